Background: an optimization exercise with open tools, aiming at small area and a short achievable clock period. Do not read the settings as production practice. RTL that was checked went through simulation tests only; none was proved equivalent to the original. Runs are listed by start time; runs that overlapped did not see each other's results, and the first one shown may already differ from the original design. The series may have gaps, and a smaller design here may also do less where the tests do not look. Function not checked in run 2: the RTL went through the layout flow alone. Power figures rest on the tool's default switching activity, not on a simulated workload.

==> design.v <==
module ALU(A, B, ALUFun, Sign, Z);
    input [31:0] A, B;
    input [5:0] ALUFun;
    input Sign;
    output reg [31:0] Z;
    wire [31:0] add_out, logic_out, shift_out;
    wire cmp_out;
    wire z, lt;
    ADD add(A, B, ALUFun[0], Sign, z, lt, add_out);
    CMP cmp(A[31], z, lt, ALUFun[3:1], cmp_out);
    LOGIC lgc(A, B, ALUFun[3:2], logic_out);
    SHIFT shift(A[4:0], B, ALUFun[1:0], shift_out);
    always@*
        case (ALUFun[5:4])
            2'b00: Z <= add_out;
            2'b01: Z <= logic_out;
            2'b10: Z <= shift_out;
            default: Z <= {31'b0, cmp_out};
        endcase
endmodule
module ADD(A, B, Fun, Sign, Z, LT, out);
    input [31:0] A, B;
    input Fun;  
    input Sign;
    output Z;
    output LT;
    output [31:0] out;
    assign out = Fun? A - B : A + B;
    assign Z = ~(|out);
    assign LT = (~Sign & (A[31] ^ B[31]))? B[31] : out[31];
endmodule
module CMP(A_31, Z, LT, Fun, out);
    input A_31;
    input Z;
    input LT;
    input [2:0] Fun;  
    output out;
    assign out =
        (Fun[2:0] == 3'b001)? Z :  
        (Fun[2:0] == 3'b000)? ~Z :  
        (Fun[2:0] == 3'b010)? LT:
        (Fun[2:0] == 3'b110)? A_31 | Z :
        (Fun[2:0] == 3'b101)? A_31 :
        ~ (A_31 | Z);
endmodule
module LOGIC(A, B, Fun, out);
    input [31:0] A, B;
    input [1:0] Fun;  
    output [31:0] out;
    assign out =
        (Fun[1:0] == 2'b10)? A & B :
        (Fun[1:0] == 2'b11)? A | B :
        (Fun[1:0] == 2'b01)? A ^ B :
        ~(A | B);
endmodule
module SHIFT(Shamt, B, Fun, out);
    input [4:0] Shamt;  
    input [31:0] B;
    input [1:0] Fun;  
    output [31:0] out;
    wire [31:0] sll_1, sll_2, sll_4, sll_8, sll_16;
    wire [31:0] srl_1, srl_2, srl_4, srl_8, srl_16;
    wire [31:0] sra_1, sra_2, sra_4, sra_8, sra_16;
    assign sll_1 = Shamt[0]? {B[30:0], 1'b0} : B;
    assign sll_2 = Shamt[1]? {sll_1[29:0], 2'b0} : sll_1;
    assign sll_4 = Shamt[2]? {sll_2[27:0], 4'b0} : sll_2;
    assign sll_8 = Shamt[3]? {sll_4[23:0], 8'b0} : sll_4;
    assign sll_16 = Shamt[4]? {sll_8[15:0], 16'b0} : sll_8;
    assign srl_1 = Shamt[0]? {1'b0, B[31:1]} : B;
    assign srl_2 = Shamt[1]? {2'b0, srl_1[31:2]} : srl_1;
    assign srl_4 = Shamt[2]? {4'b0, srl_2[31:4]} : srl_2;
    assign srl_8 = Shamt[3]? {8'b0, srl_4[31:8]} : srl_4;
    assign srl_16 = Shamt[4]? {16'b0, srl_8[31:16]} : srl_8;
    assign sra_1 = Shamt[0]? {{1{B[31]}}, B[31:1]} : B;
    assign sra_2 = Shamt[1]? {{2{B[31]}}, sra_1[31:2]} : sra_1;
    assign sra_4 = Shamt[2]? {{4{B[31]}}, sra_2[31:4]} : sra_2;
    assign sra_8 = Shamt[3]? {{8{B[31]}}, sra_4[31:8]} : sra_4;
    assign sra_16 = Shamt[4]? {{16{B[31]}}, sra_8[31:16]} : sra_8;
    assign out =
        (Fun[1:0] == 2'b00)? sll_16 :
        (Fun[1:0] == 2'b01)? srl_16 :
        sra_16;
endmodule
module Control(OpCode, Funct, IRQ,
    PCSrc, Sign, RegWrite, RegDst, 
    MemRead, MemWrite, MemtoReg, 
    ALUSrc1, ALUSrc2, ExtOp, LuOp, B, J, ALUFun);
    input [5:0] OpCode;
    input [5:0] Funct;
    input IRQ;  
    output [2:0] PCSrc;
    output Sign;
    output RegWrite;
    output [1:0] RegDst;
    output MemRead;
    output MemWrite;
    output [1:0] MemtoReg;
    output ALUSrc1;
    output ALUSrc2;
    output ExtOp;
    output LuOp;
    output reg [5:0] ALUFun;
    output B;
    output J;
    wire exception;
    assign exception = 
        (OpCode == 6'h00 ||
         OpCode == 6'h01 ||
         OpCode == 6'h02 ||
         OpCode == 6'h03 ||
         OpCode == 6'h04 ||
         OpCode == 6'h05 ||
         OpCode == 6'h06 ||
         OpCode == 6'h07 ||
         OpCode == 6'h08 ||
         OpCode == 6'h09 ||
         OpCode == 6'h0a ||
         OpCode == 6'h0b ||
         OpCode == 6'h0c ||
         OpCode == 6'h0f ||
         OpCode == 6'h23 ||
         OpCode == 6'h2b) ? 1'b0 : 1'b1;
    assign PCSrc[2:0] =
        IRQ? 3'b100 :
        exception? 3'b101 :
        (OpCode == 6'h02 ||  
         OpCode == 6'h03)? 3'b010:  
        (OpCode == 6'h00 && (Funct == 6'h08 ||  
                             Funct == 6'h09))? 3'b011:  
        3'b000;
    assign B = 
        (OpCode == 6'h04 ||  
         OpCode == 6'h05 ||  
         OpCode == 6'h06 ||  
         OpCode == 6'h07 ||  
         OpCode == 6'h01);
    assign J = 
        (OpCode == 6'h02 ||  
         OpCode == 6'h03 ||  
        (OpCode == 6'h00 && (Funct == 6'h08 ||  
                             Funct == 6'h09)));  
    assign Sign = 
    	((OpCode == 6'h00 && Funct == 6'h2b) ||  
    	 OpCode == 6'h0b)? 1'b0:  
    	1'b1;
    assign RegWrite =
        (IRQ || exception)? 1'b1:
        (OpCode == 6'h2b ||  
         OpCode == 6'h04 ||  
         OpCode == 6'h05 ||  
         OpCode == 6'h06 ||  
         OpCode == 6'h07 ||  
         OpCode == 6'h01 ||  
         OpCode == 6'h02 ||  
        (OpCode == 6'h00 && Funct == 6'h08))? 1'b0:  
        1'b1;
    assign RegDst[1:0] =
        (IRQ || exception)? 2'b11:
        (OpCode == 6'h03)? 2'b10:  
        (OpCode == 6'h00)? 2'b01:  
        2'b00;
    assign MemRead =
        (OpCode == 6'h23)? 1'b1:  
        1'b0;
    assign MemWrite =
        (OpCode == 6'h2b)? 1'b1:  
        1'b0;
    assign MemtoReg =
        IRQ? 2'b11 :
        (exception ||
        OpCode == 6'h03 ||  
        (OpCode == 6'h00 && Funct == 6'h09))? 2'b10:  
        (OpCode == 6'h23)? 2'b01:  
        2'b00;
    assign ALUSrc1 = 
        (OpCode == 6'h00 && (Funct == 6'h00 ||  
                             Funct == 6'h02 ||  
                             Funct == 6'h03))? 1'b1:  
        1'b0;
    assign ALUSrc2 =
        (OpCode == 6'h00 ||  
         OpCode == 6'h04 ||  
         OpCode == 6'h05 ||  
         OpCode == 6'h06 ||  
         OpCode == 6'h07 ||  
         OpCode == 6'h01)? 1'b0:  
        1'b1;
    assign ExtOp =
        (OpCode == 6'h0c)? 1'b0:  
        1'b1;
    assign LuOp =
        (OpCode == 6'h0f)? 1'b1:  
        1'b0;
    reg [5:0] ALUFunTmp;
    always@(*)
        case(Funct)
            6'h22: ALUFunTmp[5:0] <= 6'b000001;  
            6'h23: ALUFunTmp[5:0] <= 6'b000001;  
            6'h24: ALUFunTmp[5:0] <= 6'b011000;  
            6'h25: ALUFunTmp[5:0] <= 6'b011110;  
            6'h26: ALUFunTmp[5:0] <= 6'b010110;  
            6'h27: ALUFunTmp[5:0] <= 6'b010001;  
            6'h00: ALUFunTmp[5:0] <= 6'b100000;  
            6'h02: ALUFunTmp[5:0] <= 6'b100001;  
            6'h03: ALUFunTmp[5:0] <= 6'b100011;  
            6'h2a: ALUFunTmp[5:0] <= 6'b110101;  
            6'h2b: ALUFunTmp[5:0] <= 6'b110101;  
            default: ALUFunTmp[5:0] <= 6'b000000;
        endcase
    always@(*)
        case(OpCode)
            6'h00: ALUFun[5:0] <= ALUFunTmp;  
            6'h0c: ALUFun[5:0] <= 6'b011000;  
            6'h0a: ALUFun[5:0] <= 6'b110101;  
            6'h0b: ALUFun[5:0] <= 6'b110101;  
            6'h04: ALUFun[5:0] <= 6'b110011;  
            6'h05: ALUFun[5:0] <= 6'b110001;  
            6'h06: ALUFun[5:0] <= 6'b111101;  
            6'h07: ALUFun[5:0] <= 6'b111111;  
            6'h01: ALUFun[5:0] <= 6'b111011;  
            default: ALUFun[5:0] <= 6'b000000;
        endcase
endmodule
module hazard_detection_unit(ID_EX_MemRead,
							ID_EX_RegisterRt,
							IF_ID_RegisterRs,
							IF_ID_RegisterRt,
							stall);
input ID_EX_MemRead;
input [4:0] ID_EX_RegisterRt,IF_ID_RegisterRs,IF_ID_RegisterRt;
output stall;
assign stall = ( ID_EX_MemRead & ( (ID_EX_RegisterRt == IF_ID_RegisterRs) | (ID_EX_RegisterRt == IF_ID_RegisterRt) ) )? 1'b0 : 1'b1;
endmodule
module flush_detection_units(EX_B,
							EX_ALUOut,
							ID_J,
							IF_Flush,
							ID_Flush);
	input EX_B;
	input EX_ALUOut;
	input ID_J;
	output IF_Flush;
	output ID_Flush;
	assign IF_Flush = (ID_J | (EX_B & EX_ALUOut));
	assign ID_Flush = EX_B & EX_ALUOut;
endmodule
module bypassing_unit(ID_EX_RegisterRs,
					  ID_EX_RegisterRt,
					  EX_MEM_RegisterRd,
					  EX_MEM_RegWrite,
					  MEM_WB_RegisterRd,
					  MEM_WB_RegWrite,
					  ForwardA,
					  ForwardB);
input [4:0] ID_EX_RegisterRs,ID_EX_RegisterRt,EX_MEM_RegisterRd,MEM_WB_RegisterRd;
input EX_MEM_RegWrite,MEM_WB_RegWrite;
output [1:0] ForwardA,ForwardB;
assign ForwardA =    
					( EX_MEM_RegWrite & (EX_MEM_RegisterRd != 5'b0) & (EX_MEM_RegisterRd == ID_EX_RegisterRs) )? 2'b10:
					( MEM_WB_RegWrite & (MEM_WB_RegisterRd != 5'b0) 
						& (MEM_WB_RegisterRd == ID_EX_RegisterRs) )? 2'b01:
					2'b00;
assign ForwardB =	 
					( EX_MEM_RegWrite & (EX_MEM_RegisterRd != 5'b0) & (EX_MEM_RegisterRd == ID_EX_RegisterRt) )? 2'b10:
					( MEM_WB_RegWrite & (MEM_WB_RegisterRd != 5'b0) 
						& (MEM_WB_RegisterRd == ID_EX_RegisterRt) )? 2'b01: 
					2'b00;
endmodule
module RegFile (reset,clk,addr1,data1,addr2,data2,wr,addr3,data3);
input reset,clk;
input wr;
input [4:0] addr1,addr2,addr3;
output [31:0] data1,data2;
input [31:0] data3;
reg [31:0] RF_DATA[31:1];
integer i;
wire byp1 = wr && (addr3 != 5'b0) && (addr3 == addr1);
wire byp2 = wr && (addr3 != 5'b0) && (addr3 == addr2);
assign data1=(addr1==5'b0)?32'b0:byp1?data3:RF_DATA[addr1];	 
assign data2=(addr2==5'b0)?32'b0:byp2?data3:RF_DATA[addr2];
always@(negedge reset or posedge clk) begin
	if(~reset) begin
		for(i=1;i<32;i=i+1) RF_DATA[i]<=32'b0;
	end
	else begin
		if(wr && addr3) RF_DATA[addr3] <= data3;
	end
end
endmodule
module IF_ID_Register(sysclk,reset,IF_Flush,
					IF_ID_Write,IF_PC_plus_4,IF_Instruction,
					ID_Instruction,ID_PC_plus_4);
	input sysclk,reset;
	input IF_Flush;
	input IF_ID_Write;		 
	input [31:0] IF_Instruction;
	input [31:0] IF_PC_plus_4;
	output reg [31:0] ID_Instruction;
	output reg [31:0] ID_PC_plus_4;
	always @(posedge sysclk or negedge reset) begin
		if (~reset) begin
			ID_Instruction <= 32'b0;
		end
		else begin
			if(IF_Flush)	
				ID_Instruction <= 32'b0;
			else begin
				if(IF_ID_Write)		
					ID_Instruction <= IF_Instruction;
			end
			ID_PC_plus_4 <= IF_PC_plus_4;
		end
	end
endmodule
module ID_EX_Register(sysclk,
					reset,
					wholeSignal,
					IF_ID_RegisterRs,
					IF_ID_RegisterRt,
					IF_ID_RegisterRd,
					input_DataBusA,
					ID_ConBA,
					ID_PC_plus_4,
					ID_DataBusB,
					ID_ALUSrc2,
					ID_LUOut,
					ID_IRQ,
					ID_branchIRQ,
					EX_ctrlSignal,
					WB_ctrlSignal,
					MEM_ctrlSignal,
					Rs,Rt,Rd,
					output_DataBusA,
					EX_ConBA,
					EX_PC_plus_4,
					EX_DataBusB,
					EX_ALUSrc2,
					EX_LUOut,
					EX_IRQ,
					EX_branchIRQ);
	input sysclk,reset;		
	input [15:0] wholeSignal;	 
	input [4:0] IF_ID_RegisterRs,IF_ID_RegisterRt,IF_ID_RegisterRd;
	input [31:0] input_DataBusA; 
	input [31:0] ID_ConBA,ID_PC_plus_4,ID_DataBusB;
	input ID_ALUSrc2;
	input [31:0] ID_LUOut;
	input ID_IRQ;
	input [1:0] ID_branchIRQ;
	output reg [31:0] EX_ConBA,EX_PC_plus_4;
	output reg [10:0] EX_ctrlSignal;
	output reg [1:0] MEM_ctrlSignal;
	output reg [2:0] WB_ctrlSignal;
	output reg [4:0] Rs,Rt,Rd;
	output reg [31:0] output_DataBusA,EX_DataBusB;
	output reg EX_ALUSrc2;
	output reg [31:0] EX_LUOut;
	output reg EX_IRQ;
	output reg [1:0] EX_branchIRQ;
	always @(posedge sysclk or negedge reset) begin
		if (~reset) begin
			EX_ctrlSignal <= 11'b0;
			MEM_ctrlSignal <= 2'b0;
			WB_ctrlSignal <= 3'b0;
			Rs <= 5'b0;
			Rt <= 5'b0; 
			Rd <= 5'b0;
			output_DataBusA <= 32'b0;
			EX_ConBA <= 32'b0;
			EX_DataBusB <= 32'b0;
			EX_ALUSrc2 <= 0;
			EX_LUOut <= 32'b0;
			EX_IRQ <= 1'b0;
			EX_branchIRQ <= 2'b0;
		end
		else begin
			EX_ctrlSignal <= wholeSignal[10:0];
			MEM_ctrlSignal <= wholeSignal[12:11];
			WB_ctrlSignal <= wholeSignal[15:13];
			Rs <= IF_ID_RegisterRs;
			Rt <= IF_ID_RegisterRt;
			Rd <= IF_ID_RegisterRd;
			output_DataBusA <= input_DataBusA;
			EX_ConBA <= ID_ConBA;
			EX_PC_plus_4 <= ID_PC_plus_4;
			EX_DataBusB <= ID_DataBusB;
			EX_ALUSrc2 <= ID_ALUSrc2;
			EX_LUOut <= ID_LUOut;
			EX_IRQ <= ID_IRQ;
			EX_branchIRQ <= ID_branchIRQ;
		end
	end
endmodule
module EX_MEM_Register(sysclk,
						reset,
						ID_EX_WB_ctrlSignal,
						ID_EX_MEM_ctrlSignal,
						EX_DataBusB,
						EX_ALUOut,
						EX_AddrC,
						EX_PC_plus_4,
						EX_IRQ,
						EX_branchIRQ,
						EX_B,
						MEM_ALUOut,
						WB_ctrlSignal,
						MEM_ctrlSignal,
						EX_MEM_RegisterRd,
						MEM_DataBusB,
						MEM_PC_plus_4,
						MEM_IRQ,
						MEM_branchIRQ,
						MEM_B);
	input sysclk,reset;		
	input [1:0] ID_EX_MEM_ctrlSignal;
	input [2:0] ID_EX_WB_ctrlSignal;
	input [31:0] EX_DataBusB,EX_ALUOut,EX_PC_plus_4;
	input [4:0] EX_AddrC;
	input EX_IRQ;
	input [1:0] EX_branchIRQ;
	input EX_B;
	output reg [31:0] MEM_ALUOut,MEM_DataBusB;
	output reg [31:0] MEM_PC_plus_4;
	output reg [1:0] MEM_ctrlSignal;
	output reg [2:0] WB_ctrlSignal;
	output reg [4:0] EX_MEM_RegisterRd;
	output reg MEM_IRQ;
	output reg [1:0] MEM_branchIRQ;
	output reg MEM_B;
	always @(posedge sysclk or negedge reset) begin
		if (~reset) begin
			EX_MEM_RegisterRd <= 5'b0;
			MEM_ALUOut <= 32'b0;
			MEM_DataBusB <= 32'b0;
			MEM_ctrlSignal <= 2'b0;
			WB_ctrlSignal <= 3'b0;
			MEM_IRQ <= 1'b0;
			MEM_branchIRQ <= 2'b0;
			MEM_B <= 1'b0;
		end
		else begin
			EX_MEM_RegisterRd <= EX_AddrC;
			MEM_ALUOut <= EX_ALUOut;
			MEM_DataBusB <= EX_DataBusB;
			MEM_ctrlSignal <= ID_EX_MEM_ctrlSignal;
			WB_ctrlSignal <= ID_EX_WB_ctrlSignal;
			MEM_PC_plus_4 <= EX_PC_plus_4;
			MEM_IRQ <= EX_IRQ;
			MEM_branchIRQ <= EX_branchIRQ;
			MEM_B <= EX_B;
		end
	end
endmodule
module MEM_WB_Register(sysclk,
						reset,
						MEM_RegWrite,
						MEM_DataBusC,
						EX_MEM_RegisterRd,
						MEM_IRQ,
						WB_RegWrite,
						WB_DataBusC,
						MEM_WB_RegisterRd,
						WB_IRQ);
	input sysclk,reset;	
	input MEM_RegWrite;
	input [31:0] MEM_DataBusC;
	input [4:0] EX_MEM_RegisterRd;
	input MEM_IRQ;
	output reg WB_RegWrite;
	output reg [31:0] WB_DataBusC;
	output reg [4:0] MEM_WB_RegisterRd;
	output reg WB_IRQ;
	always @(posedge sysclk or negedge reset) begin
		if (~reset) begin
			WB_RegWrite <= 1'b0;
			MEM_WB_RegisterRd <= 5'b0;
			WB_DataBusC <= 32'b0;
			WB_IRQ <= 0;
		end
		else begin
			WB_RegWrite <= MEM_RegWrite;
			MEM_WB_RegisterRd <= EX_MEM_RegisterRd;
			WB_DataBusC <= MEM_DataBusC;
			WB_IRQ <= MEM_IRQ;
		end
	end
endmodule
module PipelineCpu (reset, clk, PerData, IRQ, MEM_MemRead, MEM_MemWrite, MEM_ALUOut, MEM_DataBusB, PC_31,
                    PC, IF_Instruction);
    input reset;
    input clk;
    input IRQ;
    output [31:0] MEM_ALUOut;
    parameter ILLOP = 32'h80000004;  
    parameter XADR = 32'h80000008;  
    wire ID_Flush,IF_Flush;
    wire stall;
    output reg [31:0] PC;
    reg [31:0] PC_next;
    always @(posedge clk or negedge reset) begin
        if (~reset)
            PC <= 32'h80000000;
        else if(stall)
            PC <= PC_next;
    end
    output PC_31;
    assign PC_31 = PC[31];
    wire [31:0] PC_plus_4;
    assign PC_plus_4 = {PC[31], PC[30:0] + 31'd4};
    input [31:0] IF_Instruction;
    wire [31:0] ID_Instruction;
    wire [31:0] ID_PC_plus_4;
    IF_ID_Register RegisterI(.sysclk(clk),
                            .reset(reset),
                            .IF_Flush(IF_Flush | IRQ),
                            .IF_ID_Write(stall),
                            .IF_PC_plus_4(PC_plus_4),
                            .IF_Instruction(IF_Instruction),
                            .ID_Instruction(ID_Instruction),
                            .ID_PC_plus_4(ID_PC_plus_4));
    wire [31:0] DataBusA;
    wire [31:0] DataBusB;
    wire [31:0] WB_DataBusC;
    wire [4:0] Rd;
    wire [4:0] Rt;
    wire [4:0] Rs;
    wire [4:0] Shamt;
    wire [15:0] Imm16;
    wire [25:0] ID_JT;
    wire [5:0] OpCode;
    wire [5:0] Funct;
    assign Rd = ID_Instruction[15:11];
    assign Rt = ID_Instruction[20:16];
    assign Rs = ID_Instruction[25:21];
    assign Imm16 = ID_Instruction[15:0];
    assign ID_JT = ID_Instruction[25:0];
    assign Shamt = ID_Instruction[10:6];
    assign OpCode = ID_Instruction[31:26];
    assign Funct = ID_Instruction[5:0];
    wire [2:0] Initial_PCSrc;
    wire [1:0] RegDst;
    wire RegWrite;
    wire ALUSrc1;
    wire ALUSrc2;
    wire [5:0] ALUFun;
    wire Sign;
    wire MemWrite;
    wire MemRead;
    wire [1:0] MemtoReg;
    wire ExtOp;
    wire LUOp;
    wire B;
    wire J;
    Control ctrl(
        .OpCode(OpCode),
        .Funct(Funct),
        .IRQ(IRQ),
        .PCSrc(Initial_PCSrc),
        .ALUSrc1(ALUSrc1),
        .ALUSrc2(ALUSrc2),
        .RegDst(RegDst),
        .RegWrite(RegWrite),
        .ALUFun(ALUFun),
        .Sign(Sign),
        .MemWrite(MemWrite),
        .MemRead(MemRead),
        .MemtoReg(MemtoReg),
        .ExtOp(ExtOp),
        .LuOp(LUOp),
        .B(B),
        .J(J));
    wire [2:0] WB_ctrlSignal;
    wire [1:0] MEM_ctrlSignal;
    wire [10:0] EX_ctrlSignal;
    wire [15:0] whole_ctrlSignal;
    assign EX_ctrlSignal = {B,J,Sign,ALUFun,RegDst};
    assign MEM_ctrlSignal = {MemRead,MemWrite};
    assign WB_ctrlSignal = {MemtoReg,RegWrite};
    assign whole_ctrlSignal = {WB_ctrlSignal,MEM_ctrlSignal,EX_ctrlSignal};
    wire [15:0] sent_to_Register_ctrlSignal;
    wire [4:0] ID_EX_RegisterRt;
    wire ID_EX_MemRead;
    hazard_detection_unit hazard_unit(.ID_EX_MemRead(ID_EX_MemRead),
                                    .ID_EX_RegisterRt(ID_EX_RegisterRt),
                                    .IF_ID_RegisterRs(Rs),
                                    .IF_ID_RegisterRt(Rt),
                                    .stall(stall));
    assign sent_to_Register_ctrlSignal = (~stall | ID_Flush | IRQ)?  16'b0 : whole_ctrlSignal;
    wire [4:0] MEM_WB_RegisterRd;
    wire MEM_WB_RegWrite;
    wire WB_IRQ;
    RegFile rgf(
        .reset(reset),
        .clk(clk),
        .addr1(Rs),
        .data1(DataBusA),
        .addr2(Rt),
        .data2(DataBusB),
        .wr(MEM_WB_RegWrite | WB_IRQ),
        .addr3(MEM_WB_RegisterRd),
        .data3(WB_DataBusC));
    wire [31:0] Ext_out;  
    assign Ext_out = {ExtOp? {16{Imm16[15]}} : 16'h0000, Imm16};
    wire [31:0] LUOut;  
    assign LUOut = (LUOp)? {Imm16, 16'h0000} : Ext_out;
    wire [31:0] ID_ConBA;
    assign ID_ConBA = {ID_PC_plus_4[31], ID_PC_plus_4[30:0] + {Ext_out[28:0], 2'b00}};
    wire [31:0] ID_processed_DataBusA; 
    assign ID_processed_DataBusA = (ALUSrc1)? {27'b0, Shamt} : DataBusA;
    wire [31:0] Branch;  
    wire [2:0] PCSrc;
    wire EX_B;
    wire EX_J;
    wire MEM_B;
    assign PCSrc = (EX_B & ~IRQ)?3'b001 : Initial_PCSrc;
    always@*
        case (PCSrc[2:0])
            3'b100: PC_next <= ILLOP;                   
            3'b001: PC_next <= Branch;
            3'b000: PC_next <= PC_plus_4;
            3'b010: PC_next <= {PC_plus_4[31:28], ID_JT, 2'b00};
            3'b011: PC_next <= DataBusA;
            default: PC_next <= XADR;
        endcase
    wire [31:0] ALUOut;
    wire [1:0] ID_branchIRQ;
    assign ID_branchIRQ = (EX_B & ALUOut[0]) ? 2'b01 :
    						(EX_J | (MEM_B & MEM_ALUOut[0]) )? 2'b10 : 2'b00;
    wire [10:0] EX_EX_ctrlSignal;
    wire [1:0] EX_MEM_ctrlSignal;
    wire [2:0] EX_WB_ctrlSignal;
    wire [31:0] EX_processed_DataBusA; 
    wire [4:0] ID_EX_RegisterRs,ID_EX_RegisterRd;
    wire [31:0] EX_ConBA,EX_PC_plus_4;
    wire [31:0] EX_DataBusA,EX_DataBusB;
    wire EX_ALUSrc2;
    wire [31:0] EX_LUOut;
    wire EX_IRQ;
    wire [1:0] EX_branchIRQ;
    ID_EX_Register RegisterII(.sysclk(clk),
                              .reset(reset),
                              .wholeSignal(sent_to_Register_ctrlSignal),
                              .IF_ID_RegisterRs(Rs),
                              .IF_ID_RegisterRt(Rt),
                              .IF_ID_RegisterRd(Rd),
                              .input_DataBusA(ID_processed_DataBusA),
                              .ID_ConBA(ID_ConBA),
                              .ID_PC_plus_4(ID_PC_plus_4),
                              .ID_DataBusB(DataBusB),
                              .ID_ALUSrc2(ALUSrc2),      
                              .ID_LUOut(LUOut),
                              .ID_IRQ(IRQ),
                              .ID_branchIRQ(ID_branchIRQ),
                              .EX_ctrlSignal(EX_EX_ctrlSignal),
                              .WB_ctrlSignal(EX_WB_ctrlSignal),
                              .MEM_ctrlSignal(EX_MEM_ctrlSignal),
                              .Rs(ID_EX_RegisterRs),
                              .Rt(ID_EX_RegisterRt),
                              .Rd(ID_EX_RegisterRd),
                              .output_DataBusA(EX_processed_DataBusA),
                              .EX_ConBA(EX_ConBA),
                              .EX_PC_plus_4(EX_PC_plus_4),
                              .EX_DataBusB(EX_DataBusB),
                              .EX_ALUSrc2(EX_ALUSrc2),
                              .EX_LUOut(EX_LUOut),
                              .EX_IRQ(EX_IRQ),
                              .EX_branchIRQ(EX_branchIRQ));
    assign EX_J = EX_EX_ctrlSignal[9];
    assign EX_B = EX_EX_ctrlSignal[10];
    wire [1:0] EX_RegDst;
    assign EX_RegDst = EX_EX_ctrlSignal[1:0];
    wire [5:0] EX_ALUFun;
    assign EX_ALUFun = EX_EX_ctrlSignal[7:2];
    wire EX_Sign;
    assign EX_Sign = EX_EX_ctrlSignal[8];
    assign ID_EX_MemRead = EX_MEM_ctrlSignal[1];
    wire [1:0] ForwardA,ForwardB;
    wire [4:0] EX_MEM_RegisterRd;
    wire EX_MEM_RegWrite;
    bypassing_unit Bypassing(.ID_EX_RegisterRs(ID_EX_RegisterRs),
                             .ID_EX_RegisterRt(ID_EX_RegisterRt),
                             .EX_MEM_RegisterRd(EX_MEM_RegisterRd),
                             .EX_MEM_RegWrite(EX_MEM_RegWrite),
                             .MEM_WB_RegisterRd(MEM_WB_RegisterRd),
                             .MEM_WB_RegWrite(MEM_WB_RegWrite),
                             .ForwardA(ForwardA),
                             .ForwardB(ForwardB));
    flush_detection_units flush_unit(.EX_B(EX_B),
                                     .EX_ALUOut(ALUOut[0]),
                                     .ID_J(J),
                                     .IF_Flush(IF_Flush),
                                     .ID_Flush(ID_Flush));
    reg [31:0] input_A;
    wire [31:0] input_B;
    always@*
        case (ForwardA[1:0])
            2'b00: input_A <= EX_processed_DataBusA;
            2'b01: input_A <= WB_DataBusC;
            2'b10: input_A <= MEM_ALUOut;
            default: input_A <= 5'b0;
        endcase
    wire [31:0] forwarding_DataBusB;
    assign forwarding_DataBusB = 
        (ForwardB == 2'b00)? EX_DataBusB:
        (ForwardB == 2'b01)? WB_DataBusC:
        (ForwardB == 2'b10)? MEM_ALUOut:
        5'b0;
    assign input_B = (EX_ALUSrc2)? EX_LUOut : forwarding_DataBusB;
    assign Branch = ALUOut[0]? EX_ConBA : PC_plus_4;
    ALU alu(
    	.A(input_A),
    	.B(input_B),
    	.ALUFun(EX_ALUFun),
    	.Sign(EX_Sign),
    	.Z(ALUOut));
    parameter Xp = 5'd26;  
    parameter Ra = 5'd31;  
    reg [4:0] EX_AddrC;
    always@*
        case (EX_RegDst[1:0])
            2'b00: EX_AddrC <= EX_IRQ? Xp : ID_EX_RegisterRt; 
            2'b01: EX_AddrC <= ID_EX_RegisterRd;
            2'b10: EX_AddrC <= Ra;
            default: EX_AddrC <= Xp;
        endcase
    wire [2:0] MEM_WB_ctrlSignal;
    wire [1:0] MEM_MEM_ctrlSignal;
    output [31:0] MEM_DataBusB;
    wire [31:0] MEM_PC_plus_4;
    wire MEM_IRQ;
    wire [1:0] MEM_branchIRQ;
    EX_MEM_Register RegisterIII(.sysclk(clk),
                                .reset(reset),
                                .ID_EX_WB_ctrlSignal(EX_WB_ctrlSignal),
                                .ID_EX_MEM_ctrlSignal(EX_MEM_ctrlSignal),
                                .EX_ALUOut(ALUOut),
                                .EX_AddrC(EX_AddrC),
                                .EX_DataBusB(forwarding_DataBusB),
                                .EX_PC_plus_4(EX_PC_plus_4),
                                .EX_IRQ(EX_IRQ),
                                .EX_branchIRQ(EX_branchIRQ),
                                .EX_B(EX_B),
                                .MEM_ALUOut(MEM_ALUOut),
                                .WB_ctrlSignal(MEM_WB_ctrlSignal),
                                .MEM_ctrlSignal(MEM_MEM_ctrlSignal),
                                .EX_MEM_RegisterRd(EX_MEM_RegisterRd),       
                                .MEM_DataBusB(MEM_DataBusB),
                                .MEM_PC_plus_4(MEM_PC_plus_4),
                                .MEM_IRQ(MEM_IRQ),
                                .MEM_branchIRQ(MEM_branchIRQ),
                                .MEM_B(MEM_B));
    output MEM_MemWrite;
    assign MEM_MemWrite = MEM_MEM_ctrlSignal[0];
    output MEM_MemRead;
    assign MEM_MemRead = MEM_MEM_ctrlSignal[1];
    assign EX_MEM_RegWrite = MEM_WB_ctrlSignal[0];
    wire [31:0] DataOut;
    input [31:0] PerData;
    assign DataOut = PerData;
    reg [31:0] interruption_target;
    always@*
        case (MEM_branchIRQ[1:0])
            2'b00: interruption_target <= MEM_PC_plus_4 - 32'd4;
            2'b01: interruption_target <= MEM_PC_plus_4 - 32'd8;
            default: interruption_target <= EX_PC_plus_4 - 32'd4;
        endcase
    reg [31:0] DataBusC;
    wire [1:0] MEM_MemtoReg = MEM_WB_ctrlSignal[2:1];
    wire MEM_RegWrite = MEM_WB_ctrlSignal[0];
    always@*
        case (MEM_MemtoReg[1:0])
            2'b00: DataBusC <= MEM_IRQ? interruption_target : MEM_ALUOut;
            2'b01: DataBusC <= DataOut;
            2'b10: DataBusC <= MEM_PC_plus_4;
            default: DataBusC <= interruption_target;
        endcase
    MEM_WB_Register  RegisterIV(.sysclk(clk),
                                .reset(reset),
                                .MEM_RegWrite(MEM_RegWrite),
                                .MEM_DataBusC(DataBusC),
                                .EX_MEM_RegisterRd(EX_MEM_RegisterRd),
                                .MEM_IRQ(MEM_IRQ),
                                .WB_RegWrite(MEM_WB_RegWrite),
                                .WB_DataBusC(WB_DataBusC),
                                .MEM_WB_RegisterRd(MEM_WB_RegisterRd),
                                .WB_IRQ(WB_IRQ));
endmodule
module mips_pipe (
    input         clk,
    input         rst_n,
    input         irq,
    output [31:0] imem_addr,
    input  [31:0] imem_data,
    output        dmem_re,
    output        dmem_we,
    output [31:0] dmem_addr,
    output [31:0] dmem_wdata,
    input  [31:0] dmem_rdata
);
    wire pc_31;
    PipelineCpu cpu (
        .reset(rst_n),
        .clk(clk),
        .PerData(dmem_rdata),
        .IRQ(irq & ~pc_31),
        .MEM_MemRead(dmem_re),
        .MEM_MemWrite(dmem_we),
        .MEM_ALUOut(dmem_addr),
        .MEM_DataBusB(dmem_wdata),
        .PC_31(pc_31),
        .PC(imem_addr),
        .IF_Instruction(imem_data));
endmodule
==> run.sh <==
#!/bin/bash
# synth_recipe.tcl (not shown) runs the flow's synth.tcl, then flattens the netlist and writes it again
# the make line also repeats each setting of config.mk as NAME=value (left out here)
make -C /OpenROAD-flow-scripts/flow DESIGN_CONFIG=/design/flow/config.mk WORK_HOME=/design/flow/orfs CLKGATE_MAP_FILE= SYNTH_SCRIPT=/design/flow/synth_recipe.tcl finish
==> config.mk <==
export PLATFORM = sky130hd
export DESIGN_NAME = mips_pipe
export DESIGN_NICKNAME = mips_pipe
export VERILOG_FILES = /design/flow/design.v
export SDC_FILE = /design/flow/constraint.sdc
export NUM_CORES = 8
export LEC_CHECK = 0
export CAP_MARGIN = 20
export CORE_MARGIN = 2
export CORE_UTILIZATION = 40
export SLEW_MARGIN = 20
==> constraint.sdc <==
create_clock -name core_clock -period 10.5 [get_ports {clk}]
set_input_delay 2.1000 -clock core_clock [delete_from_list [all_inputs] [get_ports {clk}]]
set_output_delay 2.1000 -clock core_clock [all_outputs]
set_load 0.01 [all_outputs]
==> out/metrics.yaml, run 1 <==
drt_iter0_drc: 13150
first_global_vias: 70060
fp.dieW_um: 452.2
hold_class: "reg -> reg"
critPathSlowestCell: "dfrtp_1"
synth_area_leaders: "dfrtp_1 42%, mux2_2 14%, a22oi_1 5.5%, edfxtp_1 3.6%, mux2i_1 3.6%"
antenna_found_initial: 43
synth_compound_area_share_pct: 18.30
cts_hold_buf: 0
dp_hpwl_mm: 247.1
h-tree-depth: 4
area_delta_synth_final_pct: 13.73
setup_viol: 0
clk_pin_slew_ns: 0.06
muxShareOfSynthArea_pct: 18.24
drt_wl_total_mm: 399.0
rsz0062_at_grt: "no"
cpPeakStageDelay_ns: 0.71
worst_pin_slew_ns: 1.342
synth_top_area_cell: "dfrtp_1"
slew_viol_final: 0
clock_sinks: 1432
synth-simple-area-share_pct: 9.925
grt-ovfl-total: 0
period_minus_slack_ns: 10.02
endpoint_kind: "register"
die_height_um: 452.2
final_util_pct: 45.77
syn_nets: 7822
clockBufferDepth: 3
syn_inst: 7626
critPathArrivalTime_ns: 10.74
ys_seq_area_share_pct: 45.19
synth_seq_cells: 1432
finalSetupTns_ns: 0
syn_area_per_cell_um2: 10.54
synthAdderAreaFrac_pct: 2.027
syn-cell-area_um2: 80350
crit_top_cell: "and3_1"
final_cells: 10330
vdd_drop_max_mv: 0.1952
vias: 73500
powerDensity_nw_per_um2: 351.5
drive_gt1_share_pct: 23.24
grt_max_degree: 163
die-area_um2: 204500
num_rows: 164
gp_congestion: 1.021
viasPerCell: 7.113
numCtsBuffers: 159
worstSkewPairLatency_ns: 0.89
globalRouteTotalUtil_pct: 37.90
yosysMostFrequentCell: "dfrtp_1"
firstDrtPassIters: 10
start_util_pct: 40.25
drc: 0
synthDistinctLibCells: 99
synth-edff-count: 96
async_flop_share_pct: 93.30
grt_pass1_wl_mm: 551.1
final_nets: 7724
pin_count: 165
period_share_pct: 95.40
whs_ns: 0.3516
core_area_um2: 199700
synth_xor_area_share_pct: 2.143
max-cap-violations: 0
critPathRequiredTime_ns: 11.22
status: "no timing/DRC/antenna violations"
synth_top_area_share_pct: 41.57
synthTopCellsByCount: "1,335 x dfrtp_1, 1,004 x mux2_2, 587 x a22oi_1, 585 x clkbuf_1, 464 x nor2_1"
finalHoldViolations: 0
place_inst: 10020
worst_clock_skew_ns: 0.08114
max_freq_ghz: 0.09983
synth_top_family_by_area: "compound AO/OA/AOI/OAI gates"
ys_warn_count: 9
final_antenna_net_count: 0
critPathKind: "reg -> reg"
fin_total_pwr_mw: 32.12
start_kind: "register"
ys.flop_type: "dfrtp_1"
slew_headroom_pct: 9.832
wl_per_cell_um: 38.62
p_leak_nw: 38.36
cts_tree: "done"
crit_path_max_fanout: 18
port_buffers: 164
clock-root-buffer: "clkbuf_16"
==> cells by family (layout without fill, tap and decap cells) <==
logic type	after synthesis	count (layout)
compound gates	2071	2071
xor+xnor	194	194
fa+ha+maj	129	129
buf+inv	853	887
flops	1432	1432
mux	1312	1312
other cells	0	18
simple gates	1635	1635
==> sequential cells by signal, summed over array words and instances (netlist names), 11 cells and up <==
register and cells:
cpu.RegisterII.output_DataBusA 32, cpu.PC 32, cpu.RegisterI.ID_PC_plus_4 32, cpu.RegisterII.EX_LUOut 32
cpu.RegisterII.EX_ctrlSignal 11, cpu.RegisterII.EX_ConBA 32, cpu.RegisterII.EX_PC_plus_4 32, cpu.RegisterIII.MEM_PC_plus_4 32
cpu.RegisterII.EX_DataBusB 32, cpu.RegisterIV.WB_DataBusC 32, cpu.RegisterIII.MEM_DataBusB 32, cpu.RegisterIII.MEM_ALUOut 32
cpu.RegisterI.ID_Instruction 32, cpu.rgf.RF_DATA 992
==> per-layer routing <==
metal | global-route usage, % | vias to the layer above | wire, um
li1 | - | 28690 | -
met1 | 47.18 | 36700 | 145200
met2 | 53.39 | 6119 | 161700
met3 | 14.69 | 1947 | 55660
met4 | 27.06 | 46 | 36000
met5 | 0.5364 | - | 474
==> report_power, final <==
group | internal (mW) | total, mW | switching, mW | leakage [nW]
combinational | 5.54 | 15.9 | 10.4 | 17.5
sequential | 7.75 | 10.1 | 2.38 | 18.1
clock | 3.49 | 6.07 | 2.59 | 2.76
total | 16.8 | 32.1 | 15.3 | 38.4
==> stage by stage <==
step | cell area, um2 | setup slack (ns)
2_1_floorplan | 80350 | 2.455
3_3_place_gp | 85610 | 0.3851
3_5_place_dp | 85620 | 0.4335
4_1_cts | 91260 | 0.3693
5_1_grt | 91350 | 0.04748
6_report | 91390 | 0.4831
==> what timing repair did <==
action | 4_1_cts | 5_1_grt
buffers inserted | 0 | 0
gates resized for setup | 0 | 2
setup endpoints to repair | 0 | 31
==> final timing paths <==
| check | from | endpoint | slack, ns | depth (start not counted) |
|---|---|---|---|---|
| worst max register to register | cpu.RegisterIV.MEM_WB_RegisterRd[3] | cpu.PC[15] | 0.48 | 30 |
| max in group asynchronous | rst_n | cpu.RegisterI.ID_Instruction[21] | 7.02 | 3 |
| worst max-delay path | cpu.RegisterIV.MEM_WB_RegisterRd[3] | cpu.PC[15] | 0.48 | 30 |
| worst min register to register | cpu.RegisterII.EX_branchIRQ[1] | cpu.RegisterIII.MEM_branchIRQ[1] | 0.35 | 0 |
| worst min-delay path | cpu.RegisterII.EX_branchIRQ[1] | cpu.RegisterIII.MEM_branchIRQ[1] | 0.35 | 0 |
| min in group asynchronous | rst_n | cpu.RegisterIII.MEM_ALUOut[29] | 1.19 | 1 |
==> cells in the final DEF (no fill, tap or decap), types with 192 or more instances in the layout <==
cell / n
dfrtp_1: 1325
mux2_2: 1004
a22oi_1: 587
nor2_1: 382
a21oi_1: 369
nand2_1: 333
buf_4: 286
mux2i_1: 284
o21ai_0: 258
a221oi_1: 201
nand3_1: 192
==> critical path, delay by kind of cell, from the launching register on <==
family	cells	cell delay, ns
AOI/OAI and AO/OA	11	3.62
xor gates and xnor gates	2	0.41
adders and majority gates	2	0.72
buffers and inverters	1	0.27
DFF	1	0.71
muxes	2	0.65
and+or+nand+nor	12	3.47
==> area by class of cell <==
type	instances	area, um2
inverters	135	506.7
multi-input cells	5341	41570
clock inverters	77	1066
fillers	18480	108300
diodes	18	45.04
clock buffers	216	4576
repair buffers	459	3971
flip-flops and latches	1432	36330
well taps	2656	3323
==> run 2, diff against run 1 <==
==> design.v (replaced) <==
module RegFile (
    input         clk,
    input         rst_n,
    input         we,
    input  [4:0]  wa,
    input  [31:0] wd,
    input  [4:0]  ra1,
    output [31:0] rd1,
    input  [4:0]  ra2,
    output [31:0] rd2
);
    wire [31:0] q [1:31];
    wire [31:1] valid;
    wire [31:1] sel1, sel2;
    genvar g;
    generate
        for (g = 1; g < 32; g = g + 1) begin : r
            reg [31:0] d;
            reg v;
            wire wr = we && (wa == g);
            always @(posedge clk)
                if (wr) d <= wd;
            always @(posedge clk or negedge rst_n)
                if (~rst_n) v <= 1'b0;
                else if (wr) v <= 1'b1;
            assign valid[g] = v;
            assign q[g] = d;
            assign sel1[g] = valid[g] && (ra1 == g);
            assign sel2[g] = valid[g] && (ra2 == g);
        end
    endgenerate
    reg [31:0] r1, r2;
    integer i;
    always @* begin
        r1 = 32'b0;
        r2 = 32'b0;
        for (i = 1; i < 32; i = i + 1) begin
            r1 = r1 | ({32{sel1[i]}} & q[i]);
            r2 = r2 | ({32{sel2[i]}} & q[i]);
        end
    end
    assign rd1 = r1;
    assign rd2 = r2;
endmodule
module mips_pipe (
    input         clk,
    input         rst_n,
    input         irq,
    output [31:0] imem_addr,
    input  [31:0] imem_data,
    output        dmem_re,
    output        dmem_we,
    output [31:0] dmem_addr,
    output [31:0] dmem_wdata,
    input  [31:0] dmem_rdata
);
    reg  [31:0] PC;
    reg  [31:0] ID_I;         
    reg  [31:0] ID_PC4;       
    reg         EX_B, EX_J, EX_re, EX_we, EX_wr, EX_link, EX_IRQ;
    reg  [2:0]  EX_bt;        
    reg  [3:0]  EX_op;        
    reg         EX_fwdA, EX_fwdB, EX_fwdS;
    reg  [1:0]  EX_bIRQ;
    reg  [4:0]  EX_Rt, EX_dst;
    reg  [31:0] EX_A, EX_Bv, EX_P;
    reg         MEM_re, MEM_we, MEM_wr, MEM_link, MEM_IRQ, MEM_tk;
    reg  [4:0]  MEM_dst;
    reg  [31:0] MEM_ALUOut, MEM_X;
    wire [31:0] PC4 = {PC[31], PC[30:0] + 31'd4};
    wire IRQ = irq & ~PC[31];
    wire [5:0] op = ID_I[31:26];
    wire [5:0] fn = ID_I[5:0];
    wire [4:0] Rs = ID_I[25:21];
    wire [4:0] Rt = ID_I[20:16];
    wire [4:0] Rd = ID_I[15:11];
    wire [15:0] imm = ID_I[15:0];
    wire opR   = op == 6'h00;
    wire opJ   = op == 6'h02;
    wire opJAL = op == 6'h03;
    wire opLW  = op == 6'h23;
    wire opSW  = op == 6'h2b;
    wire opB   = op == 6'h01 || op == 6'h04 || op == 6'h05 || op == 6'h06 || op == 6'h07;
    wire opANDI = op == 6'h0c;
    wire opLUI  = op == 6'h0f;
    wire opSLTI = op == 6'h0a || op == 6'h0b;
    wire opI    = op == 6'h08 || op == 6'h09 || opSLTI || opANDI || opLUI;
    wire exc = ~(opR | opJ | opJAL | opLW | opSW | opB | opI);
    wire fJR   = opR && fn == 6'h08;
    wire fJALR = opR && fn == 6'h09;
    wire isJ   = opJ | opJAL | fJR | fJALR;
    wire fSH   = opR && (fn == 6'h00 || fn == 6'h02 || fn == 6'h03);    
    wire srcImm = ~(opR | opB);                                           
    wire regWrite = exc | ~(opSW | opB | opJ | fJR);
    wire link = exc | opJAL | fJALR;
    wire [4:0] dst = exc ? 5'd26 : opJAL ? 5'd31 : opR ? Rd : Rt;
    localparam OP_ADD = 4'd0, OP_SUB = 4'd1, OP_AND = 4'd2, OP_OR = 4'd3,
               OP_XOR = 4'd4, OP_NOR = 4'd5, OP_SLL = 4'd6, OP_SRL = 4'd7,
               OP_SRA = 4'd8, OP_SLT = 4'd9, OP_SLTU = 4'd10;
    reg [3:0] aluop;
    always @* begin
        aluop = OP_ADD;
        if (opR)
            case (fn)
                6'h22, 6'h23: aluop = OP_SUB;
                6'h24: aluop = OP_AND;
                6'h25: aluop = OP_OR;
                6'h26: aluop = OP_XOR;
                6'h27: aluop = OP_NOR;
                6'h00: aluop = OP_SLL;
                6'h02: aluop = OP_SRL;
                6'h03: aluop = OP_SRA;
                6'h2a: aluop = OP_SLT;
                6'h2b: aluop = OP_SLTU;
                default: aluop = OP_ADD;
            endcase
        else if (opANDI) aluop = OP_AND;
        else if (op == 6'h0a) aluop = OP_SLT;
        else if (op == 6'h0b) aluop = OP_SLTU;
    end
    wire [2:0] bt = (op == 6'h04) ? 3'd0 : (op == 6'h05) ? 3'd1 :
                    (op == 6'h06) ? 3'd2 : (op == 6'h07) ? 3'd3 : 3'd4;
    wire [31:0] rf1, rf2;
    wire [31:0] DataBusC;
    wire        rf_we = MEM_wr | MEM_IRQ;
    RegFile rgf (
        .clk(clk), .rst_n(rst_n),
        .we(rf_we), .wa(MEM_dst), .wd(DataBusC),
        .ra1(Rs), .rd1(rf1),
        .ra2(Rt), .rd2(rf2));
    wire bypA = MEM_wr && MEM_dst == Rs;
    wire bypB = MEM_wr && MEM_dst == Rt;
    wire [31:0] valA = bypA ? DataBusC : fSH ? {27'b0, ID_I[10:6]} : rf1;
    wire [31:0] valB = bypB ? DataBusC : rf2;
    wire [31:0] ext = {opANDI ? 16'h0000 : {16{imm[15]}}, imm};
    wire [31:0] luout = opLUI ? {imm, 16'h0000} : ext;
    wire [31:0] conba = {ID_PC4[31], ID_PC4[30:0] + {ext[28:0], 2'b00}};
    wire hazard = EX_re && (EX_Rt == Rs || EX_Rt == Rt);
    wire cond;
    wire taken = EX_B & cond;
    wire kill = hazard | taken | IRQ;
    reg [31:0] PC_base;
    always @* begin
        if (IRQ)       PC_base = 32'h80000004;
        else if (EX_B) PC_base = PC4;
        else if (exc)  PC_base = 32'h80000008;
        else if (opJ | opJAL) PC_base = {PC4[31:28], ID_I[25:0], 2'b00};
        else if (fJR | fJALR) PC_base = rf1;
        else           PC_base = PC4;
    end
    wire [31:0] PC_next = (taken & ~IRQ) ? EX_P : PC_base;
    always @(posedge clk or negedge rst_n) begin
        if (~rst_n)
            PC <= 32'h80000000;
        else if (~hazard)
            PC <= PC_next;
    end
    always @(posedge clk or negedge rst_n) begin
        if (~rst_n)
            ID_I <= 32'b0;
        else if (isJ | taken | IRQ)
            ID_I <= 32'b0;
        else if (~hazard)
            ID_I <= imem_data;
    end
    always @(posedge clk)
        ID_PC4 <= PC4;
    always @(posedge clk or negedge rst_n) begin
        if (~rst_n) begin
            EX_B <= 1'b0; EX_J <= 1'b0; EX_re <= 1'b0; EX_we <= 1'b0;
            EX_wr <= 1'b0; EX_link <= 1'b0; EX_IRQ <= 1'b0;
        end else begin
            EX_B    <= ~kill & opB;
            EX_J    <= ~kill & isJ;
            EX_re   <= ~kill & opLW;
            EX_we   <= ~kill & opSW;
            EX_wr   <= ~kill & regWrite & (dst != 5'd0);
            EX_link <= ~kill & link;
            EX_IRQ  <= IRQ;
        end
    end
    wire MEM_tk_n;
    always @(posedge clk) begin
        EX_op   <= aluop;
        EX_bt   <= bt;
        EX_bIRQ <= taken ? 2'b01 : (EX_J | MEM_tk) ? 2'b10 : 2'b00;
        EX_Rt   <= Rt;
        EX_dst  <= IRQ ? 5'd26 : dst;
        EX_fwdA <= EX_wr && EX_dst == Rs;
        EX_fwdB <= EX_wr && EX_dst == Rt && ~srcImm;
        EX_fwdS <= EX_wr && EX_dst == Rt;
        EX_A    <= valA;
        EX_Bv   <= srcImm ? luout : valB;
        EX_P    <= IRQ ? ID_PC4 : opSW ? valB : opB ? conba : ID_PC4;
    end
    wire [31:0] A  = EX_fwdA ? MEM_ALUOut : EX_A;
    wire [31:0] Bo = EX_fwdB ? MEM_ALUOut : EX_Bv;
    wire sub = EX_op == OP_SUB || EX_op == OP_SLT || EX_op == OP_SLTU;
    wire [32:0] sum = {A, 1'b1} + {Bo ^ {32{sub}}, sub};
    wire [31:0] s = sum[32:1];
    wire lt = (EX_op == OP_SLTU && (A[31] ^ Bo[31])) ? Bo[31] : s[31];
    wire isSLL = EX_op == OP_SLL;
    wire [31:0] shin;
    wire [31:0] shout;
    genvar k;
    generate
        for (k = 0; k < 32; k = k + 1) begin : rv
            assign shin[k] = isSLL ? Bo[31 - k] : Bo[k];
        end
    endgenerate
    wire fill = (EX_op == OP_SRA) & Bo[31];
    wire [63:0] shx = {{32{fill}}, shin} >> A[4:0];
    generate
        for (k = 0; k < 32; k = k + 1) begin : rv2
            assign shout[k] = isSLL ? shx[31 - k] : shx[k];
        end
    endgenerate
    reg [31:0] res;
    always @* begin
        case (EX_op)
            OP_AND:  res = A & Bo;
            OP_OR:   res = A | Bo;
            OP_XOR:  res = A ^ Bo;
            OP_NOR:  res = ~(A | Bo);
            OP_SLL, OP_SRL, OP_SRA: res = shout;
            OP_SLT, OP_SLTU: res = {31'b0, lt};
            default: res = s;
        endcase
    end
    wire eq = A == Bo;
    assign cond = (EX_bt == 3'd0) ? eq :
                  (EX_bt == 3'd1) ? ~eq :
                  (EX_bt == 3'd2) ? (A[31] | eq) :
                  (EX_bt == 3'd3) ? ~(A[31] | eq) :
                  A[31];
    wire [31:0] irq_tgt = (EX_bIRQ == 2'b00) ? EX_P - 32'd4 :
                          (EX_bIRQ == 2'b01) ? EX_P - 32'd8 :
                          ID_PC4 - 32'd4;
    wire [31:0] stdata = EX_fwdS ? MEM_ALUOut : EX_P;
    always @(posedge clk or negedge rst_n) begin
        if (~rst_n) begin
            MEM_re <= 1'b0; MEM_we <= 1'b0; MEM_wr <= 1'b0;
            MEM_IRQ <= 1'b0; MEM_tk <= 1'b0;
        end else begin
            MEM_re  <= EX_re;
            MEM_we  <= EX_we;
            MEM_wr  <= EX_wr;
            MEM_IRQ <= EX_IRQ;
            MEM_tk  <= taken;
        end
    end
    always @(posedge clk) begin
        MEM_link   <= EX_link;
        MEM_dst    <= EX_dst;
        MEM_ALUOut <= res;
        MEM_X      <= EX_we ? stdata : EX_IRQ ? irq_tgt : EX_P;
    end
    assign DataBusC = (MEM_link | MEM_IRQ) ? MEM_X :
                      MEM_re ? dmem_rdata : MEM_ALUOut;
    assign imem_addr  = PC;
    assign dmem_re    = MEM_re;
    assign dmem_we    = MEM_we;
    assign dmem_addr  = MEM_ALUOut;
    assign dmem_wdata = MEM_X;
endmodule
==> out/metrics.yaml, run 2 <==
status: "no timing/DRC/antenna violations"
h-tree-depth: 4  # unchanged
critPathTopFamily: "buffers and inverters"
start_util_pct: 40.28  # about the same
critPathSlowestCell: "clkinv_1"
slew_viol_final: 0  # unchanged
rsz0062_at_grt: "no"
firstDrtPassIters: 14  # +4
async_flop_share_pct: 8.112  # -85 points
yosysMostFrequentCell: "edfxtp_1"
largest_reg_flops: 992  # unchanged
period_minus_slack_ns: 5.257  # -4.759 ns
globalRouteTotalUtil_pct: 39.86  # +2.0 points
syn_inst: 5786  # -24%
setup_viol: 0  # unchanged
p_leak_nw: 27.47  # -28%
synth_top_area_cell: "edfxtp_1"
crit_buf_inv: 3  # +2
synthDistinctLibCells: 95  # -4.0%
whs_endpoint: "MEM_dst[1]"
endpoint_kind: "register"
slew_headroom_pct: 10.47  # +0.63 points
final_antenna_net_count: 0  # unchanged
grt_pass1_wl_mm: 462.8  # -16%
path_depth: 14  # -53%
fill_cells: 14790  # -20%
antenna_found_initial: 28  # -35%
regMostFlops: "rgf.r.d"
cts_tree: "done"
mostFrequentLayoutCells: "992 x edfxtp_1, 714 x a22oi_1, 424 x nand2_1"
syn_area_per_cell_um2: 11.33  # +7.5%
layout_commonest_cell: "edfxtp_1"
vdd_drop_max_mv: 0.2004  # +2.7%
fin_total_pwr_mw: 21.23  # -34%
syn_nets: 5982  # -24%
wl_per_cell_um: 42.28  # +9.5%
seqCellArea_um2: 36880  # +1.5%
grt-ovfl-total: 0  # unchanged
grt_max_degree: 77  # -53%
synthTopCellsByCount: "992 x edfxtp_1, 714 x a22oi_1, 426 x nand2_1, 350 x clkbuf_1, 294 x nor2_1"
drt_wl_total_mm: 345.9  # -13%
worst_pin_slew_ns: 1.337  # -0.005424 ns
reg2reg_to: "MEM_ALUOut[0]"
critPathRequiredTime_ns: 11.22  # about the same
clock-root-buffer: "clkbuf_16"
gp_congestion: 0.9994  # -2.1%
synth_seq_cells: 1319  # -7.9%
num_rows: 148  # -9.8%
ys_warn_count: 2  # -7
final_area_um2: 75300  # -18%
ys_seq_area_share_pct: 56.24  # +11 points
synth-edff-count: 992  # +930%
critPathArrivalTime_ns: 5.98  # -4.76 ns
place_ws_ns: 5.434  # +5.000 ns
die_height_um: 408.9  # -9.6%
hold_class: "reg -> reg"
drt_iter0_drc: 13360  # +1.6%
pin_count: 165  # unchanged
finalSetupTns_ns: 0  # unchanged
start_kind: "register"
drc: 0  # unchanged
synth_top_area_share_pct: 45.43  # +3.9 points
reg2regPathDepth: 14  # -53%
core_area_um2: 162800  # -18%
r2r_setup_slack_ns: 5.24  # +4.76 ns
syn-cell-area_um2: 65560  # -18%
r2r-start: "EX_fwdA"
worstSkewPairLatency_ns: 0.83  # -0.06 ns
max_freq_ghz: 0.1902  # +91%
clockBufferDepth: 3  # unchanged
clock_sinks: 1319  # -7.9%
crit_chain: "buf_4, mux2i_4, buf_4, clkinv_1, ha_1, a21oi_1, nor2_1, a2111oi_0, nand3_1, o211a_1, nor2_1, o311ai_0, mux2_2, o221ai_1"
fp.dieW_um: 408.9  # -9.6%
period_share_pct: 50.07  # -45 points
hold_depth: 0  # unchanged
numCtsBuffers: 144  # -9.4%
cts-resized-gates: 0  # unchanged
min-delay-start: "EX_dst[1]"
cpPeakStageDelay_ns: 0.66  # -0.05 ns
clk_pin_slew_ns: 0.07  # about the same
viasPerCell: 7.315  # +2.8%
worst_clock_skew_ns: 0.04925  # -0.03189 ns
synth_area_leaders: "edfxtp_1 45%, a22oi_1 8.2%, dfxtp_1 6.7%, dfrtp_1 4.0%, mux2i_1 3.3%"
powerDensity_nw_per_um2: 281.9  # -20%
postCtsSetupRepairBufs: 0  # unchanged
port_buffers: 164  # unchanged
drive_gt1_share_pct: 11.74  # -12 points
area_delta_synth_final_pct: 14.85
vias: 59850  # -19%
crit_path_max_fanout: 33  # +15
max-cap-violations: 0  # unchanged
final_nets: 6061  # -22%
critPathKind: "reg -> reg"
multi_input_area_um2: 27230  # -34%
worst_slack_ns: 5.243  # +4.759 ns
dp_hpwl_mm: 209.2  # -15%
placedInstanceArea_um2: 70400  # -18%
finalHoldViolations: 0  # unchanged
cts_hold_buf: 0  # unchanged
die-area_um2: 167200  # -18%
ys.flop_type: "edfxtp_1"
first_global_vias: 55570  # -21%
## run 2: cells by family after synthesis
family	Yosys count	synth area share, %
mux	263	4.212
xor+xnor	171	2.284
compound gates	1761	19.18
simple gates	1599	12.37
fa+ha+maj	129	2.473
flops	1319	56.24
buf+inv	544	3.248
## run 2: worst max path at each step
stage	slack (ns)	start	endpoint
final	5.24	EX_fwdA	MEM_ALUOut[0]
after detailed placement	5.43	EX_fwdA	MEM_ALUOut[0]
after CTS	5.41	EX_fwdA	MEM_ALUOut[0]
after floorplan	6.25	EX_fwdA	PC[10]
after global routing	4.93	EX_fwdA	MEM_ALUOut[0]
after global placement	5.42	EX_fwdA	MEM_ALUOut[0]
## run 2: routing by layer
| layer | GRT usage (%) | wire length, um | up-vias |
|---|---|---|---|
| met5 | 0 | 470 | - |
| met1 | 47.61 | 116300 | 28940 |
| met2 | 56.88 | 140700 | 6135 |
| li1 | - | - | 22950 |
| met3 | 17.66 | 56040 | 1806 |
| met4 | 28.56 | 32320 | 30 |
## run 2: per-stage QoR
step | util, % | instances | hold slack, ns
2_1_floorplan | - | 5786 | 0.3242
3_3_place_gp | 43.23 | 7891 | 0.3942
3_5_place_dp | 43.25 | 7893 | 0.3911
4_1_cts | 46.18 | 8156 | 0.4021
5_1_grt | 46.24 | 8164 | 0.4054
6_report | 46.26 | 8182 | 0.4071
## run 2: where the power goes
part / switching (mW) / internal [mW]
Clock: 2.27 / 3.01
Combinational: 5.61 / 2.22
Sequential: 0.879 / 7.25
## run 2: area by class of cell
class,instances,share of cell area [%]
diodes,25,0.08308
inverters,102,0.5084
flip-flops and latches,1319,48.97
clock inverters,74,1.058
multi-input cells,3923,36.16
repair buffers,375,4.323
clock buffers,189,5.282
well taps,2175,3.614
==> run 3, diff against run 2 <==
==> design.v (replaced) <==
module RegFile (
    input         clk,
    input         rst_n,
    input         we,
    input  [4:0]  wa,
    input  [31:0] wd,
    input  [4:0]  ra1,
    output [31:0] rd1,
    input  [4:0]  ra2,
    output [31:0] rd2
);
    wire [31:0] q [1:31];
    wire [31:1] valid;
    wire [31:1] sel1, sel2;
    genvar g;
    generate
        for (g = 1; g < 32; g = g + 1) begin : r
            reg [31:0] d;
            reg v;
            wire wr = we && (wa == g);
            always @(posedge clk)
                if (wr) d <= wd;
            always @(posedge clk or negedge rst_n)
                if (~rst_n) v <= 1'b0;
                else if (wr) v <= 1'b1;
            assign valid[g] = v;
            assign q[g] = d;
            assign sel1[g] = valid[g] && (ra1 == g);
            assign sel2[g] = valid[g] && (ra2 == g);
        end
    endgenerate
    reg [31:0] r1, r2;
    integer i;
    always @* begin
        r1 = 32'b0;
        r2 = 32'b0;
        for (i = 1; i < 32; i = i + 1) begin
            r1 = r1 | ({32{sel1[i]}} & q[i]);
            r2 = r2 | ({32{sel2[i]}} & q[i]);
        end
    end
    assign rd1 = r1;
    assign rd2 = r2;
endmodule
module mips_pipe (
    input         clk,
    input         rst_n,
    input         irq,
    output [31:0] imem_addr,
    input  [31:0] imem_data,
    output        dmem_re,
    output        dmem_we,
    output [31:0] dmem_addr,
    output [31:0] dmem_wdata,
    input  [31:0] dmem_rdata
);
    reg  [31:0] PC;
    reg  [31:0] ID_I;         
    reg  [31:0] ID_PC4;       
    reg         EX_B, EX_J, EX_re, EX_we, EX_wr, EX_link, EX_IRQ;
    reg         EX_beq, EX_bne, EX_blez, EX_bgtz, EX_bltz;
    reg         EX_ssum, EX_sand, EX_sor, EX_sxor, EX_snor, EX_ssh, EX_sslt;
    reg         EX_sub, EX_sltu, EX_sll, EX_sra;
    reg  [1:0]  EX_bIRQ;
    reg  [4:0]  EX_Rt, EX_dst;
    reg  [31:0] EX_A, EX_Bv, EX_P;
    reg         MEM_re, MEM_we, MEM_wr, MEM_link, MEM_IRQ, MEM_tk;
    reg  [4:0]  MEM_dst;
    reg  [31:0] MEM_ALUOut, MEM_X;
    wire [31:0] PC4 = {PC[31], PC[30:0] + 31'd4};
    wire IRQ = irq & ~PC[31];
    wire [5:0] op = ID_I[31:26];
    wire [5:0] fn = ID_I[5:0];
    wire [4:0] Rs = ID_I[25:21];
    wire [4:0] Rt = ID_I[20:16];
    wire [4:0] Rd = ID_I[15:11];
    wire [15:0] imm = ID_I[15:0];
    wire opR    = op == 6'h00;
    wire opJ    = op == 6'h02;
    wire opJAL  = op == 6'h03;
    wire opLW   = op == 6'h23;
    wire opSW   = op == 6'h2b;
    wire opBEQ  = op == 6'h04;
    wire opBNE  = op == 6'h05;
    wire opBLEZ = op == 6'h06;
    wire opBGTZ = op == 6'h07;
    wire opBLTZ = op == 6'h01;
    wire opB    = opBEQ | opBNE | opBLEZ | opBGTZ | opBLTZ;
    wire opANDI = op == 6'h0c;
    wire opLUI  = op == 6'h0f;
    wire opSLTI = op == 6'h0a;
    wire opSLTIU = op == 6'h0b;
    wire opI    = op == 6'h08 || op == 6'h09 || opSLTI || opSLTIU || opANDI || opLUI;
    wire exc = ~(opR | opJ | opJAL | opLW | opSW | opB | opI);
    wire fJR   = opR && fn == 6'h08;
    wire fJALR = opR && fn == 6'h09;
    wire isJ   = opJ | opJAL | fJR | fJALR;
    wire fSH   = opR && (fn == 6'h00 || fn == 6'h02 || fn == 6'h03);    
    wire srcImm = ~(opR | opB);                                           
    wire regWrite = exc | ~(opSW | opB | opJ | fJR);
    wire link = exc | opJAL | fJALR;
    wire [4:0] dst = exc ? 5'd26 : opJAL ? 5'd31 : opR ? Rd : Rt;
    wire rSUB  = opR && (fn == 6'h22 || fn == 6'h23);
    wire rAND  = opR && fn == 6'h24;
    wire rOR   = opR && fn == 6'h25;
    wire rXOR  = opR && fn == 6'h26;
    wire rNOR  = opR && fn == 6'h27;
    wire rSLL  = opR && fn == 6'h00;
    wire rSRA  = opR && fn == 6'h03;
    wire rSLT  = opR && fn == 6'h2a;
    wire rSLTU = opR && fn == 6'h2b;
    wire aAND  = rAND | opANDI;
    wire aSLT  = rSLT | rSLTU | opSLTI | opSLTIU;
    wire aSLTU = rSLTU | opSLTIU;
    wire aSUM  = ~(aAND | rOR | rXOR | rNOR | fSH | aSLT);
    wire [31:0] rf1, rf2;
    wire [31:0] DataBusC;
    wire        rf_we = MEM_wr | MEM_IRQ;
    RegFile rgf (
        .clk(clk), .rst_n(rst_n),
        .we(rf_we), .wa(MEM_dst), .wd(DataBusC),
        .ra1(Rs), .rd1(rf1),
        .ra2(Rt), .rd2(rf2));
    wire bypA = MEM_wr && MEM_dst == Rs;
    wire bypB = MEM_wr && MEM_dst == Rt;
    wire [31:0] valA = bypA ? DataBusC : fSH ? {27'b0, ID_I[10:6]} : rf1;
    wire [31:0] valB = bypB ? DataBusC : rf2;
    wire [31:0] res;
    wire fwdA = EX_wr && EX_dst == Rs;
    wire fwdB = EX_wr && EX_dst == Rt;
    wire [31:0] opA  = fwdA ? res : valA;
    wire [31:0] rtv  = fwdB ? res : valB;
    wire [31:0] ext = {opANDI ? 16'h0000 : {16{imm[15]}}, imm};
    wire [31:0] luout = opLUI ? {imm, 16'h0000} : ext;
    wire [31:0] conba = {ID_PC4[31], ID_PC4[30:0] + {ext[28:0], 2'b00}};
    wire hazard = EX_re && (EX_Rt == Rs || EX_Rt == Rt);
    wire taken;
    wire kill = hazard | taken | IRQ;
    reg [31:0] PC_base;
    always @* begin
        if (IRQ)       PC_base = 32'h80000004;
        else if (EX_B) PC_base = PC4;
        else if (exc)  PC_base = 32'h80000008;
        else if (opJ | opJAL) PC_base = {PC4[31:28], ID_I[25:0], 2'b00};
        else if (fJR | fJALR) PC_base = rf1;
        else           PC_base = PC4;
    end
    wire [31:0] PC_next = (taken & ~IRQ) ? EX_P : PC_base;
    always @(posedge clk or negedge rst_n) begin
        if (~rst_n)
            PC <= 32'h80000000;
        else if (~hazard)
            PC <= PC_next;
    end
    always @(posedge clk or negedge rst_n) begin
        if (~rst_n)
            ID_I <= 32'b0;
        else if (isJ | taken | IRQ)
            ID_I <= 32'b0;
        else if (~hazard)
            ID_I <= imem_data;
    end
    always @(posedge clk)
        ID_PC4 <= PC4;
    always @(posedge clk or negedge rst_n) begin
        if (~rst_n) begin
            EX_B <= 1'b0; EX_J <= 1'b0; EX_re <= 1'b0; EX_we <= 1'b0;
            EX_wr <= 1'b0; EX_IRQ <= 1'b0;
            EX_beq <= 1'b0; EX_bne <= 1'b0; EX_blez <= 1'b0;
            EX_bgtz <= 1'b0; EX_bltz <= 1'b0;
        end else begin
            EX_B    <= ~kill & opB;
            EX_J    <= ~kill & isJ;
            EX_re   <= ~kill & opLW;
            EX_we   <= ~kill & opSW;
            EX_wr   <= ~kill & regWrite & (dst != 5'd0);
            EX_IRQ  <= IRQ;
            EX_beq  <= ~kill & opBEQ;
            EX_bne  <= ~kill & opBNE;
            EX_blez <= ~kill & opBLEZ;
            EX_bgtz <= ~kill & opBGTZ;
            EX_bltz <= ~kill & opBLTZ;
        end
    end
    always @(posedge clk) begin
        EX_link <= link;
        EX_ssum <= aSUM;
        EX_sand <= aAND;
        EX_sor  <= rOR;
        EX_sxor <= rXOR;
        EX_snor <= rNOR;
        EX_ssh  <= fSH;
        EX_sslt <= aSLT;
        EX_sub  <= rSUB | aSLT;
        EX_sltu <= aSLTU;
        EX_sll  <= rSLL;
        EX_sra  <= rSRA;
        EX_bIRQ <= taken ? 2'b01 : (EX_J | MEM_tk) ? 2'b10 : 2'b00;
        EX_Rt   <= Rt;
        EX_dst  <= IRQ ? 5'd26 : dst;
        EX_A    <= opA;
        EX_Bv   <= srcImm ? luout : rtv;
        EX_P    <= IRQ ? ID_PC4 : opSW ? rtv : opB ? conba : ID_PC4;
    end
    wire [31:0] A = EX_A;
    wire [31:0] B = EX_Bv;
    wire [32:0] sum = {A, 1'b1} + {B ^ {32{EX_sub}}, EX_sub};
    wire [31:0] s = sum[32:1];
    wire lt = (EX_sltu && (A[31] ^ B[31])) ? B[31] : s[31];
    wire [31:0] shin;
    wire [31:0] shout;
    genvar k;
    generate
        for (k = 0; k < 32; k = k + 1) begin : rv
            assign shin[k] = EX_sll ? B[31 - k] : B[k];
        end
    endgenerate
    wire fill = EX_sra & B[31];
    wire [63:0] shx = {{32{fill}}, shin} >> A[4:0];
    generate
        for (k = 0; k < 32; k = k + 1) begin : rv2
            assign shout[k] = EX_sll ? shx[31 - k] : shx[k];
        end
    endgenerate
    assign res = ({32{EX_ssum}} & s)
               | ({32{EX_sand}} & (A & B))
               | ({32{EX_sor}}  & (A | B))
               | ({32{EX_sxor}} & (A ^ B))
               | ({32{EX_snor}} & ~(A | B))
               | ({32{EX_ssh}}  & shout)
               | {31'b0, EX_sslt & lt};
    wire eq = A == B;
    assign taken = (EX_beq & eq) | (EX_bne & ~eq) | (EX_blez & (A[31] | eq)) |
                   (EX_bgtz & ~(A[31] | eq)) | (EX_bltz & A[31]);
    wire [31:0] tsrc = EX_bIRQ[1] ? ID_PC4 : EX_P;
    wire [31:0] irq_tgt = tsrc - ((EX_bIRQ == 2'b01) ? 32'd8 : 32'd4);
    always @(posedge clk or negedge rst_n) begin
        if (~rst_n) begin
            MEM_re <= 1'b0; MEM_we <= 1'b0; MEM_wr <= 1'b0;
            MEM_IRQ <= 1'b0; MEM_tk <= 1'b0;
        end else begin
            MEM_re  <= EX_re;
            MEM_we  <= EX_we;
            MEM_wr  <= EX_wr;
            MEM_IRQ <= EX_IRQ;
            MEM_tk  <= taken;
        end
    end
    always @(posedge clk) begin
        MEM_link   <= EX_link;
        MEM_dst    <= EX_dst;
        MEM_ALUOut <= res;
        MEM_X      <= EX_IRQ ? irq_tgt : EX_P;
    end
    assign DataBusC = (MEM_link | MEM_IRQ) ? MEM_X :
                      MEM_re ? dmem_rdata : MEM_ALUOut;
    assign imem_addr  = PC;
    assign dmem_re    = MEM_re;
    assign dmem_we    = MEM_we;
    assign dmem_addr  = MEM_ALUOut;
    assign dmem_wdata = MEM_X;
endmodule
--- a/config.mk
+++ b/config.mk
@@ -8,4 +8,5 @@
 export CAP_MARGIN = 20
 export CORE_MARGIN = 2
 export CORE_UTILIZATION = 40
+export SETUP_SLACK_MARGIN = 5
 export SLEW_MARGIN = 20
==> out/metrics.yaml, run 3 <==
hold_class: "reg -> reg"
first_global_vias: 52760  # -5.1%
critPathTopFamily: "simple AND/OR/NAND/NOR gates"
period_minus_slack_ns: 5.113  # -0.1441 ns
ys.flop_type: "edfxtp_1"
slew_headroom_pct: 12.31  # +1.8 points
final_antenna_net_count: 0  # unchanged
start_kind: "register"
ys_seq_area_share_pct: 57.57  # +1.3 points
die-area_um2: 164000  # -1.9%
slew_viol_final: 0  # unchanged
max-cap-violations: 0  # unchanged
reg2reg_to: "PC[11]"
final_nets: 5647  # -6.8%
min-delay-start: "EX_link"
syn-cell-area_um2: 64290  # -1.9%
synth_seq_cells: 1325  # +0.45%
h-tree-depth: 4  # unchanged
worst_pin_slew_ns: 1.312  # -0.02451 ns
critPathKind: "reg -> reg"
synth-edff-count: 992  # unchanged
placedInstanceArea_um2: 68710  # -2.4%
worst_clock_skew_ns: 0.05284  # +0.003584 ns
hold_depth: 0  # unchanged
reg2regPathDepth: 13  # -1
endpoint_kind: "register"
dp_hpwl_mm: 196.1  # -6.3%
r2r_setup_slack_ns: 5.39  # +0.14 ns
status: "no timing/DRC/antenna violations"
p_leak_nw: 26.27  # -4.4%
syn_area_per_cell_um2: 11.93  # +5.3%
layout_commonest_cell: "edfxtp_1"
clk_pin_slew_ns: 0.06  # about the same
cts_tree: "done"
cpPeakStageDelay_ns: 0.70  # +0.04 ns
crit_buf_inv: 2  # -1
clock-root-buffer: "clkbuf_16"
globalRouteTotalUtil_pct: 38.18  # -1.7 points
vias: 57560  # -3.8%
max_freq_ghz: 0.1956  # +2.8%
critPathSlowestCell: "dfxtp_1"
powerDensity_nw_per_um2: 284.1  # +0.75%
viasPerCell: 7.515  # +2.7%
place_ws_ns: 5.220  # -0.2133 ns
fp.dieW_um: 404.9  # -0.97%
drt_wl_total_mm: 322.9  # -6.7%
crit_path_max_fanout: 15  # -55%
final_area_um2: 73590  # -2.3%
drc: 0  # unchanged
syn_inst: 5388  # -6.9%
die_height_um: 404.9  # -0.97%
antenna_found_initial: 27  # -3.6%
clock_sinks: 1325  # +0.45%
whs_endpoint: "MEM_link"
pin_count: 165  # unchanged
numCtsBuffers: 141  # -2.1%
synth_top_area_share_pct: 46.33  # +0.90 points
core_area_um2: 160000  # -1.7%
largest_reg_flops: 992  # unchanged
async_flop_share_pct: 8.377  # +0.27 points
regMostFlops: "rgf.r.d"
drt_iter0_drc: 13330  # -0.22%
area_delta_synth_final_pct: 14.47
critPathArrivalTime_ns: 5.81  # -0.17 ns
critPathRequiredTime_ns: 11.20  # -0.02 ns
vdd_drop_max_mv: 0.1756  # -12%
ys_warn_count: 2  # unchanged
synth_top_area_cell: "edfxtp_1"
synthDistinctLibCells: 91  # -4.2%
setup_viol: 0  # unchanged
path_depth: 13  # -1
drive_gt1_share_pct: 12.87  # +1.1 points
port_buffers: 164  # unchanged
num_rows: 147  # -0.68%
grt-ovfl-total: 0  # unchanged
clockBufferDepth: 3  # unchanged
worstSkewPairLatency_ns: 0.83  # about the same
start_util_pct: 40.18  # -0.10 points
grt_max_degree: 74  # -3.9%
grt_pass1_wl_mm: 434.4  # -6.1%
synthTopCellsByCount: "992 x edfxtp_1, 516 x a22oi_1, 320 x clkbuf_1, 278 x nand2_1, 274 x a21oi_1"
synth_area_leaders: "edfxtp_1 46%, dfxtp_1 6.9%, a22oi_1 6.0%, dfrtp_1 4.3%, a221oi_1 3.7%"
rsz0062_at_grt: "no"
r2r-start: "EX_Bv[14]"
period_share_pct: 48.70  # -1.4 points
syn_nets: 5583  # -6.7%
worst_slack_ns: 5.387  # +0.1441 ns
mostFrequentLayoutCells: "992 x edfxtp_1, 516 x a22oi_1, 277 x nand2_1"
gp_congestion: 0.9994  # unchanged
crit_top_cell: "a21oi_1"
wl_per_cell_um: 42.15  # -0.29%
firstDrtPassIters: 13  # -1
yosysMostFrequentCell: "edfxtp_1"
finalSetupTns_ns: 0  # unchanged
finalHoldViolations: 0  # unchanged
postCtsSetupRepairBufs: 0  # unchanged
crit_chain: "inv_1, ha_1, nor4_1, nand4_1, or4_1, a22o_1, or2_1, nor2_1, buf_4, and2_1, a21oi_1, a21oi_1, a2bb2oi_1"
cts_hold_buf: 0  # unchanged
[run 3: worst register-to-register path, cell delays in order (launching register included)]
cell       delay [ns]
dfxtp_1          0.70
inv_1            0.20
ha_1             0.33
nor4_1           0.54
nand4_1          0.40
or4_1            0.51
a22o_1           0.37
or2_1            0.33
nor2_1           0.14
buf_4            0.26
and2_1           0.65
a21oi_1          0.23
a21oi_1          0.19
a2bb2oi_1        0.18
[run 3: stage by stage]
| step | power (mW) | instances | utilization (%) | hold slack (ns) |
|---|---|---|---|---|
| after floorplan | 11.52 | 5388 | - | 0.3096 |
| after global placement | 15.20 | 7392 | 42.94 | 0.3130 |
| after detailed placement | 15.24 | 7392 | 42.94 | 0.3227 |
| after CTS | 20.39 | 7646 | 45.92 | 0.3273 |
| after global routing | 21.27 | 7650 | 45.98 | 0.3358 |
| final | 20.90 | 7659 | 45.99 | 0.3279 |
[run 3: worst max path at each step]
| stage | slack (ns) | startpoint | endpoint |
|---|---|---|---|
| after floorplan | 5.57 | EX_bIRQ[1] | MEM_X[31] |
| after global placement | 5.09 | EX_A[2] | PC[11] |
| after detailed placement | 5.22 | EX_A[2] | PC[11] |
| after CTS | 5.20 | EX_A[2] | PC[17] |
| after global routing | 5.29 | EX_A[2] | PC[7] |
| final | 5.39 | EX_Bv[14] | PC[11] |
[run 3: power breakdown]
| group | switching, mW | internal (mW) |
|---|---|---|
| combinational | 5.49 | 2.18 |
| clock | 2.25 | 3.00 |
| sequential | 0.826 | 7.16 |
[run 3: kinds of logic (layout without fill, tap and decap cells)]
group / after synthesis / count (layout) / share of synthesized area, %
AO/OA/AOI/OAI: 1794 / 1794 / 20.93
flip-flops: 1325 / 1325 / 57.57
AND/OR/NAND/NOR: 1214 / 1214 / 9.357
buffers and inverters: 585 / 760 / 3.626
multiplexers: 177 / 177 / 3.758
XOR/XNOR: 165 / 165 / 2.248
adder cells (fa/ha/maj): 128 / 128 / 2.514
other: 0 / 10 / 0
[run 3: routing by layer]
| layer | up-vias | part of all wire [%] | global-route usage [%] |
|---|---|---|---|
| li1 | 21680 | - | - |
| met1 | 27710 | 34 | 46.47 |
| met2 | 6373 | 40 | 53.55 |
| met3 | 1770 | 17 | 17.64 |
| met4 | 34 | 8.8 | 25.85 |
| met5 | - | 0.16 | 1.427 |
[run 3: final cells by class]
class,count,area [um2]
fillers,14310,86420
flip-flops and latches,1325,37020
multi-input cells,3478,25480
clock buffers,184,3880
repair buffers,359,3139
well taps,2086,2610
clock inverters,70,885.9
inverters,147,551.8
diodes,10,25.02
[run 3: what timing repair did]
action | CTS | global route
endpoints found under the hold margin | 0 | 0
setup endpoints to repair | 0 | 7
gates resized for setup | 0 | 1
==> run 4, diff against run 3 <==
--- a/design.v
+++ b/design.v
@@ -61,7 +61,6 @@
     reg         EX_beq, EX_bne, EX_blez, EX_bgtz, EX_bltz;
     reg         EX_ssum, EX_sand, EX_sor, EX_sxor, EX_snor, EX_ssh, EX_sslt;
     reg         EX_sub, EX_sltu, EX_sll, EX_sra;
-    reg  [1:0]  EX_bIRQ;
     reg  [4:0]  EX_Rt, EX_dst;
     reg  [31:0] EX_A, EX_Bv, EX_P;
     reg         MEM_re, MEM_we, MEM_wr, MEM_link, MEM_IRQ, MEM_tk;
@@ -132,7 +131,8 @@
     wire [31:0] rtv  = fwdB ? res : valB;
     wire [31:0] ext = {opANDI ? 16'h0000 : {16{imm[15]}}, imm};
     wire [31:0] luout = opLUI ? {imm, 16'h0000} : ext;
-    wire [31:0] conba = {ID_PC4[31], ID_PC4[30:0] + {ext[28:0], 2'b00}};
+    wire [31:0] sext = {{16{imm[15]}}, imm};
+    wire [31:0] conba = {ID_PC4[31], ID_PC4[30:0] + {sext[28:0], 2'b00}};
     wire hazard = EX_re && (EX_Rt == Rs || EX_Rt == Rt);
     wire taken;
     wire kill = hazard | taken | IRQ;
@@ -182,25 +182,25 @@
             EX_bltz <= ~kill & opBLTZ;
         end
     end
+    wire irq_next = ~taken & (EX_J | MEM_tk);
     always @(posedge clk) begin
-        EX_link <= link;
-        EX_ssum <= aSUM;
-        EX_sand <= aAND;
-        EX_sor  <= rOR;
-        EX_sxor <= rXOR;
-        EX_snor <= rNOR;
-        EX_ssh  <= fSH;
-        EX_sslt <= aSLT;
-        EX_sub  <= rSUB | aSLT;
+        EX_link <= link & ~IRQ;
+        EX_ssum <= aSUM | IRQ;
+        EX_sand <= aAND & ~IRQ;
+        EX_sor  <= rOR & ~IRQ;
+        EX_sxor <= rXOR & ~IRQ;
+        EX_snor <= rNOR & ~IRQ;
+        EX_ssh  <= fSH & ~IRQ;
+        EX_sslt <= aSLT & ~IRQ;
+        EX_sub  <= (rSUB | aSLT) & ~IRQ;
         EX_sltu <= aSLTU;
         EX_sll  <= rSLL;
         EX_sra  <= rSRA;
-        EX_bIRQ <= taken ? 2'b01 : (EX_J | MEM_tk) ? 2'b10 : 2'b00;
         EX_Rt   <= Rt;
         EX_dst  <= IRQ ? 5'd26 : dst;
-        EX_A    <= opA;
-        EX_Bv   <= srcImm ? luout : rtv;
-        EX_P    <= IRQ ? ID_PC4 : opSW ? rtv : opB ? conba : ID_PC4;
+        EX_A    <= IRQ ? (irq_next ? PC4 : ID_PC4) : opA;
+        EX_Bv   <= IRQ ? {29'h1fffffff, ~taken, 2'b00} : srcImm ? luout : rtv;
+        EX_P    <= opSW ? rtv : opB ? conba : ID_PC4;
     end
     wire [31:0] A = EX_A;
     wire [31:0] B = EX_Bv;
@@ -232,8 +232,6 @@
     wire eq = A == B;
     assign taken = (EX_beq & eq) | (EX_bne & ~eq) | (EX_blez & (A[31] | eq)) |
                    (EX_bgtz & ~(A[31] | eq)) | (EX_bltz & A[31]);
-    wire [31:0] tsrc = EX_bIRQ[1] ? ID_PC4 : EX_P;
-    wire [31:0] irq_tgt = tsrc - ((EX_bIRQ == 2'b01) ? 32'd8 : 32'd4);
     always @(posedge clk or negedge rst_n) begin
         if (~rst_n) begin
             MEM_re <= 1'b0; MEM_we <= 1'b0; MEM_wr <= 1'b0;
@@ -250,10 +248,9 @@
         MEM_link   <= EX_link;
         MEM_dst    <= EX_dst;
         MEM_ALUOut <= res;
-        MEM_X      <= EX_IRQ ? irq_tgt : EX_P;
-    end
-    assign DataBusC = (MEM_link | MEM_IRQ) ? MEM_X :
-                      MEM_re ? dmem_rdata : MEM_ALUOut;
+        MEM_X      <= EX_P;
+    end
+    assign DataBusC = MEM_link ? MEM_X : MEM_re ? dmem_rdata : MEM_ALUOut;
     assign imem_addr  = PC;
     assign dmem_re    = MEM_re;
     assign dmem_we    = MEM_we;
==> flow/run.sh (new file) <==
#!/bin/bash
set -euo pipefail
MARGIN=${MARGIN:-6.8}
PORTBUF=${PORTBUF:-sky130_fd_sc_hd__buf_2}
bash standard.sh synth > log_synth.txt 2>&1
for step in floorplan place cts route finish; do
  bash standard.sh "SETUP_SLACK_MARGIN=$MARGIN" \
    "BUFFER_PORTS_ARGS=-buffer_cell $PORTBUF" $step > log_$step.txt 2>&1
done
test -f out/final.def
==> standard.sh (new file) <==
#!/bin/bash
# synth_recipe.tcl (not shown) runs the flow's synth.tcl, then flattens the netlist and writes it again
# the make line also repeats each setting of config.mk as NAME=value (left out here)
make -C /OpenROAD-flow-scripts/flow DESIGN_CONFIG=/design/flow/config.mk WORK_HOME=/design/flow/orfs CLKGATE_MAP_FILE= SYNTH_SCRIPT=/design/flow/synth_recipe.tcl "${@:-finish}"
--- a/config.mk
+++ b/config.mk
@@ -8,5 +8,6 @@
 export CAP_MARGIN = 20
 export CORE_MARGIN = 2
 export CORE_UTILIZATION = 40
-export SETUP_SLACK_MARGIN = 5
+export CTS_CLUSTER_DIAMETER = 100
+export CTS_CLUSTER_SIZE = 22
 export SLEW_MARGIN = 20
removed: run.sh
==> out/metrics.yaml, run 4 <==
status: "no timing/DRC/antenna violations"
powerDensity_nw_per_um2: 284.5  # +0.15%
regMostFlops: "rgf.r.d"
slew_headroom_pct: 19.08  # +6.8 points
syn_nets: 5571  # -0.21%
vias: 57940  # +0.66%
fin_total_pwr_mw: 20.49  # -2.0%
core_area_um2: 158700  # -0.79%
max_freq_ghz: 0.2530  # +29%
async_flop_share_pct: 8.390  # +0.013 points
area_delta_synth_final_pct: 12.38
clock-root-buffer: "clkbuf_16"
gp_congestion: 1.048  # +4.8%
drt_iter0_drc: 13770  # +3.4%
finalSetupTns_ns: 0  # unchanged
rsz0062_at_grt: "yes"
die-area_um2: 163500  # -0.30%
critPathRequiredTime_ns: 11.12  # -0.08 ns
drc: 0  # unchanged
worst_clock_skew_ns: 0.06716  # +0.01432 ns
syn_area_per_cell_um2: 11.92  # -0.14%
reg2regPathDepth: 10  # -3
first_global_vias: 53110  # +0.66%
final_nets: 5661  # +0.25%
hold_depth: 0  # unchanged
setup_viol: 0  # unchanged
vdd_drop_max_mv: 0.2401  # +37%
h-tree-depth: 3  # -1
drive_gt1_share_pct: 18.31  # +5.4 points
synthDistinctLibCells: 92  # +1.1%
grt_pass1_wl_mm: 442.1  # +1.8%
yosysMostFrequentCell: "edfxtp_1"
antenna_found_initial: 32  # +19%
clock_sinks: 1323  # -0.15%
hold_class: "reg -> reg"
slew_viol_final: 0  # unchanged
synth_area_leaders: "edfxtp_1 46%, a22oi_1 8.7%, dfxtp_1 6.9%, dfrtp_1 4.3%, ha_1 2.4%"
viasPerCell: 7.629  # +1.5%
clkPwrFrac_pct: 15.4  # -9.7 points
mostFrequentLayoutCells: "992 x edfxtp_1, 742 x a22oi_1, 326 x nand2_1"
die_height_um: 404.3  # -0.15%
period_share_pct: 37.64  # -11 points
synthTopCellsByCount: "992 x edfxtp_1, 742 x a22oi_1, 332 x nand2_1, 302 x clkbuf_1, 232 x nor2_1"
grt_max_degree: 85  # +15%
synth-edff-count: 992  # unchanged
finalHoldViolations: 0  # unchanged
layout_commonest_cell: "edfxtp_1"
wl_per_cell_um: 43.74  # +3.8%
grt-ovfl-total: 0  # unchanged
clk_pin_slew_ns: 0.11  # +0.05 ns
power_frac_seq_pct: 40.5  # +2.3 points
synth_top_area_share_pct: 46.48  # +0.14 points
fp.dieW_um: 404.3  # -0.15%
max-cap-violations: 0  # unchanged
critPathArrivalTime_ns: 4.57  # -1.24 ns
ys_warn_count: 2  # unchanged
largest_reg_flops: 992  # unchanged
ys_seq_area_share_pct: 57.68  # +0.11 points
port_buffers: 164  # unchanged
cell_internal_pwr_mw: 11.30  # -8.4%
p_sw_mw: 9.190  # +7.3%
swShare_pct: 44.85  # +3.9 points
syn-cell-area_um2: 64100  # -0.31%
final_antenna_net_count: 0  # unchanged
numCtsBuffers: 73  # -48%
worstSkewPairLatency_ns: 0.77  # -0.06 ns
start_util_pct: 40.38  # +0.20 points
dp_hpwl_mm: 199.4  # +1.6%
critPathKind: "reg -> reg"
num_rows: 146  # -0.68%
p_comb_share_pct: 44.1  # +7.4 points
p_leak_nw: 26.46  # +0.70%
crit_path_max_fanout: 21  # +6
syn_inst: 5379  # -0.17%
start_kind: "register"
clockBufferDepth: 3  # unchanged
pin_count: 165  # unchanged
worst_pin_slew_ns: 1.211  # -0.1013 ns
synth_top_area_cell: "edfxtp_1"
endpoint_kind: "register"
period_minus_slack_ns: 3.952  # -1.161 ns
drt_wl_total_mm: 332.2  # +2.9%
ys.flop_type: "edfxtp_1"
firstDrtPassIters: 15  # +2
globalRouteTotalUtil_pct: 39.16  # +0.97 points
synth_seq_cells: 1323  # -0.15%
cts_tree: "done"
==> run 4: cell count changes in the layout (fill, tap and decap cells not counted), moves of 40 or more <==
cell	before	now
nor2_1	235	195
clkdlybuf4s50_1	163	0
a22oi_1	516	742
buf_2	0	163
nand2_1	277	326
clkbuf_16	141	78
and3_1	27	129
a22o_1	252	73
a221oi_1	270	97
a21oi_1	242	138
and3_2	63	20
==> run 4: final timing paths <==
| kind | slack [ns] | from | endpoint |
|---|---|---|---|
| min in group asynchronous | 1.39 | rst_n | MEM_re |
| max | 6.55 | ID_I[17] | EX_Bv[12] |
| min reg2reg | 0.33 | EX_link | MEM_link |
| max in group asynchronous | 7.68 | rst_n | ID_I[0] |
| max reg2reg | 6.55 | ID_I[17] | EX_Bv[12] |
| min | 0.33 | EX_link | MEM_link |
==> run 4: layout make-up <==
cell class	instances	area, um2
diodes	29	72.57
clock buffers	89	1908
clock inverters	11	185.2
fillers	14340	86710
inverters	139	543.0
multi-input cells	3504	26500
flip-flops and latches	1323	37060
well taps	2072	2592
repair buffers	428	3162
==> run 4: power by group through the flow <==
stage	Combinational [mW]	Sequential (mW)	Clock [mW]
after global placement	7.89	8.33	0
after CTS	8.23	8.22	3.13
final	9.04	8.31	3.15
after floorplan	4.34	7.82	0
after detailed placement	7.94	8.32	0
after global routing	9.17	8.32	3.30
==> run 4: timing repair <==
action,CTS,global route
resized for setup,208,136
pin swaps,8,22
cloned,1,4
hold buffers,0,0
setup buffers,20,31
endpoints found under the setup margin,180,141
==> run 4: critical path: stages (launching register included) <==
cell     delay, ns
dfrtp_2       0.56
nor3_1        0.58
and3_4        0.53
buf_4         0.59
a22oi_1       0.16
nand4_1       0.16
nor2_1        0.06
a31oi_2       0.60
nor2_1        0.12
o21a_1        0.14
nor2_1        0.25
==> run 4: cells by family after synthesis <==
family	share of synthesized area, %
AOI/OAI and AO/OA	19.45
and+or+nand+nor	10.72
DFF	57.68
buffers and inverters	3.406
muxes	4.498
xor gates and xnor gates	1.790
adders and majority gates	2.452
==> run 4: routing by layer <==
| layer | routed length [um] | vias to the layer above | share of wire [%] | track usage, % |
|---|---|---|---|---|
| li1 | - | 21590 | - | - |
| met1 | 109400 | 27790 | 33 | 46.89 |
| met2 | 130300 | 6533 | 39 | 54.08 |
| met3 | 57270 | 2019 | 17 | 18.30 |
| met4 | 35060 | 14 | 11 | 30.25 |
| met5 | 176 | - | 0.053 | 0.1487 |
==> run 4: per-stage QoR <==
stage	hold WS (ns)	cells	setup WS, ns	instance area (um2)	utilization (%)
2_1_floorplan	0.3096	5379	6.659	64130	-
3_3_place_gp	0.3108	7409	5.200	68030	42.86
3_5_place_dp	0.3118	7410	5.420	68060	42.88
4_1_cts	0.3295	7531	6.803	71050	44.76
5_1_grt	0.3404	7567	6.564	71960	45.33
6_report	0.3303	7595	6.548	72030	45.37
==> run 5, diff against run 4 <==
--- a/design.v
+++ b/design.v
@@ -4,9 +4,9 @@
     input         we,
     input  [4:0]  wa,
     input  [31:0] wd,
-    input  [4:0]  ra1,
+    input  [11:0] ra1,
     output [31:0] rd1,
-    input  [4:0]  ra2,
+    input  [11:0] ra2,
     output [31:0] rd2
 );
     wire [31:0] q [1:31];
@@ -25,8 +25,8 @@
                 else if (wr) v <= 1'b1;
             assign valid[g] = v;
             assign q[g] = d;
-            assign sel1[g] = valid[g] && (ra1 == g);
-            assign sel2[g] = valid[g] && (ra2 == g);
+            assign sel1[g] = valid[g] && ra1[8 + g / 8] && ra1[g % 8];
+            assign sel2[g] = valid[g] && ra2[8 + g / 8] && ra2[g % 8];
         end
     endgenerate
     reg [31:0] r1, r2;
@@ -57,6 +57,7 @@
     reg  [31:0] PC;
     reg  [31:0] ID_I;         
     reg  [31:0] ID_PC4;       
+    reg  [11:0] ID_rs, ID_rt;  
     reg         EX_B, EX_J, EX_re, EX_we, EX_wr, EX_link, EX_IRQ;
     reg         EX_beq, EX_bne, EX_blez, EX_bgtz, EX_bltz;
     reg         EX_ssum, EX_sand, EX_sor, EX_sxor, EX_snor, EX_ssh, EX_sslt;
@@ -118,8 +119,8 @@
     RegFile rgf (
         .clk(clk), .rst_n(rst_n),
         .we(rf_we), .wa(MEM_dst), .wd(DataBusC),
-        .ra1(Rs), .rd1(rf1),
-        .ra2(Rt), .rd2(rf2));
+        .ra1(ID_rs), .rd1(rf1),
+        .ra2(ID_rt), .rd2(rf2));
     wire bypA = MEM_wr && MEM_dst == Rs;
     wire bypB = MEM_wr && MEM_dst == Rt;
     wire [31:0] valA = bypA ? DataBusC : fSH ? {27'b0, ID_I[10:6]} : rf1;
@@ -162,6 +163,14 @@
     end
     always @(posedge clk)
         ID_PC4 <= PC4;
+    always @(posedge clk)
+        if (isJ | taken | IRQ) begin
+            ID_rs <= 12'b0;
+            ID_rt <= 12'b0;
+        end else if (~hazard) begin
+            ID_rs <= {4'b0001 << imem_data[25:24], 8'b00000001 << imem_data[23:21]};
+            ID_rt <= {4'b0001 << imem_data[20:19], 8'b00000001 << imem_data[18:16]};
+        end
     always @(posedge clk or negedge rst_n) begin
         if (~rst_n) begin
             EX_B <= 1'b0; EX_J <= 1'b0; EX_re <= 1'b0; EX_we <= 1'b0;
--- a/flow/run.sh
+++ b/flow/run.sh
@@ -1,6 +1,6 @@
 #!/bin/bash
 set -euo pipefail
-MARGIN=${MARGIN:-6.8}
+MARGIN=${MARGIN:-6.9}
 PORTBUF=${PORTBUF:-sky130_fd_sc_hd__buf_2}
 bash standard.sh synth > log_synth.txt 2>&1
 for step in floorplan place cts route finish; do
==> out/metrics.yaml, run 5 <==
slew_viol_final: 0  # unchanged
drc: 0  # unchanged
synthTopCellsByCount: "992 x edfxtp_1, 559 x a22oi_1, 402 x clkbuf_1, 323 x nand2_1, 253 x a221oi_1"
grt_max_degree: 88  # +3.5%
status: "no timing/DRC/antenna violations"
cts_hold_buf: 0  # unchanged
critPathArrivalTime_ns: 4.36  # -0.21 ns
power_frac_seq_pct: 42.6  # +2.1 points
critPathKind: "reg -> reg"
hold_class: "reg -> reg"
final_nets: 5530  # -2.3%
drt_wl_total_mm: 331.2  # -0.30%
synth_compound_area_share_pct: 20.45  # +1.0 points
ys.flop_type: "edfxtp_1"
max-cap-violations: 0  # unchanged
finalSetupTns_ns: 0  # unchanged
synth_top_family_by_area: "compound AO/OA/AOI/OAI gates"
period_minus_slack_ns: 3.735  # -0.2176 ns
synth-edff-count: 992  # unchanged
clk_pin_slew_ns: 0.09  # -0.02 ns
grt_pass1_wl_mm: 439.5  # -0.58%
p_sw_mw: 8.409  # -8.5%
cell_internal_pwr_mw: 11.16  # -1.3%
clockBufferDepth: 3  # unchanged
regMostFlops: "rgf.r.d"
synth_xor_area_share_pct: 1.820  # +0.030 points
h-tree-depth: 3  # unchanged
slew_headroom_pct: 20.82  # +1.7 points
die_height_um: 404.0  # about the same
p_comb_share_pct: 40.7  # -3.4 points
critPathRequiredTime_ns: 11.12  # about the same
synthDistinctLibCells: 83  # -9.8%
synthAdderAreaFrac_pct: 2.455  # +0.0033 points
async_flop_share_pct: 8.241  # -0.15 points
final_antenna_net_count: 0  # unchanged
synth_seq_cells: 1347  # +1.8%
vias: 56780  # -2.0%
synth_top_area_share_pct: 46.54  # +0.063 points
num_rows: 146  # unchanged
globalRouteTotalUtil_pct: 39.09  # -0.066 points
endpoint_kind: "register"
crit_path_max_fanout: 20  # -4.8%
max_freq_ghz: 0.2678  # +5.8%
layout_commonest_cell: "edfxtp_1"
syn_inst: 5313  # -1.2%
ys_warn_count: 2  # unchanged
gp_congestion: 1.021  # -2.5%
setup_viol: 0  # unchanged
largest_reg_flops: 992  # unchanged
place_inst: 7274  # -1.8%
first_global_vias: 52030  # -2.0%
yosysMostFrequentCell: "edfxtp_1"
synth_top_area_cell: "edfxtp_1"
port_buffers: 164  # unchanged
syn-cell-area_um2: 64010  # -0.13%
fp.dieW_um: 404.0  # about the same
syn_nets: 5505  # -1.2%
numCtsBuffers: 74  # +1.4%
syn_area_per_cell_um2: 12.05  # +1.1%
finalHoldViolations: 0  # unchanged
ys_seq_area_share_pct: 58.51  # +0.83 points
viasPerCell: 7.600  # -0.37%
dp_hpwl_mm: 193.3  # -3.0%
clkPwrFrac_pct: 16.7  # +1.3 points
powerDensity_nw_per_um2: 273.2  # -4.0%
clock-root-buffer: "clkbuf_16"
fill_cells: 14330  # -0.13%
die-area_um2: 163200  # -0.13%
rsz0062_at_grt: "yes"
period_share_pct: 35.57  # -2.1 points
swShare_pct: 42.97  # -1.9 points
start_util_pct: 40.37  # about the same
clock_sinks: 1347  # +1.8%
mostFrequentLayoutCells: "992 x edfxtp_1, 558 x a22oi_1, 320 x nand2_1"
drt_iter0_drc: 13030  # -5.4%
area_delta_synth_final_pct: 11.91
worstSkewPairLatency_ns: 0.75  # -0.02 ns
drive_gt1_share_pct: 17.88  # -0.43 points
worst_clock_skew_ns: 0.03862  # -0.02854 ns
start_kind: "register"
core_area_um2: 158600  # -0.12%
synth-simple-area-share_pct: 9.007  # -1.7 points
muxShareOfSynthArea_pct: 4.201  # -0.30 points
final_cells: 7471  # -1.6%
pin_count: 165  # unchanged
grt-ovfl-total: 0  # unchanged
cts_tree: "done"
p_leak_nw: 25.58  # -3.3%
worst_pin_slew_ns: 1.188  # -0.02318 ns
antenna_found_initial: 23  # -28%
vdd_drop_max_mv: 0.2376  # -1.0%
wl_per_cell_um: 44.33  # +1.4%
synth_area_leaders: "edfxtp_1 47%, dfxtp_1 7.6%, a22oi_1 6.6%, dfrtp_1 4.3%, a221oi_1 3.5%"
firstDrtPassIters: 10  # -5
## run 5: per-stage QoR
step	instance area (um2)	util, %	power (mW)	hold WS (ns)	setup WS, ns
floorplan	64130	-	11.71	0.3096	6.902
global placement	67570	42.61	15.23	0.3349	5.611
detailed placement	67580	42.62	15.24	0.3428	5.445
CTS	70590	44.52	18.69	0.3670	6.737
global route	71570	45.14	19.91	0.3821	6.789
finish	71630	45.18	19.57	0.3652	6.765
## run 5: worst paths after layout
| path | from | endpoint | slack [ns] | depth (start not counted) |
|---|---|---|---|---|
| max in group asynchronous | rst_n | ID_I[2] | 7.66 | 2 |
| max reg2reg | ID_rt[11] | EX_Bv[31] | 6.77 | 12 |
| min | EX_P[6] | MEM_X[6] | 0.37 | 0 |
| min in group asynchronous | rst_n | ID_I[15] | 1.40 | 1 |
| min reg2reg | EX_P[6] | MEM_X[6] | 0.37 | 0 |
| max | ID_rt[11] | EX_Bv[31] | 6.77 | 12 |
## run 5: cells by family (layout without fill, tap and decap cells)
| group | Yosys count | after routing |
|---|---|---|
| AOI/OAI and AO/OA | 1743 | 1743 |
| xor gates and xnor gates | 133 | 133 |
| adders and majority gates | 125 | 125 |
| buffers and inverters | 592 | 652 |
| DFF | 1347 | 1347 |
| muxes | 203 | 203 |
| other | 0 | 25 |
| and+or+nand+nor | 1170 | 1171 |
## run 5: cell type report
type                       count  area [um2]  area share [%]
timing repair buffer         405        2998           4.185
tap                         2072        2592           3.619
sequential                  1347       37570           52.45
clock buffer                  96        1956           2.730
clock inverter                16       250.2          0.3493
inverter                     135       531.8          0.7423
multi-input combinational   3375       25670           35.84
antenna                       25       62.56         0.08733
## run 5: routing by layer
layer / share of wire [%] / vias to the layer above / track usage [%]
met3: 17 / 1740 / 17.42
li1: - / 21290 / -
met4: 10 / 8 / 29.16
met1: 33 / 27460 / 47.02
met5: 0.027 / - / 0.4758
met2: 40 / 6282 / 54.88
## run 5: repair_timing
action,4_1_cts,5_1_grt
pin swaps,10,25
resized for setup,142,161
setup endpoints to repair,235,173
hold endpoints to repair,0,0
cloned,4,5
buffers inserted,23,28
## run 5: critical path, cell delays in order, from the launching register on
cell	delay (ns)
dfxtp_1	0.64
and3_2	0.70
buf_4	0.66
a22o_1	0.25
a221oi_1	0.05
nand4_1	0.16
nor3_1	0.05
buf_4	0.18
nand2_1	0.07
o21ai_0	0.13
nor2_1	0.28
a21oi_2	0.07
o211ai_1	0.32
## run 5: power by group through the flow
stage          Combinational (mW)  Clock, mW  Sequential [mW]
3_3_place_gp                 6.88          0             8.35
5_1_grt                      8.15       3.41             8.36
4_1_cts                      7.20       3.24             8.25
2_1_floorplan                3.89          0             7.82
3_5_place_dp                 6.88          0             8.35
6_report                     7.97       3.26             8.34
==> run 6, diff against run 5 <==
--- a/flow/run.sh
+++ b/flow/run.sh
@@ -1,6 +1,6 @@
 #!/bin/bash
 set -euo pipefail
-MARGIN=${MARGIN:-6.9}
+MARGIN=${MARGIN:-7.1}
 PORTBUF=${PORTBUF:-sky130_fd_sc_hd__buf_2}
 bash standard.sh synth > log_synth.txt 2>&1
 for step in floorplan place cts route finish; do
--- a/config.mk
+++ b/config.mk
@@ -11,3 +11,4 @@
 export CTS_CLUSTER_DIAMETER = 100
 export CTS_CLUSTER_SIZE = 22
 export SLEW_MARGIN = 20
+export TNS_END_PERCENT = 5
==> out/metrics.yaml, run 6 <==
crit_path_max_fanout: 26  # +30%
slew_headroom_pct: 17.52  # -3.3 points
die_height_um: 404.0  # unchanged
antenna_found_initial: 21  # -8.7%
critPathArrivalTime_ns: 4.45  # +0.09 ns
syn_inst: 5313  # unchanged
largest_reg_flops: 992  # unchanged
powerDensity_nw_per_um2: 272.6  # -0.21%
vdd_drop_max_mv: 0.2101  # -12%
drc: 0  # unchanged
wl_per_cell_um: 43.54  # -1.8%
viasPerCell: 7.647  # +0.62%
drive_gt1_share_pct: 19.17  # +1.3 points
syn_area_per_cell_um2: 12.05  # unchanged
synth_top_area_share_pct: 46.54  # unchanged
cts_tree: "done"
layout_commonest_cell: "edfxtp_1"
final_area_um2: 72060  # +0.59%
area_delta_synth_final_pct: 12.57
clockBufferDepth: 3  # unchanged
drt_wl_total_mm: 325.8  # -1.6%
muxShareOfSynthArea_pct: 4.201  # unchanged
status: "no timing/DRC/antenna violations"
clock-root-buffer: "clkbuf_16"
firstDrtPassIters: 9  # -1
grt-ovfl-total: 0  # unchanged
setup_viol: 0  # unchanged
ys.flop_type: "edfxtp_1"
die-area_um2: 163200  # unchanged
whs_ns: 0.3295  # -0.03576 ns
ys_seq_area_share_pct: 58.51  # unchanged
r2r_setup_slack_ns: 6.64  # -0.12 ns
synthTopCellsByCount: "992 x edfxtp_1, 559 x a22oi_1, 402 x clkbuf_1, 323 x nand2_1, 253 x a221oi_1"
final_antenna_net_count: 0  # unchanged
cell_internal_pwr_mw: 11.22  # +0.60%
rsz0062_at_grt: "yes"
core_area_um2: 158600  # unchanged
worst_pin_slew_ns: 1.234  # +0.04650 ns
reg2regPathDepth: 11  # -1
first_global_vias: 52110  # +0.15%
p_sw_mw: 8.416  # about the same
clock_sinks: 1347  # unchanged
synth_compound_area_share_pct: 20.45  # unchanged
min-delay-start: "EX_link"
power_frac_seq_pct: 42.2  # -0.4 points
fin_total_pwr_mw: 19.64  # +0.38%
finalSetupTns_ns: 0  # unchanged
fp.dieW_um: 404.0  # unchanged
gp_congestion: 1.086  # +6.4%
period_share_pct: 36.75  # +1.2 points
h-tree-depth: 3  # unchanged
startpoint: "ID_rt[9]"
port_buffers: 164  # unchanged
r2r-start: "ID_rt[9]"
final_nets: 5561  # +0.56%
fill_cells: 14230  # -0.70%
synth-edff-count: 992  # unchanged
hold_depth: 0  # unchanged
worst_clock_skew_ns: 0.04062  # +0.001992 ns
synth_top_family_by_area: "compound AO/OA/AOI/OAI gates"
critPathKind: "reg -> reg"
critPathRequiredTime_ns: 11.09  # -0.03 ns
place_ws_ns: 5.474  # +0.02901 ns
clk_pin_slew_ns: 0.09  # about the same
placedInstanceArea_um2: 67580  # about the same
grt_pass1_wl_mm: 431.5  # -1.8%
syn-cell-area_um2: 64010  # unchanged
reg2reg_to: "EX_Bv[1]"
grt_max_degree: 88  # unchanged
clkPwrFrac_pct: 15.9  # -0.8 points
regMostFlops: "rgf.r.d"
start_kind: "register"
whs_endpoint: "MEM_link"
max-cap-violations: 0  # unchanged
async_flop_share_pct: 8.241  # unchanged
max_freq_ghz: 0.2592  # -3.2%
synth-simple-area-share_pct: 9.007  # unchanged
endpoint_kind: "register"
finalHoldViolations: 0  # unchanged
p_comb_share_pct: 41.9  # +1.2 points
synth_xor_area_share_pct: 1.820  # unchanged
final_util_pct: 45.44  # +0.27 points
vias: 57230  # +0.79%
globalRouteTotalUtil_pct: 38.19  # -0.90 points
hold_class: "reg -> reg"
period_minus_slack_ns: 3.858  # +0.1237 ns
synth_area_leaders: "edfxtp_1 47%, dfxtp_1 7.6%, a22oi_1 6.6%, dfrtp_1 4.3%, a221oi_1 3.5%"
final_cells: 7483  # +0.16%
place_inst: 7276  # +0.027%
syn_nets: 5505  # unchanged
slew_viol_final: 0  # unchanged
drt_iter0_drc: 12700  # -2.6%
dp_hpwl_mm: 192.0  # -0.69%
swShare_pct: 42.85  # -0.12 points
ys_warn_count: 2  # unchanged
worstSkewPairLatency_ns: 0.75  # about the same
synthDistinctLibCells: 83  # unchanged
worst_slack_ns: 6.642  # -0.1237 ns
synth_seq_cells: 1347  # unchanged
numCtsBuffers: 72  # -2.7%
synth_top_area_cell: "edfxtp_1"
p_leak_nw: 25.65  # +0.28%
pin_count: 165  # unchanged
synthAdderAreaFrac_pct: 2.455  # unchanged
num_rows: 146  # unchanged
yosysMostFrequentCell: "edfxtp_1"
mostFrequentLayoutCells: "992 x edfxtp_1, 558 x a22oi_1, 320 x nand2_1"
start_util_pct: 40.37  # unchanged
-- run 6: changes by cell type in the layout (fill, tap and decap cells not counted), moves of 5 or more --
cell       previous run  this run
buf_6                 8        19
a221oi_1            252       247
nor2_2                2         8
dfxtp_4              17        32
ha_4                  6        11
clkbuf_1             21        16
o21ai_1              21        15
dfxtp_1             199       188
o21ai_0              88        94
clkbuf_16            79        74
buf_4               212       229
ha_1                115       107
diode_2              25        17
-- run 6: worst max path at each step --
stage | end | slack [ns] | cells after the start
global placement | EX_A[0] | 5.56 | 10
finish | EX_Bv[1] | 6.64 | 11
global route | EX_Bv[26] | 6.91 | 15
CTS | EX_Bv[31] | 6.90 | 13
detailed placement | EX_A[0] | 5.47 | 10
floorplan | EX_P[3] | 6.91 | 6
-- run 6: per-layer routing --
layer  GRT usage (%)  routed length [um]
met3           17.44               57470
met5         0.08921                 286
met1           45.75              105200
met4           28.70               32510
met2           53.45              130400
-- run 6: timing repair --
item,in CTS,in global routing
hold buffers,0,0
cloned,8,4
endpoints found under the setup margin,270,242
gates resized for setup,149,225
pin swaps,10,52
setup buffers,17,62
-- run 6: power by group through the flow --
stage	sequential [mW]	clock (mW)	combinational, mW
global placement	8.30	0	6.88
floorplan	7.81	0	3.90
CTS	8.19	3.10	7.26
finish	8.29	3.13	8.22
detailed placement	8.30	0	6.89
global route	8.31	3.27	8.35
-- run 6: cells by family after synthesis --
| kind of cell | count (synthesis) |
|---|---|
| AO/OA/AOI/OAI | 1743 |
| XOR/XNOR | 133 |
| adder cells (fa/ha/maj) | 125 |
| buffers and inverters | 592 |
| flip-flops | 1347 |
| multiplexers | 203 |
| AND/OR/NAND/NOR | 1170 |
-- run 6: worst max-delay path, cell delays in order, from the launching register on --
cell	delay [ns]
dfxtp_1	0.45
and3_2	0.44
buf_4	0.45
a22o_1	0.36
a221oi_1	0.28
nand4_1	0.14
nor3_1	0.69
nand2_1	0.13
o211ai_1	0.16
o21ai_0	0.30
nand2_1	0.15
o41ai_1	0.08
-- run 6: layout make-up --
type                       instances  area (um2)  area share (%)
inverter                         135       539.3          0.7484
tap                             2072        2592           3.598
timing repair buffer             436        3337           4.631
clock buffer                      88        1862           2.584
timing repair inverter             1       5.005        0.006946
sequential                      1347       37620           52.22
multi-input combinational       3376       25870           35.90
clock inverter                    11       185.2          0.2570
antenna                           17       42.54         0.05904
==> run 7, diff against run 6 <==
--- a/flow/run.sh
+++ b/flow/run.sh
@@ -1,6 +1,6 @@
 #!/bin/bash
 set -euo pipefail
-MARGIN=${MARGIN:-7.1}
+MARGIN=${MARGIN:-7.05}
 PORTBUF=${PORTBUF:-sky130_fd_sc_hd__buf_2}
 bash standard.sh synth > log_synth.txt 2>&1
 for step in floorplan place cts route finish; do
--- a/config.mk
+++ b/config.mk
@@ -11,4 +11,3 @@
 export CTS_CLUSTER_DIAMETER = 100
 export CTS_CLUSTER_SIZE = 22
 export SLEW_MARGIN = 20
-export TNS_END_PERCENT = 5
==> out/metrics.yaml, run 7 <==
slew_headroom_pct: 22.44  # +4.9 points
synth_top_area_share_pct: 46.54  # unchanged
endpoint_kind: "register"
cpPeakStageDelay_ns: 0.64  # -0.05 ns
wl_met1_mm: 109.6  # +4.2%
area_delta_synth_final_pct: 15.69
ys.flop_type: "edfxtp_1"
synthDistinctLibCells: 83  # unchanged
clkPwrFrac_pct: 15.8  # about the same
synth_top_area_cell: "edfxtp_1"
regMostFlops: "rgf.r.d"
clock-root-buffer: "clkbuf_16"
syn-cell-area_um2: 64010  # unchanged
dp_hpwl_mm: 198.2  # +3.2%
num_rows: 146  # unchanged
grt-ovfl-total: 0  # unchanged
final_nets: 5656  # +1.7%
grt_max_degree: 88  # unchanged
globalRouteTotalUtil_pct: 39.48  # +1.3 points
viasPerCell: 7.560  # -1.1%
ys_warn_count: 2  # unchanged
layout_commonest_cell: "edfxtp_1"
ys_seq_area_share_pct: 58.51  # unchanged
fp.dieW_um: 404.0  # unchanged
critPathRequiredTime_ns: 11.09  # about the same
fill_cells: 14230  # +0.056%
antenna_found_initial: 21  # unchanged
largest_reg_flops: 992  # unchanged
mostFrequentLayoutCells: "992 x edfxtp_1, 556 x a22oi_1, 316 x nand2_1"
drc: 0  # unchanged
status: "no timing/DRC/antenna violations"
critPathArrivalTime_ns: 4.24  # -0.21 ns
clk_pin_slew_ns: 0.10  # about the same
place_inst: 7276  # unchanged
top_layer_used: "met5"
yosysMostFrequentCell: "edfxtp_1"
seqCellArea_um2: 37610  # about the same
start_util_pct: 40.37  # unchanged
clock_sinks: 1347  # unchanged
final_antenna_net_count: 0  # unchanged
async_flop_share_pct: 8.241  # unchanged
power_frac_seq_pct: 39.9  # -2.3 points
die_height_um: 404.0  # unchanged
worst_slack_ns: 6.856  # +0.2149 ns
syn_nets: 5505  # unchanged
p_comb_share_pct: 44.3  # +2.4 points
die-area_um2: 163200  # unchanged
drt_iter0_drc: 12780  # +0.63%
place_ws_ns: 5.210  # -0.2639 ns
syn_inst: 5313  # unchanged
synth_area_leaders: "edfxtp_1 47%, dfxtp_1 7.6%, a22oi_1 6.6%, dfrtp_1 4.3%, a221oi_1 3.5%"
crit_path_max_fanout: 19  # -27%
p_leak_nw: 26.40  # +2.9%
drt_wl_total_mm: 336.2  # +3.2%
critPathKind: "reg -> reg"
firstDrtPassIters: 12  # +3
start_kind: "register"
clockBufferDepth: 3  # unchanged
rsz0062_at_grt: "yes"
grt_pass1_wl_mm: 444.3  # +3.0%
period_minus_slack_ns: 3.644  # -0.2149 ns
port_buffers: 164  # unchanged
swShare_pct: 42.72  # -0.13 points
max_freq_ghz: 0.2745  # +5.9%
p_sw_mw: 8.804  # +4.6%
critPathSlowestCell: "buf_4"
worst_clock_skew_ns: 0.06386  # +0.02324 ns
setup_viol: 0  # unchanged
finalHoldViolations: 0  # unchanged
dr_wl_met3_mm: 56.61  # -1.5%
vias: 57340  # +0.20%
wl_met2_mm: 134.9  # +3.5%
gp_congestion: 1.016  # -6.5%
period_share_pct: 34.70  # -2.0 points
vdd_drop_max_mv: 0.2847  # +35%
finalSetupTns_ns: 0  # unchanged
max-cap-violations: 0  # unchanged
drive_gt1_share_pct: 22.57  # +3.4 points
hold_class: "reg -> reg"
powerDensity_nw_per_um2: 278.3  # +2.1%
synth_seq_cells: 1347  # unchanged
worstSkewPairLatency_ns: 0.76  # about the same
cts_tree: "done"
cell_internal_pwr_mw: 11.81  # +5.2%
numCtsBuffers: 73  # +1.4%
final_cells: 7585  # +1.4%
multi_input_area_um2: 26660  # +3.1%
synth-edff-count: 992  # unchanged
crit_chain: "and3_4, buf_4, a22o_1, a221oi_1, nand4_1, nor3_1, a21oi_1, a21oi_2, o21ai_1, a21boi_4"
h-tree-depth: 3  # unchanged
worst_pin_slew_ns: 1.163  # -0.07083 ns
core_area_um2: 158600  # unchanged
syn_area_per_cell_um2: 12.05  # unchanged
slew_viol_final: 0  # unchanged
synthTopCellsByCount: "992 x edfxtp_1, 559 x a22oi_1, 402 x clkbuf_1, 323 x nand2_1, 253 x a221oi_1"
pin_count: 165  # unchanged
first_global_vias: 52870  # +1.5%
wl_per_cell_um: 44.33  # +1.8%
## run 7: cells by family (layout without fill, tap and decap cells)
group / Yosys count / in the layout / share of synthesized area (%)
buffers and inverters: 592 / 776 / 3.558
other: 0 / 14 / 0
adders and majority gates: 125 / 125 / 2.455
DFF: 1347 / 1347 / 58.51
muxes: 203 / 203 / 4.201
xor gates and xnor gates: 133 / 133 / 1.820
and+or+nand+nor: 1170 / 1172 / 9.007
AOI/OAI and AO/OA: 1743 / 1743 / 20.45
## run 7: worst max-delay path, delay by kind of cell, from the launching register on
family	cells	cell delay [ns]
compound gates	6	1.42
simple gates	3	0.89
buf+inv	1	0.64
flops	1	0.55
## run 7: cell type report
cell class              count  area share (%)
clock buffers              94           2.631
clock inverters            16          0.3548
inverters                 135          0.7434
well taps                2072           3.501
repair buffers            530           5.914
flip-flops and latches   1347           50.79
repair inverters            1         0.01521
diodes                     14         0.04731
multi-input cells        3376           36.00
## run 7: per-stage QoR
| stage | area, um2 | utilization, % | hold WS [ns] | total power [mW] |
|---|---|---|---|---|
| floorplan | 64150 | - | 0.3096 | 11.72 |
| global placement | 67570 | 42.61 | 0.3210 | 15.21 |
| detailed placement | 67570 | 42.62 | 0.3321 | 15.22 |
| CTS | 72000 | 45.41 | 0.3464 | 19.25 |
| global route | 74020 | 46.68 | 0.3515 | 20.93 |
| finish | 74050 | 46.70 | 0.3469 | 20.61 |
## run 7: worst paths after layout
path / from / to / slack [ns] / depth (start not counted)
max: ID_rt[8] / EX_Bv[2] / 6.86 / 10
min: EX_link / MEM_link / 0.35 / 0
max reg2reg: ID_rt[8] / EX_Bv[2] / 6.86 / 10
min reg2reg: EX_link / MEM_link / 0.35 / 0
max in group asynchronous: rst_n / PC[26] / 7.69 / 2
min in group asynchronous: rst_n / ID_I[29] / 1.37 / 1
## run 7: power groups by stage
stage                     Sequential, mW  Combinational (mW)  Clock [mW]
after floorplan                     7.81                3.90           0
after global placement              8.20                7.01           0
after detailed placement            8.22                7.00           0
after CTS                           8.11                7.90        3.24
after global routing                8.24                9.28        3.41
final                               8.22                9.14        3.25
## run 7: per-layer routing
metal	vias to the layer above	track usage, %
met5	-	1.219
met1	27780	46.97
met3	1791	17.97
met4	20	29.60
li1	21520	-
met2	6226	55.61
## run 7: repair_timing
| action | in CTS | in global routing |
|---|---|---|
| endpoints found under the setup margin | 266 | 208 |
| gates resized for setup | 338 | 273 |
| hold buffers | 0 | 0 |
| buffers inserted | 84 | 85 |
| gates cloned | 7 | 9 |
| pin swaps | 32 | 97 |
==> run 8, diff against run 7 <==
--- a/flow/run.sh
+++ b/flow/run.sh
@@ -1,6 +1,6 @@
 #!/bin/bash
 set -euo pipefail
-MARGIN=${MARGIN:-7.05}
+MARGIN=${MARGIN:-7.25}
 PORTBUF=${PORTBUF:-sky130_fd_sc_hd__buf_2}
 bash standard.sh synth > log_synth.txt 2>&1
 for step in floorplan place cts route finish; do
==> out/metrics.yaml, run 8 <==
cpPeakStageDelay_ns: 0.49  # -0.15 ns
ys_warn_count: 2  # unchanged
crit_chain: "buf_6, buf_6, clkinv_8, ha_4, nor4_4, nand4_1, buf_6, or4_4, a22oi_2, buf_4, buf_6, o21ai_4, buf_12, mux2i_1, a222oi_1"
setup_viol: 0  # unchanged
pin_count: 165  # unchanged
fin_total_pwr_mw: 22.42  # +8.8%
cts_hold_buf: 0  # unchanged
syn_area_per_cell_um2: 12.05  # unchanged
worst_slack_ns: 6.873  # +0.01647 ns
start_util_pct: 40.37  # unchanged
start_kind: "register"
synthDistinctLibCells: 83  # unchanged
period_minus_slack_ns: 3.627  # -0.01647 ns
synth_area_leaders: "edfxtp_1 47%, dfxtp_1 7.6%, a22oi_1 6.6%, dfrtp_1 4.3%, a221oi_1 3.5%"
die-area_um2: 163200  # unchanged
slew_viol_final: 0  # unchanged
rsz0062_at_grt: "yes"
clockBufferDepth: 3  # unchanged
port_buffers: 164  # unchanged
finalSetupTns_ns: 0  # unchanged
dp_hpwl_mm: 193.0  # -2.6%
drc: 0  # unchanged
worst_pin_slew_ns: 1.171  # +0.007138 ns
area_delta_synth_final_pct: 21.37
synth_top_area_share_pct: 46.54  # unchanged
clock-root-buffer: "clkbuf_16"
async_flop_share_pct: 8.241  # unchanged
critPathArrivalTime_ns: 4.23  # about the same
synth_seq_cells: 1347  # unchanged
placedInstanceArea_um2: 67640  # about the same
clock_sinks: 1347  # unchanged
globalRouteTotalUtil_pct: 40.11  # +0.63 points
fp.dieW_um: 404.0  # unchanged
crit_top_cell: "buf_6"
finalHoldViolations: 0  # unchanged
gp_congestion: 1.051  # +3.5%
worstSkewPairLatency_ns: 0.76  # about the same
status: "no timing/DRC/antenna violations"
place_inst: 7256  # -0.27%
endpoint_kind: "register"
critPathRequiredTime_ns: 11.11  # +0.02 ns
critPathKind: "reg -> reg"
place_ws_ns: 5.501  # +0.2914 ns
grt-ovfl-total: 0  # unchanged
syn_nets: 5505  # unchanged
cts_tree: "done"
max-cap-violations: 0  # unchanged
drive_gt1_share_pct: 28.56  # +6.0 points
ys_seq_area_share_pct: 58.51  # unchanged
synth-edff-count: 992  # unchanged
die_height_um: 404.0  # unchanged
vdd_drop_max_mv: 0.3749  # +32%
firstDrtPassIters: 13  # +1
viasPerCell: 7.723  # +2.2%
yosysMostFrequentCell: "edfxtp_1"
numCtsBuffers: 73  # unchanged
syn_inst: 5313  # unchanged
worst_clock_skew_ns: 0.05948  # -0.004376 ns
period_share_pct: 34.54  # -0.16 points
mostFrequentLayoutCells: "992 x edfxtp_1, 557 x a22oi_1, 349 x buf_4"
syn-cell-area_um2: 64010  # unchanged
vias: 59750  # +4.2%
final_nets: 5798  # +2.5%
fill_cells: 13750  # -3.4%
final_antenna_net_count: 0  # unchanged
layout_commonest_cell: "edfxtp_1"
critPathSlowestCell: "or4_4"
num_rows: 146  # unchanged
crit_path_max_fanout: 7  # -12
clk_pin_slew_ns: 0.11  # about the same
drt_iter0_drc: 13470  # +5.4%
synth_top_area_cell: "edfxtp_1"
regMostFlops: "rgf.r.d"
grt_max_degree: 88  # unchanged
p_leak_nw: 27.57  # +4.4%
final_cells: 7737  # +2.0%
core_area_um2: 158600  # unchanged
final_util_pct: 49.00  # +2.3 points
final_area_um2: 77690  # +4.9%
hold_class: "reg -> reg"
synthTopCellsByCount: "992 x edfxtp_1, 559 x a22oi_1, 402 x clkbuf_1, 323 x nand2_1, 253 x a221oi_1"
wl_per_cell_um: 45.22  # +2.0%
powerDensity_nw_per_um2: 288.6  # +3.7%
grt_pass1_wl_mm: 451.4  # +1.6%
max_freq_ghz: 0.2757  # +0.45%
slew_headroom_pct: 21.67  # -0.77 points
antenna_found_initial: 29  # +38%
h-tree-depth: 3  # unchanged
largest_reg_flops: 992  # unchanged
ys.flop_type: "edfxtp_1"
first_global_vias: 53310  # +0.83%
drt_wl_total_mm: 349.9  # +4.1%
whs_ns: 0.3599  # +0.01298 ns
-- run 8: power breakdown --
part	internal (mW)	switching, mW
logic	3.97	6.77
registers	7.34	1.09
clock network	1.36	1.89
total	12.7	9.75
-- run 8: worst max-delay path: cells and delay by family, from the launching register on --
| family | cells | cell delay (ns) |
|---|---|---|
| AO/OA/AOI/OAI | 3 | 0.73 |
| flip-flops | 1 | 0.45 |
| multiplexers | 1 | 0.12 |
| adder cells (fa/ha/maj) | 1 | 0.24 |
| AND/OR/NAND/NOR | 3 | 0.97 |
| buffers and inverters | 7 | 0.95 |
-- run 8: layer usage --
metal	share of wire (%)	global-route usage (%)	up-vias
met5	0.099	0.4163	-
met4	10	30.54	33
met3	18	19.78	2071
met2	39	55.21	6839
met1	32	47.72	28920
li1	-	-	21890
-- run 8: cell type report --
type / instances / area, um2 / share of cell area, %
well taps: 2072 / 2592 / 3.337
repair buffers: 653 / 6291 / 8.098
inverters: 135 / 555.5 / 0.7151
flip-flops and latches: 1347 / 37780 / 48.63
multi-input cells: 3396 / 28260 / 36.37
clock inverters: 12 / 224.0 / 0.2883
diodes: 24 / 60.06 / 0.07730
clock buffers: 98 / 1931 / 2.485
-- run 8: timing repair --
item                       4_1_cts  5_1_grt
pin swaps                       90      177
resized for setup              650      451
cloned                          21       26
setup endpoints to repair      325      305
buffers inserted               168      129
-- run 8: cells by family (layout without fill, tap and decap cells) --
logic type               count (synthesis)  in the layout  share of synthesized area [%]
multiplexers                           203            203                          4.201
AND/OR/NAND/NOR                       1170           1176                          9.007
flip-flops                            1347           1347                          58.51
other                                    0             24                              0
AO/OA/AOI/OAI                         1743           1759                          20.45
XOR/XNOR                               133            133                          1.820
adder cells (fa/ha/maj)                125            125                          2.455
buffers and inverters                  592            898                          3.558
-- run 8: path summary, 6_finish.rpt --
check                                 to  cells after the start     from  slack (ns)
worst max register to register   EX_A[0]                     15  EX_A[0]        6.87
worst min-delay path            MEM_link                      0  EX_link        0.36
worst max-delay path             EX_A[0]                     15  EX_A[0]        6.87
min in group asynchronous       ID_I[15]                      1    rst_n        1.30
worst min register to register  MEM_link                      0  EX_link        0.36
max in group asynchronous         PC[25]                      2    rst_n        8.00
==> run 9, diff against run 8 <==
--- a/design.v
+++ b/design.v
@@ -123,13 +123,9 @@
         .ra2(ID_rt), .rd2(rf2));
     wire bypA = MEM_wr && MEM_dst == Rs;
     wire bypB = MEM_wr && MEM_dst == Rt;
-    wire [31:0] valA = bypA ? DataBusC : fSH ? {27'b0, ID_I[10:6]} : rf1;
-    wire [31:0] valB = bypB ? DataBusC : rf2;
     wire [31:0] res;
     wire fwdA = EX_wr && EX_dst == Rs;
     wire fwdB = EX_wr && EX_dst == Rt;
-    wire [31:0] opA  = fwdA ? res : valA;
-    wire [31:0] rtv  = fwdB ? res : valB;
     wire [31:0] ext = {opANDI ? 16'h0000 : {16{imm[15]}}, imm};
     wire [31:0] luout = opLUI ? {imm, 16'h0000} : ext;
     wire [31:0] sext = {{16{imm[15]}}, imm};
@@ -137,16 +133,19 @@
     wire hazard = EX_re && (EX_Rt == Rs || EX_Rt == Rt);
     wire taken;
     wire kill = hazard | taken | IRQ;
-    reg [31:0] PC_base;
-    always @* begin
-        if (IRQ)       PC_base = 32'h80000004;
-        else if (EX_B) PC_base = PC4;
-        else if (exc)  PC_base = 32'h80000008;
-        else if (opJ | opJAL) PC_base = {PC4[31:28], ID_I[25:0], 2'b00};
-        else if (fJR | fJALR) PC_base = rf1;
-        else           PC_base = PC4;
-    end
-    wire [31:0] PC_next = (taken & ~IRQ) ? EX_P : PC_base;
+    wire pc_irq = IRQ;
+    wire pc_tk  = ~IRQ & taken;
+    wire pc_id  = ~IRQ & ~taken & ~EX_B;
+    wire pc_exc = pc_id & exc;
+    wire pc_j   = pc_id & ~exc & (opJ | opJAL);
+    wire pc_jr  = pc_id & ~exc & (fJR | fJALR);
+    wire pc_4   = ~IRQ & ~taken & (EX_B | ~(exc | opJ | opJAL | fJR | fJALR));
+    wire [31:0] PC_next = ({32{pc_irq}} & 32'h80000004)
+                        | ({32{pc_tk}}  & EX_P)
+                        | ({32{pc_4}}   & PC4)
+                        | ({32{pc_exc}} & 32'h80000008)
+                        | ({32{pc_j}}   & {PC4[31:28], ID_I[25:0], 2'b00})
+                        | ({32{pc_jr}}  & rf1);
     always @(posedge clk or negedge rst_n) begin
         if (~rst_n)
             PC <= 32'h80000000;
@@ -192,6 +191,38 @@
         end
     end
     wire irq_next = ~taken & (EX_J | MEM_tk);
+    wire a_res = ~IRQ & fwdA;
+    wire a_pc4 = IRQ & irq_next;
+    wire a_id4 = IRQ & ~irq_next;
+    wire a_byp = ~IRQ & ~fwdA & bypA;
+    wire a_sh  = ~IRQ & ~fwdA & ~bypA & fSH;
+    wire a_rf  = ~IRQ & ~fwdA & ~bypA & ~fSH;
+    wire [31:0] EX_A_n = ({32{a_res}} & res)
+                       | ({32{a_pc4}} & PC4)
+                       | ({32{a_id4}} & ID_PC4)
+                       | ({32{a_byp}} & DataBusC)
+                       | ({32{a_sh}}  & {27'b0, ID_I[10:6]})
+                       | ({32{a_rf}}  & rf1);
+    wire b_irq = IRQ;
+    wire b_imm = ~IRQ & srcImm;
+    wire b_res = ~IRQ & ~srcImm & fwdB;
+    wire b_byp = ~IRQ & ~srcImm & ~fwdB & bypB;
+    wire b_rf  = ~IRQ & ~srcImm & ~fwdB & ~bypB;
+    wire [31:0] EX_Bv_n = ({32{b_irq}} & {29'h1fffffff, ~taken, 2'b00})
+                        | ({32{b_imm}} & luout)
+                        | ({32{b_res}} & res)
+                        | ({32{b_byp}} & DataBusC)
+                        | ({32{b_rf}}  & rf2);
+    wire p_res = opSW & fwdB;
+    wire p_byp = opSW & ~fwdB & bypB;
+    wire p_rf  = opSW & ~fwdB & ~bypB;
+    wire p_ba  = ~opSW & opB;
+    wire p_pc4 = ~opSW & ~opB;
+    wire [31:0] EX_P_n = ({32{p_res}} & res)
+                       | ({32{p_byp}} & DataBusC)
+                       | ({32{p_rf}}  & rf2)
+                       | ({32{p_ba}}  & conba)
+                       | ({32{p_pc4}} & ID_PC4);
     always @(posedge clk) begin
         EX_link <= link & ~IRQ;
         EX_ssum <= aSUM | IRQ;
@@ -207,9 +238,9 @@
         EX_sra  <= rSRA;
         EX_Rt   <= Rt;
         EX_dst  <= IRQ ? 5'd26 : dst;
-        EX_A    <= IRQ ? (irq_next ? PC4 : ID_PC4) : opA;
-        EX_Bv   <= IRQ ? {29'h1fffffff, ~taken, 2'b00} : srcImm ? luout : rtv;
-        EX_P    <= opSW ? rtv : opB ? conba : ID_PC4;
+        EX_A    <= EX_A_n;
+        EX_Bv   <= EX_Bv_n;
+        EX_P    <= EX_P_n;
     end
     wire [31:0] A = EX_A;
     wire [31:0] B = EX_Bv;
--- a/flow/run.sh
+++ b/flow/run.sh
@@ -1,6 +1,6 @@
 #!/bin/bash
 set -euo pipefail
-MARGIN=${MARGIN:-7.25}
+MARGIN=${MARGIN:-6.9}
 PORTBUF=${PORTBUF:-sky130_fd_sc_hd__buf_2}
 bash standard.sh synth > log_synth.txt 2>&1
 for step in floorplan place cts route finish; do
==> out/metrics.yaml, run 9 <==
synth_top_area_share_pct: 46.99  # +0.45 points
critPathKind: "reg -> reg"
fin_total_pwr_mw: 18.07  # -19%
async_flop_share_pct: 8.241  # unchanged
final_util_pct: 44.98  # -4.0 points
start_util_pct: 40.17  # -0.20 points
whs_ns: 0.3356  # -0.02430 ns
area_delta_synth_final_pct: 11.98
final_cells: 7362  # -4.8%
period_share_pct: 36.71  # +2.2 points
final_nets: 5437  # -6.2%
critPathRequiredTime_ns: 11.04  # -0.07 ns
yosysMostFrequentCell: "edfxtp_1"
synth_top_area_cell: "edfxtp_1"
period_minus_slack_ns: 3.854  # +0.2270 ns
wl_per_cell_um: 44.32  # -2.0%
viasPerCell: 7.662  # -0.79%
synthDistinctLibCells: 83  # unchanged
whs_endpoint: "MEM_link"
r2r_setup_slack_ns: 6.65  # -0.23 ns
synth_seq_cells: 1347  # unchanged
regMostFlops: "rgf.r.d"
cts_tree: "done"
min-delay-start: "EX_link"
drc: 0  # unchanged
cts_hold_buf: 0  # unchanged
slew_viol_final: 0  # unchanged
hold_class: "reg -> reg"
powerDensity_nw_per_um2: 254.6  # -12%
finalSetupTns_ns: 0  # unchanged
grt-ovfl-total: 0  # unchanged
max-cap-violations: 0  # unchanged
drt_iter0_drc: 13200  # -2.0%
critPathTopFamily: "simple AND/OR/NAND/NOR gates"
reg2regPathDepth: 9  # -6
clk_pin_slew_ns: 0.10  # about the same
slew_headroom_pct: 11.03  # -11 points
dp_hpwl_mm: 183.2  # -5.1%
cpPeakStageDelay_ns: 0.66  # +0.17 ns
critPathArrivalTime_ns: 4.39  # +0.16 ns
vdd_drop_max_mv: 0.1420  # -62%
numCtsBuffers: 72  # -1.4%
worst_clock_skew_ns: 0.05710  # -0.002382 ns
critPathSlowestCell: "buf_4"
crit_path_max_fanout: 25  # +18
status: "no timing/DRC/antenna violations"
globalRouteTotalUtil_pct: 38.41  # -1.7 points
finalHoldViolations: 0  # unchanged
firstDrtPassIters: 13  # unchanged
hold_depth: 0  # unchanged
fp.dieW_um: 402.1  # -0.48%
ys_seq_area_share_pct: 59.08  # +0.57 points
endpoint_kind: "register"
clock_sinks: 1347  # unchanged
place_inst: 7165  # -1.3%
rsz0062_at_grt: "yes"
drive_gt1_share_pct: 17.98  # -11 points
syn_nets: 5392  # -2.1%
grt_pass1_wl_mm: 431.2  # -4.5%
clock-root-buffer: "clkbuf_16"
r2r-start: "ID_rs[10]"
reg2reg_to: "EX_A[4]"
first_global_vias: 51150  # -4.1%
setup_viol: 0  # unchanged
worstSkewPairLatency_ns: 0.74  # -0.02 ns
layout_commonest_cell: "edfxtp_1"
grt_max_degree: 99  # +13%
mostFrequentLayoutCells: "992 x edfxtp_1, 672 x a22oi_1, 312 x nand2_1"
drt_wl_total_mm: 326.3  # -6.7%
die-area_um2: 161700  # -0.95%
core_area_um2: 157800  # -0.46%
port_buffers: 164  # unchanged
gp_congestion: 1.022  # -2.7%
syn_area_per_cell_um2: 12.19  # +1.2%
synthTopCellsByCount: "992 x edfxtp_1, 672 x a22oi_1, 376 x clkbuf_1, 316 x nand2_1, 244 x dfxtp_1"
h-tree-depth: 3  # unchanged
die_height_um: 402.1  # -0.48%
clockBufferDepth: 3  # unchanged
synth-edff-count: 992  # unchanged
vias: 56410  # -5.6%
worst_pin_slew_ns: 1.318  # +0.1473 ns
syn_inst: 5200  # -2.1%
synth_area_leaders: "edfxtp_1 47%, a22oi_1 8.0%, dfxtp_1 7.7%, dfrtp_1 4.3%, a221oi_1 2.6%"
crit_buf_inv: 1  # -6
crit_chain: "and3_2, buf_4, a22oi_1, nand4_1, or3_1, mux2i_1, nor2_1, a21oi_1, o221ai_2"
p_leak_nw: 25.14  # -8.8%
pin_count: 165  # unchanged
syn-cell-area_um2: 63390  # -0.96%
max_freq_ghz: 0.2595  # -5.9%
num_rows: 146  # unchanged
start_kind: "register"
largest_reg_flops: 992  # unchanged
antenna_found_initial: 24  # -17%
ys.flop_type: "edfxtp_1"
final_antenna_net_count: 0  # unchanged
ys_warn_count: 2  # unchanged
-- run 9: per-stage QoR --
stage                     setup slack [ns]  cell area, um2
after global routing                 6.741           70940
after floorplan                      6.901           63400
after detailed placement             5.804           66910
final                                6.646           70990
after CTS                            6.717           69550
after global placement               5.819           66900
-- run 9: cell families (layout without fill, tap and decap cells) --
logic type	Yosys count	after routing	share of synthesized area [%]
other	0	18	0
buffers and inverters	552	623	3.336
XOR/XNOR	140	140	1.934
adder cells (fa/ha/maj)	125	125	2.479
AO/OA/AOI/OAI	1683	1683	20.06
AND/OR/NAND/NOR	1176	1177	9.371
multiplexers	177	177	3.738
flip-flops	1347	1347	59.08
-- run 9: final cells by class --
class	instances	area [um2]
diodes	18	45.04
clock buffers	89	1897
clock inverters	12	168.9
fillers	14360	86840
inverters	114	467.9
multi-input cells	3302	25170
flip-flops and latches	1347	37540
well taps	2072	2592
repair buffers	407	3095
repair inverters	1	7.507
-- run 9: worst max-delay path by stage --
stage / start / endpoint / slack, ns / depth (start not counted)
2_1_floorplan: dmem_rdata[24] / EX_P[24] / 6.90 / 5
3_3_place_gp: EX_sub / EX_A[0] / 5.82 / 12
3_5_place_dp: EX_sub / EX_A[0] / 5.80 / 12
4_1_cts: ID_rs[10] / EX_A[0] / 6.72 / 10
5_1_grt: ID_rs[10] / EX_A[4] / 6.74 / 9
6_report: ID_rs[10] / EX_A[4] / 6.65 / 9
-- run 9: what timing repair did --
action / CTS / global route
setup endpoints to repair: 221 / 191
gates resized for setup: 93 / 206
cloned: 3 / 13
buffers inserted: 18 / 43
pin swaps: 11 / 43
-- run 9: worst reg2reg max path: stages, from the launching register on --
cell      delay (ns)
dfxtp_1         0.62
and3_2          0.60
buf_4           0.67
a22oi_1         0.21
nand4_1         0.14
or3_1           0.40
mux2i_1         0.15
nor2_1          0.15
a21oi_1         0.08
o221ai_2        0.64
-- run 9: power breakdown --
part	switching (mW)	leakage [nW]	internal, mW
clock network	1.86	1.00	1.31
registers	0.806	12.5	7.03
logic	4.91	11.6	2.16
-- run 9: per-layer routing --
metal	track usage [%]	share of wire, %	up-vias
li1	-	-	21010
met2	54.33	40	6214
met4	26.47	9.4	27
met3	18.15	18	1774
met5	0	0.084	-
met1	46.07	33	27390
==> run 10, diff against run 9 <==
--- a/flow/run.sh
+++ b/flow/run.sh
@@ -1,6 +1,6 @@
 #!/bin/bash
 set -euo pipefail
-MARGIN=${MARGIN:-6.9}
+MARGIN=${MARGIN:-7.05}
 PORTBUF=${PORTBUF:-sky130_fd_sc_hd__buf_2}
 bash standard.sh synth > log_synth.txt 2>&1
 for step in floorplan place cts route finish; do
==> out/metrics.yaml, run 10 <==
status: "no timing/DRC/antenna violations"
endpoint_kind: "register"
drt_wl_total_mm: 327.7  # +0.42%
p_leak_nw: 25.93  # +3.1%
vdd_drop_max_mv: 0.2026  # +43%
cpPeakStageDelay_ns: 0.74  # +0.08 ns
finalSetupTns_ns: 0  # unchanged
synthDistinctLibCells: 83  # unchanged
clock-root-buffer: "clkbuf_16"
ys_seq_area_share_pct: 59.08  # unchanged
cts_tree: "done"
first_global_vias: 52150  # +2.0%
syn_area_per_cell_um2: 12.19  # unchanged
cts_hold_buf: 0  # unchanged
grt-ovfl-total: 0  # unchanged
slew_viol_final: 0  # unchanged
powerDensity_nw_per_um2: 258.6  # +1.6%
clock_sinks: 1347  # unchanged
syn_inst: 5200  # unchanged
finalHoldViolations: 0  # unchanged
grt_pass1_wl_mm: 436.3  # +1.2%
critPathSlowestCell: "or4_1"
worst_clock_skew_ns: 0.02843  # -0.02867 ns
pin_count: 165  # unchanged
max-cap-violations: 0  # unchanged
reg2regPathDepth: 8  # -1
grt_max_degree: 63  # -36%
fill_cells: 14140  # -1.6%
synthTopCellsByCount: "992 x edfxtp_1, 672 x a22oi_1, 376 x clkbuf_1, 316 x nand2_1, 244 x dfxtp_1"
wl_per_cell_um: 43.83  # -1.1%
crit_path_end: "EX_A[6]"
setup_viol: 0  # unchanged
clockBufferDepth: 3  # unchanged
worst_pin_slew_ns: 1.205  # -0.1124 ns
drt_iter0_drc: 13250  # +0.43%
crit_chain: "and3_2, buf_4, a22o_1, a221oi_1, nand3_1, or4_1, a222oi_1, o211ai_1"
synth_top_area_share_pct: 46.99  # unchanged
drive_gt1_share_pct: 21.32  # +3.3 points
crit_path_max_fanout: 33  # +32%
critPathArrivalTime_ns: 4.22  # -0.17 ns
final_cells: 7476  # +1.5%
ys_warn_count: 2  # unchanged
layout_commonest_cell: "edfxtp_1"
area_delta_synth_final_pct: 15.35
yosysMostFrequentCell: "edfxtp_1"
port_buffers: 164  # unchanged
final_util_pct: 46.33  # +1.4 points
firstDrtPassIters: 13  # unchanged
synth_seq_cells: 1347  # unchanged
die_height_um: 402.1  # unchanged
synth_top_area_cell: "edfxtp_1"
clk_pin_slew_ns: 0.10  # about the same
mostFrequentLayoutCells: "992 x edfxtp_1, 672 x a22oi_1, 313 x nand2_1"
max_freq_ghz: 0.2628  # +1.3%
period_minus_slack_ns: 3.805  # -0.04930 ns
ys.flop_type: "edfxtp_1"
r2r_setup_slack_ns: 6.70  # +0.05 ns
h-tree-depth: 3  # unchanged
multi_input_area_um2: 25820  # +2.6%
core_area_um2: 157800  # unchanged
globalRouteTotalUtil_pct: 38.85  # +0.45 points
antenna_found_initial: 31  # +29%
worstSkewPairLatency_ns: 0.75  # about the same
synth_area_leaders: "edfxtp_1 47%, a22oi_1 8.0%, dfxtp_1 7.7%, dfrtp_1 4.3%, a221oi_1 2.6%"
place_inst: 7173  # +0.11%
path_depth: 8  # -1
r2r-start: "rgf.r[4].v"
syn-cell-area_um2: 63390  # unchanged
startpoint: "rgf.r[4].v"
critPathRequiredTime_ns: 10.91  # -0.13 ns
seqCellArea_um2: 37640  # +0.26%
final_antenna_net_count: 0  # unchanged
critPathKind: "reg -> reg"
start_kind: "register"
dp_hpwl_mm: 182.5  # -0.38%
hold_class: "reg -> reg"
num_rows: 146  # unchanged
async_flop_share_pct: 8.241  # unchanged
drc: 0  # unchanged
critPathTopFamily: "compound AO/OA/AOI/OAI gates"
whs_ns: 0.3504  # +0.01473 ns
hold_depth: 0  # unchanged
numCtsBuffers: 72  # unchanged
regMostFlops: "rgf.r.d"
syn_nets: 5392  # unchanged
fin_total_pwr_mw: 18.91  # +4.6%
start_util_pct: 40.17  # unchanged
viasPerCell: 7.642  # -0.26%
reg2reg_to: "EX_A[6]"
gp_congestion: 1.025  # +0.31%
vias: 57130  # +1.3%
fp.dieW_um: 402.1  # unchanged
final_nets: 5548  # +2.0%
largest_reg_flops: 992  # unchanged
synth-edff-count: 992  # unchanged
die-area_um2: 161700  # unchanged
rsz0062_at_grt: "yes"
crit_buf_inv: 1  # unchanged
slew_headroom_pct: 18.62  # +7.6 points
period_share_pct: 36.24  # -0.47 points
-- run 10: cell counts after synthesis --
Identical to the previous run, type by type.
-- run 10: worst register-to-register path, cell delays in order, from the launching register on --
cell      delay (ns)
dfrtp_1         0.41
and3_2          0.22
buf_4           0.41
a22o_1          0.32
a221oi_1        0.29
nand3_1         0.15
or4_1           0.74
a222oi_1        0.37
o211ai_1        0.57
-- run 10: repair_timing --
item,CTS,global route
resized for setup,350,208
gates cloned,14,6
setup buffers,97,64
hold endpoints to repair,0,0
endpoints found under the setup margin,256,188
pin swaps,53,74
-- run 10: report_power, final --
part | total, mW | leakage [nW] | internal (mW) | switching (mW)
clock network | 3.17 | 1.00 | 1.34 | 1.83
logic | 8.01 | 12.4 | 2.66 | 5.35
registers | 7.74 | 12.5 | 7.06 | 0.680
-- run 10: routing by layer --
metal	up-vias	routed length (um)	global-route usage (%)
met4	30	31360	27.97
met1	27640	108000	47.03
met5	-	429	0.5947
met2	6367	129900	53.77
met3	1855	58040	18.50
li1	21230	-	-
-- run 10: how the worst min path moves through the flow --
stage / start / to / slack, ns
after floorplan: EX_link / MEM_link / 0.31
after global placement: EX_link / MEM_link / 0.31
after detailed placement: EX_link / MEM_link / 0.32
after CTS: EX_link / MEM_link / 0.35
after global routing: EX_link / MEM_link / 0.35
final: EX_link / MEM_link / 0.35
-- run 10: cell type report --
| type | instances | share of cell area, % |
|---|---|---|
| repair buffers | 518 | 6.071 |
| repair inverters | 2 | 0.02396 |
| flip-flops and latches | 1347 | 51.48 |
| clock inverters | 9 | 0.2070 |
| well taps | 2072 | 3.545 |
| inverters | 114 | 0.6622 |
| diodes | 23 | 0.07871 |
| clock buffers | 90 | 2.628 |
| multi-input cells | 3301 | 35.31 |
-- run 10: kinds of logic after synthesis --
family	Yosys count	share of synthesized area (%)
compound gates	1683	20.06
flops	1347	59.08
simple gates	1176	9.371
buf+inv	552	3.336
mux	177	3.738
xor+xnor	140	1.934
fa+ha+maj	125	2.479
-- run 10: through the flow --
step	setup WS [ns]	cell area (um2)
floorplan	7.039	63530
global placement	5.470	66950
detailed placement	5.614	66970
CTS	6.898	71580
global route	6.804	73070
finish	6.695	73120
==> run 11, diff against run 10 <==
==> design.v: back to that of run 5 <==
--- a/flow/run.sh
+++ b/flow/run.sh
@@ -1,6 +1,6 @@
 #!/bin/bash
 set -euo pipefail
-MARGIN=${MARGIN:-7.05}
+MARGIN=${MARGIN:-6.75}
 PORTBUF=${PORTBUF:-sky130_fd_sc_hd__buf_2}
 bash standard.sh synth > log_synth.txt 2>&1
 for step in floorplan place cts route finish; do
==> out/metrics.yaml, run 11 <==
status: "no timing/DRC/antenna violations"
globalRouteTotalUtil_pct: 38.16  # -0.69 points
start_kind: "register"
antenna_found_initial: 35  # +13%
place_ws_ns: 5.645  # +0.03066 ns
finalSetupTns_ns: 0  # unchanged
synthTopCellsByCount: "992 x edfxtp_1, 559 x a22oi_1, 402 x clkbuf_1, 323 x nand2_1, 253 x a221oi_1"
die_height_um: 404.0  # +0.48%
place_inst: 7282  # +1.5%
clock-root-buffer: "clkbuf_16"
clkPwrFrac_pct: 16.7  # about the same
cts_tree: "done"
clock_sinks: 1347  # unchanged
firstDrtPassIters: 13  # unchanged
syn-cell-area_um2: 64010  # +0.97%
worst_pin_slew_ns: 1.202  # -0.003380 ns
num_rows: 146  # unchanged
synth_top_area_share_pct: 46.54  # -0.45 points
yosysMostFrequentCell: "edfxtp_1"
syn_area_per_cell_um2: 12.05  # -1.2%
grt-ovfl-total: 0  # unchanged
cts_hold_buf: 0  # unchanged
fin_total_pwr_mw: 19.15  # +1.3%
core_area_um2: 158600  # +0.46%
power_frac_seq_pct: 43.0  # +2.1 points
worst_clock_skew_ns: 0.02790  # -0.0005344 ns
final_nets: 5514  # -0.61%
fp.dieW_um: 404.0  # +0.48%
setup_viol: 0  # unchanged
gp_congestion: 1.078  # +5.1%
max-cap-violations: 0  # unchanged
whs_ns: 0.3599  # +0.009555 ns
grt_pass1_wl_mm: 431.3  # -1.1%
vdd_drop_max_mv: 0.1788  # -12%
slew_viol_final: 0  # unchanged
synthDistinctLibCells: 83  # unchanged
ys_seq_area_share_pct: 58.51  # -0.57 points
synth_top_area_cell: "edfxtp_1"
async_flop_share_pct: 8.241  # unchanged
regMostFlops: "rgf.r.d"
synth-edff-count: 992  # unchanged
period_minus_slack_ns: 3.930  # +0.1248 ns
critPathRequiredTime_ns: 11.12  # +0.21 ns
swShare_pct: 42.71  # +1.2 points
clockBufferDepth: 3  # unchanged
final_antenna_net_count: 0  # unchanged
p_leak_nw: 25.39  # -2.1%
critPathKind: "reg -> reg"
ys.flop_type: "edfxtp_1"
final_area_um2: 70760  # -3.2%
numCtsBuffers: 72  # unchanged
pin_count: 165  # unchanged
slew_headroom_pct: 19.86  # +1.2 points
grt_max_degree: 88  # +40%
h-tree-depth: 3  # unchanged
ys_warn_count: 2  # unchanged
endpoint_kind: "register"
syn_nets: 5505  # +2.1%
period_share_pct: 37.42  # +1.2 points
vias: 56380  # -1.3%
synth_seq_cells: 1347  # unchanged
drt_wl_total_mm: 323.5  # -1.3%
drive_gt1_share_pct: 15.98  # -5.3 points
mostFrequentLayoutCells: "992 x edfxtp_1, 558 x a22oi_1, 320 x nand2_1"
p_comb_share_pct: 40.2  # -2.1 points
drc: 0  # unchanged
clk_pin_slew_ns: 0.09  # about the same
critPathArrivalTime_ns: 4.55  # +0.33 ns
p_sw_mw: 8.180  # +4.2%
largest_reg_flops: 992  # unchanged
viasPerCell: 7.571  # -0.92%
drt_iter0_drc: 13730  # +3.6%
fill_cells: 14500  # +2.6%
final_util_pct: 44.62  # -1.7 points
start_util_pct: 40.37  # +0.20 points
synth_area_leaders: "edfxtp_1 47%, dfxtp_1 7.6%, a22oi_1 6.6%, dfrtp_1 4.3%, a221oi_1 3.5%"
die-area_um2: 163200  # +0.96%
rsz0062_at_grt: "yes"
finalHoldViolations: 0  # unchanged
port_buffers: 164  # unchanged
wl_per_cell_um: 43.45  # -0.87%
syn_inst: 5313  # +2.2%
max_freq_ghz: 0.2545  # -3.2%
cell_internal_pwr_mw: 10.97  # -0.75%
final_cells: 7446  # -0.40%
layout_commonest_cell: "edfxtp_1"
first_global_vias: 51500  # -1.3%
area_delta_synth_final_pct: 10.54
hold_class: "reg -> reg"
worst_slack_ns: 6.570  # -0.1248 ns
placedInstanceArea_um2: 67600  # +0.94%
powerDensity_nw_per_um2: 270.7  # +4.7%
dp_hpwl_mm: 189.5  # +3.8%
crit_path_max_fanout: 7  # -79%
worstSkewPairLatency_ns: 0.75  # about the same
[run 11: changes by cell type after synthesis, moves of 30 or more]
cell and delta:
nand4_1 +30, nor2_1 +37, a21oi_1 +33, a221oi_1 +65, a222oi_1 -45, a22o_1 +59
a221o_1 -32, nor3_1 +40, a22oi_1 -113, nand3_1 -66
[run 11: cells by family (layout without fill, tap and decap cells)]
kind of cell    Yosys count  count (layout)  synth area share (%)
other cells               0              18                     0
buf+inv                 592             635                 3.558
compound gates         1743            1743                 20.45
xor+xnor                133             133                 1.820
mux                     203             203                 4.201
simple gates           1170            1170                 9.007
fa+ha+maj               125             125                 2.455
flops                  1347            1347                 58.51
[run 11: power by group through the flow]
| stage | sequential (mW) | clock, mW | combinational, mW |
|---|---|---|---|
| global route | 8.27 | 3.35 | 7.86 |
| finish | 8.24 | 3.20 | 7.71 |
| detailed placement | 8.29 | 0 | 6.89 |
| CTS | 8.16 | 3.18 | 7.10 |
| floorplan | 7.83 | 0 | 3.85 |
| global placement | 8.28 | 0 | 6.86 |
[run 11: layout make-up]
| cell class | count | area (um2) | share of cell area (%) |
|---|---|---|---|
| Inverter | 135 | 525.5 | 0.7427 |
| Timing Repair Buffer | 391 | 2763 | 3.904 |
| Sequential cell | 1347 | 37500 | 53.00 |
| Clock inverter | 11 | 167.7 | 0.2370 |
| Antenna cell | 18 | 45.04 | 0.06366 |
| Clock buffer | 97 | 1938 | 2.739 |
| Multi-Input combinational cell | 3374 | 25220 | 35.65 |
| Timing Repair inverter | 1 | 5.005 | 0.007073 |
| Tap cell | 2072 | 2592 | 3.664 |
[run 11: timing repair]
action | CTS | global route
hold endpoints to repair | 0 | 0
setup buffers | 15 | 15
cloned | 3 | 4
gates resized for setup | 69 | 73
endpoints found under the setup margin | 213 | 85
pin swaps | 6 | 9
[run 11: worst max-delay path, cell delays in order, from the launching register on]
cell and delay (ns):
dfxtp_1 0.72, mux4_2 0.42, mux2_2 0.16, mux2i_1 0.08, o22ai_1 0.58, nor2_1 0.12, o31ai_1 0.56, a21oi_1 0.19
buf_4 0.26, o21ai_0 0.29, nand2_1 0.10, nand3_1 0.32
[run 11: final timing paths]
path	slack, ns	depth (start not counted)	from	end
max in group asynchronous	7.77	2	rst_n	MEM_re
worst min register to register	0.36	0	EX_P[14]	MEM_X[14]
worst min-delay path	0.36	0	EX_P[14]	MEM_X[14]
min in group asynchronous	1.42	1	rst_n	ID_I[28]
worst max register to register	6.57	11	EX_Bv[9]	EX_Bv[4]
worst max-delay path	6.57	11	EX_Bv[9]	EX_Bv[4]
[run 11: per-layer routing]
layer	routed length, um	GRT usage, %	vias up
met2	130500	53.88	6135
met1	106900	46.68	27260
met5	422	0	-
li1	-	-	21250
met3	54900	16.34	1705
met4	30830	27.06	28
==> run 12, diff against run 11 <==
==> design.v: back to that of run 9 <==
==> out/metrics.yaml, run 12 <==
synth_top_area_share_pct: 46.99  # +0.45 points
clockBufferDepth: 3  # unchanged
clk_pin_slew_ns: 0.10  # about the same
clock_sinks: 1347  # unchanged
critPathArrivalTime_ns: 4.54  # about the same
numCtsBuffers: 72  # unchanged
start_util_pct: 40.17  # -0.20 points
yosysMostFrequentCell: "edfxtp_1"
layout_commonest_cell: "edfxtp_1"
firstDrtPassIters: 13  # unchanged
drc: 0  # unchanged
final_area_um2: 69760  # -1.4%
max_freq_ghz: 0.2490  # -2.2%
critPathRequiredTime_ns: 11.02  # -0.10 ns
dp_hpwl_mm: 182.0  # -4.0%
ys_seq_area_share_pct: 59.08  # +0.57 points
start_kind: "primary input"
slew_headroom_pct: 14.67  # -5.2 points
final_antenna_net_count: 0  # unchanged
port_buffers: 164  # unchanged
gr-max-usage-layer: "met2"
worstSkewPairLatency_ns: 0.73  # -0.02 ns
max-cap-violations: 0  # unchanged
grt_max_degree: 65  # -26%
drt_iter0_drc: 13780  # +0.31%
synthTopCellsByCount: "992 x edfxtp_1, 672 x a22oi_1, 376 x clkbuf_1, 316 x nand2_1, 244 x dfxtp_1"
vdd_drop_max_mv: 0.1942  # +8.7%
final_nets: 5376  # -2.5%
cts_tree: "done"
fill_cells: 14380  # -0.81%
critPathKind: "in -> reg"
grt_pass1_wl_mm: 431.5  # about the same
ys.flop_type: "edfxtp_1"
period_minus_slack_ns: 4.017  # +0.08700 ns
synth_top_area_cell: "edfxtp_1"
fin_total_pwr_mw: 17.69  # -7.7%
setup_viol: 0  # unchanged
grt-ovfl-total: 0  # unchanged
syn_nets: 5392  # -2.1%
viasPerCell: 7.681  # +1.5%
globalRouteTotalUtil_pct: 38.39  # +0.23 points
wl_per_cell_um: 44.41  # +2.2%
die_height_um: 402.1  # -0.48%
mostFrequentLayoutCells: "992 x edfxtp_1, 672 x a22oi_1, 314 x nand2_1"
cts_hold_buf: 0  # unchanged
num_rows: 146  # unchanged
regMostFlops: "rgf.r.d"
rsz0062_at_grt: "yes"
largest_reg_flops: 992  # unchanged
area_delta_synth_final_pct: 10.05
clock-root-buffer: "clkbuf_16"
core_area_um2: 157800  # -0.46%
synth-edff-count: 992  # unchanged
p_leak_nw: 24.73  # -2.6%
globalRouteMet1Util_pct: 46.61  # -0.078 points
vias: 56040  # -0.59%
gp_congestion: 1.016  # -5.7%
synth_seq_cells: 1347  # unchanged
die-area_um2: 161700  # -0.95%
whs_ns: 0.3354  # -0.02446 ns
period_share_pct: 38.25  # +0.83 points
worst_clock_skew_ns: 0.03885  # +0.01096 ns
antenna_found_initial: 28  # -20%
gr-usage-met2_pct: 53.57  # -0.31 points
pin_count: 165  # unchanged
synthDistinctLibCells: 83  # unchanged
status: "no timing/DRC/antenna violations"
synth_area_leaders: "edfxtp_1 47%, a22oi_1 8.0%, dfxtp_1 7.7%, dfrtp_1 4.3%, a221oi_1 2.6%"
syn_inst: 5200  # -2.1%
powerDensity_nw_per_um2: 253.5  # -6.3%
placedInstanceArea_um2: 66890  # -1.0%
grt_use_met3_pct: 18.12  # +1.8 points
endpoint_kind: "register"
first_global_vias: 51540  # +0.091%
slew_viol_final: 0  # unchanged
hold_class: "reg -> reg"
finalHoldViolations: 0  # unchanged
syn-cell-area_um2: 63390  # -0.96%
async_flop_share_pct: 8.241  # unchanged
fp.dieW_um: 402.1  # -0.48%
h-tree-depth: 3  # unchanged
crit_path_max_fanout: 35  # +28
drive_gt1_share_pct: 15.18  # -0.81 points
ys_warn_count: 2  # unchanged
finalSetupTns_ns: 0  # unchanged
syn_area_per_cell_um2: 12.19  # +1.2%
drt_wl_total_mm: 324.0  # +0.15%
worst_pin_slew_ns: 1.277  # +0.07495 ns
## run 12: worst max-delay path, stage by stage
cell and delay, ns:
buf_2 0.10, nand2b_1 0.07, buf_4 0.41, clkinvlp_2 1.01
a221oi_1 0.55, nand3_1 0.27
## run 12: through the flow
step	instances	setup WS (ns)	util, %
2_1_floorplan	5200	6.771	-
3_3_place_gp	7159	5.722	42.38
3_5_place_dp	7160	5.648	42.38
4_1_cts	7268	6.680	43.85
5_1_grt	7286	6.678	44.19
6_report	7296	6.483	44.20
## run 12: kinds of logic (layout without fill, tap and decap cells)
kind of cell | Yosys count | in the layout | share of synthesized area, %
DFF | 1347 | 1347 | 59.08
and+or+nand+nor | 1176 | 1176 | 9.371
other | 0 | 12 | 0
xor gates and xnor gates | 140 | 140 | 1.934
adders and majority gates | 125 | 125 | 2.479
AOI/OAI and AO/OA | 1683 | 1683 | 20.06
buffers and inverters | 552 | 564 | 3.336
muxes | 177 | 177 | 3.738
## run 12: what timing repair did
action,CTS,global route
endpoints found under the setup margin,197,161
resized for setup,61,75
buffers inserted,6,8
pin swaps,6,7
cloned,0,7
## run 12: path summary, 6_finish.rpt
kind                            startpoint           to  slack (ns)  cells past startpoint
worst max register to register   ID_rs[11]      EX_A[0]        6.68                     10
worst min-delay path               EX_link     MEM_link        0.34                      0
worst max-delay path                   irq     EX_Bv[3]        6.48                      6
min in group asynchronous            rst_n     ID_I[27]        1.40                      1
max in group asynchronous            rst_n  rgf.r[14].v        7.76                      2
worst min register to register     EX_link     MEM_link        0.34                      0
## run 12: layer usage
| layer | wire [um] | share of wire [%] |
|---|---|---|
| met4 | 29700 | 9.2 |
| met2 | 129900 | 40 |
| met5 | 483 | 0.15 |
| met1 | 106800 | 33 |
| met3 | 57190 | 18 |
## run 12: cell type report
type	count	area, um2	area share [%]
timing repair inverter	1	5.005	0.007174
antenna	12	30.03	0.04304
timing repair buffer	347	2442	3.501
clock buffer	91	1894	2.715
tap	2072	2592	3.716
sequential	1347	37510	53.77
inverter	114	467.9	0.6708
clock inverter	11	157.7	0.2260
multi-input combinational	3301	24660	35.35
## run 12: power breakdown
part / internal, mW / switching [mW]
sequential: 7.03 / 0.886
combinational: 1.93 / 4.68
clock: 1.32 / 1.83
total: 10.3 / 7.40
==> run 13, diff against run 12 <==
--- a/flow/run.sh
+++ b/flow/run.sh
@@ -1,6 +1,6 @@
 #!/bin/bash
 set -euo pipefail
-MARGIN=${MARGIN:-6.75}
+MARGIN=${MARGIN:-6.9}
 PORTBUF=${PORTBUF:-sky130_fd_sc_hd__buf_2}
 bash standard.sh synth > log_synth.txt 2>&1
 for step in floorplan place cts route finish; do
--- a/config.mk
+++ b/config.mk
@@ -7,7 +7,7 @@
 export LEC_CHECK = 0
 export CAP_MARGIN = 20
 export CORE_MARGIN = 2
-export CORE_UTILIZATION = 40
+export CORE_UTILIZATION = 50
 export CTS_CLUSTER_DIAMETER = 100
 export CTS_CLUSTER_SIZE = 22
 export SLEW_MARGIN = 20
==> out/metrics.yaml, run 13 <==
status: "no timing/DRC/antenna violations"
area_delta_synth_final_pct: 12.25
final_nets: 5494  # +2.2%
first_global_vias: 51610  # +0.12%
gp_congestion: 1.008  # -0.77%
period_minus_slack_ns: 3.776  # -0.2409 ns
ys_warn_count: 2  # unchanged
die_height_um: 360.1  # -10%
synthTopCellsByCount: "992 x edfxtp_1, 672 x a22oi_1, 376 x clkbuf_1, 316 x nand2_1, 244 x dfxtp_1"
yosysMostFrequentCell: "edfxtp_1"
grt-ovfl-total: 0  # unchanged
wl_per_cell_um: 46.40  # +4.5%
endpoint_kind: "register"
antenna_found_initial: 24  # -14%
hold_depth: 0  # unchanged
syn_inst: 5200  # unchanged
clock-root-buffer: "clkbuf_16"
cell_internal_pwr_mw: 10.73  # +4.4%
reg2regPathDepth: 12  # +2
syn_area_per_cell_um2: 12.19  # unchanged
syn-cell-area_um2: 63390  # unchanged
syn_nets: 5392  # unchanged
clockBufferDepth: 3  # unchanged
powerDensity_nw_per_um2: 257.7  # +1.7%
clock_sinks: 1347  # unchanged
numCtsBuffers: 73  # +1.4%
rsz0062_at_grt: "yes"
crit_path_max_fanout: 9  # -74%
drt_wl_total_mm: 324.9  # +0.26%
slew_viol_final: 0  # unchanged
synth_top_area_cell: "edfxtp_1"
firstDrtPassIters: 11  # -2
worst_clock_skew_ns: 0.03436  # -0.004489 ns
power_frac_seq_pct: 43.0  # -1.8 points
worstSkewPairLatency_ns: 0.72  # about the same
dp_hpwl_mm: 187.2  # +2.9%
clk_pin_slew_ns: 0.10  # about the same
async_flop_share_pct: 8.241  # unchanged
mostFrequentLayoutCells: "992 x edfxtp_1, 672 x a22oi_1, 313 x nand2_1"
start_util_pct: 50.42  # +10 points
slew_headroom_pct: 15.24  # +0.57 points
p_leak_nw: 25.48  # +3.0%
start_kind: "register"
grt_pass1_wl_mm: 432.1  # +0.16%
final_antenna_net_count: 0  # unchanged
swShare_pct: 41.48  # -0.37 points
worst_pin_slew_ns: 1.271  # -0.005514 ns
synthDistinctLibCells: 83  # unchanged
h-tree-depth: 3  # unchanged
largest_reg_flops: 992  # unchanged
synth_seq_cells: 1347  # unchanged
p_sw_mw: 7.606  # +2.8%
drive_gt1_share_pct: 18.90  # +3.7 points
globalRouteTotalUtil_pct: 48.36  # +10 points
hold_class: "reg -> reg"
pin_count: 165  # unchanged
fill_cells: 10380  # -28%
period_share_pct: 35.96  # -2.3 points
critPathRequiredTime_ns: 11.07  # +0.05 ns
vdd_drop_max_mv: 0.1728  # -11%
drc: 0  # unchanged
layout_commonest_cell: "edfxtp_1"
synth-edff-count: 992  # unchanged
max_freq_ghz: 0.2649  # +6.4%
regMostFlops: "rgf.r.d"
grt_max_degree: 99  # +52%
synth_top_area_share_pct: 46.99  # unchanged
port_buffers: 164  # unchanged
cts_tree: "done"
ys_seq_area_share_pct: 59.08  # unchanged
viasPerCell: 8.079  # +5.2%
vias: 56570  # +0.95%
ys.flop_type: "edfxtp_1"
p_comb_share_pct: 39.7  # +2.3 points
fp.dieW_um: 360.1  # -10%
final_util_pct: 56.60  # +12 points
drt_iter0_drc: 12220  # -11%
clkPwrFrac_pct: 17.3  # -0.5 points
num_rows: 130  # -11%
finalHoldViolations: 0  # unchanged
synth_area_leaders: "edfxtp_1 47%, a22oi_1 8.0%, dfxtp_1 7.7%, dfrtp_1 4.3%, a221oi_1 2.6%"
die-area_um2: 129700  # -20%
setup_viol: 0  # unchanged
critPathArrivalTime_ns: 4.35  # -0.19 ns
max-cap-violations: 0  # unchanged
critPathKind: "reg -> reg"
finalSetupTns_ns: 0  # unchanged
core_area_um2: 125700  # -20%
## run 13: final cells by class
class / instances / area [um2] / share of cell area, %
clock buffers: 94 / 1926 / 2.706
well taps: 1650 / 2064 / 2.901
diodes: 19 / 47.55 / 0.06681
flip-flops and latches: 1347 / 37670 / 52.93
repair buffers: 462 / 3651 / 5.131
clock inverters: 12 / 173.9 / 0.2444
inverters: 114 / 495.5 / 0.6963
repair inverters: 3 / 30.03 / 0.04220
multi-input cells: 3301 / 25110 / 35.28
## run 13: power groups by stage
stage          Combinational (mW)  Clock, mW  Sequential, mW
2_1_floorplan                3.31          0            7.54
4_1_cts                      6.30       3.15            7.84
5_1_grt                      7.39       3.33            7.91
6_report                     7.27       3.18            7.89
3_3_place_gp                 6.00          0            7.93
3_5_place_dp                 6.00          0            7.93
## run 13: layer usage
layer  share of wire [%]  track usage [%]
met1                  33            57.49
met5                0.13            1.332
met2                  41            68.60
met4                  10            36.96
met3                  16            21.27
## run 13: cells by family (layout without fill, tap and decap cells)
kind of cell    after synthesis  count (layout)  synth area share, %
buf+inv                     552             685                3.336
other cells                   0              19                    0
fa+ha+maj                   125             125                2.479
flops                      1347            1347                59.08
compound gates             1683            1683                20.06
xor+xnor                    140             140                1.934
simple gates               1176            1176                9.371
mux                         177             177                3.738
## run 13: final timing paths
path,start,endpoint,slack [ns]
setup / recovery,EX_sub,EX_A[7],6.72
hold / removal,EX_link,MEM_link,0.33
setup reg to reg,EX_sub,EX_A[7],6.72
hold reg to reg,EX_link,MEM_link,0.33
max in group asynchronous,rst_n,PC[24],7.74
min in group asynchronous,rst_n,rgf.r[17].v,1.45
## run 13: timing repair
item,4_1_cts,5_1_grt
setup buffers,19,84
endpoints found under the hold margin,0,0
gates cloned,10,10
setup endpoints to repair,210,169
hold buffers,0,0
pin swaps,17,44
gates resized for setup,156,188
## run 13: worst max-delay path, cell delays in order, from the launching register on
cell       delay (ns)
dfxtp_4          0.44
clkbuf_16        0.20
xor2_1           0.17
ha_1             0.30
a21oi_1          0.17
o211ai_1         0.19
and2_1           0.22
a21o_1           0.19
a21oi_1          0.17
xor2_1           0.31
o221a_2          0.59
o211ai_1         0.34
clkbuf_4         0.33
## run 13: per-stage QoR
step                      instance area [um2]  std cells  total power, mW  hold slack, ns  setup slack [ns]
after floorplan                         63400       5200            10.85          0.3096             6.901
after global placement                  66430       6752            13.93          0.3138             5.757
after detailed placement                66440       6752            13.93          0.3182             5.772
after CTS                               69520       6887            17.29          0.3337             6.759
after global routing                    71120       6985            18.63          0.3411             6.745
final                                   71160       7002            18.34          0.3342             6.724
==> run 14, diff against run 13 <==
--- a/config.mk
+++ b/config.mk
@@ -7,7 +7,7 @@
 export LEC_CHECK = 0
 export CAP_MARGIN = 20
 export CORE_MARGIN = 2
-export CORE_UTILIZATION = 50
+export CORE_UTILIZATION = 60
 export CTS_CLUSTER_DIAMETER = 100
 export CTS_CLUSTER_SIZE = 22
 export SLEW_MARGIN = 20
==> out/metrics.yaml, run 14 <==
start_util_pct: 60.39  # +10 points
fp.dieW_um: 329.0  # -8.6%
viasPerCell: 8.590  # +6.3%
wl_per_cell_um: 46.12  # -0.59%
synthTopCellsByCount: "992 x edfxtp_1, 672 x a22oi_1, 376 x clkbuf_1, 316 x nand2_1, 244 x dfxtp_1"
multi_input_area_um2: 25040  # -0.27%
gr-max-usage-layer: "met2"
worst_slack_ns: 6.659  # -0.06495 ns
min-delay-start: "EX_link"
drt_wl_total_mm: 309.1  # -4.8%
hold_depth: 0  # unchanged
grt_max_degree: 76  # -23%
drive_gt1_share_pct: 17.21  # -1.7 points
largest_reg_flops: 992  # unchanged
synth_area_leaders: "edfxtp_1 47%, a22oi_1 8.0%, dfxtp_1 7.7%, dfrtp_1 4.3%, a221oi_1 2.6%"
drt_iter0_drc: 14210  # +16%
finalSetupTns_ns: 0  # unchanged
slew_headroom_pct: 10.21  # -5.0 points
syn-cell-area_um2: 63390  # unchanged
synth_top_area_cell: "edfxtp_1"
port_buffers: 164  # unchanged
mostFrequentLayoutCells: "992 x edfxtp_1, 672 x a22oi_1, 313 x nand2_1"
grt-ovfl-total: 0  # unchanged
place_ws_ns: 5.477  # -0.2951 ns
r2r-start: "EX_sub"
gp_congestion: 1.071  # +6.2%
syn_inst: 5200  # unchanged
first_global_vias: 52160  # +1.1%
numCtsBuffers: 73  # unchanged
ys.flop_type: "edfxtp_1"
hold_class: "reg -> reg"
area_delta_synth_final_pct: 10.53
cts_tree: "done"
synth-edff-count: 992  # unchanged
regMostFlops: "rgf.r.d"
period_minus_slack_ns: 3.841  # +0.06495 ns
period_share_pct: 36.58  # +0.62 points
die-area_um2: 108300  # -16%
ys_warn_count: 2  # unchanged
whs_endpoint: "MEM_link"
status: "no timing/DRC/antenna violations"
globalRouteTotalUtil_pct: 55.31  # +7.0 points
critPathKind: "reg -> reg"
clk_pin_slew_ns: 0.11  # about the same
reg2regPathDepth: 13  # +1
grt_use_met3_pct: 29.51  # +8.2 points
max_freq_ghz: 0.2604  # -1.7%
clock-root-buffer: "clkbuf_16"
clockBufferDepth: 3  # unchanged
reg2reg_to: "EX_A[10]"
r2r_setup_slack_ns: 6.66  # -0.06 ns
dp_hpwl_mm: 175.0  # -6.5%
core_area_um2: 105000  # -17%
critPathRequiredTime_ns: 11.02  # -0.05 ns
firstDrtPassIters: 12  # +1
grt_pass1_wl_mm: 411.2  # -4.9%
num_rows: 119  # -8.5%
endpoint_kind: "register"
critPathArrivalTime_ns: 4.36  # about the same
h-tree-depth: 3  # unchanged
vdd_drop_max_mv: 0.3491  # +100%
syn_nets: 5392  # unchanged
crit_path_max_fanout: 18  # +9
cts_hold_buf: 0  # unchanged
max-cap-violations: 0  # unchanged
setup_viol: 0  # unchanged
pin_count: 165  # unchanged
finalHoldViolations: 0  # unchanged
synthDistinctLibCells: 83  # unchanged
worst_pin_slew_ns: 1.335  # +0.06308 ns
gr-usage-met2_pct: 74.64  # +6.0 points
worstSkewPairLatency_ns: 0.75  # +0.03 ns
powerDensity_nw_per_um2: 257.2  # -0.19%
slew_viol_final: 0  # unchanged
globalRouteMet1Util_pct: 64.57  # +7.1 points
start_kind: "register"
layout_commonest_cell: "edfxtp_1"
rsz0062_at_grt: "yes"
drc: 0  # unchanged
ys_seq_area_share_pct: 59.08  # unchanged
p_leak_nw: 25.21  # -1.1%
final_antenna_net_count: 0  # unchanged
whs_ns: 0.3596  # +0.02540 ns
synth_top_area_share_pct: 46.99  # unchanged
syn_area_per_cell_um2: 12.19  # unchanged
synth_seq_cells: 1347  # unchanged
seqCellArea_um2: 37540  # -0.33%
vias: 57570  # +1.8%
worst_clock_skew_ns: 0.03955  # +0.005183 ns
yosysMostFrequentCell: "edfxtp_1"
clock_sinks: 1347  # unchanged
final_nets: 5432  # -1.1%
fill_cells: 7859  # -24%
antenna_found_initial: 32  # +33%
async_flop_share_pct: 8.241  # unchanged
die_height_um: 329.0  # -8.6%
[run 14: cell types whose count changed in the layout (fill, tap and decap cells not counted), sizes merged, moves of 2 or more]
cell | before | now
buf | 449 | 389
diode | 19 | 36
clkbuf | 103 | 106
bufbuf | 4 | 6
clkinvlp | 5 | 3
inv | 118 | 116
[run 14: cell type report]
type	count	area share, %
Multi-Input combinational cell	3303	35.73
Sequential cell	1347	53.58
Tap cell	1391	2.484
Antenna cell	36	0.1286
Clock buffer	101	2.877
Clock inverter	9	0.2107
Timing Repair Buffer	400	4.307
Inverter	114	0.6732
Timing Repair inverter	1	0.007143
[run 14: how the worst max path moves through the flow]
stage	startpoint	end	slack [ns]	cells past startpoint
2_1_floorplan	dmem_rdata[24]	EX_P[24]	6.90	5
3_3_place_gp	EX_A[3]	PC[15]	5.52	11
3_5_place_dp	EX_A[3]	PC[16]	5.48	11
4_1_cts	EX_Bv[28]	EX_A[10]	6.90	11
5_1_grt	EX_sub	EX_A[10]	6.74	13
6_report	EX_sub	EX_A[10]	6.66	13
[run 14: what timing repair did]
action	in CTS	in global routing
resized for setup	115	127
pin swaps	11	22
gates cloned	7	8
setup endpoints to repair	221	155
buffers inserted	18	37
[run 14: per-stage QoR]
stage | instance area [um2] | util (%) | cells | power (mW)
after floorplan | 63400 | - | 5200 | 10.85
after global placement | 66040 | 62.91 | 6485 | 13.72
after detailed placement | 66060 | 62.93 | 6486 | 13.75
after CTS | 69050 | 65.78 | 6621 | 17.13
after global routing | 69980 | 66.67 | 6668 | 18.22
final | 70070 | 66.75 | 6702 | 18.02
[run 14: cells by family (layout without fill, tap and decap cells)]
group                      after synthesis  after routing  share of synthesized area (%)
other                                    0             36                              0
muxes                                  177            177                          3.738
xor gates and xnor gates               140            140                          1.934
and+or+nand+nor                       1176           1177                          9.371
DFF                                   1347           1347                          59.08
buffers and inverters                  552            625                          3.336
adders and majority gates              125            125                          2.479
AOI/OAI and AO/OA                     1683           1684                          20.06
[run 14: per-layer routing]
metal  wire length [um]  part of all wire (%)  vias up
met5                505                  0.16        -
met3              59370                    19     2325
met1              93790                    30    27120
met2             119600                    39     7047
met4              35880                    12       35
li1                   -                     -    21050
[run 14: worst max-delay path, cell delays in order, from the launching register on]
cell,delay [ns]
dfxtp_2,0.36
buf_12,0.16
buf_4,0.15
xor2_1,0.13
ha_1,0.38
o211ai_1,0.13
o211ai_1,0.37
buf_4,0.19
nand3b_1,0.17
nand2_1,0.14
xor2_1,0.16
nand2_1,0.07
and3_4,0.29
o211ai_1,0.89
[run 14: power breakdown]
part           leakage, nW  internal [mW]  switching (mW)
clock                 1.05           1.38            1.83
combinational         11.6           2.16            4.76
sequential            12.6           7.03           0.863
total                 25.2           10.6            7.45
==> run 15, diff against run 14 <==
--- a/config.mk
+++ b/config.mk
@@ -7,7 +7,7 @@
 export LEC_CHECK = 0
 export CAP_MARGIN = 20
 export CORE_MARGIN = 2
-export CORE_UTILIZATION = 60
+export CORE_UTILIZATION = 45
 export CTS_CLUSTER_DIAMETER = 100
 export CTS_CLUSTER_SIZE = 22
 export SLEW_MARGIN = 20
==> out/metrics.yaml, run 15 <==
whs_ns: 0.3447  # -0.01495 ns
synth_top_area_cell: "edfxtp_1"
critPathKind: "reg -> reg"
synth_top_area_share_pct: 46.99  # unchanged
swShare_pct: 41.62  # +0.29 points
viasPerCell: 7.840  # -8.7%
globalRouteTotalUtil_pct: 43.65  # -12 points
start_kind: "register"
placedInstanceArea_um2: 66750  # +1.0%
r2r_setup_slack_ns: 6.77  # +0.11 ns
async_flop_share_pct: 8.241  # unchanged
finalSetupTns_ns: 0  # unchanged
synth-edff-count: 992  # unchanged
synth_top_family_by_area: "compound AO/OA/AOI/OAI gates"
layout_commonest_cell: "edfxtp_1"
fill_cells: 12160  # +55%
first_global_vias: 51400  # -1.5%
num_rows: 137  # +15%
syn-cell-area_um2: 63390  # unchanged
slew_viol_final: 0  # unchanged
core_area_um2: 139700  # +33%
grt_max_degree: 99  # +30%
pin_count: 165  # unchanged
ys_seq_area_share_pct: 59.08  # unchanged
fp.dieW_um: 379.3  # +15%
endpoint_kind: "register"
syn_nets: 5392  # unchanged
period_share_pct: 35.56  # -1.0 points
p_sw_mw: 7.472  # +0.32%
die_height_um: 379.3  # +15%
max_freq_ghz: 0.2679  # +2.9%
clkPwrFrac_pct: 17.8  # about the same
start_util_pct: 45.38  # -15 points
grt-ovfl-total: 0  # unchanged
die-area_um2: 143900  # +33%
rsz0062_at_grt: "yes"
synth-simple-area-share_pct: 9.371  # unchanged
clk_pin_slew_ns: 0.10  # about the same
setup_viol: 0  # unchanged
gp_congestion: 1.030  # -3.9%
synthAdderAreaFrac_pct: 2.479  # unchanged
final_nets: 5425  # -0.13%
final_antenna_net_count: 0  # unchanged
worst_clock_skew_ns: 0.05692  # +0.01737 ns
r2r-start: "ID_rs[11]"
grt_pass1_wl_mm: 429.7  # +4.5%
startpoint: "ID_rs[11]"
yosysMostFrequentCell: "edfxtp_1"
ys_warn_count: 2  # unchanged
mostFrequentLayoutCells: "992 x edfxtp_1, 670 x a22oi_1, 313 x nand2_1"
vdd_drop_max_mv: 0.2336  # -33%
regMostFlops: "rgf.r.d"
clock-root-buffer: "clkbuf_16"
clockBufferDepth: 3  # unchanged
largest_reg_flops: 992  # unchanged
synthDistinctLibCells: 83  # unchanged
reg2reg_to: "EX_A[0]"
p_comb_share_pct: 38.2  # -0.2 points
dp_hpwl_mm: 188.0  # +7.4%
antenna_found_initial: 27  # -16%
cts_tree: "done"
area_delta_synth_final_pct: 11.30
reg2regPathDepth: 10  # -3
clock_sinks: 1347  # unchanged
crit_path_max_fanout: 18  # unchanged
syn_inst: 5200  # unchanged
crit_path_end: "EX_A[0]"
muxShareOfSynthArea_pct: 3.738  # unchanged
period_minus_slack_ns: 3.733  # -0.1074 ns
critPathArrivalTime_ns: 4.32  # -0.04 ns
final_util_pct: 50.51  # -16 points
final_area_um2: 70560  # +0.70%
synth_compound_area_share_pct: 20.06  # unchanged
synth_seq_cells: 1347  # unchanged
drc: 0  # unchanged
drive_gt1_share_pct: 17.26  # +0.048 points
powerDensity_nw_per_um2: 254.5  # -1.1%
drt_iter0_drc: 13370  # -5.9%
synth_area_leaders: "edfxtp_1 47%, a22oi_1 8.0%, dfxtp_1 7.7%, dfrtp_1 4.3%, a221oi_1 2.6%"
numCtsBuffers: 72  # -1.4%
ys.flop_type: "edfxtp_1"
hold_class: "reg -> reg"
firstDrtPassIters: 13  # +1
worst_pin_slew_ns: 1.344  # +0.009918 ns
finalHoldViolations: 0  # unchanged
status: "no timing/DRC/antenna violations"
power_frac_seq_pct: 44.0  # +0.2 points
port_buffers: 164  # unchanged
h-tree-depth: 3  # unchanged
p_leak_nw: 25.07  # -0.53%
worstSkewPairLatency_ns: 0.76  # about the same
synth_xor_area_share_pct: 1.934  # unchanged
vias: 56130  # -2.5%
critPathRequiredTime_ns: 11.09  # +0.07 ns
drt_wl_total_mm: 323.8  # +4.7%
cell_internal_pwr_mw: 10.48  # -0.87%
wl_per_cell_um: 45.23  # -1.9%
synthTopCellsByCount: "992 x edfxtp_1, 672 x a22oi_1, 376 x clkbuf_1, 316 x nand2_1, 244 x dfxtp_1"
max-cap-violations: 0  # unchanged
slew_headroom_pct: 9.725  # -0.48 points
syn_area_per_cell_um2: 12.19  # unchanged
==> run 15: how the worst min path moves through the flow <==
stage	cells past startpoint	endpoint	from	slack, ns
floorplan	0	MEM_link	EX_link	0.31
global placement	0	MEM_link	EX_link	0.32
detailed placement	0	MEM_link	EX_link	0.31
CTS	0	MEM_link	EX_link	0.34
global route	0	MEM_link	EX_link	0.35
finish	0	MEM_link	EX_link	0.34
==> run 15: power groups by stage <==
stage	Sequential [mW]	Clock (mW)	Combinational, mW
floorplan	7.54	0	3.31
global placement	7.92	0	5.96
detailed placement	7.92	0	5.98
CTS	7.81	3.17	6.17
global route	7.92	3.35	6.97
finish	7.91	3.20	6.85
==> run 15: metrics by stage <==
stage / instances / power (mW) / worst slack (ns)
final: 7159 / 17.95 / 6.767
after global routing: 7147 / 18.24 / 6.801
after CTS: 7107 / 17.16 / 6.809
after detailed placement: 6981 / 13.90 / 5.766
after global placement: 6981 / 13.88 / 5.767
after floorplan: 5200 / 10.85 / 6.901
==> run 15: cell type report <==
type | instances | area, um2 | area share (%)
flip-flops and latches | 1347 | 37580 | 53.26
repair inverters | 1 | 5.005 | 0.007093
inverters | 114 | 467.9 | 0.6632
repair buffers | 396 | 3020 | 4.281
well taps | 1876 | 2347 | 3.327
multi-input cells | 3301 | 24980 | 35.41
clock buffers | 97 | 1927 | 2.731
diodes | 17 | 42.54 | 0.06029
clock inverters | 10 | 188.9 | 0.2678
==> run 15: per-layer routing <==
| metal | vias to the layer above | wire length [um] | track usage (%) |
|---|---|---|---|
| met4 | 26 | 31340 | 31.03 |
| met5 | - | 267 | 0 |
| met1 | 27170 | 106300 | 52.80 |
| met3 | 1814 | 56780 | 20.31 |
| met2 | 6127 | 129100 | 61.09 |
| li1 | 20990 | - | - |
==> run 15: what timing repair did <==
action / 4_1_cts / 5_1_grt
gates cloned: 3 / 8
hold buffers: 0 / 0
setup endpoints to repair: 218 / 158
pin swaps: 11 / 19
buffers inserted: 16 / 27
gates resized for setup: 115 / 155
==> run 15: critical path: stages, from the launching register on <==
cell and delay (ns):
dfxtp_1 0.49, and3_2 0.30, buf_4 0.30, buf_4 0.37, a22oi_1 0.26, nand4_1 0.12, or4_4 0.69, mux2i_1 0.19
o21ai_0 0.10, a222oi_1 0.59, o21ai_1 0.13
==> run 15: cell families after synthesis <==
group                      count (synthesis)
xor gates and xnor gates                 140
and+or+nand+nor                         1176
buffers and inverters                    552
muxes                                    177
AOI/OAI and AO/OA                       1683
adders and majority gates                125
DFF                                     1347
==> run 16, diff against run 15 <==
--- a/flow/run.sh
+++ b/flow/run.sh
@@ -1,6 +1,6 @@
 #!/bin/bash
 set -euo pipefail
-MARGIN=${MARGIN:-6.9}
+MARGIN=${MARGIN:-7.0}
 PORTBUF=${PORTBUF:-sky130_fd_sc_hd__buf_2}
 bash standard.sh synth > log_synth.txt 2>&1
 for step in floorplan place cts route finish; do
--- a/config.mk
+++ b/config.mk
@@ -7,7 +7,7 @@
 export LEC_CHECK = 0
 export CAP_MARGIN = 20
 export CORE_MARGIN = 2
-export CORE_UTILIZATION = 45
+export CORE_UTILIZATION = 50
 export CTS_CLUSTER_DIAMETER = 100
 export CTS_CLUSTER_SIZE = 22
 export SLEW_MARGIN = 20
==> out/metrics.yaml, run 16 <==
regMostFlops: "rgf.r.d"
start_kind: "register"
syn_nets: 5392  # unchanged
synth_area_leaders: "edfxtp_1 47%, a22oi_1 8.0%, dfxtp_1 7.7%, dfrtp_1 4.3%, a221oi_1 2.6%"
final_cells: 7001  # -2.2%
synthDistinctLibCells: 83  # unchanged
status: "no timing/DRC/antenna violations"
fin_total_pwr_mw: 18.58  # +3.5%
period_share_pct: 35.10  # -0.45 points
numCtsBuffers: 73  # +1.4%
powerDensity_nw_per_um2: 258.6  # +1.6%
syn_area_per_cell_um2: 12.19  # unchanged
synth-edff-count: 992  # unchanged
endpoint_kind: "register"
multi_input_area_um2: 25650  # +2.7%
clockBufferDepth: 3  # unchanged
max_freq_ghz: 0.2713  # +1.3%
globalRouteTotalUtil_pct: 48.18  # +4.5 points
mostFrequentLayoutCells: "992 x edfxtp_1, 672 x a22oi_1, 312 x nand2_1"
area_delta_synth_final_pct: 13.31
num_rows: 130  # -5.1%
critPathRequiredTime_ns: 10.90  # -0.19 ns
worstSkewPairLatency_ns: 0.74  # -0.02 ns
grt-ovfl-total: 0  # unchanged
grt_max_degree: 80  # -19%
antenna_found_initial: 21  # -22%
viasPerCell: 8.031  # +2.4%
ys_seq_area_share_pct: 59.08  # unchanged
core_area_um2: 125700  # -10%
yosysMostFrequentCell: "edfxtp_1"
grt_pass1_wl_mm: 431.2  # +0.35%
ys.flop_type: "edfxtp_1"
die-area_um2: 129700  # -9.9%
slew_viol_final: 0  # unchanged
worst_pin_slew_ns: 1.171  # -0.1739 ns
critPathArrivalTime_ns: 4.08  # -0.24 ns
port_buffers: 164  # unchanged
dp_hpwl_mm: 185.3  # -1.4%
start_util_pct: 50.42  # +5.0 points
rsz0062_at_grt: "yes"
critPathKind: "reg -> reg"
async_flop_share_pct: 8.241  # unchanged
slew_headroom_pct: 21.14  # +11 points
placedInstanceArea_um2: 66490  # -0.38%
fill_cells: 10420  # -14%
cpPeakStageDelay_ns: 0.55  # -0.14 ns
finalSetupTns_ns: 0  # unchanged
max-cap-violations: 0  # unchanged
first_global_vias: 51670  # +0.52%
synth_top_area_share_pct: 46.99  # unchanged
wl_per_cell_um: 46.56  # +2.9%
final_antenna_net_count: 0  # unchanged
largest_reg_flops: 992  # unchanged
crit_top_cell: "nor2_4"
vdd_drop_max_mv: 0.2068  # -11%
worst_clock_skew_ns: 0.05891  # +0.001992 ns
h-tree-depth: 3  # unchanged
vias: 56220  # +0.17%
critPathSlowestCell: "or4_4"
die_height_um: 360.1  # -5.1%
setup_viol: 0  # unchanged
synth_seq_cells: 1347  # unchanged
fp.dieW_um: 360.1  # -5.1%
gp_congestion: 0.9936  # -3.5%
layout_commonest_cell: "edfxtp_1"
drt_iter0_drc: 12550  # -6.2%
finalHoldViolations: 0  # unchanged
syn-cell-area_um2: 63390  # unchanged
drt_wl_total_mm: 326.0  # +0.67%
place_inst: 6752  # -3.3%
clock-root-buffer: "clkbuf_16"
drive_gt1_share_pct: 20.46  # +3.2 points
pin_count: 165  # unchanged
final_nets: 5498  # +1.3%
final_area_um2: 71830  # +1.8%
hold_class: "reg -> reg"
p_leak_nw: 25.65  # +2.3%
clock_sinks: 1347  # unchanged
ys_warn_count: 2  # unchanged
synth_top_area_cell: "edfxtp_1"
clk_pin_slew_ns: 0.10  # about the same
drc: 0  # unchanged
seqCellArea_um2: 37650  # +0.19%
cts_tree: "done"
period_minus_slack_ns: 3.686  # -0.04776 ns
synthTopCellsByCount: "992 x edfxtp_1, 672 x a22oi_1, 376 x clkbuf_1, 316 x nand2_1, 244 x dfxtp_1"
crit_path_max_fanout: 3  # -15
crit_chain: "inv_1, ha_1, nor4_4, nand4_1, or4_4, a22o_4, nor2_4, nor2_4, buf_12, a222oi_1, o211ai_1"
syn_inst: 5200  # unchanged
firstDrtPassIters: 11  # -2
## run 16: cell counts after synthesis
Identical to the previous run, type by type.
## run 16: area by class of cell
class,count,share of cell area [%]
Timing Repair inverter,3,0.04180
Sequential cell,1347,52.41
Antenna cell,13,0.04529
Clock inverter,12,0.2735
Multi-Input combinational cell,3303,35.72
Inverter,114,0.6846
Clock buffer,95,2.733
Timing Repair Buffer,464,5.219
Tap cell,1650,2.874
## run 16: cells by family after synthesis
family                     count (synthesis)  synth area share, %
AOI/OAI and AO/OA                       1683                20.06
DFF                                     1347                59.08
and+or+nand+nor                         1176                9.371
buffers and inverters                    552                3.336
muxes                                    177                3.738
xor gates and xnor gates                 140                1.934
adders and majority gates                125                2.479
## run 16: per-layer routing
layer | wire length [um] | global-route usage [%] | up-vias
met5 | 149 | 0.03700 | -
met4 | 33330 | 36.04 | 18
met3 | 54670 | 20.59 | 1825
met2 | 131600 | 68.34 | 6026
met1 | 106200 | 58.12 | 27250
li1 | - | - | 21100
## run 16: stage by stage
| step | utilization, % | setup slack (ns) | hold WS (ns) |
|---|---|---|---|
| after detailed placement | 52.88 | 5.839 | 0.3196 |
| after global routing | 57.11 | 6.860 | 0.3463 |
| after global placement | 52.84 | 5.884 | 0.3092 |
| after CTS | 55.34 | 6.850 | 0.3362 |
| final | 57.13 | 6.814 | 0.3347 |
| after floorplan | - | 6.901 | 0.3096 |
## run 16: repair_timing
item                       in CTS  in global routing
pin swaps                      20                 80
cloned                          3                 22
hold buffers                    0                  0
setup endpoints to repair     228                195
setup buffers                  24                 80
gates resized for setup       172                272
## run 16: final timing paths
| path | start | endpoint | slack [ns] | depth (start not counted) |
|---|---|---|---|---|
| max in group asynchronous | rst_n | MEM_re | 7.74 | 2 |
| hold / removal | EX_link | MEM_link | 0.33 | 0 |
| setup reg to reg | EX_A[25] | EX_A[16] | 6.81 | 11 |
| min in group asynchronous | rst_n | rgf.r[22].v | 1.41 | 1 |
| hold reg to reg | EX_link | MEM_link | 0.33 | 0 |
| setup / recovery | EX_A[25] | EX_A[16] | 6.81 | 11 |
## run 16: worst max-delay path: cells and delay by family, from the launching register on
| family | cells | cell delay, ns |
|---|---|---|
| simple gates | 5 | 1.32 |
| compound gates | 3 | 1.11 |
| flops | 1 | 0.40 |
| fa+ha+maj | 1 | 0.35 |
| buf+inv | 2 | 0.20 |
## run 16: where the power goes
group	leakage [nW]	switching, mW	internal (mW)	total (mW)
Clock	1.05	1.85	1.37	3.22
Combinational	12.1	5.04	2.46	7.49
Sequential	12.5	0.807	7.06	7.87
Total	25.7	7.70	10.9	18.6

afterwards: timing with drivers on the ports:
The flow's constraints put no driver on any port. The routed layouts listed below were extracted and timed again, unchanged, in two steps. Step 1 sets driving cells, clkbuf_16 on the clock port and buf_2 on the other inputs (assumed; they add their load-dependent delay and slew). Step 2, shift: input delay + t, output delay - t, t = (earliest + latest rising clock arrival at the registers) / 2. This alone moves slack from input paths to output paths. Slacks: no drivers / after step 1 / after step 2; pairs: no drivers / after step 1.
| run | t (ns) | setup WS [ns] | pins driven straight from the clock port |
|---|---|---|---|
| run 1 | 0.930 | 0.483 / 0.483 / 0.483 | 1 |
| run 2 | 0.879 | 5.243 / 5.243 / 5.243 | 1 |
| run 3 | 0.889 | 5.387 / 5.387 / 5.082 | 1 |
| run 4 | 0.813 | 6.548 / 6.548 / 6.105 | 1 |
| run 5 | 0.812 | 6.765 / 6.765 / 6.091 | 1 |
| run 6 | 0.807 | 6.642 / 6.642 / 6.094 | 1 |
| run 7 | 0.803 | 6.856 / 6.826 / 6.285 | 1 |
| run 8 | 0.801 | 6.873 / 6.857 / 6.267 | 1 |
| run 9 | 0.798 | 6.646 / 6.646 / 6.168 | 1 |
| run 10 | 0.810 | 6.695 / 6.695 / 6.064 | 1 |
| run 11 | 0.829 | 6.570 / 6.570 / 5.988 | 1 |
| run 12 | 0.794 | 6.483 / 6.534 / 5.739 | 1 |
| run 13 | 0.782 | 6.724 / 6.724 / 6.115 | 1 |
| run 14 | 0.808 | 6.659 / 6.659 / 6.115 | 1 |
| run 15 | 0.804 | 6.767 / 6.767 / 6.151 | 1 |
| run 16 | 0.792 | 6.814 / 6.814 / 6.106 | 1 |
After both steps setup and hold are still met in every run listed. For run 12, which loses most, drivers alone change the setup slack by +0.051 ns; drivers and shift together by -0.744 ns.
